What follows belongs to an exercise in optimizing a design on an open flow for small area; a production flow would make more cautious choices. Where RTL was checked, it was by simulation tests only, not by an equivalence proof against the original. Runs are listed by start time; runs that overlapped did not see each other's results, and the first one shown may already differ from the original design. Some runs may be left out. An edit can pass the tests and still lose a function that they never use. For runs 7 to 9 and 17, only the layout was checked, not whether the RTL still works. In runs 22 to 24 the design's own scripts or RTL, not TritonCTS, make the clock network. The clock input has no modelled driver; a real chip could not lean on it and would need a root buffer or a full tree. Power figures rest on the tool's default switching activity, not on a simulated workload.

--- flow/design.v ---
module ClockDivider(clk, reset, clockOut, tick);
	parameter frequency = 50000000;
	input clk, reset;
	output clockOut;
	output tick;
	reg clockOutReg;
	assign clockOut = clockOutReg;
	reg[31:0] counter;
	assign tick = (counter == frequency) & ~clockOutReg;
	always @ (posedge clk) begin
		if(reset) begin
			counter <= 32'd0;
			clockOutReg <= 1'b0;
		end
		else begin
			counter <= counter + 1;
			if(counter == frequency) begin
				clockOutReg <= ~clockOutReg;
				counter <= 32'd0;
			end
		end
	end  
endmodule
module TimerController(clk, reset, set, startStop, isTimeFlat, 
	flashEn, decEn, timeWrtEn, initValEn, minEn);
	parameter Reset = 3'b000, SetSec = 3'b001, SetMin = 3'b010, WaitForStart = 3'b011, 
		RunTimer = 3'b100, Flash = 3'b101;
	input clk, reset, set, startStop, isTimeFlat;
	output reg flashEn, decEn, timeWrtEn, initValEn, minEn;
	reg[2:0] state;
	always @ (posedge clk) begin
		if(reset) state <= reset;
		else begin
			case(state)
				Reset: begin
					if(set) state <= SetSec;
				end
				SetSec: begin
					if(set) state <= SetMin;
				end
				SetMin: begin
					if(set) state <= WaitForStart;
				end
				WaitForStart: begin
					if(startStop) state <= RunTimer;
				end
				RunTimer: begin
					if(startStop) state <= WaitForStart;
					else if(isTimeFlat) state <= Flash;
				end
				Flash: begin
					if(reset) state <= SetSec;
				end
				default: begin
					state <= Reset;
				end
			endcase
		end
	end
	always @ (state) begin
		case(state)
			Reset: begin
				flashEn <= 1'b0;  
				decEn <= 1'b0;  
				timeWrtEn <= 1'b0;  
				initValEn <= 1'b0;  
				minEn <= 1'b0;  
			end
			SetSec: begin
				flashEn <= 1'b0;
				decEn <= 1'b0;
				timeWrtEn <= 1'b1;
				initValEn <= 1'b1;
				minEn <= 1'b0;
			end
			SetMin: begin
				flashEn <= 1'b0;
				decEn <= 1'b0;
				timeWrtEn <= 1'b1;
				initValEn <= 1'b1;
				minEn <= 1'b1;
			end
			WaitForStart: begin
				flashEn <= 1'b0;
				decEn <= 1'b0;
				timeWrtEn <= 1'b0;
				initValEn <= 1'b0;
				minEn <= 1'b0;
			end
			RunTimer	: begin
				flashEn <= 1'b0;
				decEn <= 1'b1;
				timeWrtEn <= 1'b0;
				initValEn <= 1'b0;
				minEn <= 1'b0;
			end
			Flash: begin
				flashEn <= 1'b1;
				decEn <= 1'b0;
				timeWrtEn <= 1'b0;
				initValEn <= 1'b0;
				minEn <= 1'b0;
			end
			default: begin
				flashEn <= 1'b0;
				decEn <= 1'b0;
				timeWrtEn <= 1'b0;
				initValEn <= 1'b0;
				minEn <= 1'b0;
			end
		endcase
	end
endmodule
module TimeRegister(clk, reset, wrtEn, minEn, dIn, dOut);
	input clk, reset, wrtEn, minEn;
	input[7:0] dIn;
	output reg [15:0] dOut;
	always @ (posedge clk) begin
		if(reset == 1'b1)
			dOut <= 16'h0000;
		else begin
			if(wrtEn) begin
				if(minEn == 1'b1) dOut[15:8] <= dIn;
				else dOut[7:0] <= dIn;
			end
		end
	end
endmodule
module SwitchValidator(clk, timeVal, validTime);
	input clk;
	input[15:0] timeVal;
	output reg [15:0] validTime;
	always @(posedge clk) begin
			if(timeVal[15:12] > 4'h5)
				validTime[15:12] <= 4'b0101;
			else
				validTime[15:12] <= timeVal[15:12];
			if(timeVal[11:8] > 4'h9)
				validTime[11:8] <= 4'h9;
			else
				validTime[11:8] <= timeVal[11:8];
			if(timeVal[7:4] > 4'h5)
				validTime[7:4] <= 4'b0101;
			else
				validTime[7:4] <= timeVal[7:4];
			if(timeVal[3:0] > 4'h9)
				validTime[3:0] <= 4'h9;
			else
				validTime[3:0] <= timeVal[3:0];
	end
endmodule
module DecrementTime(clk, tick, reset, wrtEn, decEn, minsSecsIn, 
	secOnes, secTens, minOnes, minTens);
	input clk, tick, reset, wrtEn, decEn;
	input[15:0] minsSecsIn;
	output reg[3:0] secOnes, secTens, minOnes, minTens;
	always @ (posedge clk) begin
		if(reset == 1'b1) begin
			secOnes <= 4'h0;
			secTens <= 4'h0;
			minOnes <= 4'h0;
			minTens <= 4'h0;
		end
		else if(tick == 1'b1 && wrtEn == 1'b1) begin
			secOnes <= minsSecsIn[3:0];
			secTens <= minsSecsIn[7:4];
			minOnes <= minsSecsIn[11:8];
			minTens <= minsSecsIn[15:12];
		end
		else if(tick == 1'b1 && decEn == 1'b1) begin
			secOnes <= secOnes - 4'h1;
			if(secOnes == 4'h0) begin
				secOnes <= 4'h9;
				secTens <= secTens - 4'h1;
				if(secTens == 4'h0) begin
					secTens <= 4'h5;
					minOnes <= minOnes - 4'h1;
					if(minOnes == 4'h0) begin
						minOnes <= 4'h9;
						minTens <= minTens - 4'h1;
						if(minTens == 4'h0) begin  
							minOnes <= 4'h0;
							minTens <= 4'h0;
							secOnes <= 4'h0;
							secTens <= 4'h0;
						end
					end
				end  
			end  
		end  
	end  
endmodule
module FlashLights(clk, flashEn, ledr);
	input clk, flashEn;
	output[9:0] ledr;
	reg[9:0] ledr;
	always @(posedge clk) begin
		if(flashEn)
			ledr[9:0] = 10'b1111111111;
		else
			ledr[9:0] = 10'b0000000000;
	end
endmodule
module dec2_7seg(input [3:0] num, output[6:0] display);
	assign display =
	num == 0 ? ~7'b0111111 :
	num == 1 ? ~7'b0000110 :
	num == 2 ? ~7'b1011011 :
	num == 3 ? ~7'b1001111 :
	num == 4 ? ~7'b1100110 :
	num == 5 ? ~7'b1101101 :
	num == 6 ? ~7'b1111101 :
	num == 7 ? ~7'b0000111 :
	num == 8 ? ~7'b1111111 :
	num == 9 ? ~7'b1100111 :
	7'b1111111;  
endmodule
module EggTimer(CLOCK_50, KEY, SW, HEX3, HEX2, HEX1, HEX0, LEDR);
	input CLOCK_50;
	input [2:0] KEY;
	input[7:0] SW;
	output[6:0] HEX3;
	output[6:0] HEX2;
	output[6:0] HEX1;
	output[6:0] HEX0;
	output[9:0] LEDR;
	wire reset = ~KEY[0];
	wire set = ~KEY[1];
	wire startStop = ~KEY[2];
	wire clk = CLOCK_50;
	wire oneSecClock, oneSecTick;
	ClockDivider #(15000) dcd(clk, reset, oneSecClock, oneSecTick);
	wire halfSecClock, halfSecTick;
	ClockDivider #(12500) fcd(clk, reset, halfSecClock, halfSecTick);
	wire [3:0] secOnes, secTens, minOnes, minTens;
	wire isTimeFlat = ({secOnes, secTens, minOnes, minTens} == 0) ? 1 : 0;
	wire flashEn, decEn, timeWrtEn, initDecEn, minEn;	
	TimerController tc(clk, reset, set, startStop, isTimeFlat, 
		flashEn, decEn, timeWrtEn, initDecEn, minEn);
	wire[15:0] initMinsSecs;
	TimeRegister tr(clk, reset, timeWrtEn, minEn, SW, initMinsSecs);
	wire[15:0] validInitMinsSecs;
	SwitchValidator sv(clk, initMinsSecs, validInitMinsSecs);
	DecrementTime dt(clk, oneSecTick, reset, initDecEn, decEn, validInitMinsSecs, 
		secOnes, secTens, minOnes, minTens);
	FlashLights fl(clk, flashEn & halfSecClock, LEDR);
	dec2_7seg d1(secOnes, HEX0);
	dec2_7seg d2(secTens, HEX1);
	dec2_7seg d3(minOnes, HEX2);
	dec2_7seg d4(minTens, HEX3);
endmodule
--- flow/constraint.sdc ---
create_clock -name core_clock -period 20.0 [get_ports {CLOCK_50}]
set_input_delay 4.0000 -clock core_clock [delete_from_list [all_inputs] [get_ports {CLOCK_50}]]
set_output_delay 4.0000 -clock core_clock [all_outputs]
set_load 0.01 [all_outputs]
--- flow/config.mk ---
export PLATFORM = sky130hd
export DESIGN_NAME = EggTimer
export DESIGN_NICKNAME = EggTimer
export VERILOG_FILES = /design/flow/design.v
export SDC_FILE = /design/flow/constraint.sdc
export NUM_CORES = 4
export LEC_CHECK = 0
export CAP_MARGIN = 20
export CORE_MARGIN = 2
export CORE_UTILIZATION = 40
export SLEW_MARGIN = 20
--- flow/run.sh ---
#!/bin/bash
# synth_recipe.tcl (not shown) runs the flow's synth.tcl, then flattens the netlist and writes it again
# the make line also repeats each setting of config.mk as NAME=value (left out here)
make -C /OpenROAD-flow-scripts/flow DESIGN_CONFIG=/design/flow/config.mk WORK_HOME=/design/flow/orfs CLKGATE_MAP_FILE= SYNTH_SCRIPT=/design/flow/synth_recipe.tcl finish
==> impl_results.rst, run 1 <==
.. list-table::
   :header-rows: 1

   * - Metric
     - Value
   * - Run status
     - timing/DRC/antenna clean
   * - Most numerous cell in the Yosys netlist
     - sky130_fd_sc_hd__nor2_1
   * - Reported max-cap violation count
     - 0
   * - Aggregate routed wire length
     - 13500 um
   * - Overall Global Routing Usage
     - 17.1%
   * - Worst Setup Path Type
     - reg -> out
   * - Total of hold buffers inserted after clock tree synthesis
     - 0
   * - Average instance area after synthesis
     - 8.36 um2
   * - Count of final max-slew check failures
     - 0
   * - Antenna fix cells
     - 0
   * - Final worst-path cycle share
     - 30.5%
   * - Clock Path Buffers
     - 2
   * - Cts bufs inserted
     - 17
   * - Depth of the worst hold-timing path
     - 0
   * - Transition at the pin with the smallest max-transition slack
     - 863 ps
   * - Fraction of synthesized cell area taken by the top area cell type
     - 38.6%
   * - Endpoint required time on the critical path
     - 16000 ps
   * - Classification of the worst-slack hold path
     - reg -> reg
   * - Area of the mapped netlist
     - 0.00606 mm2
   * - Yosys reg bits
     - 118
   * - HPWL Detailed
     - 9230 um
   * - WL/cell
     - 14.4 um
   * - Via density
     - 5.36
   * - Worst Setup End Kind
     - primary output
   * - CTS-repair resized insts
     - 0
   * - # setup viols final
     - 0
   * - Standard-cell rows
     - 44
   * - Clock-pin slew on the worst setup and hold paths
     - 50 ps
   * - Synth area leader
     - sky130_fd_sc_hd__dfxtp_1
   * - Initial core utilization
     - 41.4%
   * - Top_reg_cell synth
     - sky130_fd_sc_hd__dfxtp_1
   * - Fin Setup TNS
     - 0 ps
   * - Fraction of registers with async set/reset
     - 0%
   * - Final setup skew
     - 13.0 ps
   * - Cell types occupying the most area after synthesis
     - sky130_fd_sc_hd__dfxtp_1 (39%), sky130_fd_sc_hd__nor2_1 (7.7%), sky130_fd_sc_hd__xnor2_1 (4.9%), sky130_fd_sc_hd__xor2_1 (4.5%), sky130_fd_sc_hd__nand2_1 (3.7%)
   * - Aggregate global routing overflow
     - 0
   * - Cell-by-cell listing of the critical path
     - inv_1 -> nand2_1 -> a21boi_0 -> o21a_1 -> clkdlybuf4s50_1
   * - Count of endpoints failing hold in the final timing report
     - 0
   * - IO Pins
     - 50
   * - # H-tree levels
     - 4
   * - RSZ-0062 raised after global routing
     - false
   * - Number of flops mapped to enable cells by yosys
     - 1
   * - Synthesis-to-finish area growth
     - 17.9%
   * - Number of global-route vias before repair
     - 4699
   * - Slowest library cell on the worst path
     - sky130_fd_sc_hd__dfxtp_1
   * - R2r worst-path depth
     - 5
   * - Setup fix buffers added after clock tree synthesis
     - 0
   * - Highest attainable clock frequency
     - 164 MHz
   * - Die ar.
     - 0.0162 mm2
   * - Port Buf Inserts
     - 49
   * - Share of the yosys chip area belonging to registers
     - 39.1%
   * - Pre-Repair DR Iteration Count
     - 5
   * - Library cells used by synthesis
     - 64
   * - Power Density
     - 81.4 mW/mm2
   * - CP Max Fanout
     - 12
   * - Startpoint type of the worst setup path
     - flop
   * - Global-route wire length before repair
     - 22900 um
   * - Lkg Pwr
     - 2.52 nW
   * - Number of nets still failing antenna checks after routing
     - 0
   * - Critical path's largest stage delay
     - 590 ps
   * - Routability Congestion
     - 0.842
   * - Horizontal die dimension
     - 127 um
   * - Via Count
     - 5030
   * - Core occupancy in the finished layout
     - 48.8%
   * - CTS Sinks
     - 118
   * - TritonCTS clock tree
     - built
   * - Worst IR drop on VDD
     - 0.0962 mV
   * - Maximum number of pins on one net before global-route repair
     - 34
   * - Minimum period implied by the final worst setup slack
     - 6100 ps
   * - Clock latency at the later pin of the worst-skew pair
     - 420 ps
   * - Count of unresolved DRC violations after routing
     - 0
   * - Y dimension of the die
     - 127 um
   * - Most used standard cells in the synthesized netlist
     - sky130_fd_sc_hd__nor2_1 (125), sky130_fd_sc_hd__dfxtp_1 (117), sky130_fd_sc_hd__nand2_1 (60)
   * - Master cell of the clock root buffer
     - sky130_fd_sc_hd__clkbuf_16
   * - Initial DRC Count
     - 386
   * - Core Area
     - 0.0146 mm2
   * - Max-Slew Margin vs Limit
     - 42.2%
   * - Synth Instances
     - 725
   * - Share of post-route cells with drive strength above 1
     - 7.43%
   * - Net total in the final layout
     - 759
   * - Count of warnings emitted by yosys
     - 7
   * - Antenna violations before repair
     - 0
   * - Arrival time reported for the critical path endpoint
     - 2100 ps
[state kept, by name, indices dropped and copies added, names as in the netlist, 3 cells and up]
name          flops
dt.minTens        4
dt.secOnes        4
dt.secTens        4
fcd.counter      32
tr.dOut          16
sv.validTime     16
tc.state          3
dt.minOnes        4
dcd.counter      32
[metrics by stage]
| step | setup slack [ps] | total power [W] | hold WS (ps) | cells | cell area (um2) |
|---|---|---|---|---|---|
| floorplan | 14710 | 0.000271 | 410 | 726 | 6060 |
| global placement | 14180 | 0.000278 | 389 | 907 | 6530 |
| detailed placement | 14090 | 0.000279 | 390 | 907 | 6530 |
| CTS | 13900 | 0.000587 | 394 | 937 | 7120 |
| global route | 13710 | 0.000604 | 412 | 938 | 7140 |
| finish | 13900 | 0.000581 | 396 | 938 | 7140 |
[worst max-delay path, delay by kind of cell (launching register included)]
family	cells	cell delay (ps)
flip-flops	1	590
AND/OR/NAND/NOR	1	110
buffers and inverters	2	670
AO/OA/AOI/OAI	2	320
[kinds of logic after synthesis]
| family | Yosys count | share of synthesized area, % |
|---|---|---|
| and+or+nand+nor | 350 | 30.9 |
| DFF | 118 | 39.1 |
| AOI/OAI and AO/OA | 94 | 10.3 |
| buffers and inverters | 70 | 5.45 |
| xor gates and xnor gates | 66 | 9.66 |
| muxes | 22 | 3.65 |
| adders and majority gates | 4 | 0.826 |
| other | 1 | 0.0619 |
[power by group]
group	switching [W]	internal (W)	total, W	leakage, nW
Combinational	0.0000157	0.0000114	0.0000272	1.27
Sequential	0.00000560	0.000242	0.000248	0.958
Clock	0.0000988	0.000208	0.000306	0.288
Total	0.000120	0.000461	0.000581	2.52
[per-layer routing]
layer / up-vias / GRT usage, % / wire length, um
met5: - / 0 / 0
met4: 0 / 3.75 / 67
met3: 6 / 5.19 / 495
met2: 97 / 25.1 / 5950
met1: 2363 / 24.9 / 6960
li1: 2564 / - / -
[final timing paths]
kind                         from          endpoint  slack, ps
setup / recovery    dt.secOnes[2]           HEX0[3]      13900
hold / removal        tr.dOut[11]  sv.validTime[11]        400
setup reg to reg  dcd.counter[22]   dcd.counter[23]      17710
hold reg to reg       tr.dOut[11]  sv.validTime[11]        400
[final cells by class]
| type | instances | area (um2) |
|---|---|---|
| multi-input combinational | 538 | 3370 |
| timing repair buffer | 52 | 520 |
| sequential | 118 | 2370 |
| tap | 184 | 230 |
| inverter | 16 | 60.1 |
| clock inverter | 3 | 90.1 |
| fill | 1370 | 7500 |
| clock buffer | 27 | 503 |
[placed cells by master (no fill, tap or decap), drive strengths merged, types with 4 or more instances in the layout]
cell	instances
a21oi	22
a31oi	9
and2	6
and3	7
and4	16
clkbuf	27
clkdlybuf4s50	49
dfxtp	117
ha	4
inv	15
mux2i	21
nand2	60
nand2b	9
nand3	37
nand4	23
nor2	125
nor2b	6
nor3	13
nor4	25
nor4b	7
o21ai	33
o22a	4
or2	6
xnor2	35
xor2	31
==> run 2: changes to the inputs <==
==> flow/design.v (replaced) <==
module EggTimer(CLOCK_50, KEY, SW, HEX3, HEX2, HEX1, HEX0, LEDR);
	input CLOCK_50;
	input [2:0] KEY;
	input [7:0] SW;
	output [6:0] HEX3;
	output [6:0] HEX2;
	output [6:0] HEX1;
	output [6:0] HEX0;
	output [9:0] LEDR;
	wire clk = CLOCK_50;
	wire reset = ~KEY[0];
	wire set = ~KEY[1];
	wire startStop = ~KEY[2];
	reg [13:0] ca;
	reg ba;
	wire fa = ca[13] ^ (~ca[12] & ca[7]);
	wire lastA = (~ca[13] & ~ca[12] & ~ca[11] & ~ca[10] & ca[9] & ~ca[8] & ~ca[7] & ca[6] & ca[5] & ~ca[4] & ~ca[3] & ca[2] & ca[1] & ca[0]);   
	wire prevA = (ca[13] & ca[12] & ca[11] & ca[10] & ca[9] & ~ca[8] & ca[7] & ca[6] & ~ca[5] & ~ca[4] & ca[3] & ca[2] & ~ca[1] & ~ca[0]);   
	wire step = lastA & ~ba;    
	wire pre = prevA & ~ba;     
	always @(posedge clk) begin
		ca <= (reset | lastA) ? 14'd0 : {~ca[12:0], fa};
		ba <= ~reset & (ba ^ lastA);
	end
	reg [13:0] cb;
	reg bb;
	wire fb = cb[13] ^ (~cb[12] & cb[7]);
	wire lastB = (~cb[13] & ~cb[12] & ~cb[11] & ~cb[10] & ~cb[9] & ~cb[8] & cb[7] & ~cb[6] & ~cb[5] & ~cb[4] & ~cb[3] & ~cb[2] & cb[1] & cb[0]);   
	always @(posedge clk) begin
		cb <= (reset | lastB) ? 14'd0 : {~cb[12:0], fb};
		bb <= ~reset & (bb ^ lastB);
	end
	reg [3:0] so, mo;
	reg [2:0] st, mt;
	wire zso = (so == 4'd0);
	wire zst = (st == 3'd0);
	wire zmo = (mo == 4'd0);
	wire zmt = (mt == 3'd0);
	wire flat = zso & zst & zmo & zmt;
	reg [2:0] state;
	localparam SS = 3'd1;
	localparam SM1 = 3'd6;
	localparam SM = 3'd2;
	localparam SM0 = 3'd0;
	localparam W = 3'd3;
	localparam R = 3'd4;
	localparam F = 3'd5;
	wire isSS = state == SS, isSM = state == SM, isSM0 = state == SM0, isSM1 = state == SM1;
	wire isW = state == W, isR = state == R, isF = state == F;
	reg [2:0] nstate;
	always @(*) begin
		case (state)
			SS: nstate = set ? (pre ? SM0 : SM1) : SS;
			SM1: nstate = set ? W : (pre ? SM0 : SM);
			SM, SM0: nstate = set ? W : SM;
			W: nstate = startStop ? R : W;
			R: nstate = startStop ? W : (flat ? F : R);
			F: nstate = F;
			default: nstate = SS;
		endcase
	end
	always @(posedge clk) state <= reset ? SS : nstate;
	reg [3:0] cO; reg [2:0] cT;
	always @(*) begin
		case (SW[3:0])
			4'd0: cO = 4'd0;
			4'd1: cO = 4'd1;
			4'd2: cO = 4'd2;
			4'd3: cO = 4'd3;
			4'd4: cO = 4'd4;
			4'd5: cO = 4'd5;
			4'd6: cO = 4'd6;
			4'd7: cO = 4'd7;
			4'd8: cO = 4'd8;
			4'd9: cO = 4'd9;
			4'd10: cO = 4'd9;
			4'd11: cO = 4'd9;
			4'd12: cO = 4'd9;
			4'd13: cO = 4'd9;
			4'd14: cO = 4'd9;
			4'd15: cO = 4'd9;
		endcase
		case (SW[7:4])
			4'd0: cT = 3'd0;
			4'd1: cT = 3'd1;
			4'd2: cT = 3'd2;
			4'd3: cT = 3'd3;
			4'd4: cT = 3'd4;
			4'd5: cT = 3'd5;
			4'd6: cT = 3'd5;
			4'd7: cT = 3'd5;
			4'd8: cT = 3'd5;
			4'd9: cT = 3'd5;
			4'd10: cT = 3'd5;
			4'd11: cT = 3'd5;
			4'd12: cT = 3'd5;
			4'd13: cT = 3'd5;
			4'd14: cT = 3'd5;
			4'd15: cT = 3'd5;
		endcase
	end
	reg [6:0] lo, hi;
	wire [6:0] c = {cT, cO};
	wire shift = isSS | isSM1 | isSM0;
	wire hold = pre & (isSM | isSM1);
	always @(posedge clk) begin
		if (shift) lo <= hi;
		if (!hold) hi <= c;
	end
	wire [3:0] dso;
	assign dso[0] = (~so[0]);
	assign dso[1] = (~so[0] & so[3]) | (so[0] & so[1]) | (~so[0] & ~so[1] & so[2]);
	assign dso[2] = (~so[0] & so[3]) | (so[0] & so[2]) | (so[1] & so[2]);
	assign dso[3] = (~so[0] & ~so[1] & ~so[2] & ~so[3]) | (so[0] & so[3]);
	wire [2:0] dst;
	assign dst[0] = (~st[0]);
	assign dst[1] = (st[0] & st[1]) | (~st[0] & st[2]);
	assign dst[2] = (~st[0] & ~st[1] & ~st[2]) | (st[0] & st[2]);
	wire [3:0] dmo;
	assign dmo[0] = (~mo[0]);
	assign dmo[1] = (~mo[0] & mo[3]) | (mo[0] & mo[1]) | (~mo[0] & ~mo[1] & mo[2]);
	assign dmo[2] = (~mo[0] & mo[3]) | (mo[0] & mo[2]) | (mo[1] & mo[2]);
	assign dmo[3] = (~mo[0] & ~mo[1] & ~mo[2] & ~mo[3]) | (mo[0] & mo[3]);
	wire [2:0] dmt;
	assign dmt[0] = (~mt[0]);
	assign dmt[1] = (mt[0] & mt[1]) | (~mt[0] & mt[2]);
	assign dmt[2] = (~mt[0] & ~mt[1] & ~mt[2]) | (mt[0] & mt[2]);
	wire load = step & (isSS | isSM | isSM0);
	wire dec = step & isR & ~flat;
	wire [6:0] zhi = {3'd0, 4'd0};
	wire [6:0] ldhi = (isSM) ? hi : zhi;
	always @(posedge clk) begin
		if (reset) begin
			so <= 4'd0; st <= 3'd0; mo <= 4'd0; mt <= 3'd0;
		end else if (load) begin
			{st, so} <= lo; {mt, mo} <= ldhi;
		end else if (dec) begin
			so <= dso;
			if (zso) st <= dst;
			if (zso & zst) mo <= dmo;
			if (zso & zst & zmo) mt <= dmt;
		end
	end
	reg led;
	always @(posedge clk) led <= isF & bb;
	assign LEDR = {10{led}};
	assign HEX0[0] = (so[0] & ~so[1] & ~so[2] & ~so[3]) | (~so[0] & ~so[1] & so[2]);
	assign HEX0[1] = (so[0] & ~so[1] & so[2]) | (~so[0] & so[1] & so[2]);
	assign HEX0[2] = (~so[0] & so[1] & ~so[2]);
	assign HEX0[3] = (so[0] & ~so[1] & ~so[2]) | (~so[0] & ~so[1] & so[2]) | (so[0] & so[1] & so[2]);
	assign HEX0[4] = (so[0]) | (~so[1] & so[2]);
	assign HEX0[5] = (so[0] & ~so[2] & ~so[3]) | (so[1] & ~so[2]) | (so[0] & so[1]);
	assign HEX0[6] = (~so[1] & ~so[2] & ~so[3]) | (so[0] & so[1] & so[2]);
	assign HEX1[0] = (st[0] & ~st[1] & ~st[2]) | (~st[0] & st[2]);
	assign HEX1[1] = (st[0] & st[2]);
	assign HEX1[2] = (~st[0] & st[1]);
	assign HEX1[3] = (st[0] & ~st[1] & ~st[2]) | (~st[0] & st[2]);
	assign HEX1[4] = (st[0]) | (st[2]);
	assign HEX1[5] = (st[0] & ~st[2]) | (st[1]);
	assign HEX1[6] = (~st[1] & ~st[2]);
	assign HEX2[0] = (mo[0] & ~mo[1] & ~mo[2] & ~mo[3]) | (~mo[0] & ~mo[1] & mo[2]);
	assign HEX2[1] = (mo[0] & ~mo[1] & mo[2]) | (~mo[0] & mo[1] & mo[2]);
	assign HEX2[2] = (~mo[0] & mo[1] & ~mo[2]);
	assign HEX2[3] = (mo[0] & ~mo[1] & ~mo[2]) | (~mo[0] & ~mo[1] & mo[2]) | (mo[0] & mo[1] & mo[2]);
	assign HEX2[4] = (mo[0]) | (~mo[1] & mo[2]);
	assign HEX2[5] = (mo[0] & ~mo[2] & ~mo[3]) | (mo[1] & ~mo[2]) | (mo[0] & mo[1]);
	assign HEX2[6] = (~mo[1] & ~mo[2] & ~mo[3]) | (mo[0] & mo[1] & mo[2]);
	assign HEX3[0] = (mt[0] & ~mt[1] & ~mt[2]) | (~mt[0] & mt[2]);
	assign HEX3[1] = (mt[0] & mt[2]);
	assign HEX3[2] = (~mt[0] & mt[1]);
	assign HEX3[3] = (mt[0] & ~mt[1] & ~mt[2]) | (~mt[0] & mt[2]);
	assign HEX3[4] = (mt[0]) | (mt[2]);
	assign HEX3[5] = (mt[0] & ~mt[2]) | (mt[1]);
	assign HEX3[6] = (~mt[1] & ~mt[2]);
endmodule
==> impl_results.rst, run 2 <==
.. list-table::
   :header-rows: 1

   * - Metric
     - Value
   * - IO Pins
     - 50
   * - Count of warnings emitted by yosys
     - 1
   * - Area of the mapped netlist
     - 0.00280 mm2
   * - Routability Congestion
     - 0.782
   * - Count of endpoints failing hold in the final timing report
     - 0
   * - Fraction of registers with async set/reset
     - 0%
   * - Cell area after placement
     - 0.00326 mm2
   * - Synthesis-to-finish area growth
     - 23.9%
   * - Reported max-cap violation count
     - 0
   * - Aggregate global routing overflow
     - 0
   * - Total power of the final layout
     - 0.000280 W
   * - Number of buffers and inverters on the critical path
     - 1
   * - Count of final max-slew check failures
     - 0
   * - Average instance area after synthesis
     - 9.07 um2
   * - Pre-Repair DR Iteration Count
     - 4
   * - Y dimension of the die
     - 87.7 um
   * - CTS Sinks
     - 62
   * - Synth Instances
     - 309
   * - Highest attainable clock frequency
     - 171 MHz
   * - Clock latency at the later pin of the worst-skew pair
     - 330 ps
   * - Number of global-route vias before repair
     - 1953
   * - Worst Setup Path Type
     - reg -> out
   * - Final Instance Area
     - 0.00347 mm2
   * - Max-Slew Margin vs Limit
     - 30.3%
   * - # setup viols final
     - 0
   * - Core occupancy in the finished layout
     - 51.1%
   * - Final worst-path cycle share
     - 29.2%
   * - Regs by FF count
     - ca (14), cb (14)
   * - Antenna violations before repair
     - 0
   * - Top_reg_cell synth
     - sky130_fd_sc_hd__dfxtp_1
   * - Count of unresolved DRC violations after routing
     - 0
   * - Most numerous cell in the Yosys netlist
     - sky130_fd_sc_hd__nor2_1
   * - CTS-repair resized insts
     - 0
   * - Cts bufs inserted
     - 9
   * - Via density
     - 5.04
   * - Cell types occupying the most area after synthesis
     - sky130_fd_sc_hd__dfxtp_1 (34%), sky130_fd_sc_hd__edfxtp_1 (15%), sky130_fd_sc_hd__nor2_1 (7.4%), sky130_fd_sc_hd__buf_4 (3.2%), sky130_fd_sc_hd__nand2b_1 (3.1%)
   * - Run status
     - timing/DRC/antenna clean
   * - Synth area leader
     - sky130_fd_sc_hd__dfxtp_1
   * - Antenna fix cells
     - 0
   * - Crit path max-delay family
     - flip-flops
   * - Number of nets still failing antenna checks after routing
     - 0
   * - Highest-count cells in the layout ignoring fill and taps
     - sky130_fd_sc_hd__nor2_1 (55), sky130_fd_sc_hd__clkdlybuf4s50_1 (49), sky130_fd_sc_hd__dfxtp_1 (48), sky130_fd_sc_hd__nand2_1 (19)
   * - Cell-by-cell listing of the critical path
     - nor2b_1 -> o21a_1 -> clkdlybuf4s50_1
   * - Global-route wire length before repair
     - 9180 um
   * - Classification of the worst-slack hold path
     - reg -> reg
   * - Fraction of synthesized cell area taken by the top area cell type
     - 34.3%
   * - Core Area
     - 0.00679 mm2
   * - Number of flops mapped to enable cells by yosys
     - 14
   * - Endpoint required time on the critical path
     - 16000 ps
   * - Power Density
     - 80.5 mW/mm2
   * - Share of post-route cells with drive strength above 1
     - 10.1%
   * - Via Count
     - 2231
   * - Die ar.
     - 0.00770 mm2
   * - Most common library cell in the layout ignoring fill and taps
     - sky130_fd_sc_hd__nor2_1
   * - Master cell of the clock root buffer
     - sky130_fd_sc_hd__clkbuf_8
   * - Standard-cell rows
     - 30
   * - Worst Setup End Kind
     - primary output
   * - # H-tree levels
     - 3
   * - Setup fix buffers added after clock tree synthesis
     - 0
   * - Critical path's largest stage delay
     - 620 ps
   * - Horizontal die dimension
     - 87.7 um
   * - Worst IR drop on VDD
     - 0.0415 mV
   * - Total of hold buffers inserted after clock tree synthesis
     - 0
   * - Port Buf Inserts
     - 49
   * - Slowest library cell on the worst path
     - sky130_fd_sc_hd__dfxtp_1
   * - Maximum number of pins on one net before global-route repair
     - 19
   * - Overall Global Routing Usage
     - 15.4%
   * - WL/cell
     - 12.5 um
   * - Clock Path Buffers
     - 2
   * - Startpoint type of the worst setup path
     - flop
   * - Yosys reg bits
     - 62
   * - Most used standard cells in the synthesized netlist
     - sky130_fd_sc_hd__nor2_1 (55), sky130_fd_sc_hd__dfxtp_1 (48), sky130_fd_sc_hd__nand2_1 (19)
   * - CP Max Fanout
     - 16
   * - Share of the yosys chip area belonging to registers
     - 49.3%
   * - RSZ-0062 raised after global routing
     - false
   * - HPWL Detailed
     - 3890 um
   * - Net total in the final layout
     - 355
   * - Arrival time reported for the critical path endpoint
     - 1850 ps
   * - Final setup skew
     - 7.39 ps
   * - Lkg Pwr
     - 1.31 nW
   * - Initial DRC Count
     - 133
   * - Library cells used by synthesis
     - 51
   * - Fin Setup TNS
     - 0 ps
   * - Clock-pin slew on the worst setup and hold paths
     - 60 ps
   * - Transition at the pin with the smallest max-transition slack
     - 1030 ps
   * - Minimum period implied by the final worst setup slack
     - 5850 ps
   * - Initial core utilization
     - 41.3%
   * - Aggregate routed wire length
     - 5560 um
   * - Total of fill cells in the finished design
     - 663
   * - TritonCTS clock tree
     - built
[run 2: logic make-up (layout without fill, tap and decap cells)]
family          after synthesis  count (layout)  synth area share, %
mux                           4               4                 1.47
flops                        62              62                 49.3
buf+inv                      32              70                 6.07
simple gates                146             146                 27.6
compound gates               59              59                 13.6
fa+ha+maj                     1               1                0.446
xor+xnor                      5               5                 1.56
[run 2: area by class of cell]
type                       instances  area, um2  share of cell area, %
sequential                        62       1380                   39.8
multi-input combinational        215       1250                   36.1
timing repair buffer              49        490                   14.1
clock buffer                      12        188                   5.40
tap                               96        120                   3.46
clock inverter                     4       22.5                  0.648
inverter                           5       18.8                  0.540
[run 2: through the flow]
step | std cells | worst slack, ps | hold slack, ps
floorplan | 309 | 14980 | 383
global placement | 427 | 14180 | 396
detailed placement | 427 | 14140 | 400
CTS | 443 | 14120 | 409
global route | 443 | 14020 | 426
finish | 443 | 14150 | 403
[run 2: path summary, 6_finish.rpt]
check | startpoint | end | slack, ps | depth (start not counted)
worst max-delay path | mo[0] | HEX2[1] | 14150 | 3
worst min-delay path | cb[0] | cb[1] | 400 | 1
worst min register to register | cb[0] | cb[1] | 400 | 1
worst max register to register | ca[8] | flop | 16780 | 9
[run 2: where the power goes]
group	internal [W]	leakage (nW)	switching, W	total [W]
combinational	0.00000967	0.654	0.00000986	0.0000195
sequential	0.000139	0.538	0.00000977	0.000148
clock	0.0000632	0.113	0.0000485	0.000112
total	0.000211	1.31	0.0000682	0.000280
[run 2: per-layer routing]
metal | up-vias | global-route usage (%) | wire [um]
li1 | 1142 | - | -
met1 | 1033 | 21.7 | 2760
met2 | 50 | 22.0 | 2470
met3 | 6 | 4.05 | 240
met4 | 0 | 7.55 | 83
met5 | - | 0 | 0
==> run 3: changes to the inputs <==
==> flow/flow/run.sh (new file) <==
#!/bin/bash
# Own layout flow: the standard layout (standard.sh, unchanged synthesis),
# with the port buffers made from the smallest buffer cell instead of the
# default choice. Every tool's output goes to a log file in this folder.
set -euo pipefail
export BUFFER_PORTS_ARGS="-buffer_cell sky130_fd_sc_hd__buf_1"
bash standard.sh finish > standard_flow.log 2>&1
==> flow/standard.sh (new file) <==
#!/bin/bash
# synth_recipe.tcl (not shown) runs the flow's synth.tcl, then flattens the netlist and writes it again
# the make line also repeats each setting of config.mk as NAME=value (left out here)
make -C /OpenROAD-flow-scripts/flow DESIGN_CONFIG=/design/flow/config.mk WORK_HOME=/design/flow/orfs CLKGATE_MAP_FILE= SYNTH_SCRIPT=/design/flow/synth_recipe.tcl "${@:-finish}"
removed: flow/run.sh
==> impl_results.rst, run 3 <==
.. list-table::
   :header-rows: 1

   * - Metric
     - Value
   * - HPWL Detailed
     - 3890 um
   * - Arrival time reported for the critical path endpoint
     - 1500 ps
   * - Number of global-route vias before repair
     - 1905
   * - IO Pins
     - 50
   * - Net total in the final layout
     - 355
   * - Final Instance Area
     - 0.00319 mm2
   * - Count of final max-slew check failures
     - 0
   * - Initial core utilization
     - 41.3%
   * - Most used standard cells in the synthesized netlist
     - sky130_fd_sc_hd__nor2_1 (55), sky130_fd_sc_hd__dfxtp_1 (48), sky130_fd_sc_hd__nand2_1 (19)
   * - Horizontal die dimension
     - 87.7 um
   * - Global-route wire length before repair
     - 9050 um
   * - Port Buf Inserts
     - 49
   * - Number of nets still failing antenna checks after routing
     - 0
   * - Aggregate global routing overflow
     - 0
   * - Initial DRC Count
     - 62
   * - Main combinational cell family by area after synthesis
     - simple AND/OR/NAND/NOR gates
   * - Switch share
     - 22.7%
   * - CP Max Fanout
     - 16
   * - Xor-xnor portion of the synthesized cell area
     - 1.56%
   * - Antenna fix cells
     - 0
   * - Total of hold buffers inserted after clock tree synthesis
     - 0
   * - Library cells used by synthesis
     - 51
   * - Mux contribution to synthesized area
     - 1.47%
   * - Master cell of the clock root buffer
     - sky130_fd_sc_hd__clkbuf_8
   * - Cell area after placement
     - 0.00296 mm2
   * - Minimum period implied by the final worst setup slack
     - 5500 ps
   * - Power Density
     - 90.2 mW/mm2
   * - Comb power frac
     - 6.3%
   * - Standard-cell rows
     - 30
   * - R2R Setup Slk
     - 16840 ps
   * - Most common library cell in the layout ignoring fill and taps
     - sky130_fd_sc_hd__nor2_1
   * - Via Count
     - 2232
   * - Final setup skew
     - 5.80 ps
   * - Y dimension of the die
     - 87.7 um
   * - Endpoint required time on the critical path
     - 16000 ps
   * - Startpoint type of the worst setup path
     - flop
   * - Maximum number of pins on one net before global-route repair
     - 19
   * - Number of flops mapped to enable cells by yosys
     - 14
   * - Transition at the pin with the smallest max-transition slack
     - 1020 ps
   * - Basic-gate share of the synthesized area counting and, or, nand and nor cells
     - 27.6%
   * - Share of the yosys chip area belonging to registers
     - 49.3%
   * - Worst Setup End Kind
     - primary output
   * - Most numerous cell in the Yosys netlist
     - sky130_fd_sc_hd__nor2_1
   * - Fraction of synthesized cell area taken by the top area cell type
     - 34.3%
   * - Yosys reg bits
     - 62
   * - Die ar.
     - 0.00770 mm2
   * - Reported max-cap violation count
     - 0
   * - Worst Setup Path Type
     - reg -> out
   * - Count of unresolved DRC violations after routing
     - 0
   * - Flop pwr share
     - 51.6%
   * - Aggregate routed wire length
     - 5520 um
   * - Area of the mapped netlist
     - 0.00280 mm2
   * - Pre-Repair DR Iteration Count
     - 4
   * - Synthesis-to-finish area growth
     - 13.6%
   * - Max-Slew Margin vs Limit
     - 31.2%
   * - Highest attainable clock frequency
     - 182 MHz
   * - Core Area
     - 0.00679 mm2
   * - Classification of the worst-slack hold path
     - reg -> reg
   * - Clock Path Buffers
     - 2
   * - Synth area leader
     - sky130_fd_sc_hd__dfxtp_1
   * - RSZ-0062 raised after global routing
     - false
   * - Average instance area after synthesis
     - 9.07 um2
   * - Internal power
     - 0.000222 W
   * - CTS-repair resized insts
     - 0
   * - WL/cell
     - 12.5 um
   * - Area fraction in compound gates after synthesis
     - 13.6%
   * - Cts bufs inserted
     - 9
   * - Count of endpoints failing hold in the final timing report
     - 0
   * - Top_reg_cell synth
     - sky130_fd_sc_hd__dfxtp_1
   * - Clock-pin slew on the worst setup and hold paths
     - 70 ps
   * - Antenna violations before repair
     - 0
   * - Highest-count cells in the layout ignoring fill and taps
     - sky130_fd_sc_hd__nor2_1 (55), sky130_fd_sc_hd__buf_1 (49), sky130_fd_sc_hd__dfxtp_1 (48), sky130_fd_sc_hd__nand2_1 (19)
   * - Adder-cell area share of the yosys netlist
     - 0.446%
   * - Via density
     - 5.04
   * - Total of fill cells in the finished design
     - 633
   * - TritonCTS clock tree
     - built
   * - Regs by FF count
     - ca (14), cb (14)
   * - Fraction of registers with async set/reset
     - 0%
   * - Share of post-route cells with drive strength above 1
     - 9.80%
   * - Clock latency at the later pin of the worst-skew pair
     - 330 ps
   * - Synth Instances
     - 309
   * - Clock share of power
     - 42.1%
   * - Worst IR drop on VDD
     - 0.0531 mV
   * - CTS Sinks
     - 62
   * - Lkg Pwr
     - 1.19 nW
   * - Routability Congestion
     - 0.765
   * - Tightest hold margin
     - 405 ps
   * - Count of warnings emitted by yosys
     - 1
   * - # H-tree levels
     - 3
   * - Setup fix buffers added after clock tree synthesis
     - 0
   * - Fin Setup TNS
     - 0 ps
   * - # setup viols final
     - 0
   * - Final worst-path cycle share
     - 27.5%
   * - Reported net switching power
     - 0.0000654 W
   * - Run status
     - timing/DRC/antenna clean
   * - Overall Global Routing Usage
     - 15.3%
   * - Cell types occupying the most area after synthesis
     - sky130_fd_sc_hd__dfxtp_1 (34%), sky130_fd_sc_hd__edfxtp_1 (15%), sky130_fd_sc_hd__nor2_1 (7.4%), sky130_fd_sc_hd__buf_4 (3.2%), sky130_fd_sc_hd__nand2b_1 (3.1%)
run 3: cell counts after synthesis:
No cell type changed its count.
run 3: through the flow:
stage                     utilization [%]  power (W)  worst slack, ps  std cells
after floorplan                         -   0.000163            14980        309
final                                46.9   0.000287            14500        443
after global placement               43.5   0.000169            14500        427
after global routing                 46.9   0.000301            14410        443
after CTS                            46.9   0.000290            14490        443
after detailed placement             43.5   0.000169            14480        427
run 3: layer usage:
| metal | global-route usage, % | share of wire (%) |
|---|---|---|
| met5 | 0 | 0 |
| met1 | 20.9 | 51 |
| met2 | 22.7 | 44 |
| met3 | 5.37 | 4.3 |
| met4 | 5.45 | 1.4 |
run 3: worst paths after layout:
kind | startpoint | end | depth (start not counted)
worst max-delay path | mo[0] | HEX2[1] | 3
worst min-delay path | cb[0] | cb[1] | 1
worst max register to register | ca[8] | flop | 9
worst min register to register | cb[0] | cb[1] | 1
run 3: kinds of logic after synthesis:
logic type | Yosys count
flops | 62
xor+xnor | 5
mux | 4
compound gates | 59
simple gates | 146
buf+inv | 32
fa+ha+maj | 1
run 3: power by group through the flow:
stage / Clock (W) / Sequential, W / Combinational, W
global route: 0.000130 / 0.000150 / 0.0000210
floorplan: 0 / 0.000146 / 0.0000173
CTS: 0.000123 / 0.000148 / 0.0000183
detailed placement: 0 / 0.000151 / 0.0000183
global placement: 0 / 0.000151 / 0.0000178
finish: 0.000121 / 0.000148 / 0.0000182
run 3: worst max-delay path: stages, from the launching register on:
cell,delay [ps]
sky130_fd_sc_hd__dfxtp_1,640
sky130_fd_sc_hd__nor2b_1,240
sky130_fd_sc_hd__o21a_1,140
sky130_fd_sc_hd__buf_1,140
run 3: layout make-up:
class	count	area [um2]	share of cell area, %
well taps	96	120	3.77
repair buffers	49	184	5.77
multi-input cells	215	1250	39.3
clock buffers	14	194	6.09
clock inverters	2	35.0	1.10
flip-flops and latches	62	1380	43.4
inverters	5	18.8	0.589
==> run 4: changes to the inputs <==
==> flow/run.sh (new file) <==
#!/bin/bash
# synth_recipe.tcl (not shown) runs the flow's synth.tcl, then flattens the netlist and writes it again
# the make line also repeats each setting of config.mk as NAME=value (left out here)
make -C /OpenROAD-flow-scripts/flow DESIGN_CONFIG=/design/flow/config.mk WORK_HOME=/design/flow/orfs CLKGATE_MAP_FILE= SYNTH_SCRIPT=/design/flow/synth_recipe.tcl finish
--- a/flow/config.mk
+++ b/flow/config.mk
@@ -10,2 +10,3 @@
 export CORE_UTILIZATION = 40
+export CTS_BUF_LIST = sky130_fd_sc_hd__clkbuf_4
 export SLEW_MARGIN = 20
removed: flow/flow/run.sh
removed: flow/standard.sh
==> impl_results.rst, run 4 <==
.. list-table::
   :header-rows: 1

   * - Metric
     - Value
   * - Run status
     - timing/DRC/antenna clean
   * - Maximum number of pins on one net before global-route repair
     - 19
   * - Internal power
     - 0.000198 W
   * - IO Pins
     - 50
   * - R2R Setup Slk
     - 16710 ps
   * - Start of the worst register-to-register path
     - ca[8]
   * - Beginning of the worst hold path
     - cb[0]
   * - Antenna fix cells
     - 0
   * - Endpoint required time on the critical path
     - 16000 ps
   * - Cell area after placement
     - 0.00326 mm2
   * - Aggregate routed wire length
     - 5570 um
   * - Register area
     - 0.00138 mm2
   * - Regs by FF count
     - ca (14), cb (14)
   * - Library cells used by synthesis
     - 51
   * - Power Density
     - 76.9 mW/mm2
   * - Hold Path End
     - cb[1]
   * - CP Max Fanout
     - 16
   * - Port Buf Inserts
     - 49
   * - Yosys reg bits
     - 62
   * - Net total in the final layout
     - 355
   * - # H-tree levels
     - 3
   * - Worst Setup Path Type
     - reg -> out
   * - Clock share of power
     - 36.2%
   * - Fraction of synthesized cell area taken by the top area cell type
     - 34.3%
   * - Minimum period implied by the final worst setup slack
     - 5920 ps
   * - CTS Sinks
     - 62
   * - Startpoint type of the worst setup path
     - flop
   * - RSZ-0062 raised after global routing
     - false
   * - Core Area
     - 0.00679 mm2
   * - Transition at the pin with the smallest max-transition slack
     - 985 ps
   * - Switch share
     - 24.6%
   * - Cell types occupying the most area after synthesis
     - sky130_fd_sc_hd__dfxtp_1 (34%), sky130_fd_sc_hd__edfxtp_1 (15%), sky130_fd_sc_hd__nor2_1 (7.4%), sky130_fd_sc_hd__buf_4 (3.2%), sky130_fd_sc_hd__nand2b_1 (3.1%)
   * - Lkg Pwr
     - 1.28 nW
   * - Highest-count cells in the layout ignoring fill and taps
     - sky130_fd_sc_hd__nor2_1 (55), sky130_fd_sc_hd__clkdlybuf4s50_1 (49), sky130_fd_sc_hd__dfxtp_1 (48), sky130_fd_sc_hd__nand2_1 (19)
   * - Via Count
     - 2235
   * - Share of the yosys chip area belonging to registers
     - 49.3%
   * - Cts bufs inserted
     - 9
   * - HPWL Detailed
     - 3890 um
   * - Average instance area after synthesis
     - 9.07 um2
   * - Die ar.
     - 0.00770 mm2
   * - Worst IR drop on VDD
     - 0.0496 mV
   * - Initial core utilization
     - 41.3%
   * - Flop pwr share
     - 56.4%
   * - Via density
     - 5.05
   * - Number of global-route vias before repair
     - 1985
   * - Top_reg_cell synth
     - sky130_fd_sc_hd__dfxtp_1
   * - Arrival time reported for the critical path endpoint
     - 1920 ps
   * - CTS-repair resized insts
     - 0
   * - Clock-pin slew on the worst setup and hold paths
     - 100 ps
   * - Highest attainable clock frequency
     - 169 MHz
   * - Reported max-cap violation count
     - 0
   * - Depth of the worst hold-timing path
     - 1
   * - Global-route wire length before repair
     - 9200 um
   * - TritonCTS clock tree
     - built
   * - Share of post-route cells with drive strength above 1
     - 9.80%
   * - Fraction of registers with async set/reset
     - 0%
   * - Count of final max-slew check failures
     - 0
   * - Number of nets still failing antenna checks after routing
     - 0
   * - Number of flops mapped to enable cells by yosys
     - 14
   * - Total of hold buffers inserted after clock tree synthesis
     - 0
   * - Clock Path Buffers
     - 2
   * - Total of fill cells in the finished design
     - 657
   * - Reported net switching power
     - 0.0000645 W
   * - Final Instance Area
     - 0.00342 mm2
   * - Count of unresolved DRC violations after routing
     - 0
   * - Clock latency at the later pin of the worst-skew pair
     - 390 ps
   * - Count of warnings emitted by yosys
     - 1
   * - R2r worst-path depth
     - 9
   * - Area of the mapped netlist
     - 0.00280 mm2
   * - Initial DRC Count
     - 77
   * - Final setup skew
     - 11.4 ps
   * - Final worst-path cycle share
     - 29.6%
   * - Synth Instances
     - 309
   * - Setup fix buffers added after clock tree synthesis
     - 0
   * - Most used standard cells in the synthesized netlist
     - sky130_fd_sc_hd__nor2_1 (55), sky130_fd_sc_hd__dfxtp_1 (48), sky130_fd_sc_hd__nand2_1 (19)
   * - Comb power frac
     - 7.4%
   * - Count of endpoints failing hold in the final timing report
     - 0
   * - Synth area leader
     - sky130_fd_sc_hd__dfxtp_1
   * - Standard-cell rows
     - 30
   * - WL/cell
     - 12.6 um
   * - Max-Slew Margin vs Limit
     - 33.6%
   * - Horizontal die dimension
     - 87.7 um
   * - Antenna violations before repair
     - 0
   * - Footprint of the multi-input gates
     - 0.00125 mm2
   * - Classification of the worst-slack hold path
     - reg -> reg
   * - Y dimension of the die
     - 87.7 um
   * - Most numerous cell in the Yosys netlist
     - sky130_fd_sc_hd__nor2_1
   * - Pre-Repair DR Iteration Count
     - 4
   * - Routability Congestion
     - 0.782
   * - Master cell of the clock root buffer
     - sky130_fd_sc_hd__clkbuf_4
   * - Worst Setup End Kind
     - primary output
   * - Fin Setup TNS
     - 0 ps
   * - Synthesis-to-finish area growth
     - 21.9%
   * - # setup viols final
     - 0
   * - Most common library cell in the layout ignoring fill and taps
     - sky130_fd_sc_hd__nor2_1
   * - Overall Global Routing Usage
     - 15.4%
   * - Aggregate global routing overflow
     - 0
## run 4: cell counts after synthesis
Identical to the previous run, type by type.
## run 4: cells by family after synthesis
logic type | share of synthesized area [%]
AO/OA/AOI/OAI | 13.6
XOR/XNOR | 1.56
adder cells (fa/ha/maj) | 0.446
buffers and inverters | 6.07
flip-flops | 49.3
multiplexers | 1.47
AND/OR/NAND/NOR | 27.6
## run 4: critical path: stages, from the launching register on
cell and delay [ps]:
sky130_fd_sc_hd__dfxtp_1 630, sky130_fd_sc_hd__nor2b_1 230, sky130_fd_sc_hd__o21a_1 140, sky130_fd_sc_hd__clkdlybuf4s50_1 520
## run 4: layer usage
layer,wire length (um),global-route usage [%],vias to the layer above
met2,2510,22.7,51
met5,0,0,-
met3,246,3.77,9
met4,102,6.71,0
li1,-,-,1143
met1,2710,21.3,1032
## run 4: worst max-delay path by stage
stage	depth (start not counted)	slack, ps	from	end
2_1_floorplan	3	14980	mt[2]	HEX3[3]
3_3_place_gp	3	14180	KEY[0]	flop
3_5_place_dp	3	14140	KEY[0]	flop
4_1_cts	3	14050	mo[0]	HEX2[1]
5_1_grt	3	13930	mo[0]	HEX2[1]
6_report	3	14080	mo[0]	HEX2[1]
## run 4: layout make-up
cell class | instances | area share, %
clock inverters | 7 | 2.53
clock buffers | 9 | 1.98
inverters | 5 | 0.549
repair buffers | 49 | 14.4
multi-input cells | 215 | 36.7
well taps | 96 | 3.52
flip-flops and latches | 62 | 40.4
## run 4: metrics by stage
step / cells / worst slack (ps) / utilization (%) / hold WS [ps] / power, W
after floorplan: 309 / 14980 / - / 383 / 0.000163
after global placement: 427 / 14180 / 48.0 / 396 / 0.000170
after detailed placement: 427 / 14140 / 48.0 / 400 / 0.000170
after CTS: 443 / 14050 / 50.3 / 414 / 0.000264
after global routing: 443 / 13930 / 50.3 / 430 / 0.000275
final: 443 / 14080 / 50.3 / 408 / 0.000263
## run 4: power by group through the flow
| stage | registers, W | logic (W) | clock network, W |
|---|---|---|---|
| after floorplan | 0.000146 | 0.0000173 | 0 |
| after CTS | 0.000148 | 0.0000196 | 0.0000968 |
| after global placement | 0.000151 | 0.0000192 | 0 |
| after detailed placement | 0.000151 | 0.0000194 | 0 |
| after global routing | 0.000150 | 0.0000221 | 0.000103 |
| final | 0.000148 | 0.0000195 | 0.0000951 |
==> run 5: changes to the inputs <==
==> flow/flow/run.sh (new file) <==
#!/bin/bash
# Own layout flow: the standard layout (standard.sh, unchanged synthesis)
# with two changes: the port buffers use the smallest buffer cell, and clock
# tree synthesis uses small clock buffers and inserts no dummy loads.
# Every tool's output goes to a log file in this folder (standard_flow.log,
# and ORFS's per-step logs under orfs/logs/).
set -euo pipefail
export BUFFER_PORTS_ARGS="-buffer_cell sky130_fd_sc_hd__buf_1"
export CTS_ARGS="-sink_clustering_enable -repair_clock_nets -dont_use_dummy_load -buf_list sky130_fd_sc_hd__clkbuf_4 -sink_clustering_size 25 -sink_clustering_max_diameter 200"
bash standard.sh finish > standard_flow.log 2>&1
==> flow/standard.sh (new file) <==
#!/bin/bash
# synth_recipe.tcl (not shown) runs the flow's synth.tcl, then flattens the netlist and writes it again
# the make line also repeats each setting of config.mk as NAME=value (left out here)
make -C /OpenROAD-flow-scripts/flow DESIGN_CONFIG=/design/flow/config.mk WORK_HOME=/design/flow/orfs CLKGATE_MAP_FILE= SYNTH_SCRIPT=/design/flow/synth_recipe.tcl "${@:-finish}"
--- a/flow/config.mk
+++ b/flow/config.mk
@@ -10,3 +10,2 @@
 export CORE_UTILIZATION = 40
-export CTS_BUF_LIST = sky130_fd_sc_hd__clkbuf_4
 export SLEW_MARGIN = 20
removed: flow/run.sh
==> impl_results.rst, run 5 <==
.. list-table::
   :header-rows: 1

   * - Metric
     - Value
   * - Run status
     - timing/DRC/antenna clean
   * - Endpoint required time on the critical path
     - 16000 ps
   * - Share of the yosys chip area belonging to registers
     - 49.3%
   * - Cell-by-cell listing of the critical path
     - nor2b_1 -> o21a_1 -> buf_1
   * - Reported max-cap violation count
     - 0
   * - Share of post-route cells with drive strength above 1
     - 8.24%
   * - Yosys reg bits
     - 62
   * - Count of unresolved DRC violations after routing
     - 0
   * - Global-route wire length before repair
     - 8890 um
   * - Top_reg_cell synth
     - sky130_fd_sc_hd__dfxtp_1
   * - RSZ-0062 raised after global routing
     - false
   * - Synth Instances
     - 309
   * - WL/cell
     - 12.4 um
   * - Synth area leader
     - sky130_fd_sc_hd__dfxtp_1
   * - Count of final max-slew check failures
     - 0
   * - Regs by FF count
     - ca (14), cb (14)
   * - Classification of the worst-slack hold path
     - reg -> reg
   * - Total of hold buffers inserted after clock tree synthesis
     - 0
   * - Slowest library cell on the worst path
     - sky130_fd_sc_hd__dfxtp_1
   * - CTS Sinks
     - 62
   * - Pre-CTS setup slack
     - 14480 ps
   * - Crit path max-delay family
     - flip-flops
   * - Fraction of registers with async set/reset
     - 0%
   * - Number of global-route vias before repair
     - 1872
   * - # setup viols final
     - 0
   * - Y dimension of the die
     - 87.7 um
   * - Number of buffers and inverters on the critical path
     - 1
   * - Count of warnings emitted by yosys
     - 1
   * - Net total in the final layout
     - 355
   * - Hold Path End
     - cb[10]
   * - Highest-count cells in the layout ignoring fill and taps
     - sky130_fd_sc_hd__nor2_1 (55), sky130_fd_sc_hd__buf_1 (49), sky130_fd_sc_hd__dfxtp_1 (48), sky130_fd_sc_hd__nand2_1 (19)
   * - IO Pins
     - 50
   * - Cts bufs inserted
     - 9
   * - Beginning of the worst hold path
     - cb[9]
   * - R2r worst-path depth
     - 9
   * - Power Density
     - 73.9 mW/mm2
   * - Depth of the worst hold-timing path
     - 1
   * - Depth of the critical timing path with buffers and inverters included
     - 3
   * - Antenna fix cells
     - 0
   * - Aggregate routed wire length
     - 5430 um
   * - Total placed cells including tap cells
     - 427
   * - Die ar.
     - 0.00770 mm2
   * - Routability Congestion
     - 0.765
   * - Most used standard cells in the synthesized netlist
     - sky130_fd_sc_hd__nor2_1 (55), sky130_fd_sc_hd__dfxtp_1 (48), sky130_fd_sc_hd__nand2_1 (19)
   * - Highest attainable clock frequency
     - 180 MHz
   * - Worst Setup Path Type
     - reg -> out
   * - Clock Path Buffers
     - 2
   * - Clock latency at the later pin of the worst-skew pair
     - 380 ps
   * - Port Buf Inserts
     - 49
   * - Core Area
     - 0.00679 mm2
   * - Aggregate global routing overflow
     - 0
   * - Most numerous cell in the Yosys netlist
     - sky130_fd_sc_hd__nor2_1
   * - Standard-cell rows
     - 30
   * - Maximum number of pins on one net before global-route repair
     - 19
   * - Critical path's largest stage delay
     - 650 ps
   * - Number of flops mapped to enable cells by yosys
     - 14
   * - Cell types occupying the most area after synthesis
     - sky130_fd_sc_hd__dfxtp_1 (34%), sky130_fd_sc_hd__edfxtp_1 (15%), sky130_fd_sc_hd__nor2_1 (7.4%), sky130_fd_sc_hd__buf_4 (3.2%), sky130_fd_sc_hd__nand2b_1 (3.1%)
   * - # H-tree levels
     - 3
   * - Max-Slew Margin vs Limit
     - 32.5%
   * - Via Count
     - 2226
   * - Total of fill cells in the finished design
     - 667
   * - Setup fix buffers added after clock tree synthesis
     - 0
   * - Fin Setup TNS
     - 0 ps
   * - Clock-pin slew on the worst setup and hold paths
     - 100 ps
   * - Worst Setup SP
     - mo[0]
   * - CTS-repair resized insts
     - 0
   * - Antenna violations before repair
     - 0
   * - Number of nets still failing antenna checks after routing
     - 0
   * - Initial DRC Count
     - 93
   * - Final worst-path cycle share
     - 27.7%
   * - Overall Global Routing Usage
     - 15.0%
   * - HPWL Detailed
     - 3890 um
   * - Minimum period implied by the final worst setup slack
     - 5540 ps
   * - Tightest hold margin
     - 410 ps
   * - Lkg Pwr
     - 1.12 nW
   * - Count of endpoints failing hold in the final timing report
     - 0
   * - Pre-Repair DR Iteration Count
     - 4
   * - Final setup skew
     - 17.5 ps
   * - Initial core utilization
     - 41.3%
   * - TritonCTS clock tree
     - built
   * - Most common library cell in the layout ignoring fill and taps
     - sky130_fd_sc_hd__nor2_1
   * - Average instance area after synthesis
     - 9.07 um2
   * - Area of the mapped netlist
     - 0.00280 mm2
   * - Library cells used by synthesis
     - 51
   * - Horizontal die dimension
     - 87.7 um
   * - Transition at the pin with the smallest max-transition slack
     - 1000 ps
   * - Worst Setup End Kind
     - primary output
   * - Arrival time reported for the critical path endpoint
     - 1540 ps
   * - Via density
     - 5.11
   * - Synthesis-to-finish area growth
     - 7.85%
   * - Post-route insts no fill
     - 436
   * - Fraction of synthesized cell area taken by the top area cell type
     - 34.3%
   * - CP Max Fanout
     - 16
   * - Worst IR drop on VDD
     - 0.0478 mV
   * - Startpoint type of the worst setup path
     - flop
   * - R2R Setup Slk
     - 16840 ps
   * - Worst-case setup margin in the final layout
     - 14460 ps
   * - Start of the worst register-to-register path
     - ca[8]
   * - Master cell of the clock root buffer
     - sky130_fd_sc_hd__clkbuf_4
-- run 5: through the flow --
stage / util, % / power [W] / cell area, um2
5_1_grt: 44.5 / 0.000236 / 3020
3_3_place_gp: 43.5 / 0.000169 / 2960
3_5_place_dp: 43.5 / 0.000169 / 2960
4_1_cts: 44.5 / 0.000227 / 3020
2_1_floorplan: - / 0.000163 / 2800
6_report: 44.5 / 0.000224 / 3020
-- run 5: power breakdown --
part | switching [W] | internal, W
Clock | 0.0000366 | 0.0000209
Combinational | 0.00000986 | 0.00000826
Sequential | 0.00000953 | 0.000138
-- run 5: layout make-up --
type	count	area, um2	share of cell area [%]
Timing Repair Buffer	49	184	6.08
Multi-Input combinational cell	215	1250	41.4
Sequential cell	62	1380	45.7
Clock buffer	9	67.6	2.23
Inverter	5	18.8	0.621
Tap cell	96	120	3.97
-- run 5: how the worst max path moves through the flow --
stage and endpoint:
6_report HEX2[1], 5_1_grt HEX2[1], 4_1_cts HEX2[1], 3_5_place_dp flop, 3_3_place_gp flop, 2_1_floorplan HEX3[3]
-- run 5: kinds of logic (layout without fill, tap and decap cells) --
kind of cell	count (synthesis)	count (layout)	share of synthesized area, %
muxes	4	4	1.47
and+or+nand+nor	146	146	27.6
adders and majority gates	1	1	0.446
xor gates and xnor gates	5	5	1.56
buffers and inverters	32	63	6.07
DFF	62	62	49.3
AOI/OAI and AO/OA	59	59	13.6
-- run 5: per-layer routing --
| metal | wire length [um] | part of all wire, % | up-vias | track usage (%) |
|---|---|---|---|---|
| met4 | 29 | 0.53 | 0 | 4.20 |
| li1 | - | - | 1133 | - |
| met3 | 276 | 5.1 | 2 | 5.37 |
| met5 | 0 | 0 | - | 0 |
| met1 | 2700 | 50 | 1038 | 20.8 |
| met2 | 2420 | 45 | 53 | 22.1 |
==> run 6: changes to the inputs <==
--- a/flow/flow/run.sh
+++ b/flow/flow/run.sh
@@ -8,3 +8,3 @@
 export BUFFER_PORTS_ARGS="-buffer_cell sky130_fd_sc_hd__buf_1"
-export CTS_ARGS="-sink_clustering_enable -repair_clock_nets -dont_use_dummy_load -buf_list sky130_fd_sc_hd__clkbuf_4 -sink_clustering_size 25 -sink_clustering_max_diameter 200"
+export CTS_ARGS="-sink_clustering_enable -repair_clock_nets -dont_use_dummy_load -buf_list sky130_fd_sc_hd__clkbuf_4"
 bash standard.sh finish > standard_flow.log 2>&1
==> impl_results.rst, run 6 <==
.. list-table::
   :header-rows: 1

   * - Metric
     - Value
   * - Run status
     - timing/DRC/antenna clean
   * - Crit path max-delay family
     - flip-flops
   * - Fraction of synthesized cell area taken by the top area cell type
     - 34.3%
   * - Final worst-path cycle share
     - 27.7%
   * - Most numerous cell in the Yosys netlist
     - sky130_fd_sc_hd__nor2_1
   * - Overall Global Routing Usage
     - 15.0%
   * - Clock latency at the later pin of the worst-skew pair
     - 380 ps
   * - Share of post-route cells with drive strength above 1
     - 8.24%
   * - Antenna fix cells
     - 0
   * - Top_reg_cell synth
     - sky130_fd_sc_hd__dfxtp_1
   * - # setup viols final
     - 0
   * - Max-Slew Margin vs Limit
     - 32.5%
   * - Post-route insts no fill
     - 436
   * - CTS Sinks
     - 62
   * - Net total in the final layout
     - 355
   * - Cell types occupying the most area after synthesis
     - sky130_fd_sc_hd__dfxtp_1 (34%), sky130_fd_sc_hd__edfxtp_1 (15%), sky130_fd_sc_hd__nor2_1 (7.4%), sky130_fd_sc_hd__buf_4 (3.2%), sky130_fd_sc_hd__nand2b_1 (3.1%)
   * - Pre-CTS setup slack
     - 14480 ps
   * - Start of the worst register-to-register path
     - ca[8]
   * - Global-route wire length before repair
     - 8890 um
   * - Worst IR drop on VDD
     - 0.0478 mV
   * - R2R Setup Slk
     - 16840 ps
   * - Initial DRC Count
     - 93
   * - Tightest hold margin
     - 410 ps
   * - Count of warnings emitted by yosys
     - 1
   * - Count of endpoints failing hold in the final timing report
     - 0
   * - Total of fill cells in the finished design
     - 667
   * - HPWL Detailed
     - 3890 um
   * - Minimum period implied by the final worst setup slack
     - 5540 ps
   * - Area of the mapped netlist
     - 0.00280 mm2
   * - CTS-repair resized insts
     - 0
   * - Endpoint required time on the critical path
     - 16000 ps
   * - Most common library cell in the layout ignoring fill and taps
     - sky130_fd_sc_hd__nor2_1
   * - Port Buf Inserts
     - 49
   * - Lkg Pwr
     - 1.12 nW
   * - Fraction of registers with async set/reset
     - 0%
   * - Average instance area after synthesis
     - 9.07 um2
   * - Worst Setup End Kind
     - primary output
   * - Slowest library cell on the worst path
     - sky130_fd_sc_hd__dfxtp_1
   * - Aggregate routed wire length
     - 5430 um
   * - Synth Instances
     - 309
   * - Power Density
     - 73.9 mW/mm2
   * - Yosys reg bits
     - 62
   * - Transition at the pin with the smallest max-transition slack
     - 1000 ps
   * - Worst-case setup margin in the final layout
     - 14460 ps
   * - Cts bufs inserted
     - 9
   * - RSZ-0062 raised after global routing
     - false
   * - Total of hold buffers inserted after clock tree synthesis
     - 0
   * - Via density
     - 5.11
   * - Via Count
     - 2226
   * - Standard-cell rows
     - 30
   * - Hold Path End
     - cb[10]
   * - # H-tree levels
     - 3
   * - Final setup skew
     - 17.5 ps
   * - Count of final max-slew check failures
     - 0
   * - Cell-by-cell listing of the critical path
     - nor2b_1 -> o21a_1 -> buf_1
   * - Beginning of the worst hold path
     - cb[9]
   * - Synthesis-to-finish area growth
     - 7.85%
   * - Arrival time reported for the critical path endpoint
     - 1540 ps
   * - Setup fix buffers added after clock tree synthesis
     - 0
   * - Startpoint type of the worst setup path
     - flop
   * - IO Pins
     - 50
   * - Aggregate global routing overflow
     - 0
   * - Horizontal die dimension
     - 87.7 um
   * - Regs by FF count
     - ca (14), cb (14)
   * - Core Area
     - 0.00679 mm2
   * - CP Max Fanout
     - 16
   * - Maximum number of pins on one net before global-route repair
     - 19
   * - Highest attainable clock frequency
     - 180 MHz
   * - Worst Setup Path Type
     - reg -> out
   * - Critical path's largest stage delay
     - 650 ps
   * - R2r worst-path depth
     - 9
   * - Total power of the final layout
     - 0.000224 W
   * - Fin Setup TNS
     - 0 ps
   * - Highest-count cells in the layout ignoring fill and taps
     - sky130_fd_sc_hd__nor2_1 (55), sky130_fd_sc_hd__buf_1 (49), sky130_fd_sc_hd__dfxtp_1 (48), sky130_fd_sc_hd__nand2_1 (19)
   * - Number of nets still failing antenna checks after routing
     - 0
   * - Library cells used by synthesis
     - 51
   * - Number of global-route vias before repair
     - 1872
   * - Depth of the worst hold-timing path
     - 1
   * - Clock Path Buffers
     - 2
   * - WL/cell
     - 12.4 um
   * - Master cell of the clock root buffer
     - sky130_fd_sc_hd__clkbuf_4
   * - Number of flops mapped to enable cells by yosys
     - 14
   * - Y dimension of the die
     - 87.7 um
   * - Number of buffers and inverters on the critical path
     - 1
   * - Classification of the worst-slack hold path
     - reg -> reg
   * - Antenna violations before repair
     - 0
   * - Pre-Repair DR Iteration Count
     - 4
   * - Initial core utilization
     - 41.3%
   * - Reported max-cap violation count
     - 0
   * - Share of the yosys chip area belonging to registers
     - 49.3%
   * - TritonCTS clock tree
     - built
   * - Die ar.
     - 0.00770 mm2
   * - Most used standard cells in the synthesized netlist
     - sky130_fd_sc_hd__nor2_1 (55), sky130_fd_sc_hd__dfxtp_1 (48), sky130_fd_sc_hd__nand2_1 (19)
   * - Routability Congestion
     - 0.765
   * - Total placed cells including tap cells
     - 427
   * - Synth area leader
     - sky130_fd_sc_hd__dfxtp_1
   * - Count of unresolved DRC violations after routing
     - 0
   * - Clock-pin slew on the worst setup and hold paths
     - 100 ps
[run 6: cell counts in the layout (fill, tap and decap cells not counted)]
Identical to the previous run, type by type.
[run 6: power breakdown]
part	switching, W	internal (W)	total [W]
combinational	0.00000986	0.00000826	0.0000181
clock	0.0000366	0.0000209	0.0000575
sequential	0.00000953	0.000138	0.000148
total	0.0000560	0.000168	0.000224
[run 6: worst max path at each step]
stage	start	endpoint	slack, ps	cells past startpoint
finish	mo[0]	HEX2[1]	14460	3
global placement	KEY[0]	flop	14500	3
floorplan	mt[2]	HEX3[3]	14980	3
detailed placement	KEY[0]	flop	14480	3
CTS	mo[0]	HEX2[1]	14420	3
global route	mo[0]	HEX2[1]	14340	3
[run 6: cell type report]
| type | count | area [um2] | area share [%] |
|---|---|---|---|
| clock buffers | 9 | 67.6 | 2.23 |
| inverters | 5 | 18.8 | 0.621 |
| multi-input cells | 215 | 1250 | 41.4 |
| flip-flops and latches | 62 | 1380 | 45.7 |
| well taps | 96 | 120 | 3.97 |
| repair buffers | 49 | 184 | 6.08 |
[run 6: through the flow]
stage / instance area (um2) / util [%]
finish: 3020 / 44.5
global route: 3020 / 44.5
CTS: 3020 / 44.5
detailed placement: 2960 / 43.5
global placement: 2960 / 43.5
floorplan: 2800 / -
[run 6: cell families (layout without fill, tap and decap cells)]
family | after synthesis | count (layout) | synth area share [%]
adder cells (fa/ha/maj) | 1 | 1 | 0.446
AND/OR/NAND/NOR | 146 | 146 | 27.6
flip-flops | 62 | 62 | 49.3
XOR/XNOR | 5 | 5 | 1.56
multiplexers | 4 | 4 | 1.47
buffers and inverters | 32 | 63 | 6.07
AO/OA/AOI/OAI | 59 | 59 | 13.6
[run 6: layer usage]
metal	vias to the layer above	GRT usage, %	routed length, um
met1	1038	20.8	2700
met3	2	5.37	276
met5	-	0	0
met4	0	4.20	29
li1	1133	-	-
met2	53	22.1	2420
==> run 7: changes to the inputs <==
--- a/flow/design.v
+++ b/flow/design.v
@@ -15,5 +15,5 @@
 	reg ba;
-	wire fa = ca[13] ^ (~ca[12] & ca[7]);
-	wire lastA = (~ca[13] & ~ca[12] & ~ca[11] & ~ca[10] & ca[9] & ~ca[8] & ~ca[7] & ca[6] & ca[5] & ~ca[4] & ~ca[3] & ca[2] & ca[1] & ca[0]);   
-	wire prevA = (ca[13] & ca[12] & ca[11] & ca[10] & ca[9] & ~ca[8] & ca[7] & ca[6] & ~ca[5] & ~ca[4] & ca[3] & ca[2] & ~ca[1] & ~ca[0]);   
+	wire fa = ca[13] ^ (ca[5] & ca[8]);
+	wire lastA = (ca[13] & ca[12] & ca[11] & ~ca[10] & ca[9] & ~ca[8] & ~ca[7] & ~ca[4] & ~ca[3] & ~ca[2] & ~ca[1] & ~ca[0]);   
+	wire prevA = (~ca[13] & ~ca[12] & ~ca[11] & ~ca[10] & ca[9] & ~ca[8] & ca[7] & ca[6] & ca[3] & ca[2] & ca[1] & ca[0]);   
 	wire step = lastA & ~ba;    
@@ -26,4 +26,4 @@
 	reg bb;
-	wire fb = cb[13] ^ (~cb[12] & cb[7]);
-	wire lastB = (~cb[13] & ~cb[12] & ~cb[11] & ~cb[10] & ~cb[9] & ~cb[8] & cb[7] & ~cb[6] & ~cb[5] & ~cb[4] & ~cb[3] & ~cb[2] & cb[1] & cb[0]);   
+	wire fb = cb[13] ^ (cb[5] & cb[8]);
+	wire lastB = (cb[13] & cb[10] & cb[9] & cb[8] & cb[7] & cb[5] & ~cb[4] & ~cb[3] & cb[2] & cb[1] & ~cb[0]);   
 	always @(posedge clk) begin
@@ -40,23 +40,19 @@
 	reg [2:0] state;
-	localparam SS = 3'd1;
-	localparam SM1 = 3'd6;
-	localparam SM = 3'd2;
-	localparam SM0 = 3'd0;
-	localparam W = 3'd3;
+	localparam SS = 3'd0;
+	localparam SM1 = 3'd1;
+	localparam SM0 = 3'd3;
+	localparam SM = 3'd7;
+	localparam W = 3'd2;
 	localparam R = 3'd4;
-	localparam F = 3'd5;
-	wire isSS = state == SS, isSM = state == SM, isSM0 = state == SM0, isSM1 = state == SM1;
-	wire isW = state == W, isR = state == R, isF = state == F;
-	reg [2:0] nstate;
-	always @(*) begin
-		case (state)
-			SS: nstate = set ? (pre ? SM0 : SM1) : SS;
-			SM1: nstate = set ? W : (pre ? SM0 : SM);
-			SM, SM0: nstate = set ? W : SM;
-			W: nstate = startStop ? R : W;
-			R: nstate = startStop ? W : (flat ? F : R);
-			F: nstate = F;
-			default: nstate = SS;
-		endcase
-	end
+	localparam F = 3'd6;
+	wire [2:0] nstate;
+	assign nstate[0] = (state[0] & ~set) | (~state[0] & ~state[1] & ~state[2] & set);
+	assign nstate[1] = (state[0]) | (state[1] & ~startStop) | (state[2] & startStop) | (state[2] & flat) | (~state[1] & ~state[2] & set & pre);
+	assign nstate[2] = (state[0] & ~set & ~pre) | (~state[0] & state[1] & startStop) | (~state[0] & state[2] & ~startStop) | (state[0] & state[2] & ~set);
+	wire shift = (~state[2]);
+	wire holdsel = (state[0]);
+	wire loadsel = (~state[1] & ~state[2]) | (state[0]);
+	wire ldhisel = (state[2]);
+	wire decsel = (~state[1] & state[2]);
+	wire ledsel = (~state[0] & state[1] & state[2]);
 	always @(posedge clk) state <= reset ? SS : nstate;
@@ -103,4 +99,3 @@
 	wire [6:0] c = {cT, cO};
-	wire shift = isSS | isSM1 | isSM0;
-	wire hold = pre & (isSM | isSM1);
+	wire hold = pre & holdsel;
 	always @(posedge clk) begin
@@ -127,6 +122,6 @@
 	assign dmt[2] = (~mt[0] & ~mt[1] & ~mt[2]) | (mt[0] & mt[2]);
-	wire load = step & (isSS | isSM | isSM0);
-	wire dec = step & isR & ~flat;
+	wire load = step & loadsel;
+	wire dec = step & decsel & ~flat;
 	wire [6:0] zhi = {3'd0, 4'd0};
-	wire [6:0] ldhi = (isSM) ? hi : zhi;
+	wire [6:0] ldhi = ldhisel ? hi : zhi;
 	always @(posedge clk) begin
@@ -144,3 +139,3 @@
 	reg led;
-	always @(posedge clk) led <= isF & bb;
+	always @(posedge clk) led <= ledsel & bb;
 	assign LEDR = {10{led}};
==> impl_results.rst, run 7 <==
.. list-table::
   :header-rows: 1

   * - Metric
     - Value
   * - Synth Instances
     - 299
   * - Synthesis-to-finish area growth
     - 7.26%
   * - Core occupancy in the finished layout
     - 44.4%
   * - Number of nets still failing antenna checks after routing
     - 0
   * - Power Density
     - 68.8 mW/mm2
   * - Most common library cell in the layout ignoring fill and taps
     - sky130_fd_sc_hd__buf_1
   * - Area of the mapped netlist
     - 0.00283 mm2
   * - Count of endpoints failing hold in the final timing report
     - 0
   * - Count of final max-slew check failures
     - 0
   * - Count of warnings emitted by yosys
     - 1
   * - Fraction of registers with async set/reset
     - 0%
   * - CP Max Fanout
     - 9
   * - Count of unresolved DRC violations after routing
     - 0
   * - IO Pins
     - 50
   * - Classification of the worst-slack hold path
     - reg -> reg
   * - Standard-cell rows
     - 30
   * - Minimum period implied by the final worst setup slack
     - 5570 ps
   * - Max-Slew Margin vs Limit
     - 49.4%
   * - Tightest hold margin
     - 381 ps
   * - Average instance area after synthesis
     - 9.45 um2
   * - Routability Congestion
     - 0.770
   * - Transition at the pin with the smallest max-transition slack
     - 754 ps
   * - Aggregate global routing overflow
     - 0
   * - Horizontal die dimension
     - 88.1 um
   * - Final worst-path cycle share
     - 27.9%
   * - Share of post-route cells with drive strength above 1
     - 7.01%
   * - Share of the yosys chip area belonging to registers
     - 48.9%
   * - Port Buf Inserts
     - 49
   * - Clock latency at the later pin of the worst-skew pair
     - 400 ps
   * - Net total in the final layout
     - 343
   * - Worst Setup Path Type
     - reg -> out
   * - Worst IR drop on VDD
     - 0.0298 mV
   * - Antenna fix cells
     - 0
   * - Via density
     - 4.88
   * - Number of global-route vias before repair
     - 1743
   * - Setup fix buffers added after clock tree synthesis
     - 0
   * - Beginning of the worst hold path
     - cb[10]
   * - Lkg Pwr
     - 1.18 nW
   * - Master cell of the clock root buffer
     - sky130_fd_sc_hd__clkbuf_4
   * - CTS-repair resized insts
     - 0
   * - Reported max-cap violation count
     - 0
   * - Worst Setup End Kind
     - primary output
   * - Clock Path Buffers
     - 2
   * - CTS Sinks
     - 62
   * - Pre-Repair DR Iteration Count
     - 5
   * - Total of hold buffers inserted after clock tree synthesis
     - 0
   * - Overall Global Routing Usage
     - 13.9%
   * - Highest-count cells in the layout ignoring fill and taps
     - sky130_fd_sc_hd__buf_1 (49), sky130_fd_sc_hd__dfxtp_1 (48), sky130_fd_sc_hd__nor2_1 (36), sky130_fd_sc_hd__nand2_1 (23), sky130_fd_sc_hd__o21ai_0 (21)
   * - Core Area
     - 0.00683 mm2
   * - Aggregate routed wire length
     - 5020 um
   * - Endpoint required time on the critical path
     - 16000 ps
   * - Number of flops mapped to enable cells by yosys
     - 14
   * - Most used standard cells in the synthesized netlist
     - sky130_fd_sc_hd__dfxtp_1 (48), sky130_fd_sc_hd__nor2_1 (36), sky130_fd_sc_hd__nand2_1 (23)
   * - Global-route wire length before repair
     - 8210 um
   * - Final setup skew
     - 44.3 ps
   * - Y dimension of the die
     - 88.1 um
   * - TritonCTS clock tree
     - built
   * - Initial DRC Count
     - 123
   * - Total of fill cells in the finished design
     - 697
   * - Via Count
     - 2068
   * - WL/cell
     - 11.8 um
   * - Register area
     - 0.00138 mm2
   * - Antenna violations before repair
     - 0
   * - Synth area leader
     - sky130_fd_sc_hd__dfxtp_1
   * - Top_reg_cell synth
     - sky130_fd_sc_hd__dfxtp_1
   * - Library cells used by synthesis
     - 58
   * - Footprint of the multi-input gates
     - 0.00125 mm2
   * - Highest attainable clock frequency
     - 179 MHz
   * - # setup viols final
     - 0
   * - Cts bufs inserted
     - 9
   * - Cell types occupying the most area after synthesis
     - sky130_fd_sc_hd__dfxtp_1 (34%), sky130_fd_sc_hd__edfxtp_1 (15%), sky130_fd_sc_hd__nor2_1 (4.8%), sky130_fd_sc_hd__o21ai_0 (3.9%), sky130_fd_sc_hd__mux2i_1 (3.5%)
   * - R2R Setup Slk
     - 17580 ps
   * - Fin Setup TNS
     - 0 ps
   * - Maximum number of pins on one net before global-route repair
     - 39
   * - # H-tree levels
     - 3
   * - Fraction of synthesized cell area taken by the top area cell type
     - 34.0%
   * - Worst Setup SP
     - so[1]
   * - Arrival time reported for the critical path endpoint
     - 1570 ps
   * - Run status
     - timing/DRC/antenna clean
   * - Die ar.
     - 0.00775 mm2
   * - Most numerous cell in the Yosys netlist
     - sky130_fd_sc_hd__dfxtp_1
   * - Clock-pin slew on the worst setup and hold paths
     - 120 ps
   * - Initial core utilization
     - 41.4%
   * - Yosys reg bits
     - 62
   * - RSZ-0062 raised after global routing
     - false
   * - Regs by FF count
     - ca (14), cb (14)
   * - Startpoint type of the worst setup path
     - flop
   * - HPWL Detailed
     - 3580 um
   * - Start of the worst register-to-register path
     - ca[2]
[run 7: final cells by class]
cell class,count,area share [%]
clock buffers,9,2.23
inverters,6,0.743
multi-input cells,201,41.2
flip-flops and latches,62,45.6
well taps,96,3.96
repair buffers,50,6.31
[run 7: cells by family after synthesis]
kind of cell               after synthesis  share of synthesized area [%]
and+or+nand+nor                        131                           26.1
DFF                                     62                           48.9
AOI/OAI and AO/OA                       53                           12.2
buffers and inverters                   36                           6.95
muxes                                   11                           3.94
xor gates and xnor gates                 5                           1.55
adders and majority gates                1                          0.443
[run 7: path summary, 6_finish.rpt]
| kind | endpoint | cells past startpoint |
|---|---|---|
| worst max-delay path | HEX0[6] | 3 |
| worst min-delay path | cb[11] | 1 |
| worst max register to register | st[2] | 8 |
| worst min register to register | cb[11] | 1 |
[run 7: stage by stage]
step / cells / power, W / cell area, um2 / setup slack [ps]
2_1_floorplan: 299 / 0.000150 / 2830 / 14960
6_report: 424 / 0.000209 / 3030 / 14430
3_5_place_dp: 415 / 0.000154 / 2960 / 14840
3_3_place_gp: 415 / 0.000154 / 2960 / 14850
4_1_cts: 424 / 0.000212 / 3030 / 14400
5_1_grt: 424 / 0.000221 / 3030 / 14280
[run 7: power by group]
group	internal (W)	total [W]	switching [W]
logic	0.00000507	0.0000112	0.00000613
registers	0.000135	0.000140	0.00000481
clock network	0.0000209	0.0000572	0.0000363
[run 7: metal layers]
layer / wire length [um] / GRT usage, % / vias up / share of wire [%]
met5: 0 / 0 / - / 0
met4: 61 / 6.75 / 0 / 1.2
met3: 197 / 4.52 / 5 / 3.9
li1: - / - / 1078 / -
met2: 2150 / 18.5 / 46 / 43
met1: 2610 / 20.1 / 939 / 52
[run 7: critical path: stages (launching register included)]
cell	delay (ps)
sky130_fd_sc_hd__dfxtp_1	390
sky130_fd_sc_hd__or3_1	550
sky130_fd_sc_hd__nand2_1	100
sky130_fd_sc_hd__buf_1	160
==> run 8: changes to the inputs <==
--- a/flow/config.mk
+++ b/flow/config.mk
@@ -7,2 +7,3 @@
 export LEC_CHECK = 0
+export ABC_AREA = 1
 export CAP_MARGIN = 20
==> impl_results.rst, run 8 <==
.. list-table::
   :header-rows: 1

   * - Metric
     - Value
   * - Run status
     - timing/DRC/antenna clean
   * - Count of warnings emitted by yosys
     - 1
   * - Aggregate routed wire length
     - 5270 um
   * - # setup viols final
     - 0
   * - Mux contribution to synthesized area
     - 0%
   * - Library cells used by synthesis
     - 34
   * - Final Instance Area
     - 0.00299 mm2
   * - Worst IR drop on VDD
     - 0.0276 mV
   * - Slowest library cell on the worst path
     - sky130_fd_sc_hd__dfxtp_1
   * - Count of unresolved DRC violations after routing
     - 0
   * - Max-Slew Margin vs Limit
     - 58.5%
   * - Area of the mapped netlist
     - 0.00276 mm2
   * - Cts bufs inserted
     - 9
   * - Final worst-path cycle share
     - 27.0%
   * - Pre-Repair DR Iteration Count
     - 4
   * - Average instance area after synthesis
     - 7.90 um2
   * - Global-route wire length before repair
     - 8810 um
   * - Yosys reg bits
     - 62
   * - Most numerous cell in the Yosys netlist
     - sky130_fd_sc_hd__nand2_1
   * - Share of the yosys chip area belonging to registers
     - 50.0%
   * - Final setup skew
     - 32.0 ps
   * - Cell-by-cell listing of the critical path
     - inv_2 -> nand2_1 -> inv_1 -> nand2_1 -> o21ai_0 -> buf_1
   * - Aggregate global routing overflow
     - 0
   * - Endpoint required time on the critical path
     - 16000 ps
   * - Synthesis-to-finish area growth
     - 8.10%
   * - R2R Setup Slk
     - 18050 ps
   * - Most common library cell in the layout ignoring fill and taps
     - sky130_fd_sc_hd__nand2_1
   * - Highest attainable clock frequency
     - 185 MHz
   * - Number of nets still failing antenna checks after routing
     - 0
   * - Minimum period implied by the final worst setup slack
     - 5410 ps
   * - Reported max-cap violation count
     - 0
   * - Cell types occupying the most area after synthesis
     - sky130_fd_sc_hd__dfxtp_1 (35%), sky130_fd_sc_hd__edfxtp_1 (15%), sky130_fd_sc_hd__nand2_1 (8.8%), sky130_fd_sc_hd__nor2_1 (8.3%), sky130_fd_sc_hd__nand3_1 (4.3%)
   * - Synth Instances
     - 350
   * - Clock-pin slew on the worst setup and hold paths
     - 100 ps
   * - TritonCTS clock tree
     - built
   * - Cell type with the highest occurrence count on the critical path
     - sky130_fd_sc_hd__nand2_1
   * - Transition at the pin with the smallest max-transition slack
     - 623 ps
   * - IO Pins
     - 50
   * - Y dimension of the die
     - 87.1 um
   * - Classification of the worst-slack hold path
     - reg -> reg
   * - Highest-count cells in the layout ignoring fill and taps
     - sky130_fd_sc_hd__nand2_1 (65), sky130_fd_sc_hd__nor2_1 (61), sky130_fd_sc_hd__buf_1 (49), sky130_fd_sc_hd__dfxtp_1 (48), sky130_fd_sc_hd__inv_1 (32)
   * - Power Density
     - 69.5 mW/mm2
   * - Lkg Pwr
     - 1.26 nW
   * - Fraction of registers with async set/reset
     - 0%
   * - Net total in the final layout
     - 403
   * - Initial DRC Count
     - 76
   * - Startpoint type of the worst setup path
     - flop
   * - Number of global-route vias before repair
     - 2003
   * - Die ar.
     - 0.00759 mm2
   * - WL/cell
     - 11.3 um
   * - Horizontal die dimension
     - 87.1 um
   * - Number of flops mapped to enable cells by yosys
     - 14
   * - Arrival time reported for the critical path endpoint
     - 1410 ps
   * - Critical path's largest stage delay
     - 450 ps
   * - # H-tree levels
     - 3
   * - RSZ-0062 raised after global routing
     - false
   * - Overall Global Routing Usage
     - 14.8%
   * - Fraction of synthesized cell area taken by the top area cell type
     - 34.8%
   * - R2r worst-path depth
     - 8
   * - Area fraction in compound gates after synthesis
     - 10.0%
   * - Antenna violations before repair
     - 0
   * - Via density
     - 4.88
   * - Standard-cell rows
     - 30
   * - Maximum number of pins on one net before global-route repair
     - 26
   * - Count of final max-slew check failures
     - 0
   * - Worst Setup End Kind
     - primary output
   * - Port Buf Inserts
     - 49
   * - Fin Setup TNS
     - 0 ps
   * - Most used standard cells in the synthesized netlist
     - sky130_fd_sc_hd__nand2_1 (65), sky130_fd_sc_hd__nor2_1 (61), sky130_fd_sc_hd__dfxtp_1 (48)
   * - Share of post-route cells with drive strength above 1
     - 7.73%
   * - CP Max Fanout
     - 6
   * - HPWL Detailed
     - 3890 um
   * - Xor-xnor portion of the synthesized cell area
     - 0.634%
   * - Count of endpoints failing hold in the final timing report
     - 0
   * - Adder-cell area share of the yosys netlist
     - 0.453%
   * - Post-route insts no fill
     - 468
   * - Total of hold buffers inserted after clock tree synthesis
     - 0
   * - Core Area
     - 0.00676 mm2
   * - Cell area after placement
     - 0.00292 mm2
   * - Total placed cells including tap cells
     - 459
   * - Basic-gate share of the synthesized area counting and, or, nand and nor cells
     - 29.2%
   * - Top_reg_cell synth
     - sky130_fd_sc_hd__dfxtp_1
   * - Routability Congestion
     - 0.813
   * - Main combinational cell family by area after synthesis
     - simple AND/OR/NAND/NOR gates
   * - Master cell of the clock root buffer
     - sky130_fd_sc_hd__clkbuf_4
   * - Synth area leader
     - sky130_fd_sc_hd__dfxtp_1
   * - Setup fix buffers added after clock tree synthesis
     - 0
   * - CTS-repair resized insts
     - 0
   * - CTS Sinks
     - 62
   * - Clock latency at the later pin of the worst-skew pair
     - 390 ps
   * - Clock Path Buffers
     - 2
   * - Via Count
     - 2282
   * - Regs by FF count
     - ca (14), cb (14)
   * - Antenna fix cells
     - 0
   * - Worst Setup Path Type
     - reg -> out
   * - Initial core utilization
     - 40.9%
   * - Depth of the worst hold-timing path
     - 1
[run 8: cell count changes in the layout (fill, tap and decap cells not counted), sizes merged, moves of 3 or more]
cell	before	now
nor3	6	3
and2	13	0
nor2	37	65
a21oi	4	15
nand2b	9	0
o31ai	3	0
nand2	23	72
nand3	9	25
nand4	1	5
nor2b	15	0
and4	3	0
mux2i	10	0
inv	6	36
[run 8: layout make-up]
type | count | area (um2)
fillers | 708 | 3770
clock buffers | 9 | 67.6
well taps | 80 | 100
repair buffers | 49 | 184
multi-input cells | 231 | 1110
flip-flops and latches | 62 | 1380
inverters | 37 | 140
[run 8: critical path: cells and delay by family (launching register included)]
family          cells  cell delay, ps
flops               1             450
buf+inv             3             290
simple gates        2             200
compound gates      1              90
[run 8: logic make-up after synthesis]
logic type / after synthesis
compound gates: 50
buf+inv: 57
fa+ha+maj: 1
simple gates: 178
xor+xnor: 2
flops: 62
[run 8: path summary, 6_finish.rpt]
check,startpoint,endpoint
worst max-delay path,mo[0],HEX2[0]
worst min-delay path,cb[12],cb[13]
worst max register to register,state[2],st[2]
worst min register to register,cb[12],cb[13]
[run 8: per-layer routing]
metal | part of all wire, % | track usage (%) | up-vias
li1 | - | - | 1196
met1 | 48 | 19.2 | 1024
met2 | 46 | 23.7 | 52
met3 | 4.2 | 3.22 | 10
met4 | 2.0 | 6.71 | 0
met5 | 0 | 0 | -
[run 8: where the power goes]
part           leakage, nW  switching, W  internal, W
logic                0.675    0.00000639   0.00000376
registers            0.541    0.00000418     0.000135
clock network       0.0414     0.0000377    0.0000209
[run 8: stage by stage]
| stage | util [%] | hold slack, ps | worst slack, ps | total power [W] |
|---|---|---|---|---|
| 6_report | 44.2 | 391 | 14590 | 0.000208 |
| 5_1_grt | 44.2 | 402 | 14420 | 0.000218 |
| 4_1_cts | 44.2 | 394 | 14560 | 0.000210 |
| 3_5_place_dp | 43.2 | 377 | 14550 | 0.000152 |
| 3_3_place_gp | 43.2 | 372 | 14610 | 0.000152 |
| 2_1_floorplan | - | 368 | 15040 | 0.000148 |
==> run 9: changes to the inputs <==
==> flow/flow/run.sh (replaced) <==
#!/bin/bash
# Own layout flow: the standard layout (standard.sh) with three changes:
#  - synthesis is the standard flow's script with an area-oriented ABC script (flow/synth.tcl,
#    flow/synth.abc); registers are the same as in the standard synthesis;
#  - the port buffers use the smallest buffer cell;
#  - clock tree synthesis uses clkbuf_4 and inserts no dummy loads.
# Every tool's output goes to a log file in this folder (standard_flow.log,
# and ORFS's per-step logs under orfs/logs/).
set -euo pipefail
export OWN_ABC_SCRIPT="$PWD/flow/synth.abc"
export BUFFER_PORTS_ARGS="-buffer_cell sky130_fd_sc_hd__buf_1"
export CTS_ARGS="-sink_clustering_enable -repair_clock_nets -dont_use_dummy_load -buf_list sky130_fd_sc_hd__clkbuf_4"
bash standard.sh SYNTH_SCRIPT="$PWD/flow/synth.tcl" finish > standard_flow.log 2>&1
==> flow/flow/synth.abc (new file) <==
strash
&get -n
&st
&deepsyn -T 20
&dch
&nf -R 1000 -p
&put
topo
==> flow/flow/synth.tcl (new file) <==
# The standard synthesis script (synth_recipe.tcl), with one change: the
# ABC step maps the combinational logic with flow/synth.abc (area-oriented)
# instead of ORFS's speed script. Registers, their names and cell types are
# untouched (ABC only sees the logic between registers).
proc synth {args} { yosys synth -nofsm -noshare {*}$args }
proc abc {args} {
  set i [lsearch -exact $args -script]
  if { $i >= 0 } { lset args [expr {$i + 1}] $::env(OWN_ABC_SCRIPT) }
  yosys abc {*}$args
}
source $::env(SCRIPTS_DIR)/synth.tcl
# left out here: clear keep_hierarchy, flatten, clean up, hide names made inside functions, write 1_2_yosys.v
--- a/flow/config.mk
+++ b/flow/config.mk
@@ -7,3 +7,2 @@
 export LEC_CHECK = 0
-export ABC_AREA = 1
 export CAP_MARGIN = 20
==> impl_results.rst, run 9 <==
.. list-table::
   :header-rows: 1

   * - Metric
     - Value
   * - Worst Setup Path Type
     - reg -> out
   * - Maximum number of pins on one net before global-route repair
     - 15
   * - Minimum period implied by the final worst setup slack
     - 5640 ps
   * - HPWL Detailed
     - 3410 um
   * - Routability Congestion
     - 0.775
   * - Worst Setup SP
     - mo[1]
   * - Yosys reg bits
     - 62
   * - # setup viols final
     - 0
   * - Number of nets still failing antenna checks after routing
     - 0
   * - Clock Path Buffers
     - 2
   * - Horizontal die dimension
     - 82.1 um
   * - Area fraction in compound gates after synthesis
     - 11.0%
   * - Overall Global Routing Usage
     - 15.0%
   * - Classification of the worst-slack hold path
     - reg -> reg
   * - CTS Sinks
     - 62
   * - IO Pins
     - 50
   * - Number of global-route vias before repair
     - 1608
   * - Clock latency at the later pin of the worst-skew pair
     - 390 ps
   * - Synthesis-to-finish area growth
     - 10.5%
   * - Initial core utilization
     - 41.2%
   * - CP Max Fanout
     - 5
   * - Port Buf Inserts
     - 49
   * - Synth area leader
     - sky130_fd_sc_hd__dfxtp_1
   * - Standard-cell rows
     - 28
   * - Most used standard cells in the synthesized netlist
     - sky130_fd_sc_hd__dfxtp_1 (48), sky130_fd_sc_hd__nor2_1 (40), sky130_fd_sc_hd__nand2_1 (30)
   * - Cts bufs inserted
     - 9
   * - Share of post-route cells with drive strength above 1
     - 2.96%
   * - Adder-cell area share of the yosys netlist
     - 0.513%
   * - Start of the worst register-to-register path
     - ca[3]
   * - Fraction of synthesized cell area taken by the top area cell type
     - 39.4%
   * - CTS-repair resized insts
     - 0
   * - Synth Instances
     - 258
   * - Startpoint type of the worst setup path
     - flop
   * - Core Area
     - 0.00592 mm2
   * - Cell area after placement
     - 0.00263 mm2
   * - Count of final max-slew check failures
     - 0
   * - Run status
     - timing/DRC/antenna clean
   * - Via density
     - 4.85
   * - Pre-CTS setup slack
     - 14440 ps
   * - Highest attainable clock frequency
     - 177 MHz
   * - Final worst-path cycle share
     - 28.2%
   * - Average instance area after synthesis
     - 9.46 um2
   * - WL/cell
     - 12.1 um
   * - Antenna fix cells
     - 0
   * - # H-tree levels
     - 3
   * - Setup fix buffers added after clock tree synthesis
     - 0
   * - Library cells used by synthesis
     - 39
   * - Beginning of the worst hold path
     - cb[11]
   * - Endpoint required time on the critical path
     - 16000 ps
   * - Basic-gate share of the synthesized area counting and, or, nand and nor cells
     - 25.2%
   * - Clock-pin slew on the worst setup and hold paths
     - 80 ps
   * - Via Count
     - 1837
   * - Max-Slew Margin vs Limit
     - 64.9%
   * - Most common library cell in the layout ignoring fill and taps
     - sky130_fd_sc_hd__buf_1
   * - Fraction of registers with async set/reset
     - 0%
   * - Aggregate routed wire length
     - 4600 um
   * - Count of endpoints failing hold in the final timing report
     - 0
   * - Final Instance Area
     - 0.00270 mm2
   * - Transition at the pin with the smallest max-transition slack
     - 523 ps
   * - Initial DRC Count
     - 61
   * - Worst-case setup margin in the final layout
     - 14360 ps
   * - Global-route wire length before repair
     - 7460 um
   * - Regs by FF count
     - ca (14), cb (14)
   * - Count of warnings emitted by yosys
     - 1
   * - Total of fill cells in the finished design
     - 616
   * - Total of hold buffers inserted after clock tree synthesis
     - 0
   * - Antenna violations before repair
     - 0
   * - Xor-xnor portion of the synthesized cell area
     - 1.08%
   * - Worst IR drop on VDD
     - 0.0457 mV
   * - Net total in the final layout
     - 319
   * - R2R Setup Slk
     - 16750 ps
   * - Y dimension of the die
     - 82.1 um
   * - Main combinational cell family by area after synthesis
     - simple AND/OR/NAND/NOR gates
   * - Share of the yosys chip area belonging to registers
     - 56.6%
   * - Cell types occupying the most area after synthesis
     - sky130_fd_sc_hd__dfxtp_1 (39%), sky130_fd_sc_hd__edfxtp_1 (17%), sky130_fd_sc_hd__nor2_1 (6.2%), sky130_fd_sc_hd__nand2_1 (4.6%), sky130_fd_sc_hd__buf_4 (3.7%)
   * - Number of flops mapped to enable cells by yosys
     - 14
   * - Core occupancy in the finished layout
     - 45.5%
   * - TritonCTS clock tree
     - built
   * - Power Density
     - 76.3 mW/mm2
   * - Fin Setup TNS
     - 0 ps
   * - Master cell of the clock root buffer
     - sky130_fd_sc_hd__clkbuf_4
   * - Mux contribution to synthesized area
     - 0.871%
   * - Reported max-cap violation count
     - 0
   * - Lkg Pwr
     - 1.06 nW
   * - Most numerous cell in the Yosys netlist
     - sky130_fd_sc_hd__dfxtp_1
   * - Area of the mapped netlist
     - 0.00244 mm2
   * - Highest-count cells in the layout ignoring fill and taps
     - sky130_fd_sc_hd__buf_1 (49), sky130_fd_sc_hd__dfxtp_1 (48), sky130_fd_sc_hd__nor2_1 (40), sky130_fd_sc_hd__nand2_1 (30), sky130_fd_sc_hd__o21ai_0 (15)
   * - Die ar.
     - 0.00674 mm2
   * - Count of unresolved DRC violations after routing
     - 0
   * - Arrival time reported for the critical path endpoint
     - 1640 ps
   * - Top_reg_cell synth
     - sky130_fd_sc_hd__dfxtp_1
   * - Final setup skew
     - 23.8 ps
   * - Total power of the final layout
     - 0.000206 W
   * - Worst Setup End Kind
     - primary output
   * - Aggregate global routing overflow
     - 0
   * - RSZ-0062 raised after global routing
     - false
   * - Pre-Repair DR Iteration Count
     - 5
-- run 9: worst paths after layout --
| path | end | depth (start not counted) |
|---|---|---|
| setup / recovery | HEX2[5] | 5 |
| hold / removal | cb[12] | 1 |
| setup reg to reg | flop | 12 |
| hold reg to reg | cb[12] | 1 |
-- run 9: layer usage --
layer / wire (um) / part of all wire (%) / track usage (%)
met5: 0 / 0 / 0
met4: 79 / 1.7 / 8.00
met3: 215 / 4.7 / 3.59
met2: 1960 / 43 / 21.7
met1: 2340 / 51 / 20.7
-- run 9: metrics by stage --
step,hold WS (ps),instances
floorplan,368,258
global placement,372,370
detailed placement,372,370
CTS,388,379
global route,399,379
finish,383,379
-- run 9: report_power, final --
| part | total, W | internal (W) | switching, W | leakage, nW |
|---|---|---|---|---|
| clock network | 0.0000575 | 0.0000209 | 0.0000366 | 0.0414 |
| logic | 0.00000914 | 0.00000399 | 0.00000516 | 0.473 |
| registers | 0.000139 | 0.000135 | 0.00000418 | 0.541 |
| total | 0.000206 | 0.000160 | 0.0000459 | 1.06 |
-- run 9: logic make-up (layout without fill, tap and decap cells) --
family,count (synthesis),count (layout)
XOR/XNOR,3,3
multiplexers,2,2
AO/OA/AOI/OAI,44,44
flip-flops,62,62
adder cells (fa/ha/maj),1,1
buffers and inverters,19,65
AND/OR/NAND/NOR,127,127
-- run 9: critical path, cell delays in order, from the launching register on --
cell and delay, ps:
sky130_fd_sc_hd__dfxtp_1 350, sky130_fd_sc_hd__nor3_1 470, sky130_fd_sc_hd__a31o_1 180, sky130_fd_sc_hd__nand2_1 50, sky130_fd_sc_hd__nand2_1 80, sky130_fd_sc_hd__buf_1 140
-- run 9: cell type report --
type	instances	area [um2]	share of cell area, %
timing repair buffer	49	184	6.82
clock buffer	9	67.6	2.51
tap	75	93.8	3.48
multi-input combinational	177	943	35.0
inverter	7	26.3	0.974
sequential	62	1380	51.2
==> run 10: changes to the inputs <==
--- a/flow/design.v
+++ b/flow/design.v
@@ -54,3 +54,3 @@
 	wire loadsel = (~state[1] & ~state[2]) | (state[0]);
-	wire ldhisel = (state[2]);
+	wire ldhisel = (state[0] & state[2]);
 	wire decsel = (~state[1] & state[2]);
@@ -124,4 +124,3 @@
 	wire dec = step & decsel & ~flat;
-	wire [6:0] zhi = {3'd0, 4'd0};
-	wire [6:0] ldhi = ldhisel ? hi : zhi;
+	wire loadhi = step & ldhisel;   
 	always @(posedge clk) begin
@@ -129,9 +128,13 @@
 			so <= 4'd0; st <= 3'd0; mo <= 4'd0; mt <= 3'd0;
-		end else if (load) begin
-			{st, so} <= lo; {mt, mo} <= ldhi;
-		end else if (dec) begin
-			so <= dso;
-			if (zso) st <= dst;
-			if (zso & zst) mo <= dmo;
-			if (zso & zst & zmo) mt <= dmt;
+		end else begin
+			if (load) {st, so} <= lo;
+			else if (dec) begin
+				so <= dso;
+				if (zso) st <= dst;
+			end
+			if (loadhi) {mt, mo} <= hi;
+			else if (dec) begin
+				if (zso & zst) mo <= dmo;
+				if (zso & zst & zmo) mt <= dmt;
+			end
 		end
==> flow/flow/run.sh (replaced) <==
#!/bin/bash
# Own layout flow: the standard layout (standard.sh) with three changes:
#  - synthesis: the standard synthesis runs first (its netlist and log are
#    kept in std_synth/); then the same script runs again with an area-oriented
#    ABC script (flow/synth.tcl, flow/synth.abc), and its registers, which are
#    the same cells, get the standard synthesis's instance names;
#  - the port buffers use the smallest buffer cell;
#  - clock tree synthesis uses clkbuf_4 and inserts no dummy loads.
# Every tool's output goes to a log file in this folder (std_synth.log,
# standard_flow.log, and ORFS's per-step logs under orfs/logs/).
set -euo pipefail
W=$PWD
R=$W/orfs/results/$FLOW_PLATFORM/EggTimer/base
L=$W/orfs/logs/$FLOW_PLATFORM/EggTimer/base
bash standard.sh synth > std_synth.log 2>&1
mkdir -p std_synth
cp $R/1_2_yosys.v std_synth/netlist.v
cp $L/1_2_yosys.log std_synth/1_2_yosys.log
rm -f $R/1_2_yosys.v $R/1_2_yosys.sdc $R/1_synth.odb $R/1_synth.sdc
export OWN_FLOW_DIR=$W/flow
export OWN_STD_NETLIST=$W/std_synth/netlist.v
export OWN_ABC_SCRIPT=$W/flow/synth.abc
export BUFFER_PORTS_ARGS="-buffer_cell sky130_fd_sc_hd__buf_1"
export CTS_ARGS="-sink_clustering_enable -repair_clock_nets -dont_use_dummy_load -buf_list sky130_fd_sc_hd__clkbuf_4"
bash standard.sh SYNTH_SCRIPT=$W/flow/synth.tcl finish > standard_flow.log 2>&1
==> flow/flow/rename_regs.py (new file) <==
#!/usr/bin/env python3
"""Give each register of our netlist the instance name the standard synthesis
gave the register that drives the same net (registers are matched by their Q
net, and the cell type must match). An unrelated net or cell that already uses
such a name is renamed out of the way first. usage: rename_regs.py STD.v OWN.v"""
import re, sys

INST = re.compile(r'^\s*(sky130_fd_sc_hd__\w+)\s+(\\\S+|[A-Za-z_][\w$]*)\s*\(', re.M)

def regs(text):
    out = {}
    for m in INST.finditer(text):
        cell, name = m.group(1), m.group(2)
        if not re.search(r'__(s?e?df|sdf)', cell):
            continue
        body = text[m.end():text.index(';', m.end())]
        q = re.search(r'\.Q\(\s*(\\\S+|[\w$\[\]]+)\s*\)', body)
        if not q:
            sys.exit(f'register {name} has no Q connection')
        out[name] = (cell, q.group(1).strip())
    return out

def tok(name):
    if name.startswith('\\'):
        return re.compile(re.escape(name) + r'(?=\s)')
    return re.compile(r'(?<![\w$\\])' + re.escape(name) + r'(?![\w$])')

def sub(text, old, new):
    return tok(old).sub(lambda m: new, text)

std_text = open(sys.argv[1]).read()
text = open(sys.argv[2]).read()
std = {q: (name, cell) for name, (cell, q) in regs(std_text).items()}
own = regs(text)
if len(std) != len(own):
    sys.exit(f'register count differs: standard {len(std)}, own {len(own)}')
plan = []
for name, (cell, q) in own.items():
    if q not in std:
        sys.exit(f'no standard register drives {q}')
    sname, scell = std[q]
    if scell != cell:
        sys.exit(f'register on {q}: cell {cell}, standard {scell}')
    if sname != name:
        plan.append((name, sname))
for i, (name, _) in enumerate(plan):
    text = sub(text, name, f'my_tmp_reg_{i}')
n = 0
for _, sname in plan:
    if tok(sname).search(text):
        while tok(f'_own{n}_').search(text):
            n += 1
        text = sub(text, sname, f'_own{n}_' if not sname.startswith('\\') else f'\\own{n}_' )
        n += 1
for i, (_, sname) in enumerate(plan):
    text = sub(text, f'my_tmp_reg_{i}', sname + (' ' if sname.startswith('\\') else ''))
check = regs(text)
assert {q: (nm, c) for nm, (c, q) in check.items()} == std, 'renaming failed'
open(sys.argv[2], 'w').write(text)
print(f'renamed {len(plan)} registers')
==> flow/flow/synth.tcl (replaced) <==
# The standard synthesis script (synth_recipe.tcl), with two changes: the
# ABC step maps the combinational logic with flow/synth.abc (area-oriented)
# instead of ORFS's speed script, and the registers, which ABC does not touch,
# get the instance names the standard synthesis gave them (flow/rename_regs.py,
# matching each register by the net it drives).
proc synth {args} { yosys synth -nofsm -noshare {*}$args }
proc abc {args} {
  set i [lsearch -exact $args -script]
  if { $i >= 0 } { lset args [expr {$i + 1}] $::env(OWN_ABC_SCRIPT) }
  yosys abc {*}$args
}
source $::env(SCRIPTS_DIR)/synth.tcl
# left out here: clear keep_hierarchy, flatten, clean up, hide names made inside functions, write 1_2_yosys.v
puts [exec python3 $::env(OWN_FLOW_DIR)/rename_regs.py $::env(OWN_STD_NETLIST) $::env(RESULTS_DIR)/1_2_yosys.v]
==> impl_results.rst, run 10 <==
.. list-table::
   :header-rows: 1

   * - Metric
     - Value
   * - Arrival time reported for the critical path endpoint
     - 1730 ps
   * - Share of the yosys chip area belonging to registers
     - 56.4%
   * - HPWL Detailed
     - 3300 um
   * - Most numerous cell in the Yosys netlist
     - sky130_fd_sc_hd__dfxtp_1
   * - Classification of the worst-slack hold path
     - reg -> reg
   * - Maximum number of pins on one net before global-route repair
     - 17
   * - Clock share of power
     - 27.6%
   * - Minimum period implied by the final worst setup slack
     - 5730 ps
   * - IO Pins
     - 50
   * - Routability Congestion
     - 0.830
   * - R2r worst-path depth
     - 12
   * - Initial core utilization
     - 41.3%
   * - Cts bufs inserted
     - 9
   * - Library cells used by synthesis
     - 35
   * - Via Count
     - 1862
   * - WL/cell
     - 11.9 um
   * - Count of warnings emitted by yosys
     - 1
   * - Reported net switching power
     - 0.0000476 W
   * - Initial DRC Count
     - 81
   * - Yosys reg bits
     - 62
   * - Antenna violations before repair
     - 0
   * - Number of nets still failing antenna checks after routing
     - 0
   * - Tightest hold margin
     - 375 ps
   * - Synth Instances
     - 255
   * - Reported max-cap violation count
     - 0
   * - TritonCTS clock tree
     - built
   * - Horizontal die dimension
     - 82.2 um
   * - Count of final max-slew check failures
     - 0
   * - Start of the worst register-to-register path
     - ca[4]
   * - Number of flops mapped to enable cells by yosys
     - 14
   * - Most used standard cells in the synthesized netlist
     - sky130_fd_sc_hd__dfxtp_1 (48), sky130_fd_sc_hd__nor2_1 (43), sky130_fd_sc_hd__nand2_1 (28)
   * - Aggregate global routing overflow
     - 0
   * - CP Max Fanout
     - 5
   * - Overall Global Routing Usage
     - 14.1%
   * - Endpoint required time on the critical path
     - 16000 ps
   * - Master cell of the clock root buffer
     - sky130_fd_sc_hd__clkbuf_4
   * - Total of hold buffers inserted after clock tree synthesis
     - 0
   * - RSZ-0062 raised after global routing
     - false
   * - Regs by FF count
     - ca (14), cb (14)
   * - Highest attainable clock frequency
     - 174 MHz
   * - Pre-Repair DR Iteration Count
     - 4
   * - Fraction of synthesized cell area taken by the top area cell type
     - 39.3%
   * - Depth of the worst hold-timing path
     - 1
   * - Fin Setup TNS
     - 0 ps
   * - # H-tree levels
     - 3
   * - Flop pwr share
     - 67.7%
   * - Run status
     - timing/DRC/antenna clean
   * - Global-route wire length before repair
     - 6960 um
   * - Clock Path Buffers
     - 2
   * - Beginning of the worst hold path
     - cb[1]
   * - Switch share
     - 22.8%
   * - Top_reg_cell synth
     - sky130_fd_sc_hd__dfxtp_1
   * - Worst Setup SP
     - so[2]
   * - Count of unresolved DRC violations after routing
     - 0
   * - Area of the mapped netlist
     - 0.00245 mm2
   * - CTS-repair resized insts
     - 0
   * - Pre-CTS setup slack
     - 14430 ps
   * - Fraction of registers with async set/reset
     - 0%
   * - R2R Setup Slk
     - 16290 ps
   * - Critical path's largest stage delay
     - 380 ps
   * - Internal power
     - 0.000161 W
   * - Worst IR drop on VDD
     - 0.0380 mV
   * - Highest-count cells in the layout ignoring fill and taps
     - sky130_fd_sc_hd__buf_1 (49), sky130_fd_sc_hd__dfxtp_1 (48), sky130_fd_sc_hd__nor2_1 (43), sky130_fd_sc_hd__nand2_1 (28), sky130_fd_sc_hd__o21ai_0 (19)
   * - Slowest library cell on the worst path
     - sky130_fd_sc_hd__dfxtp_1
   * - Net total in the final layout
     - 316
   * - Cell types occupying the most area after synthesis
     - sky130_fd_sc_hd__dfxtp_1 (39%), sky130_fd_sc_hd__edfxtp_1 (17%), sky130_fd_sc_hd__nor2_1 (6.6%), sky130_fd_sc_hd__nand2_1 (4.3%), sky130_fd_sc_hd__o21ai_0 (3.9%)
   * - Via density
     - 4.95
   * - Die ar.
     - 0.00676 mm2
   * - Worst Setup Path Type
     - reg -> out
   * - Synthesis-to-finish area growth
     - 10.4%
   * - Setup fix buffers added after clock tree synthesis
     - 0
   * - Worst Setup End Kind
     - primary output
   * - Lkg Pwr
     - 1.05 nW
   * - Standard-cell rows
     - 28
   * - Most common library cell in the layout ignoring fill and taps
     - sky130_fd_sc_hd__buf_1
   * - Worst-case setup margin in the final layout
     - 14270 ps
   * - Core Area
     - 0.00592 mm2
   * - Core occupancy in the finished layout
     - 45.6%
   * - Cell-by-cell listing of the critical path
     - nor2b_1 -> nor2_1 -> a21oi_1 -> a21o_1 -> nand2_1 -> nand2_1 -> buf_1
   * - Port Buf Inserts
     - 49
   * - Number of global-route vias before repair
     - 1529
   * - Power Density
     - 77.2 mW/mm2
   * - Max-Slew Margin vs Limit
     - 62.1%
   * - Cell type with the highest occurrence count on the critical path
     - sky130_fd_sc_hd__nand2_1
   * - Final setup skew
     - 33.0 ps
   * - Final worst-path cycle share
     - 28.7%
   * - Count of endpoints failing hold in the final timing report
     - 0
   * - Transition at the pin with the smallest max-transition slack
     - 569 ps
   * - Comb power frac
     - 4.7%
   * - Synth area leader
     - sky130_fd_sc_hd__dfxtp_1
   * - CTS Sinks
     - 62
   * - # setup viols final
     - 0
   * - Antenna fix cells
     - 0
   * - Clock-pin slew on the worst setup and hold paths
     - 110 ps
   * - Y dimension of the die
     - 82.2 um
   * - Startpoint type of the worst setup path
     - flop
   * - Share of post-route cells with drive strength above 1
     - 2.99%
   * - Clock latency at the later pin of the worst-skew pair
     - 390 ps
   * - Aggregate routed wire length
     - 4480 um
   * - Average instance area after synthesis
     - 9.60 um2
run 10: changes by cell type after synthesis, moves of 2 or more:
cell | previous run | this run
sky130_fd_sc_hd__nand2b_1 | 6 | 8
sky130_fd_sc_hd__or3_1 | 2 | 0
sky130_fd_sc_hd__xor2_1 | 2 | 4
sky130_fd_sc_hd__nand2_1 | 30 | 28
sky130_fd_sc_hd__and2_0 | 6 | 2
sky130_fd_sc_hd__and3_1 | 2 | 0
sky130_fd_sc_hd__a21oi_1 | 11 | 8
sky130_fd_sc_hd__nor3b_1 | 1 | 3
sky130_fd_sc_hd__nor2_1 | 40 | 43
sky130_fd_sc_hd__clkinv_1 | 7 | 4
sky130_fd_sc_hd__o21ai_0 | 15 | 19
run 10: final timing paths:
path | endpoint
hold / removal | cb[2]
hold reg to reg | cb[2]
setup reg to reg | mt[2]
setup / recovery | HEX0[5]
run 10: kinds of logic after synthesis:
group	share of synthesized area [%]
and+or+nand+nor	24.2
xor gates and xnor gates	1.79
buffers and inverters	4.29
muxes	1.74
DFF	56.4
adders and majority gates	0.511
AOI/OAI and AO/OA	11.0
run 10: metal layers:
| layer | global-route usage, % | wire (um) | up-vias |
|---|---|---|---|
| met4 | 8.17 | 112 | 0 |
| li1 | - | - | 968 |
| met1 | 19.4 | 2270 | 832 |
| met5 | 0 | 0 | - |
| met3 | 4.57 | 233 | 11 |
| met2 | 19.4 | 1860 | 51 |
run 10: stage by stage:
step | cells | instance area (um2) | power (W)
finish | 376 | 2700 | 0.000209
global route | 376 | 2700 | 0.000218
CTS | 376 | 2700 | 0.000211
detailed placement | 367 | 2640 | 0.000154
global placement | 367 | 2640 | 0.000154
floorplan | 255 | 2450 | 0.000150
run 10: cell type report:
type                            instances  area, um2
Tap cell                               75       93.8
Clock buffer                            9       67.6
Inverter                                4       15.0
Multi-Input combinational cell        177        961
Fill cell                             600       3220
Sequential cell                        62       1380
Timing Repair Buffer                   49        184
run 10: power groups by stage:
stage / sequential, W / combinational (W) / clock [W]
floorplan: 0.000142 / 0.00000721 / 0
finish: 0.000141 / 0.00000990 / 0.0000576
global placement: 0.000144 / 0.00000985 / 0
global route: 0.000142 / 0.0000115 / 0.0000642
detailed placement: 0.000144 / 0.0000101 / 0
CTS: 0.000141 / 0.0000101 / 0.0000598
run 10: critical path, delay by kind of cell, from the launching register on:
family          cells  cell delay, ps
compound gates      2             370
buf+inv             1             140
flops               1             380
simple gates        4             440
==> run 11: changes to the inputs <==
==> flow/flow/run.sh (replaced) <==
#!/bin/bash
# Own layout flow: the standard layout (standard.sh) with three changes:
#  - synthesis: the standard synthesis runs first (netlist and log kept in
#    std_synth/). Then the same script (flow/synth.tcl) runs once per ABC script
#    in flow/abc/ (area-oriented mappings of the logic between registers); each
#    run's netlist, log and area go to own_synth/NAME/, and the smallest netlist
#    is laid out. Registers are the standard synthesis's cells, and get its
#    instance names (flow/rename_regs.py matches them by the net they drive).
#  - the port buffers use the smallest buffer cell;
#  - clock tree synthesis uses clkbuf_4 and inserts no dummy loads.
# Every tool's output goes to a log file in this folder (std_synth.log,
# own_synth/*/make.log, standard_flow.log and ORFS's logs under orfs/logs/).
set -euo pipefail
W=$PWD
R=$W/orfs/results/$FLOW_PLATFORM/EggTimer/base
L=$W/orfs/logs/$FLOW_PLATFORM/EggTimer/base
P=$W/orfs/reports/$FLOW_PLATFORM/EggTimer/base
bash standard.sh synth > std_synth.log 2>&1
mkdir -p std_synth own_synth
cp $R/1_2_yosys.v std_synth/netlist.v
cp $L/1_2_yosys.log std_synth/1_2_yosys.log
export OWN_FLOW_DIR=$W/flow
export OWN_STD_NETLIST=$W/std_synth/netlist.v
best=""; best_area=""
for s in $W/flow/abc/*.abc; do
  n=$(basename $s .abc)
  mkdir -p own_synth/$n
  rm -f $R/1_2_yosys.v $R/1_2_yosys.sdc $R/1_synth.odb $R/1_synth.sdc $P/synth_stat.txt
  if OWN_ABC_SCRIPT=$s bash standard.sh SYNTH_SCRIPT=$W/flow/synth.tcl synth > own_synth/$n/make.log 2>&1; then
    cp $R/1_2_yosys.v $R/1_2_yosys.sdc own_synth/$n/
    cp $L/1_2_yosys.log own_synth/$n/
    a=$(grep -oE "Chip area for module .*: [0-9.]+" $P/synth_stat.txt | awk '{print $NF}')
    echo "$a" > own_synth/$n/area.txt
    echo "$n $a" >> own_synth/areas.txt
    if [[ -z "$best" ]] || awk "BEGIN{exit !($a < $best_area)}"; then best=$n; best_area=$a; fi
  else
    echo "$n failed" >> own_synth/areas.txt
  fi
done
[[ -n "$best" ]]
echo "best $best $best_area" >> own_synth/areas.txt
rm -f $R/1_synth.odb $R/1_synth.sdc
cp own_synth/$best/1_2_yosys.v own_synth/$best/1_2_yosys.sdc $R/
export OWN_ABC_SCRIPT=$W/flow/abc/$best.abc
export BUFFER_PORTS_ARGS="-buffer_cell sky130_fd_sc_hd__buf_1"
export CTS_ARGS="-sink_clustering_enable -repair_clock_nets -dont_use_dummy_load -buf_list sky130_fd_sc_hd__clkbuf_4"
bash standard.sh SYNTH_SCRIPT=$W/flow/synth.tcl finish > standard_flow.log 2>&1
==> flow/flow/abc/amap.abc (new file) <==
strash
dch
amap
topo
==> flow/flow/abc/deep0.abc (new file) <==
strash
&get -n
&st
&deepsyn -T 20 -S 0
&dch
&nf -R 1000 -p
&put
topo
==> flow/flow/abc/deep1.abc (new file) <==
strash
&get -n
&st
&deepsyn -T 20 -S 1
&dch
&nf -R 1000 -p
&put
topo
==> flow/flow/abc/deep2.abc (new file) <==
strash
&get -n
&st
&deepsyn -T 20 -S 2
&dch
&nf -R 1000 -p
&put
topo
==> flow/flow/abc/deep3.abc (new file) <==
strash
&get -n
&st
&deepsyn -T 20 -S 3
&dch
&nf -R 1000 -p
&put
topo
==> flow/flow/abc/nf2.abc (new file) <==
strash
&get -n
&st
&syn2
&dch -f
&nf -R 1000
&st
&syn2
&dch -f
&nf -R 1000
&put
topo
removed: flow/flow/synth.abc
==> impl_results.rst, run 11 <==
.. list-table::
   :header-rows: 1

   * - Metric
     - Value
   * - Terminus of the critical flop-to-flop path
     - mt[0]
   * - Area of the mapped netlist
     - 0.00244 mm2
   * - Critical path's largest stage delay
     - 370 ps
   * - Worst Setup Path Type
     - reg -> out
   * - Master cell of the clock root buffer
     - sky130_fd_sc_hd__clkbuf_4
   * - Classification of the worst-slack hold path
     - reg -> reg
   * - Antenna fix cells
     - 0
   * - HPWL Detailed
     - 3220 um
   * - Via Count
     - 1860
   * - Pre-Repair DR Iteration Count
     - 5
   * - Hold Path End
     - cb[12]
   * - Cell-by-cell listing of the critical path
     - nor2b_1 -> nor2_1 -> a21oi_1 -> nand2_1 -> nand2_1 -> nand2_1 -> nand2_1 -> buf_1
   * - Final worst-path cycle share
     - 28.5%
   * - Arrival time reported for the critical path endpoint
     - 1700 ps
   * - Final setup skew
     - 18.1 ps
   * - Core Area
     - 0.00592 mm2
   * - RSZ-0062 raised after global routing
     - false
   * - Cell type with the highest occurrence count on the critical path
     - sky130_fd_sc_hd__nand2_1
   * - IO Pins
     - 50
   * - Global-route wire length before repair
     - 7210 um
   * - Start of the worst register-to-register path
     - ca[4]
   * - Via density
     - 4.92
   * - Cell area after placement
     - 0.00263 mm2
   * - # setup viols final
     - 0
   * - Worst Setup End Kind
     - primary output
   * - Most common library cell in the layout ignoring fill and taps
     - sky130_fd_sc_hd__buf_1
   * - Count of unresolved DRC violations after routing
     - 0
   * - Synth Instances
     - 257
   * - Total placed cells including tap cells
     - 369
   * - Minimum period implied by the final worst setup slack
     - 5700 ps
   * - Fin Setup TNS
     - 0 ps
   * - Depth of the worst hold-timing path
     - 1
   * - Aggregate global routing overflow
     - 0
   * - Crit path max-delay family
     - simple AND/OR/NAND/NOR gates
   * - Average instance area after synthesis
     - 9.48 um2
   * - TritonCTS clock tree
     - built
   * - Number of nets still failing antenna checks after routing
     - 0
   * - CTS-repair resized insts
     - 0
   * - Synthesis-to-finish area growth
     - 10.5%
   * - Max-Slew Margin vs Limit
     - 49.8%
   * - CTS Sinks
     - 62
   * - Die ar.
     - 0.00673 mm2
   * - Reported max-cap violation count
     - 0
   * - Net total in the final layout
     - 318
   * - Routability Congestion
     - 0.751
   * - Beginning of the worst hold path
     - cb[11]
   * - Clock-pin slew on the worst setup and hold paths
     - 90 ps
   * - # H-tree levels
     - 3
   * - Regs by FF count
     - ca (14), cb (14)
   * - Count of final max-slew check failures
     - 0
   * - Y dimension of the die
     - 82.1 um
   * - R2R Setup Slk
     - 16490 ps
   * - Power Density
     - 77.0 mW/mm2
   * - Core occupancy in the finished layout
     - 45.5%
   * - R2r worst-path depth
     - 11
   * - WL/cell
     - 11.9 um
   * - Overall Global Routing Usage
     - 14.8%
   * - Share of post-route cells with drive strength above 1
     - 2.97%
   * - Standard-cell rows
     - 28
   * - Initial DRC Count
     - 87
   * - Run status
     - timing/DRC/antenna clean
   * - Slowest library cell on the worst path
     - sky130_fd_sc_hd__dfxtp_1
   * - Post-route insts no fill
     - 378
   * - Aggregate routed wire length
     - 4490 um
   * - Final Instance Area
     - 0.00269 mm2
   * - Cts bufs inserted
     - 9
   * - Count of endpoints failing hold in the final timing report
     - 0
   * - Count of warnings emitted by yosys
     - 1
   * - Highest-count cells in the layout ignoring fill and taps
     - sky130_fd_sc_hd__buf_1 (49), sky130_fd_sc_hd__dfxtp_1 (48), sky130_fd_sc_hd__nor2_1 (47), sky130_fd_sc_hd__nand2_1 (27), sky130_fd_sc_hd__o21ai_0 (15)
   * - Worst IR drop on VDD
     - 0.0302 mV
   * - Startpoint type of the worst setup path
     - flop
   * - Maximum number of pins on one net before global-route repair
     - 15
   * - Port Buf Inserts
     - 49
   * - Number of global-route vias before repair
     - 1511
   * - Total of hold buffers inserted after clock tree synthesis
     - 0
   * - Number of buffers and inverters on the critical path
     - 1
   * - Endpoint required time on the critical path
     - 16000 ps
   * - Initial core utilization
     - 41.2%
   * - Horizontal die dimension
     - 82.1 um
   * - Clock Path Buffers
     - 2
   * - Setup fix buffers added after clock tree synthesis
     - 0
   * - Lkg Pwr
     - 1.04 nW
   * - Antenna violations before repair
     - 0
   * - Transition at the pin with the smallest max-transition slack
     - 747 ps
   * - CP Max Fanout
     - 5
   * - Highest attainable clock frequency
     - 175 MHz
   * - Clock latency at the later pin of the worst-skew pair
     - 400 ps
==> run 11: worst max path at each step <==
stage | from | end | slack, ps | depth (start not counted)
after floorplan | so[2] | HEX0[5] | 14730 | 7
after CTS | so[2] | HEX0[5] | 14270 | 8
after global placement | KEY[0] | flop | 14190 | 6
after global routing | so[2] | HEX0[5] | 14080 | 8
final | so[2] | HEX0[5] | 14300 | 8
after detailed placement | KEY[0] | flop | 14130 | 6
==> run 11: cell type report <==
cell class,instances,area (um2)
multi-input cells,174,932
flip-flops and latches,62,1380
clock buffers,9,67.6
fillers,631,3230
repair buffers,49,184
inverters,9,33.8
well taps,75,93.8
==> run 11: metal layers <==
layer	vias up	routed length (um)	global-route usage [%]
met5	-	0	0
li1	965	-	-
met3	9	277	4.95
met4	0	107	9.00
met1	827	2270	20.7
met2	59	1830	19.4
==> run 11: metrics by stage <==
| step | total power, W | setup slack, ps | hold slack (ps) |
|---|---|---|---|
| 2_1_floorplan | 0.000147 | 14730 | 368 |
| 3_3_place_gp | 0.000151 | 14190 | 371 |
| 3_5_place_dp | 0.000151 | 14130 | 378 |
| 4_1_cts | 0.000209 | 14270 | 391 |
| 5_1_grt | 0.000218 | 14080 | 408 |
| 6_report | 0.000207 | 14300 | 387 |
==> run 11: power breakdown <==
| part | switching, W | internal (W) | total, W |
|---|---|---|---|
| registers | 0.00000428 | 0.000135 | 0.000139 |
| clock network | 0.0000382 | 0.0000209 | 0.0000591 |
| logic | 0.00000497 | 0.00000390 | 0.00000887 |
==> run 11: worst reg2reg max path, cell delays in order (launching register included) <==
cell,delay [ps]
sky130_fd_sc_hd__dfxtp_1,320
sky130_fd_sc_hd__or4_1,520
sky130_fd_sc_hd__nor4b_1,440
sky130_fd_sc_hd__ha_1,300
sky130_fd_sc_hd__nand2_1,100
sky130_fd_sc_hd__or3_1,420
sky130_fd_sc_hd__nor2_1,240
sky130_fd_sc_hd__nand2_1,140
sky130_fd_sc_hd__or3_1,430
sky130_fd_sc_hd__nor2_1,220
sky130_fd_sc_hd__xor2_1,100
sky130_fd_sc_hd__a22o_1,200
==> run 12: changes to the inputs <==
--- a/flow/design.v
+++ b/flow/design.v
@@ -80,19 +80,37 @@
 			4'd0: cT = 3'd0;
-			4'd1: cT = 3'd1;
-			4'd2: cT = 3'd2;
-			4'd3: cT = 3'd3;
-			4'd4: cT = 3'd4;
-			4'd5: cT = 3'd5;
-			4'd6: cT = 3'd5;
-			4'd7: cT = 3'd5;
-			4'd8: cT = 3'd5;
-			4'd9: cT = 3'd5;
-			4'd10: cT = 3'd5;
-			4'd11: cT = 3'd5;
-			4'd12: cT = 3'd5;
-			4'd13: cT = 3'd5;
-			4'd14: cT = 3'd5;
-			4'd15: cT = 3'd5;
+			4'd1: cT = 3'd7;
+			4'd2: cT = 3'd4;
+			4'd3: cT = 3'd6;
+			4'd4: cT = 3'd3;
+			4'd5: cT = 3'd2;
+			4'd6: cT = 3'd2;
+			4'd7: cT = 3'd2;
+			4'd8: cT = 3'd2;
+			4'd9: cT = 3'd2;
+			4'd10: cT = 3'd2;
+			4'd11: cT = 3'd2;
+			4'd12: cT = 3'd2;
+			4'd13: cT = 3'd2;
+			4'd14: cT = 3'd2;
+			4'd15: cT = 3'd2;
 		endcase
 	end
+	wire [3:0] dso;
+	assign dso[0] = (~so[0]);
+	assign dso[1] = (~so[0] & so[3]) | (so[0] & so[1]) | (~so[0] & ~so[1] & so[2]);
+	assign dso[2] = (~so[0] & so[3]) | (so[0] & so[2]) | (so[1] & so[2]);
+	assign dso[3] = (~so[0] & ~so[1] & ~so[2] & ~so[3]) | (so[0] & so[3]);
+	wire [2:0] dst;
+	assign dst[0] = (~st[0] & st[1] & ~st[2]) | (~st[1] & st[2]);
+	assign dst[1] = (~st[2]) | (~st[1]);
+	assign dst[2] = (st[0] & ~st[2]) | (~st[0] & st[2]);
+	wire [3:0] dmo;
+	assign dmo[0] = (~mo[0]);
+	assign dmo[1] = (~mo[0] & mo[3]) | (mo[0] & mo[1]) | (~mo[0] & ~mo[1] & mo[2]);
+	assign dmo[2] = (~mo[0] & mo[3]) | (mo[0] & mo[2]) | (mo[1] & mo[2]);
+	assign dmo[3] = (~mo[0] & ~mo[1] & ~mo[2] & ~mo[3]) | (mo[0] & mo[3]);
+	wire [2:0] dmt;
+	assign dmt[0] = (~mt[0] & mt[1] & ~mt[2]) | (~mt[1] & mt[2]);
+	assign dmt[1] = (~mt[2]) | (~mt[1]);
+	assign dmt[2] = (mt[0] & ~mt[2]) | (~mt[0] & mt[2]);
 	reg [6:0] lo, hi;
@@ -104,20 +122,2 @@
 	end
-	wire [3:0] dso;
-	assign dso[0] = (~so[0]);
-	assign dso[1] = (~so[0] & so[3]) | (so[0] & so[1]) | (~so[0] & ~so[1] & so[2]);
-	assign dso[2] = (~so[0] & so[3]) | (so[0] & so[2]) | (so[1] & so[2]);
-	assign dso[3] = (~so[0] & ~so[1] & ~so[2] & ~so[3]) | (so[0] & so[3]);
-	wire [2:0] dst;
-	assign dst[0] = (~st[0]);
-	assign dst[1] = (st[0] & st[1]) | (~st[0] & st[2]);
-	assign dst[2] = (~st[0] & ~st[1] & ~st[2]) | (st[0] & st[2]);
-	wire [3:0] dmo;
-	assign dmo[0] = (~mo[0]);
-	assign dmo[1] = (~mo[0] & mo[3]) | (mo[0] & mo[1]) | (~mo[0] & ~mo[1] & mo[2]);
-	assign dmo[2] = (~mo[0] & mo[3]) | (mo[0] & mo[2]) | (mo[1] & mo[2]);
-	assign dmo[3] = (~mo[0] & ~mo[1] & ~mo[2] & ~mo[3]) | (mo[0] & mo[3]);
-	wire [2:0] dmt;
-	assign dmt[0] = (~mt[0]);
-	assign dmt[1] = (mt[0] & mt[1]) | (~mt[0] & mt[2]);
-	assign dmt[2] = (~mt[0] & ~mt[1] & ~mt[2]) | (mt[0] & mt[2]);
 	wire load = step & loadsel;
@@ -151,9 +151,9 @@
 	assign HEX0[6] = (~so[1] & ~so[2] & ~so[3]) | (so[0] & so[1] & so[2]);
-	assign HEX1[0] = (st[0] & ~st[1] & ~st[2]) | (~st[0] & st[2]);
-	assign HEX1[1] = (st[0] & st[2]);
-	assign HEX1[2] = (~st[0] & st[1]);
-	assign HEX1[3] = (st[0] & ~st[1] & ~st[2]) | (~st[0] & st[2]);
-	assign HEX1[4] = (st[0]) | (st[2]);
-	assign HEX1[5] = (st[0] & ~st[2]) | (st[1]);
-	assign HEX1[6] = (~st[1] & ~st[2]);
+	assign HEX1[0] = (st[0]);
+	assign HEX1[1] = (~st[0] & st[1] & ~st[2]);
+	assign HEX1[2] = (~st[1] & st[2]);
+	assign HEX1[3] = (st[0]);
+	assign HEX1[4] = (st[1]);
+	assign HEX1[5] = (st[2]);
+	assign HEX1[6] = (~st[1] & ~st[2]) | (st[0] & st[2]);
 	assign HEX2[0] = (mo[0] & ~mo[1] & ~mo[2] & ~mo[3]) | (~mo[0] & ~mo[1] & mo[2]);
@@ -165,9 +165,9 @@
 	assign HEX2[6] = (~mo[1] & ~mo[2] & ~mo[3]) | (mo[0] & mo[1] & mo[2]);
-	assign HEX3[0] = (mt[0] & ~mt[1] & ~mt[2]) | (~mt[0] & mt[2]);
-	assign HEX3[1] = (mt[0] & mt[2]);
-	assign HEX3[2] = (~mt[0] & mt[1]);
-	assign HEX3[3] = (mt[0] & ~mt[1] & ~mt[2]) | (~mt[0] & mt[2]);
-	assign HEX3[4] = (mt[0]) | (mt[2]);
-	assign HEX3[5] = (mt[0] & ~mt[2]) | (mt[1]);
-	assign HEX3[6] = (~mt[1] & ~mt[2]);
+	assign HEX3[0] = (mt[0]);
+	assign HEX3[1] = (~mt[0] & mt[1] & ~mt[2]);
+	assign HEX3[2] = (~mt[1] & mt[2]);
+	assign HEX3[3] = (mt[0]);
+	assign HEX3[4] = (mt[1]);
+	assign HEX3[5] = (mt[2]);
+	assign HEX3[6] = (~mt[1] & ~mt[2]) | (mt[0] & mt[2]);
 endmodule
removed: flow/flow/abc/amap.abc
removed: flow/flow/abc/deep0.abc
removed: flow/flow/abc/deep1.abc
removed: flow/flow/abc/deep2.abc
removed: flow/flow/abc/deep3.abc
==> impl_results.rst, run 12 <==
.. list-table::
   :header-rows: 1

   * - Metric
     - Value
   * - Count of final max-slew check failures
     - 0
   * - HPWL Detailed
     - 3450 um
   * - Net total in the final layout
     - 336
   * - Crit path max-delay family
     - flip-flops
   * - Most common library cell in the layout ignoring fill and taps
     - sky130_fd_sc_hd__buf_1
   * - Average instance area after synthesis
     - 9.24 um2
   * - Minimum period implied by the final worst setup slack
     - 5470 ps
   * - Power Density
     - 73.7 mW/mm2
   * - Overall Global Routing Usage
     - 14.3%
   * - CP Max Fanout
     - 12
   * - Area of the mapped netlist
     - 0.00253 mm2
   * - Worst Setup Path Type
     - reg -> out
   * - Fraction of registers with async set/reset
     - 0%
   * - Synthesis-to-finish area growth
     - 10.4%
   * - Global-route wire length before repair
     - 8000 um
   * - Antenna fix cells
     - 0
   * - Count of endpoints failing hold in the final timing report
     - 0
   * - Lkg Pwr
     - 1.03 nW
   * - # setup viols final
     - 0
   * - Fin Setup TNS
     - 0 ps
   * - Port Buf Inserts
     - 49
   * - Cell area after placement
     - 0.00273 mm2
   * - RSZ-0062 raised after global routing
     - false
   * - Aggregate routed wire length
     - 4790 um
   * - Top_reg_cell synth
     - sky130_fd_sc_hd__dfxtp_1
   * - Count of unresolved DRC violations after routing
     - 0
   * - Clock-pin slew on the worst setup and hold paths
     - 110 ps
   * - Highest attainable clock frequency
     - 183 MHz
   * - Transition at the pin with the smallest max-transition slack
     - 862 ps
   * - Startpoint type of the worst setup path
     - flop
   * - Die ar.
     - 0.00698 mm2
   * - Number of global-route vias before repair
     - 1760
   * - WL/cell
     - 12.1 um
   * - CTS Sinks
     - 62
   * - Switch share
     - 22.4%
   * - Fraction of synthesized cell area taken by the top area cell type
     - 38.0%
   * - Classification of the worst-slack hold path
     - reg -> reg
   * - Yosys reg bits
     - 62
   * - Most numerous cell in the Yosys netlist
     - sky130_fd_sc_hd__dfxtp_1
   * - Run status
     - timing/DRC/antenna clean
   * - Synth Instances
     - 274
   * - Via density
     - 5.21
   * - Share of the yosys chip area belonging to registers
     - 54.6%
   * - Worst Setup End Kind
     - primary output
   * - Most used standard cells in the synthesized netlist
     - sky130_fd_sc_hd__dfxtp_1 (48), sky130_fd_sc_hd__nor2_1 (42), sky130_fd_sc_hd__nand2_1 (27), sky130_fd_sc_hd__o21ai_0 (27)
   * - Reported max-cap violation count
     - 0
   * - Final worst-path cycle share
     - 27.3%
   * - Max-Slew Margin vs Limit
     - 42.5%
   * - Arrival time reported for the critical path endpoint
     - 1470 ps
   * - Share of post-route cells with drive strength above 1
     - 3.12%
   * - Synth area leader
     - sky130_fd_sc_hd__dfxtp_1
   * - Clock latency at the later pin of the worst-skew pair
     - 390 ps
   * - IO Pins
     - 50
   * - Aggregate global routing overflow
     - 0
   * - Core Area
     - 0.00603 mm2
   * - Antenna violations before repair
     - 0
   * - Clock Path Buffers
     - 2
   * - # H-tree levels
     - 3
   * - Cts bufs inserted
     - 9
   * - Via Count
     - 2063
   * - Number of flops mapped to enable cells by yosys
     - 14
   * - Internal power
     - 0.000160 W
   * - Number of buffers and inverters on the critical path
     - 1
   * - Comb power frac
     - 4.3%
   * - Cell types occupying the most area after synthesis
     - sky130_fd_sc_hd__dfxtp_1 (38%), sky130_fd_sc_hd__edfxtp_1 (17%), sky130_fd_sc_hd__nor2_1 (6.2%), sky130_fd_sc_hd__o21ai_0 (5.3%), sky130_fd_sc_hd__nand2_1 (4.0%)
   * - Y dimension of the die
     - 83.6 um
   * - Initial core utilization
     - 42.0%
   * - Library cells used by synthesis
     - 36
   * - Horizontal die dimension
     - 83.6 um
   * - Initial DRC Count
     - 114
   * - Final Instance Area
     - 0.00279 mm2
   * - Count of warnings emitted by yosys
     - 1
   * - Flop pwr share
     - 67.8%
   * - Reported net switching power
     - 0.0000462 W
   * - Maximum number of pins on one net before global-route repair
     - 22
   * - CTS-repair resized insts
     - 0
   * - Master cell of the clock root buffer
     - sky130_fd_sc_hd__clkbuf_4
   * - Number of nets still failing antenna checks after routing
     - 0
   * - Clock share of power
     - 27.9%
   * - Total of hold buffers inserted after clock tree synthesis
     - 0
   * - Pre-Repair DR Iteration Count
     - 4
   * - Routability Congestion
     - 0.870
   * - TritonCTS clock tree
     - built
   * - Highest-count cells in the layout ignoring fill and taps
     - sky130_fd_sc_hd__buf_1 (49), sky130_fd_sc_hd__dfxtp_1 (48), sky130_fd_sc_hd__nor2_1 (42), sky130_fd_sc_hd__nand2_1 (27), sky130_fd_sc_hd__o21ai_0 (27)
   * - Slowest library cell on the worst path
     - sky130_fd_sc_hd__dfxtp_1
   * - Regs by FF count
     - ca (14), cb (14)
   * - Endpoint required time on the critical path
     - 16000 ps
   * - Setup fix buffers added after clock tree synthesis
     - 0
   * - Final setup skew
     - 41.3 ps
   * - Cell-by-cell listing of the critical path
     - nand2b_1 -> o32ai_1 -> buf_1
   * - Standard-cell rows
     - 28
   * - Worst IR drop on VDD
     - 0.0492 mV
   * - Critical path's largest stage delay
     - 540 ps
-- run 12: cell families after synthesis --
family                   share of synthesized area [%]
AO/OA/AOI/OAI                                     15.4
XOR/XNOR                                          2.08
adder cells (fa/ha/maj)                          0.494
buffers and inverters                             5.04
flip-flops                                        54.6
multiplexers                                     0.791
AND/OR/NAND/NOR                                   21.7
-- run 12: per-layer routing --
layer	wire length, um	up-vias	GRT usage, %
li1	-	1058	-
met5	0	-	0
met3	184	8	3.96
met4	80	0	6.74
met1	2390	953	19.4
met2	2130	44	21.0
-- run 12: area by class of cell --
class                           count  area, um2
Tap cell                           75       93.8
Clock buffer                        9       67.6
Timing Repair Buffer               50        191
Fill cell                         636       3230
Inverter                           10       37.5
Multi-Input combinational cell    190       1020
Sequential cell                    62       1380
-- run 12: worst paths after layout --
path                              from       to  slack (ps)  cells after the start
worst max register to register  ca[10]    mo[2]       17200                     13
worst min-delay path            cb[12]   cb[13]         390                      1
worst max-delay path             so[0]  HEX0[0]       14530                      3
worst min register to register  cb[12]   cb[13]         390                      1
-- run 12: through the flow --
step           setup slack [ps]  cells  hold WS, ps  utilization, %  power, W
5_1_grt                   14350    396          409            46.4  0.000217
3_5_place_dp              14620    387          379            45.2  0.000151
3_3_place_gp              14680    387          371            45.2  0.000151
4_1_cts                   14500    396          396            46.4  0.000208
6_report                  14530    396          391            46.4  0.000206
2_1_floorplan             15070    274          368               -  0.000147
-- run 12: power groups by stage --
| stage | clock, W | sequential [W] | combinational, W |
|---|---|---|---|
| floorplan | 0 | 0.000141 | 0.00000605 |
| global placement | 0 | 0.000142 | 0.00000866 |
| detailed placement | 0 | 0.000142 | 0.00000907 |
| CTS | 0.0000598 | 0.000140 | 0.00000906 |
| global route | 0.0000656 | 0.000140 | 0.0000104 |
| finish | 0.0000574 | 0.000140 | 0.00000889 |
==> run 13: changes to the inputs <==
--- a/flow/flow/run.sh
+++ b/flow/flow/run.sh
@@ -45,3 +45,3 @@
 export BUFFER_PORTS_ARGS="-buffer_cell sky130_fd_sc_hd__buf_1"
-export CTS_ARGS="-sink_clustering_enable -repair_clock_nets -dont_use_dummy_load -buf_list sky130_fd_sc_hd__clkbuf_4"
+export CTS_ARGS="-sink_clustering_enable -repair_clock_nets -dont_use_dummy_load -buf_list sky130_fd_sc_hd__clkbuf_8"
 bash standard.sh SYNTH_SCRIPT=$W/flow/synth.tcl finish > standard_flow.log 2>&1
==> impl_results.rst, run 13 <==
.. list-table::
   :header-rows: 1

   * - Metric
     - Value
   * - Run status
     - timing/DRC/antenna clean
   * - Cell area after placement
     - 0.00273 mm2
   * - Y dimension of the die
     - 83.6 um
   * - Aggregate routed wire length
     - 4800 um
   * - Count of endpoints failing hold in the final timing report
     - 0
   * - Fraction of synthesized cell area taken by the top area cell type
     - 38.0%
   * - Standard-cell rows
     - 28
   * - Clock latency at the later pin of the worst-skew pair
     - 330 ps
   * - Total of hold buffers inserted after clock tree synthesis
     - 0
   * - Via Count
     - 2074
   * - Regs by FF count
     - ca (14), cb (14)
   * - Number of global-route vias before repair
     - 1777
   * - Total of fill cells in the finished design
     - 624
   * - Most common library cell in the layout ignoring fill and taps
     - sky130_fd_sc_hd__buf_1
   * - Yosys reg bits
     - 62
   * - Highest attainable clock frequency
     - 185 MHz
   * - Antenna violations before repair
     - 0
   * - CTS Sinks
     - 62
   * - Final worst-path cycle share
     - 27.1%
   * - Worst IR drop on VDD
     - 0.0573 mV
   * - R2r worst-path depth
     - 13
   * - Share of the yosys chip area belonging to registers
     - 54.6%
   * - Start of the worst register-to-register path
     - ca[10]
   * - Beginning of the worst hold path
     - cb[12]
   * - Initial DRC Count
     - 115
   * - Max-Slew Margin vs Limit
     - 44.8%
   * - Maximum number of pins on one net before global-route repair
     - 22
   * - CTS-repair resized insts
     - 0
   * - Most numerous cell in the Yosys netlist
     - sky130_fd_sc_hd__dfxtp_1
   * - Count of unresolved DRC violations after routing
     - 0
   * - Die ar.
     - 0.00698 mm2
   * - RSZ-0062 raised after global routing
     - false
   * - Via density
     - 5.24
   * - Fraction of registers with async set/reset
     - 0%
   * - Master cell of the clock root buffer
     - sky130_fd_sc_hd__clkbuf_8
   * - Classification of the worst-slack hold path
     - reg -> reg
   * - Highest-count cells in the layout ignoring fill and taps
     - sky130_fd_sc_hd__buf_1 (49), sky130_fd_sc_hd__dfxtp_1 (48), sky130_fd_sc_hd__nor2_1 (42), sky130_fd_sc_hd__nand2_1 (27), sky130_fd_sc_hd__o21ai_0 (27)
   * - HPWL Detailed
     - 3450 um
   * - Worst Setup Path Type
     - reg -> out
   * - Final Instance Area
     - 0.00285 mm2
   * - Port Buf Inserts
     - 49
   * - Synthesis-to-finish area growth
     - 12.6%
   * - TritonCTS clock tree
     - built
   * - # H-tree levels
     - 3
   * - Synth area leader
     - sky130_fd_sc_hd__dfxtp_1
   * - CP Max Fanout
     - 7
   * - Startpoint type of the worst setup path
     - flop
   * - Core Area
     - 0.00603 mm2
   * - Antenna fix cells
     - 0
   * - Arrival time reported for the critical path endpoint
     - 1410 ps
   * - Worst Setup End Kind
     - primary output
   * - Cts bufs inserted
     - 9
   * - WL/cell
     - 12.1 um
   * - Share of post-route cells with drive strength above 1
     - 3.12%
   * - Aggregate global routing overflow
     - 0
   * - Setup fix buffers added after clock tree synthesis
     - 0
   * - Number of nets still failing antenna checks after routing
     - 0
   * - Most used standard cells in the synthesized netlist
     - sky130_fd_sc_hd__dfxtp_1 (48), sky130_fd_sc_hd__nor2_1 (42), sky130_fd_sc_hd__nand2_1 (27), sky130_fd_sc_hd__o21ai_0 (27)
   * - Depth of the worst hold-timing path
     - 1
   * - Synth Instances
     - 274
   * - Initial core utilization
     - 42.0%
   * - Transition at the pin with the smallest max-transition slack
     - 828 ps
   * - Power Density
     - 79.7 mW/mm2
   * - Clock Path Buffers
     - 2
   * - Count of warnings emitted by yosys
     - 1
   * - Lkg Pwr
     - 1.05 nW
   * - Total power of the final layout
     - 0.000227 W
   * - Overall Global Routing Usage
     - 14.1%
   * - Global-route wire length before repair
     - 7970 um
   * - Reported max-cap violation count
     - 0
   * - Pre-Repair DR Iteration Count
     - 4
   * - Cell types occupying the most area after synthesis
     - sky130_fd_sc_hd__dfxtp_1 (38%), sky130_fd_sc_hd__edfxtp_1 (17%), sky130_fd_sc_hd__nor2_1 (6.2%), sky130_fd_sc_hd__o21ai_0 (5.3%), sky130_fd_sc_hd__nand2_1 (4.0%)
   * - # setup viols final
     - 0
   * - Fin Setup TNS
     - 0 ps
   * - Worst Setup SP
     - mo[1]
   * - Horizontal die dimension
     - 83.6 um
   * - Endpoint required time on the critical path
     - 16000 ps
   * - Count of final max-slew check failures
     - 0
   * - Minimum period implied by the final worst setup slack
     - 5410 ps
   * - Final setup skew
     - 23.6 ps
   * - R2R Setup Slk
     - 17190 ps
   * - Routability Congestion
     - 0.870
   * - Top_reg_cell synth
     - sky130_fd_sc_hd__dfxtp_1
   * - Hold Path End
     - cb[13]
   * - Library cells used by synthesis
     - 36
   * - Net total in the final layout
     - 336
   * - Clock-pin slew on the worst setup and hold paths
     - 70 ps
   * - Average instance area after synthesis
     - 9.24 um2
   * - Area of the mapped netlist
     - 0.00253 mm2
   * - Number of flops mapped to enable cells by yosys
     - 14
   * - Terminus of the critical flop-to-flop path
     - mo[2]
   * - IO Pins
     - 50
## run 13: worst max-delay path by stage
stage                          to  cells after the start
after floorplan           HEX0[0]                      2
after global placement      ca[0]                      3
after detailed placement    cb[5]                      3
after CTS                 HEX0[0]                      3
after global routing      HEX2[3]                      5
final                     HEX2[3]                      5
## run 13: stage by stage
step	hold WS (ps)	setup slack (ps)	std cells	utilization, %
after floorplan	368	15070	274	-
after global placement	371	14680	387	45.2
after detailed placement	379	14620	387	45.2
after CTS	390	14580	396	47.3
after global routing	403	14430	396	47.3
final	385	14590	396	47.3
## run 13: layout make-up
type / count / area, um2 / share of cell area, %
Clock buffer: 9 / 124 / 4.35
Multi-Input combinational cell: 190 / 1020 / 35.9
Timing Repair Buffer: 50 / 191 / 6.72
Tap cell: 75 / 93.8 / 3.29
Sequential cell: 62 / 1380 / 48.5
Inverter: 10 / 37.5 / 1.32
## run 13: layer usage
layer / up-vias / global-route usage [%] / wire (um)
met1: 955 / 19.3 / 2390
met3: 9 / 3.36 / 203
met4: 0 / 6.30 / 61
li1: 1056 / - / -
met2: 54 / 21.1 / 2140
met5: - / 0 / 0
## run 13: report_power, final
part	switching, W	leakage [nW]	internal [W]	total (W)
sequential	0.00000443	0.545	0.000135	0.000140
clock	0.0000385	0.0647	0.0000399	0.0000784
combinational	0.00000515	0.444	0.00000368	0.00000883
## run 13: critical path, cell delays in order (launching register included)
cell	delay [ps]
sky130_fd_sc_hd__dfxtp_1	420
sky130_fd_sc_hd__clkinv_1	190
sky130_fd_sc_hd__nand2_1	160
sky130_fd_sc_hd__nand3_1	80
sky130_fd_sc_hd__o21ai_0	80
sky130_fd_sc_hd__buf_1	170
## run 13: cell families after synthesis
| group | after synthesis | share of synthesized area, % |
|---|---|---|
| AO/OA/AOI/OAI | 65 | 15.4 |
| XOR/XNOR | 6 | 2.08 |
| adder cells (fa/ha/maj) | 1 | 0.494 |
| buffers and inverters | 22 | 5.04 |
| flip-flops | 62 | 54.6 |
| multiplexers | 2 | 0.791 |
| AND/OR/NAND/NOR | 116 | 21.7 |
==> run 14: changes to the inputs <==
--- a/flow/flow/run.sh
+++ b/flow/flow/run.sh
@@ -45,3 +45,3 @@
 export BUFFER_PORTS_ARGS="-buffer_cell sky130_fd_sc_hd__buf_1"
-export CTS_ARGS="-sink_clustering_enable -repair_clock_nets -dont_use_dummy_load -buf_list sky130_fd_sc_hd__clkbuf_8"
+export CTS_ARGS="-sink_clustering_enable -repair_clock_nets -dont_use_dummy_load -buf_list sky130_fd_sc_hd__clkbuf_4"
 bash standard.sh SYNTH_SCRIPT=$W/flow/synth.tcl finish > standard_flow.log 2>&1
==> flow/flow/abc/amap.abc (new file) <==
strash
dch
amap
topo
==> flow/flow/abc/deep0.abc (new file) <==
strash
&get -n
&st
&deepsyn -T 20 -S 0
&dch
&nf -R 1000 -p
&put
topo
==> flow/flow/abc/deep1.abc (new file) <==
strash
&get -n
&st
&deepsyn -T 20 -S 1
&dch
&nf -R 1000 -p
&put
topo
==> flow/flow/abc/deep2.abc (new file) <==
strash
&get -n
&st
&deepsyn -T 20 -S 2
&dch
&nf -R 1000 -p
&put
topo
==> flow/flow/abc/deep3.abc (new file) <==
strash
&get -n
&st
&deepsyn -T 20 -S 3
&dch
&nf -R 1000 -p
&put
topo
==> impl_results.rst, run 14 <==
.. list-table::
   :header-rows: 1

   * - Metric
     - Value
   * - Area of the mapped netlist
     - 0.00242 mm2
   * - Standard-cell rows
     - 28
   * - Clock share of power
     - 28.1%
   * - Global-route wire length before repair
     - 7410 um
   * - Switch share
     - 22.8%
   * - Pre-CTS setup slack
     - 14090 ps
   * - Clock Path Buffers
     - 2
   * - Startpoint type of the worst setup path
     - flop
   * - Final setup skew
     - 24.6 ps
   * - Flop pwr share
     - 67.6%
   * - CTS Sinks
     - 62
   * - Horizontal die dimension
     - 81.8 um
   * - Antenna violations before repair
     - 0
   * - Pre-Repair DR Iteration Count
     - 4
   * - Clock latency at the later pin of the worst-skew pair
     - 400 ps
   * - TritonCTS clock tree
     - built
   * - Count of unresolved DRC violations after routing
     - 0
   * - Via density
     - 4.91
   * - Master cell of the clock root buffer
     - sky130_fd_sc_hd__clkbuf_4
   * - Endpoint required time on the critical path
     - 16000 ps
   * - CP Max Fanout
     - 5
   * - Average instance area after synthesis
     - 9.18 um2
   * - Aggregate routed wire length
     - 4610 um
   * - Antenna fix cells
     - 0
   * - Number of global-route vias before repair
     - 1667
   * - Fin Setup TNS
     - 0 ps
   * - Worst IR drop on VDD
     - 0.0361 mV
   * - Power Density
     - 77.3 mW/mm2
   * - Maximum number of pins on one net before global-route repair
     - 14
   * - Total of hold buffers inserted after clock tree synthesis
     - 0
   * - # H-tree levels
     - 3
   * - Transition at the pin with the smallest max-transition slack
     - 769 ps
   * - IO Pins
     - 50
   * - Minimum period implied by the final worst setup slack
     - 5760 ps
   * - Aggregate global routing overflow
     - 0
   * - Arrival time reported for the critical path endpoint
     - 1760 ps
   * - Worst Setup Path Type
     - reg -> out
   * - Total power of the final layout
     - 0.000207 W
   * - Net total in the final layout
     - 325
   * - Y dimension of the die
     - 81.8 um
   * - Highest attainable clock frequency
     - 174 MHz
   * - Classification of the worst-slack hold path
     - reg -> reg
   * - RSZ-0062 raised after global routing
     - false
   * - Synthesis-to-finish area growth
     - 10.5%
   * - CTS-repair resized insts
     - 0
   * - Critical path's largest stage delay
     - 380 ps
   * - Initial DRC Count
     - 111
   * - Slowest library cell on the worst path
     - sky130_fd_sc_hd__dfxtp_1
   * - HPWL Detailed
     - 3330 um
   * - Cell type with the highest occurrence count on the critical path
     - sky130_fd_sc_hd__nand2_1
   * - Via Count
     - 1891
   * - Reported net switching power
     - 0.0000473 W
   * - Share of post-route cells with drive strength above 1
     - 2.90%
   * - Core Area
     - 0.00589 mm2
   * - Number of nets still failing antenna checks after routing
     - 0
   * - Count of endpoints failing hold in the final timing report
     - 0
   * - Comb power frac
     - 4.4%
   * - Cts bufs inserted
     - 9
   * - R2R Setup Slk
     - 16810 ps
   * - Regs by FF count
     - ca (14), cb (14)
   * - Run status
     - timing/DRC/antenna clean
   * - Synth Instances
     - 264
   * - Die ar.
     - 0.00670 mm2
   * - Port Buf Inserts
     - 49
   * - Lkg Pwr
     - 1.01 nW
   * - Cell-by-cell listing of the critical path
     - nor2b_1 -> nor2_1 -> a21oi_1 -> nand2_1 -> nand2_1 -> nand2_1 -> nand2_1 -> buf_1
   * - # setup viols final
     - 0
   * - Setup fix buffers added after clock tree synthesis
     - 0
   * - Highest-count cells in the layout ignoring fill and taps
     - sky130_fd_sc_hd__nor2_1 (49), sky130_fd_sc_hd__buf_1 (49), sky130_fd_sc_hd__dfxtp_1 (48), sky130_fd_sc_hd__nand2_1 (35), sky130_fd_sc_hd__o21ai_0 (19)
   * - Worst-case setup margin in the final layout
     - 14240 ps
   * - Final worst-path cycle share
     - 28.8%
   * - Total of fill cells in the finished design
     - 623
   * - Overall Global Routing Usage
     - 14.9%
   * - Routability Congestion
     - 0.738
   * - WL/cell
     - 12.0 um
   * - Count of final max-slew check failures
     - 0
   * - Count of warnings emitted by yosys
     - 1
   * - Clock-pin slew on the worst setup and hold paths
     - 100 ps
   * - Tightest hold margin
     - 389 ps
   * - Internal power
     - 0.000160 W
   * - Max-Slew Margin vs Limit
     - 48.3%
   * - Initial core utilization
     - 41.2%
   * - Reported max-cap violation count
     - 0
   * - Worst Setup End Kind
     - primary output
## run 14: final timing paths
check,startpoint,depth (start not counted),end
worst max-delay path,so[2],8,HEX0[5]
worst min register to register,cb[11],1,cb[12]
worst max register to register,ca[3],13,mt[2]
worst min-delay path,cb[11],1,cb[12]
## run 14: area by class of cell
type	count	area (um2)	area share [%]
Sequential cell	62	1380	51.6
Multi-Input combinational cell	184	930	34.7
Timing Repair Buffer	49	184	6.87
Tap cell	75	93.8	3.50
Clock buffer	9	67.6	2.52
Inverter	6	22.5	0.841
## run 14: critical path: cells and delay by family (launching register included)
kind                   cells  cell delay, ps
AND/OR/NAND/NOR            6             620
flip-flops                 1             380
AO/OA/AOI/OAI              1             240
buffers and inverters      1             140
## run 14: stage by stage
stage          instance area [um2]  cells  utilization, %
4_1_cts                       2680    385            45.5
6_report                      2680    385            45.5
3_3_place_gp                  2610    376            44.4
2_1_floorplan                 2420    264               -
5_1_grt                       2680    385            45.5
3_5_place_dp                  2610    376            44.4
## run 14: layer usage
layer	global-route usage, %	vias to the layer above	share of wire, %
met5	0	-	0
met4	8.00	0	2.5
met3	3.63	8	3.9
met2	23.0	43	44
met1	19.1	852	49
li1	-	988	-
## run 14: power by group through the flow
stage          sequential (W)  combinational [W]   clock, W
3_5_place_dp         0.000143         0.00000930          0
6_report             0.000140         0.00000903  0.0000582
5_1_grt              0.000141          0.0000108  0.0000652
3_3_place_gp         0.000143         0.00000888          0
2_1_floorplan        0.000141         0.00000634          0
4_1_cts              0.000140         0.00000929  0.0000609
==> run 15: changes to the inputs <==
==> flow/flow/run.sh (replaced) <==
#!/bin/bash
# Own layout flow: the standard layout (standard.sh) with three changes:
#  - synthesis: the standard synthesis runs first (netlist and log kept in
#    std_synth/). Then the same script (flow/synth.tcl) runs once per ABC script
#    in flow/abc/ (area-oriented mappings of the logic between registers), four
#    at a time, each in its own ORFS work folder own_synth/NAME/orfs (logs there
#    and in own_synth/NAME/make.log); the smallest netlist is laid out.
#    Registers are the standard synthesis's cells, and get its instance names
#    (flow/rename_regs.py matches them by the net they drive).
#  - the port buffers use the smallest buffer cell;
#  - clock tree synthesis uses clkbuf_4 and inserts no dummy loads.
# Every tool's output goes to a log file in this folder (std_synth.log,
# own_synth/*/make.log, standard_flow.log and ORFS's logs under orfs/logs/).
set -euo pipefail
W=$PWD
SUB=$FLOW_PLATFORM/EggTimer/base
R=$W/orfs/results/$SUB
L=$W/orfs/logs/$SUB
bash standard.sh synth > std_synth.log 2>&1
mkdir -p std_synth own_synth
cp $R/1_2_yosys.v std_synth/netlist.v
cp $L/1_2_yosys.log std_synth/1_2_yosys.log
export OWN_FLOW_DIR=$W/flow
export OWN_STD_NETLIST=$W/std_synth/netlist.v
one() {
  local s=$1 n; n=$(basename $s .abc)
  mkdir -p $W/own_synth/$n
  if OWN_ABC_SCRIPT=$s bash $W/standard.sh WORK_HOME=$W/own_synth/$n/orfs SYNTH_SCRIPT=$W/flow/synth.tcl synth > $W/own_synth/$n/make.log 2>&1; then
    grep -oE "Chip area for module .*: [0-9.]+" $W/own_synth/$n/orfs/reports/$SUB/synth_stat.txt | awk '{print $NF}' > $W/own_synth/$n/area.txt
  fi
}
i=0
for s in $W/flow/abc/*.abc; do
  one $s &
  i=$((i + 1))
  if (( i % 4 == 0 )); then wait; fi
done
wait
best=""; best_area=""
for s in $W/flow/abc/*.abc; do
  n=$(basename $s .abc)
  if [[ -s own_synth/$n/area.txt ]]; then
    a=$(cat own_synth/$n/area.txt)
    echo "$n $a" >> own_synth/areas.txt
    if [[ -z "$best" ]] || awk "BEGIN{exit !($a < $best_area)}"; then best=$n; best_area=$a; fi
  else
    echo "$n failed" >> own_synth/areas.txt
  fi
done
[[ -n "$best" ]]
echo "best $best $best_area" >> own_synth/areas.txt
rm -f $R/1_synth.odb $R/1_synth.sdc $R/1_2_yosys.v $R/1_2_yosys.sdc
cp own_synth/$best/orfs/results/$SUB/1_2_yosys.v own_synth/$best/orfs/results/$SUB/1_2_yosys.sdc $R/
export OWN_ABC_SCRIPT=$W/flow/abc/$best.abc
export BUFFER_PORTS_ARGS="-buffer_cell sky130_fd_sc_hd__buf_1"
export CTS_ARGS="-sink_clustering_enable -repair_clock_nets -dont_use_dummy_load -buf_list sky130_fd_sc_hd__clkbuf_4"
bash standard.sh SYNTH_SCRIPT=$W/flow/synth.tcl finish > standard_flow.log 2>&1
==> flow/flow/abc/deep4.abc (new file) <==
strash
&get -n
&st
&deepsyn -T 20 -S 4
&dch
&nf -R 1000 -p
&put
topo
==> flow/flow/abc/deep5.abc (new file) <==
strash
&get -n
&st
&deepsyn -T 20 -S 5
&dch
&nf -R 1000 -p
&put
topo
==> flow/flow/abc/deep6.abc (new file) <==
strash
&get -n
&st
&deepsyn -T 20 -S 6
&dch
&nf -R 1000 -p
&put
topo
==> flow/flow/abc/deep7.abc (new file) <==
strash
&get -n
&st
&deepsyn -T 20 -S 7
&dch
&nf -R 1000 -p
&put
topo
==> flow/flow/abc/deepa1.abc (new file) <==
strash
&get -n
&st
&deepsyn -T 20 -S 1
&dch -f
&nf -R 1000 -p -F 8 -A 8 -a
&put
topo
==> flow/flow/abc/deepa2.abc (new file) <==
strash
&get -n
&st
&deepsyn -T 20 -S 2
&dch -f
&nf -R 1000 -p -F 8 -A 8 -a
&put
topo
removed: flow/flow/abc/amap.abc
==> impl_results.rst, run 15 <==
.. list-table::
   :header-rows: 1

   * - Metric
     - Value
   * - Run status
     - timing/DRC/antenna clean
   * - Maximum number of pins on one net before global-route repair
     - 17
   * - Fin Setup TNS
     - 0 ps
   * - Synth Instances
     - 257
   * - Die ar.
     - 0.00673 mm2
   * - Routability Congestion
     - 0.785
   * - Footprint of the multi-input gates
     - 930 um2
   * - Endpoint required time on the critical path
     - 16000 ps
   * - R2R Setup Slk
     - 16400 ps
   * - HPWL Detailed
     - 3240 um
   * - Final worst-path cycle share
     - 28.6%
   * - R2r worst-path depth
     - 11
   * - Core occupancy in the finished layout
     - 45.7%
   * - Minimum period implied by the final worst setup slack
     - 5730 ps
   * - Net total in the final layout
     - 318
   * - Crit path max-delay family
     - flip-flops
   * - IO Pins
     - 50
   * - Area of the mapped netlist
     - 0.00243 mm2
   * - Master cell of the clock root buffer
     - sky130_fd_sc_hd__clkbuf_4
   * - Number of global-route vias before repair
     - 1623
   * - Cell-by-cell listing of the critical path
     - nand2b_1 -> o21ai_0 -> o21ai_0 -> clkinv_1 -> nor2_1 -> buf_1
   * - Transition at the pin with the smallest max-transition slack
     - 613 ps
   * - Slowest library cell on the worst path
     - sky130_fd_sc_hd__dfxtp_1
   * - Clock-pin slew on the worst setup and hold paths
     - 120 ps
   * - Antenna fix cells
     - 0
   * - Worst IR drop on VDD
     - 0.0299 mV
   * - Total of hold buffers inserted after clock tree synthesis
     - 0
   * - Pre-Repair DR Iteration Count
     - 4
   * - Lkg Pwr
     - 1.03 nW
   * - Highest attainable clock frequency
     - 175 MHz
   * - Clock latency at the later pin of the worst-skew pair
     - 400 ps
   * - Cell type with the highest occurrence count on the critical path
     - sky130_fd_sc_hd__o21ai_0
   * - Count of warnings emitted by yosys
     - 1
   * - Initial DRC Count
     - 108
   * - Terminus of the critical flop-to-flop path
     - mt[2]
   * - Setup fix buffers added after clock tree synthesis
     - 0
   * - Worst Setup Path Type
     - reg -> out
   * - # setup viols final
     - 0
   * - Reported max-cap violation count
     - 0
   * - WL/cell
     - 11.8 um
   * - Beginning of the worst hold path
     - cb[6]
   * - Core Area
     - 0.00589 mm2
   * - Port Buf Inserts
     - 49
   * - Post-route insts no fill
     - 378
   * - Number of buffers and inverters on the critical path
     - 2
   * - Max-Slew Margin vs Limit
     - 58.8%
   * - Number of nets still failing antenna checks after routing
     - 0
   * - Count of unresolved DRC violations after routing
     - 0
   * - Total power of the final layout
     - 0.000207 W
   * - Total placed cells including tap cells
     - 369
   * - Register area
     - 0.00138 mm2
   * - Standard-cell rows
     - 28
   * - RSZ-0062 raised after global routing
     - false
   * - Critical path's largest stage delay
     - 460 ps
   * - Antenna violations before repair
     - 0
   * - Y dimension of the die
     - 82.0 um
   * - CTS Sinks
     - 62
   * - Highest-count cells in the layout ignoring fill and taps
     - sky130_fd_sc_hd__buf_1 (49), sky130_fd_sc_hd__dfxtp_1 (48), sky130_fd_sc_hd__nor2_1 (42), sky130_fd_sc_hd__nand2_1 (28), sky130_fd_sc_hd__o21ai_0 (22)
   * - Horizontal die dimension
     - 82.0 um
   * - CTS-repair resized insts
     - 0
   * - Count of endpoints failing hold in the final timing report
     - 0
   * - Clock Path Buffers
     - 2
   * - Regs by FF count
     - ca (14), cb (14)
   * - Power Density
     - 77.0 mW/mm2
   * - Initial core utilization
     - 41.4%
   * - Classification of the worst-slack hold path
     - reg -> reg
   * - Cts bufs inserted
     - 9
   * - Count of final max-slew check failures
     - 0
   * - Share of post-route cells with drive strength above 1
     - 2.97%
   * - Total of fill cells in the finished design
     - 594
   * - Via density
     - 4.91
   * - # H-tree levels
     - 3
   * - Startpoint type of the worst setup path
     - flop
   * - TritonCTS clock tree
     - built
   * - Via Count
     - 1856
   * - Most common library cell in the layout ignoring fill and taps
     - sky130_fd_sc_hd__buf_1
   * - Arrival time reported for the critical path endpoint
     - 1730 ps
   * - Aggregate global routing overflow
     - 0
   * - Aggregate routed wire length
     - 4470 um
   * - Start of the worst register-to-register path
     - ca[4]
   * - Worst Setup End Kind
     - primary output
   * - Overall Global Routing Usage
     - 14.8%
   * - Depth of the worst hold-timing path
     - 1
   * - Average instance area after synthesis
     - 9.47 um2
   * - Final setup skew
     - 36.1 ps
   * - Hold Path End
     - cb[7]
   * - Global-route wire length before repair
     - 7530 um
   * - CP Max Fanout
     - 8
   * - Synthesis-to-finish area growth
     - 10.5%
==> run 15: where the power goes <==
| group | internal [W] | switching, W |
|---|---|---|
| combinational | 0.00000380 | 0.00000520 |
| clock | 0.0000209 | 0.0000366 |
| sequential | 0.000136 | 0.00000497 |
| total | 0.000160 | 0.0000468 |
==> run 15: metrics by stage <==
step	instance area (um2)	worst slack, ps	hold WS (ps)
global placement	2620	14480	372
finish	2690	14270	348
detailed placement	2620	14490	378
CTS	2690	14250	353
global route	2690	14120	380
floorplan	2430	14830	368
==> run 15: worst max path at each step <==
stage                     startpoint      end  slack, ps  cells past startpoint
final                          mo[0]  HEX2[1]      14270                      6
after global routing           mo[0]  HEX2[1]      14120                      6
after CTS                      mo[0]  HEX2[1]      14250                      6
after floorplan                mo[0]  HEX2[1]      14830                      5
after detailed placement      KEY[0]    mo[2]      14490                      5
after global placement        KEY[0]    mo[2]      14480                      5
==> run 15: layer usage <==
metal | vias to the layer above | global-route usage [%] | wire, um
met5 | - | 0 | 0
met4 | 0 | 8.50 | 85
li1 | 976 | - | -
met3 | 9 | 3.30 | 178
met2 | 43 | 21.5 | 1980
met1 | 828 | 20.2 | 2230
==> run 15: cell type report <==
type                    instances  share of cell area (%)
inverters                       9                    1.26
flip-flops and latches         62                    51.3
multi-input cells             174                    34.6
clock buffers                   9                    2.51
repair buffers                 49                    6.84
well taps                      75                    3.49
==> run 16: changes to the inputs <==
==> flow/flow/abc/j10s0.abc (new file) <==
strash
&get -n
&st
&deepsyn -J 10 -T 300 -S 0
&dch
&nf -R 1000 -p
&put
topo
==> flow/flow/abc/j10s1.abc (new file) <==
strash
&get -n
&st
&deepsyn -J 10 -T 300 -S 1
&dch
&nf -R 1000 -p
&put
topo
==> flow/flow/abc/j10s2.abc (new file) <==
strash
&get -n
&st
&deepsyn -J 10 -T 300 -S 2
&dch
&nf -R 1000 -p
&put
topo
==> flow/flow/abc/j10s3.abc (new file) <==
strash
&get -n
&st
&deepsyn -J 10 -T 300 -S 3
&dch
&nf -R 1000 -p
&put
topo
==> flow/flow/abc/j200s0.abc (new file) <==
strash
&get -n
&st
&deepsyn -J 200 -T 300 -S 0
&dch
&nf -R 1000 -p
&put
topo
==> flow/flow/abc/j200s1.abc (new file) <==
strash
&get -n
&st
&deepsyn -J 200 -T 300 -S 1
&dch
&nf -R 1000 -p
&put
topo
==> flow/flow/abc/j50s0.abc (new file) <==
strash
&get -n
&st
&deepsyn -J 50 -T 300 -S 0
&dch
&nf -R 1000 -p
&put
topo
==> flow/flow/abc/j50s1.abc (new file) <==
strash
&get -n
&st
&deepsyn -J 50 -T 300 -S 1
&dch
&nf -R 1000 -p
&put
topo
==> flow/flow/abc/j50s2.abc (new file) <==
strash
&get -n
&st
&deepsyn -J 50 -T 300 -S 2
&dch
&nf -R 1000 -p
&put
topo
==> flow/flow/abc/j50s3.abc (new file) <==
strash
&get -n
&st
&deepsyn -J 50 -T 300 -S 3
&dch
&nf -R 1000 -p
&put
topo
==> flow/flow/abc/j50s4.abc (new file) <==
strash
&get -n
&st
&deepsyn -J 50 -T 300 -S 4
&dch
&nf -R 1000 -p
&put
topo
==> flow/flow/abc/j50s5.abc (new file) <==
strash
&get -n
&st
&deepsyn -J 50 -T 300 -S 5
&dch
&nf -R 1000 -p
&put
topo
==> flow/flow/abc/j50s6.abc (new file) <==
strash
&get -n
&st
&deepsyn -J 50 -T 300 -S 6
&dch
&nf -R 1000 -p
&put
topo
==> flow/flow/abc/j50s7.abc (new file) <==
strash
&get -n
&st
&deepsyn -J 50 -T 300 -S 7
&dch
&nf -R 1000 -p
&put
topo
removed: flow/flow/abc/deep0.abc
removed: flow/flow/abc/deep1.abc
removed: flow/flow/abc/deep2.abc
removed: flow/flow/abc/deep3.abc
removed: flow/flow/abc/deep4.abc
removed: flow/flow/abc/deep5.abc
removed: flow/flow/abc/deep6.abc
removed: flow/flow/abc/deep7.abc
removed: flow/flow/abc/deepa1.abc
removed: flow/flow/abc/deepa2.abc
==> impl_results.rst, run 16 <==
.. list-table::
   :header-rows: 1

   * - Metric
     - Value
   * - Hold Path End
     - cb[7]
   * - Most common library cell in the layout ignoring fill and taps
     - sky130_fd_sc_hd__buf_1
   * - Worst Setup End Kind
     - flop
   * - Total of hold buffers inserted after clock tree synthesis
     - 0
   * - M1 GR Usage
     - 20.1%
   * - Count of endpoints failing hold in the final timing report
     - 0
   * - Y dimension of the die
     - 82.0 um
   * - Fin Setup TNS
     - 0 ps
   * - CP Max Fanout
     - 15
   * - Power Density
     - 76.9 mW/mm2
   * - Initial DRC Count
     - 93
   * - Clock Path Buffers
     - 2
   * - Clock latency at the later pin of the worst-skew pair
     - 400 ps
   * - Area of the mapped netlist
     - 0.00243 mm2
   * - Final worst-path cycle share
     - 28.2%
   * - Global-route wire length before repair
     - 7230 um
   * - Core Area
     - 0.00589 mm2
   * - Max-Slew Margin vs Limit
     - 45.4%
   * - Average instance area after synthesis
     - 9.55 um2
   * - # setup viols final
     - 0
   * - Tightest hold margin
     - 389 ps
   * - Overall Global Routing Usage
     - 14.7%
   * - Clock-pin slew on the worst setup and hold paths
     - 120 ps
   * - Number of global-route vias before repair
     - 1602
   * - CTS Sinks
     - 62
   * - Startpoint type of the worst setup path
     - input port
   * - Number of nets still failing antenna checks after routing
     - 0
   * - Antenna fix cells
     - 0
   * - Final setup skew
     - 37.1 ps
   * - Worst Setup Path Type
     - in -> reg
   * - Antenna violations before repair
     - 0
   * - Via density
     - 5.02
   * - Routability Congestion
     - 0.780
   * - TritonCTS clock tree
     - built
   * - Horizontal die dimension
     - 82.0 um
   * - Reported max-cap violation count
     - 0
   * - IO Pins
     - 50
   * - Synth Instances
     - 255
   * - Net total in the final layout
     - 316
   * - Internal power
     - 0.000160 W
   * - # H-tree levels
     - 3
   * - Beginning of the worst hold path
     - cb[6]
   * - Master cell of the clock root buffer
     - sky130_fd_sc_hd__clkbuf_4
   * - Worst IR drop on VDD
     - 0.0364 mV
   * - Flop pwr share
     - 67.5%
   * - Via Count
     - 1887
   * - Count of unresolved DRC violations after routing
     - 0
   * - Die ar.
     - 0.00673 mm2
   * - Setup fix buffers added after clock tree synthesis
     - 0
   * - Port Buf Inserts
     - 49
   * - GR Util met3
     - 3.74%
   * - Comb power frac
     - 4.5%
   * - Endpoint required time on the critical path
     - 20250 ps
   * - Synthesis-to-finish area growth
     - 10.5%
   * - Total of fill cells in the finished design
     - 584
   * - R2R Setup Slk
     - 16840 ps
   * - Count of final max-slew check failures
     - 0
   * - Met2 capacity usage during global routing
     - 20.5%
   * - Arrival time reported for the critical path endpoint
     - 5880 ps
   * - Regs by FF count
     - ca (14), cb (14)
   * - Transition at the pin with the smallest max-transition slack
     - 812 ps
   * - Aggregate global routing overflow
     - 0
   * - Clock share of power
     - 27.9%
   * - Most Crowded Layer GR
     - met2
   * - R2r worst-path depth
     - 11
   * - Maximum number of pins on one net before global-route repair
     - 16
   * - Terminus of the critical flop-to-flop path
     - mt[0]
   * - Pre-Repair DR Iteration Count
     - 4
   * - Aggregate routed wire length
     - 4550 um
   * - HPWL Detailed
     - 3300 um
   * - Highest attainable clock frequency
     - 177 MHz
   * - Start of the worst register-to-register path
     - ca[4]
   * - Share of post-route cells with drive strength above 1
     - 2.99%
   * - Standard-cell rows
     - 28
   * - CTS-repair resized insts
     - 0
   * - Highest-count cells in the layout ignoring fill and taps
     - sky130_fd_sc_hd__buf_1 (49), sky130_fd_sc_hd__dfxtp_1 (48), sky130_fd_sc_hd__nor2_1 (44), sky130_fd_sc_hd__nand2_1 (31), sky130_fd_sc_hd__edfxtp_1 (14)
   * - Count of warnings emitted by yosys
     - 1
   * - Lkg Pwr
     - 1.00 nW
   * - Cts bufs inserted
     - 9
   * - Classification of the worst-slack hold path
     - reg -> reg
   * - WL/cell
     - 12.1 um
   * - Initial core utilization
     - 41.4%
   * - Depth of the worst hold-timing path
     - 1
   * - Reported net switching power
     - 0.0000466 W
   * - Run status
     - timing/DRC/antenna clean
   * - Minimum period implied by the final worst setup slack
     - 5630 ps
   * - RSZ-0062 raised after global routing
     - false
   * - Switch share
     - 22.5%
-- run 16: worst max path at each step --
stage                     startpoint       to  slack [ps]  cells past startpoint
after global routing          KEY[0]    mo[1]       14140                      7
after CTS                      so[0]  HEX0[1]       14380                      6
after detailed placement      KEY[0]    so[1]       14030                      8
final                         KEY[0]    so[1]       14370                      8
after floorplan               KEY[0]    so[1]       14700                      7
after global placement        KEY[0]    so[1]       14060                      8
-- run 16: through the flow --
step           worst slack, ps  cell area (um2)  util [%]  power [W]  cells
5_1_grt                  14140             2690      45.7   0.000216    376
3_5_place_dp             14030             2620      44.6   0.000152    367
2_1_floorplan            14700             2430         -   0.000148    255
3_3_place_gp             14060             2620      44.6   0.000152    367
4_1_cts                  14380             2690      45.7   0.000209    376
6_report                 14370             2690      45.7   0.000207    376
-- run 16: critical path: stages --
cell and delay (ps):
sky130_fd_sc_hd__buf_1 430, sky130_fd_sc_hd__nand2_1 120, sky130_fd_sc_hd__o31ai_1 680, sky130_fd_sc_hd__nor2b_1 190, sky130_fd_sc_hd__nand2_1 140, sky130_fd_sc_hd__o21ai_0 80
sky130_fd_sc_hd__a31oi_1 150, sky130_fd_sc_hd__o31ai_1 90
-- run 16: power groups by stage --
stage / combinational (W) / clock (W) / sequential [W]
finish: 0.00000931 / 0.0000578 / 0.000140
global route: 0.0000109 / 0.0000646 / 0.000141
CTS: 0.00000949 / 0.0000599 / 0.000140
detailed placement: 0.00000947 / 0 / 0.000143
global placement: 0.00000924 / 0 / 0.000143
floorplan: 0.00000677 / 0 / 0.000141
-- run 16: area by class of cell --
cell class	count	area [um2]	area share [%]
tap	75	93.8	3.49
inverter	5	18.8	0.698
timing repair buffer	49	184	6.84
clock buffer	9	67.6	2.51
sequential	62	1380	51.3
multi-input combinational	176	945	35.1
-- run 16: routing by layer --
layer,wire length [um],up-vias
met4,95,0
met3,283,8
met2,1840,67
met1,2340,827
li1,-,985
met5,0,-
==> run 17: changes to the inputs <==
--- a/flow/design.v
+++ b/flow/design.v
@@ -125,18 +125,12 @@
 	wire loadhi = step & ldhisel;   
-	always @(posedge clk) begin
-		if (reset) begin
-			so <= 4'd0; st <= 3'd0; mo <= 4'd0; mt <= 3'd0;
-		end else begin
-			if (load) {st, so} <= lo;
-			else if (dec) begin
-				so <= dso;
-				if (zso) st <= dst;
-			end
-			if (loadhi) {mt, mo} <= hi;
-			else if (dec) begin
-				if (zso & zst) mo <= dmo;
-				if (zso & zst & zmo) mt <= dmt;
-			end
-		end
-	end
+	wire nr = ~reset;
+	wire dst_en = dec & zso, dmo_en = dec & zso & zst, dmt_en = dec & zso & zst & zmo;
+	wire so_l = nr & load, so_d = nr & dec, so_h = nr & ~load & ~dec;
+	always @(posedge clk) so <= ({4{so_l}} & lo[3:0]) | ({4{so_d}} & dso) | ({4{so_h}} & so);
+	wire st_l = nr & load, st_d = nr & dst_en, st_h = nr & ~load & ~dst_en;
+	always @(posedge clk) st <= ({3{st_l}} & lo[6:4]) | ({3{st_d}} & dst) | ({3{st_h}} & st);
+	wire mo_l = nr & loadhi, mo_d = nr & dmo_en, mo_h = nr & ~loadhi & ~dmo_en;
+	always @(posedge clk) mo <= ({4{mo_l}} & hi[3:0]) | ({4{mo_d}} & dmo) | ({4{mo_h}} & mo);
+	wire mt_l = nr & loadhi, mt_d = nr & dmt_en, mt_h = nr & ~loadhi & ~dmt_en;
+	always @(posedge clk) mt <= ({3{mt_l}} & hi[6:4]) | ({3{mt_d}} & dmt) | ({3{mt_h}} & mt);
 	reg led;
==> impl_results.rst, run 17 <==
.. list-table::
   :header-rows: 1

   * - Metric
     - Value
   * - Lkg Pwr
     - 1.03 nW
   * - # H-tree levels
     - 3
   * - Synth Instances
     - 254
   * - Routability Congestion
     - 0.824
   * - Count of endpoints failing hold in the final timing report
     - 0
   * - HPWL Detailed
     - 3400 um
   * - Via Count
     - 1917
   * - Number of global-route vias before repair
     - 1686
   * - Pre-Repair DR Iteration Count
     - 4
   * - Count of warnings emitted by yosys
     - 1
   * - Antenna violations before repair
     - 0
   * - Total of hold buffers inserted after clock tree synthesis
     - 0
   * - Max-Slew Margin vs Limit
     - 58.0%
   * - Setup fix buffers added after clock tree synthesis
     - 0
   * - Worst Setup Path Type
     - in -> reg
   * - Count of final max-slew check failures
     - 0
   * - Worst IR drop on VDD
     - 0.0385 mV
   * - Fin Setup TNS
     - 0 ps
   * - Area of the mapped netlist
     - 0.00240 mm2
   * - Highest attainable clock frequency
     - 169 MHz
   * - Cell area after placement
     - 0.00259 mm2
   * - Power Density
     - 77.8 mW/mm2
   * - Number of nets still failing antenna checks after routing
     - 0
   * - WL/cell
     - 12.2 um
   * - Clock Path Buffers
     - 2
   * - Cts bufs inserted
     - 9
   * - Final setup skew
     - 34.3 ps
   * - Aggregate global routing overflow
     - 0
   * - Maximum number of pins on one net before global-route repair
     - 15
   * - Worst Setup End Kind
     - flop
   * - Global-route wire length before repair
     - 7690 um
   * - Final worst-path cycle share
     - 29.5%
   * - Footprint of the multi-input gates
     - 911 um2
   * - Startpoint type of the worst setup path
     - input port
   * - Arrival time reported for the critical path endpoint
     - 6150 ps
   * - Average instance area after synthesis
     - 9.47 um2
   * - Final Instance Area
     - 0.00266 mm2
   * - Endpoint required time on the critical path
     - 20250 ps
   * - Total of fill cells in the finished design
     - 599
   * - Highest-count cells in the layout ignoring fill and taps
     - sky130_fd_sc_hd__nor2_1 (49), sky130_fd_sc_hd__buf_1 (49), sky130_fd_sc_hd__dfxtp_1 (48), sky130_fd_sc_hd__nand2_1 (26), sky130_fd_sc_hd__o21ai_0 (15)
   * - Share of post-route cells with drive strength above 1
     - 3.00%
   * - Synthesis-to-finish area growth
     - 10.6%
   * - Horizontal die dimension
     - 81.5 um
   * - Via density
     - 5.11
   * - Classification of the worst-slack hold path
     - reg -> reg
   * - Regs by FF count
     - ca (14), cb (14)
   * - CP Max Fanout
     - 14
   * - Master cell of the clock root buffer
     - sky130_fd_sc_hd__clkbuf_4
   * - GR Util met3
     - 2.97%
   * - Register area
     - 0.00138 mm2
   * - Met2 capacity usage during global routing
     - 22.5%
   * - IO Pins
     - 50
   * - Initial core utilization
     - 41.1%
   * - Transition at the pin with the smallest max-transition slack
     - 623 ps
   * - Port Buf Inserts
     - 49
   * - TritonCTS clock tree
     - built
   * - Standard-cell rows
     - 28
   * - Overall Global Routing Usage
     - 15.5%
   * - Minimum period implied by the final worst setup slack
     - 5900 ps
   * - Clock-pin slew on the worst setup and hold paths
     - 100 ps
   * - # setup viols final
     - 0
   * - Count of unresolved DRC violations after routing
     - 0
   * - Die ar.
     - 0.00665 mm2
   * - RSZ-0062 raised after global routing
     - false
   * - Clock latency at the later pin of the worst-skew pair
     - 390 ps
   * - Antenna fix cells
     - 0
   * - Net total in the final layout
     - 315
   * - Y dimension of the die
     - 81.5 um
   * - Reported max-cap violation count
     - 0
   * - M1 GR Usage
     - 21.2%
   * - Run status
     - timing/DRC/antenna clean
   * - Initial DRC Count
     - 110
   * - Most Crowded Layer GR
     - met2
   * - Core Area
     - 0.00585 mm2
   * - CTS-repair resized insts
     - 0
   * - CTS Sinks
     - 62
   * - Aggregate routed wire length
     - 4580 um
## run 17: cell type report
class	count	share of cell area [%]
flip-flops and latches	62	51.9
multi-input cells	174	34.2
repair buffers	49	6.91
well taps	75	3.53
clock buffers	9	2.54
inverters	6	0.847
## run 17: layer usage
metal / routed length (um) / vias up
met5: 0 / -
met4: 106 / 0
met3: 226 / 10
met2: 1960 / 60
met1: 2280 / 864
li1: - / 983
## run 17: path summary, 6_finish.rpt
check | startpoint | end | slack (ps) | depth (start not counted)
setup / recovery | KEY[0] | mt[2] | 14100 | 9
hold / removal | cb[6] | cb[7] | 390 | 1
setup reg to reg | ca[7] | mt[2] | 16960 | 12
hold reg to reg | cb[6] | cb[7] | 390 | 1
## run 17: metrics by stage
stage	hold WS, ps	util (%)	power [W]	worst slack, ps	std cells
final	390	45.5	0.000207	14100	375
after global routing	405	45.5	0.000217	13620	375
after CTS	394	45.5	0.000210	14100	375
after detailed placement	378	44.3	0.000152	13710	366
after global placement	371	44.3	0.000152	13750	366
after floorplan	368	-	0.000148	14550	254
## run 17: power breakdown
group / total [W] / internal (W) / leakage (nW) / switching, W
Sequential: 0.000140 / 0.000135 / 0.544 / 0.00000479
Combinational: 0.00000934 / 0.00000369 / 0.442 / 0.00000564
Clock: 0.0000574 / 0.0000209 / 0.0414 / 0.0000365
Total: 0.000207 / 0.000160 / 1.03 / 0.0000470
## run 17: worst max-delay path: stages
cell                       delay [ps]
sky130_fd_sc_hd__buf_1            440
sky130_fd_sc_hd__nand3_1          200
sky130_fd_sc_hd__nor2_1           120
sky130_fd_sc_hd__o21ai_0          230
sky130_fd_sc_hd__nor3_1           450
sky130_fd_sc_hd__nand2b_1         130
sky130_fd_sc_hd__nor2_1           190
sky130_fd_sc_hd__nor2_1           100
sky130_fd_sc_hd__a221o_1          300
==> run 18: changes to the inputs <==
--- a/flow/design.v
+++ b/flow/design.v
@@ -43,16 +43,16 @@
 	localparam SM0 = 3'd3;
-	localparam SM = 3'd7;
-	localparam W = 3'd2;
-	localparam R = 3'd4;
-	localparam F = 3'd6;
+	localparam SM = 3'd2;
+	localparam W = 3'd7;
+	localparam R = 3'd6;
+	localparam F = 3'd4;
 	wire [2:0] nstate;
-	assign nstate[0] = (state[0] & ~set) | (~state[0] & ~state[1] & ~state[2] & set);
-	assign nstate[1] = (state[0]) | (state[1] & ~startStop) | (state[2] & startStop) | (state[2] & flat) | (~state[1] & ~state[2] & set & pre);
-	assign nstate[2] = (state[0] & ~set & ~pre) | (~state[0] & state[1] & startStop) | (~state[0] & state[2] & ~startStop) | (state[0] & state[2] & ~set);
-	wire shift = (~state[2]);
-	wire holdsel = (state[0]);
-	wire loadsel = (~state[1] & ~state[2]) | (state[0]);
-	wire ldhisel = (state[0] & state[2]);
-	wire decsel = (~state[1] & state[2]);
-	wire ledsel = (~state[0] & state[1] & state[2]);
+	assign nstate[0] = (state[0] & state[2] & ~startStop) | (~state[2] & set) | (~state[0] & state[1] & state[2] & startStop) | (state[0] & ~state[2] & pre);
+	assign nstate[1] = (state[0]) | (state[1] & ~flat) | (~state[2] & set & pre) | (state[1] & ~state[2]) | (state[1] & startStop);
+	assign nstate[2] = (state[2]) | (state[0] & set) | (state[1] & set);
+	wire shift = (~state[1]) | (state[0]);
+	wire holdsel = (state[0]) | (state[1]);
+	wire loadsel = (~state[2]);
+	wire ldhisel = (~state[0] & state[1] & ~state[2]);
+	wire decsel = (~state[0] & state[1] & state[2]);
+	wire ledsel = (~state[1] & state[2]);
 	always @(posedge clk) state <= reset ? SS : nstate;
==> impl_results.rst, run 18 <==
.. list-table::
   :header-rows: 1

   * - Metric
     - Value
   * - CP Max Fanout
     - 14
   * - CTS Sinks
     - 62
   * - Maximum number of pins on one net before global-route repair
     - 15
   * - Total of hold buffers inserted after clock tree synthesis
     - 0
   * - Final setup skew
     - 53.2 ps
   * - IO Pins
     - 50
   * - RSZ-0062 raised after global routing
     - false
   * - Startpoint type of the worst setup path
     - input port
   * - Lkg Pwr
     - 1.03 nW
   * - # H-tree levels
     - 3
   * - Pre-Repair DR Iteration Count
     - 4
   * - Count of unresolved DRC violations after routing
     - 0
   * - Aggregate global routing overflow
     - 0
   * - R2R Setup Slk
     - 16840 ps
   * - CTS-repair resized insts
     - 0
   * - Classification of the worst-slack hold path
     - reg -> reg
   * - Regs by FF count
     - ca (14), cb (14)
   * - Final worst-path cycle share
     - 29.8%
   * - WL/cell
     - 11.8 um
   * - Count of endpoints failing hold in the final timing report
     - 0
   * - Highest attainable clock frequency
     - 168 MHz
   * - Y dimension of the die
     - 81.3 um
   * - Global-route wire length before repair
     - 7300 um
   * - Arrival time reported for the critical path endpoint
     - 6250 ps
   * - Synthesis-to-finish area growth
     - 11.0%
   * - Number of global-route vias before repair
     - 1619
   * - Initial DRC Count
     - 74
   * - Worst Setup SP
     - KEY[0]
   * - HPWL Detailed
     - 3260 um
   * - Highest-count cells in the layout ignoring fill and taps
     - sky130_fd_sc_hd__buf_1 (49), sky130_fd_sc_hd__dfxtp_1 (48), sky130_fd_sc_hd__nor2_1 (42), sky130_fd_sc_hd__nand2_1 (27), sky130_fd_sc_hd__edfxtp_1 (14)
   * - Reported max-cap violation count
     - 0
   * - Total power of the final layout
     - 0.000205 W
   * - Fin Setup TNS
     - 0 ps
   * - Share of post-route cells with drive strength above 1
     - 3.39%
   * - Overall Global Routing Usage
     - 14.7%
   * - Run status
     - timing/DRC/antenna clean
   * - Max-Slew Margin vs Limit
     - 39.0%
   * - Terminus of the critical flop-to-flop path
     - mt[2]
   * - TritonCTS clock tree
     - built
   * - Most common library cell in the layout ignoring fill and taps
     - sky130_fd_sc_hd__buf_1
   * - Worst Setup End Kind
     - flop
   * - Power Density
     - 77.4 mW/mm2
   * - Minimum period implied by the final worst setup slack
     - 5960 ps
   * - Worst-case setup margin in the final layout
     - 14040 ps
   * - Average instance area after synthesis
     - 9.64 um2
   * - Standard-cell rows
     - 28
   * - Antenna violations before repair
     - 0
   * - Start of the worst register-to-register path
     - ca[7]
   * - Initial core utilization
     - 40.9%
   * - Clock latency at the later pin of the worst-skew pair
     - 410 ps
   * - Net total in the final layout
     - 310
   * - Port Buf Inserts
     - 49
   * - Area of the mapped netlist
     - 0.00239 mm2
   * - Number of nets still failing antenna checks after routing
     - 0
   * - Die ar.
     - 0.00661 mm2
   * - Synth Instances
     - 248
   * - Antenna fix cells
     - 0
   * - Tightest hold margin
     - 392 ps
   * - Via Count
     - 1822
   * - Count of warnings emitted by yosys
     - 1
   * - Master cell of the clock root buffer
     - sky130_fd_sc_hd__clkbuf_4
   * - Via density
     - 4.92
   * - R2r worst-path depth
     - 12
   * - Crit path capture
     - st[1]
   * - Core Area
     - 0.00585 mm2
   * - Count of final max-slew check failures
     - 0
   * - Cts bufs inserted
     - 9
   * - Transition at the pin with the smallest max-transition slack
     - 906 ps
   * - Horizontal die dimension
     - 81.3 um
   * - Pre-CTS setup slack
     - 13720 ps
   * - Clock Path Buffers
     - 2
   * - Worst Setup Path Type
     - in -> reg
   * - Clock-pin slew on the worst setup and hold paths
     - 120 ps
   * - Worst IR drop on VDD
     - 0.0323 mV
   * - Routability Congestion
     - 0.765
   * - Setup fix buffers added after clock tree synthesis
     - 0
   * - Endpoint required time on the critical path
     - 20280 ps
   * - Aggregate routed wire length
     - 4350 um
   * - Core occupancy in the finished layout
     - 45.4%
   * - # setup viols final
     - 0
==> run 18: per-layer routing <==
layer  wire, um  global-route usage, %
met1       2200                   19.8
met4         69                   9.66
met3        173                   3.67
met5          0                      0
met2       1910                   20.8
==> run 18: metrics by stage <==
stage,area [um2],std cells
6_report,2650,370
2_1_floorplan,2390,248
3_3_place_gp,2590,361
4_1_cts,2650,370
3_5_place_dp,2590,361
5_1_grt,2650,370
==> run 18: worst min path at each step <==
| stage | slack, ps | start | cells past startpoint | end |
|---|---|---|---|---|
| detailed placement | 370 | cb[12] | 1 | cb[13] |
| floorplan | 370 | cb[11] | 1 | cb[12] |
| finish | 390 | cb[12] | 1 | cb[13] |
| global route | 400 | cb[7] | 1 | cb[8] |
| global placement | 370 | cb[6] | 1 | cb[7] |
| CTS | 390 | cb[7] | 1 | cb[8] |
==> run 18: final cells by class <==
type                       instances  area [um2]
timing repair buffer              50         191
fill                             576        3200
tap                               75        93.8
inverter                           6        22.5
multi-input combinational        168         897
clock buffer                       9        67.6
sequential                        62        1380
==> run 18: critical path, cell delays in order <==
cell and delay (ps):
sky130_fd_sc_hd__buf_1 290, sky130_fd_sc_hd__clkinv_1 420, sky130_fd_sc_hd__nor3b_1 780, sky130_fd_sc_hd__nor2_1 280
sky130_fd_sc_hd__a22oi_1 250, sky130_fd_sc_hd__a21oi_1 70, sky130_fd_sc_hd__a21o_1 160
==> run 18: power breakdown <==
part,switching [W],internal [W]
registers,0.00000440,0.000135
logic,0.00000512,0.00000381
clock network,0.0000359,0.0000208
total,0.0000455,0.000160
==> run 19: changes to the inputs <==
==> flow/flow/abc/j50s10.abc (new file) <==
strash
&get -n
&st
&deepsyn -J 50 -T 300 -S 10
&dch
&nf -R 1000 -p
&put
topo
==> flow/flow/abc/j50s11.abc (new file) <==
strash
&get -n
&st
&deepsyn -J 50 -T 300 -S 11
&dch
&nf -R 1000 -p
&put
topo
==> flow/flow/abc/j50s12.abc (new file) <==
strash
&get -n
&st
&deepsyn -J 50 -T 300 -S 12
&dch
&nf -R 1000 -p
&put
topo
==> flow/flow/abc/j50s13.abc (new file) <==
strash
&get -n
&st
&deepsyn -J 50 -T 300 -S 13
&dch
&nf -R 1000 -p
&put
topo
==> flow/flow/abc/j50s14.abc (new file) <==
strash
&get -n
&st
&deepsyn -J 50 -T 300 -S 14
&dch
&nf -R 1000 -p
&put
topo
==> flow/flow/abc/j50s15.abc (new file) <==
strash
&get -n
&st
&deepsyn -J 50 -T 300 -S 15
&dch
&nf -R 1000 -p
&put
topo
==> flow/flow/abc/j50s16.abc (new file) <==
strash
&get -n
&st
&deepsyn -J 50 -T 300 -S 16
&dch
&nf -R 1000 -p
&put
topo
==> flow/flow/abc/j50s17.abc (new file) <==
strash
&get -n
&st
&deepsyn -J 50 -T 300 -S 17
&dch
&nf -R 1000 -p
&put
topo
==> flow/flow/abc/j50s18.abc (new file) <==
strash
&get -n
&st
&deepsyn -J 50 -T 300 -S 18
&dch
&nf -R 1000 -p
&put
topo
==> flow/flow/abc/j50s19.abc (new file) <==
strash
&get -n
&st
&deepsyn -J 50 -T 300 -S 19
&dch
&nf -R 1000 -p
&put
topo
==> flow/flow/abc/j50s8.abc (new file) <==
strash
&get -n
&st
&deepsyn -J 50 -T 300 -S 8
&dch
&nf -R 1000 -p
&put
topo
==> flow/flow/abc/j50s9.abc (new file) <==
strash
&get -n
&st
&deepsyn -J 50 -T 300 -S 9
&dch
&nf -R 1000 -p
&put
topo
==> impl_results.rst, run 19 <==
.. list-table::
   :header-rows: 1

   * - Metric
     - Value
   * - Run status
     - timing/DRC/antenna clean
   * - Arrival time reported for the critical path endpoint
     - 6250 ps
   * - Cts bufs inserted
     - 9
   * - Overall Global Routing Usage
     - 14.7%
   * - Net total in the final layout
     - 310
   * - Worst Setup Path Type
     - in -> reg
   * - Routability Congestion
     - 0.765
   * - Count of final max-slew check failures
     - 0
   * - Pre-Repair DR Iteration Count
     - 4
   * - Final setup skew
     - 53.2 ps
   * - Area of the mapped netlist
     - 0.00239 mm2
   * - Die ar.
     - 0.00661 mm2
   * - TritonCTS clock tree
     - built
   * - Total power of the final layout
     - 0.000205 W
   * - Clock Path Buffers
     - 2
   * - Via density
     - 4.92
   * - Master cell of the clock root buffer
     - sky130_fd_sc_hd__clkbuf_4
   * - Highest attainable clock frequency
     - 168 MHz
   * - Highest-count cells in the layout ignoring fill and taps
     - sky130_fd_sc_hd__buf_1 (49), sky130_fd_sc_hd__dfxtp_1 (48), sky130_fd_sc_hd__nor2_1 (42), sky130_fd_sc_hd__nand2_1 (27), sky130_fd_sc_hd__edfxtp_1 (14)
   * - Startpoint type of the worst setup path
     - input port
   * - Transition at the pin with the smallest max-transition slack
     - 906 ps
   * - Max-Slew Margin vs Limit
     - 39.0%
   * - Average instance area after synthesis
     - 9.64 um2
   * - IO Pins
     - 50
   * - Most common library cell in the layout ignoring fill and taps
     - sky130_fd_sc_hd__buf_1
   * - Fin Setup TNS
     - 0 ps
   * - Port Buf Inserts
     - 49
   * - Count of warnings emitted by yosys
     - 1
   * - R2R Setup Slk
     - 16840 ps
   * - Regs by FF count
     - ca (14), cb (14)
   * - Reported max-cap violation count
     - 0
   * - Antenna fix cells
     - 0
   * - RSZ-0062 raised after global routing
     - false
   * - Horizontal die dimension
     - 81.3 um
   * - # H-tree levels
     - 3
   * - Antenna violations before repair
     - 0
   * - Clock-pin slew on the worst setup and hold paths
     - 120 ps
   * - Initial core utilization
     - 40.9%
   * - Share of post-route cells with drive strength above 1
     - 3.39%
   * - CP Max Fanout
     - 14
   * - Y dimension of the die
     - 81.3 um
   * - Number of global-route vias before repair
     - 1619
   * - Count of unresolved DRC violations after routing
     - 0
   * - Global-route wire length before repair
     - 7300 um
   * - WL/cell
     - 11.8 um
   * - HPWL Detailed
     - 3260 um
   * - Via Count
     - 1822
   * - Synthesis-to-finish area growth
     - 11.0%
   * - Setup fix buffers added after clock tree synthesis
     - 0
   * - Worst Setup End Kind
     - flop
   * - Total of fill cells in the finished design
     - 576
   * - Aggregate routed wire length
     - 4350 um
   * - Lkg Pwr
     - 1.03 nW
   * - Power Density
     - 77.4 mW/mm2
   * - Worst IR drop on VDD
     - 0.0323 mV
   * - Clock latency at the later pin of the worst-skew pair
     - 410 ps
   * - Classification of the worst-slack hold path
     - reg -> reg
   * - CTS Sinks
     - 62
   * - # setup viols final
     - 0
   * - Synth Instances
     - 248
   * - Count of endpoints failing hold in the final timing report
     - 0
   * - Core Area
     - 0.00585 mm2
   * - Number of nets still failing antenna checks after routing
     - 0
   * - Final worst-path cycle share
     - 29.8%
   * - Endpoint required time on the critical path
     - 20280 ps
   * - Standard-cell rows
     - 28
   * - CTS-repair resized insts
     - 0
   * - Initial DRC Count
     - 74
   * - Total of hold buffers inserted after clock tree synthesis
     - 0
   * - Aggregate global routing overflow
     - 0
   * - Maximum number of pins on one net before global-route repair
     - 15
   * - Minimum period implied by the final worst setup slack
     - 5960 ps
-- run 19: power by group --
part	switching (W)	total [W]	internal [W]
Sequential	0.00000440	0.000140	0.000135
Combinational	0.00000512	0.00000893	0.00000381
Clock	0.0000359	0.0000568	0.0000208
-- run 19: worst max-delay path, stage by stage --
cell	delay, ps
sky130_fd_sc_hd__buf_1	290
sky130_fd_sc_hd__clkinv_1	420
sky130_fd_sc_hd__nor3b_1	780
sky130_fd_sc_hd__nor2_1	280
sky130_fd_sc_hd__a22oi_1	250
sky130_fd_sc_hd__a21oi_1	70
sky130_fd_sc_hd__a21o_1	160
-- run 19: per-stage QoR --
step	hold slack, ps	std cells	util (%)	setup WS [ps]	cell area [um2]
global route	398	370	45.4	13870	2650
floorplan	368	248	-	14450	2390
CTS	392	370	45.4	14120	2650
detailed placement	373	361	44.2	13720	2590
finish	392	370	45.4	14040	2650
global placement	371	361	44.2	13850	2590
-- run 19: worst paths after layout --
path	start	end	cells past startpoint
worst max-delay path	KEY[0]	st[1]	7
worst min-delay path	cb[12]	cb[13]	1
worst max register to register	ca[7]	mt[2]	12
worst min register to register	cb[12]	cb[13]	1
-- run 19: final cells by class --
type | count | area (um2) | area share [%]
Clock buffer | 9 | 67.6 | 2.55
Tap cell | 75 | 93.8 | 3.54
Timing Repair Buffer | 50 | 191 | 7.21
Sequential cell | 62 | 1380 | 52.1
Multi-Input combinational cell | 168 | 897 | 33.8
Inverter | 6 | 22.5 | 0.849
-- run 19: layer usage --
metal,GRT usage (%),share of wire [%]
met4,9.66,1.6
met2,20.8,44
met3,3.67,4.0
met5,0,0
met1,19.8,51
==> run 20: changes to the inputs <==
--- a/flow/config.mk
+++ b/flow/config.mk
@@ -7,5 +7,5 @@
 export LEC_CHECK = 0
-export CAP_MARGIN = 20
+export CAP_MARGIN = 0
 export CORE_MARGIN = 2
 export CORE_UTILIZATION = 40
-export SLEW_MARGIN = 20
+export SLEW_MARGIN = 0
==> impl_results.rst, run 20 <==
.. list-table::
   :header-rows: 1

   * - Metric
     - Value
   * - Highest-count cells in the layout ignoring fill and taps
     - sky130_fd_sc_hd__buf_1 (49), sky130_fd_sc_hd__dfxtp_1 (48), sky130_fd_sc_hd__nor2_1 (42), sky130_fd_sc_hd__nand2_1 (27), sky130_fd_sc_hd__edfxtp_1 (14)
   * - WL/cell
     - 11.8 um
   * - Total power of the final layout
     - 0.000205 W
   * - Y dimension of the die
     - 81.3 um
   * - Routability Congestion
     - 0.765
   * - Fin Setup TNS
     - 0 ps
   * - Total of hold buffers inserted after clock tree synthesis
     - 0
   * - Aggregate global routing overflow
     - 0
   * - Final worst-path cycle share
     - 29.8%
   * - CP Max Fanout
     - 14
   * - IO Pins
     - 50
   * - Count of warnings emitted by yosys
     - 1
   * - Total of fill cells in the finished design
     - 576
   * - Area of the mapped netlist
     - 0.00239 mm2
   * - Highest attainable clock frequency
     - 168 MHz
   * - Standard-cell rows
     - 28
   * - Aggregate routed wire length
     - 4350 um
   * - Beginning of the worst hold path
     - cb[12]
   * - RSZ-0062 raised after global routing
     - false
   * - Power Density
     - 77.4 mW/mm2
   * - Overall Global Routing Usage
     - 14.7%
   * - # H-tree levels
     - 3
   * - Synthesis-to-finish area growth
     - 11.0%
   * - Startpoint type of the worst setup path
     - input port
   * - Regs by FF count
     - ca (14), cb (14)
   * - Worst Setup Path Type
     - in -> reg
   * - Port Buf Inserts
     - 49
   * - Worst IR drop on VDD
     - 0.0323 mV
   * - Endpoint required time on the critical path
     - 20280 ps
   * - Core Area
     - 0.00585 mm2
   * - Maximum number of pins on one net before global-route repair
     - 15
   * - Count of unresolved DRC violations after routing
     - 0
   * - Lkg Pwr
     - 1.03 nW
   * - Master cell of the clock root buffer
     - sky130_fd_sc_hd__clkbuf_4
   * - Horizontal die dimension
     - 81.3 um
   * - Worst Setup SP
     - KEY[0]
   * - Initial DRC Count
     - 74
   * - Number of nets still failing antenna checks after routing
     - 0
   * - Most common library cell in the layout ignoring fill and taps
     - sky130_fd_sc_hd__buf_1
   * - Net total in the final layout
     - 310
   * - Cts bufs inserted
     - 9
   * - Via Count
     - 1822
   * - Average instance area after synthesis
     - 9.64 um2
   * - Clock latency at the later pin of the worst-skew pair
     - 410 ps
   * - Clock Path Buffers
     - 2
   * - Global-route wire length before repair
     - 7300 um
   * - Count of final max-slew check failures
     - 0
   * - Count of endpoints failing hold in the final timing report
     - 0
   * - Synth Instances
     - 248
   * - Worst Setup End Kind
     - flop
   * - Arrival time reported for the critical path endpoint
     - 6250 ps
   * - Antenna violations before repair
     - 0
   * - HPWL Detailed
     - 3260 um
   * - Via density
     - 4.92
   * - Initial core utilization
     - 40.9%
   * - TritonCTS clock tree
     - built
   * - CTS-repair resized insts
     - 0
   * - Transition at the pin with the smallest max-transition slack
     - 906 ps
   * - Pre-Repair DR Iteration Count
     - 4
   * - Start of the worst register-to-register path
     - ca[7]
   * - Final setup skew
     - 53.2 ps
   * - Antenna fix cells
     - 0
   * - CTS Sinks
     - 62
   * - Setup fix buffers added after clock tree synthesis
     - 0
   * - Max-Slew Margin vs Limit
     - 39.0%
   * - Clock-pin slew on the worst setup and hold paths
     - 120 ps
   * - Die ar.
     - 0.00661 mm2
   * - # setup viols final
     - 0
   * - Number of global-route vias before repair
     - 1619
   * - Run status
     - timing/DRC/antenna clean
   * - Minimum period implied by the final worst setup slack
     - 5960 ps
   * - Reported max-cap violation count
     - 0
   * - Classification of the worst-slack hold path
     - reg -> reg
   * - Share of post-route cells with drive strength above 1
     - 3.39%
-- run 20: final timing paths --
path	end	slack [ps]	cells after the start
max	st[1]	14040	7
max reg2reg	mt[2]	16840	12
min	cb[13]	390	1
min reg2reg	cb[13]	390	1
-- run 20: power breakdown --
group / switching (W) / internal, W
Clock: 0.0000359 / 0.0000208
Combinational: 0.00000512 / 0.00000381
Sequential: 0.00000440 / 0.000135
-- run 20: cell type report --
cell class	count	area, um2	share of cell area (%)
tap	75	93.8	3.54
sequential	62	1380	52.1
timing repair buffer	50	191	7.21
multi-input combinational	168	897	33.8
clock buffer	9	67.6	2.55
inverter	6	22.5	0.849
-- run 20: per-layer routing --
layer	global-route usage, %	wire length (um)	up-vias
met3	3.67	173	6
met1	19.8	2200	828
met2	20.8	1910	40
met5	0	0	-
li1	-	-	948
met4	9.66	69	0
-- run 20: stage by stage --
stage                     util, %  instance area (um2)  setup slack (ps)  hold slack [ps]  std cells
after detailed placement     44.2                 2590             13720              373        361
final                        45.4                 2650             14040              392        370
after CTS                    45.4                 2650             14120              392        370
after global placement       44.2                 2590             13850              371        361
after global routing         45.4                 2650             13870              398        370
after floorplan                 -                 2390             14450              368        248
-- run 20: worst max-delay path: stages --
cell and delay (ps):
sky130_fd_sc_hd__buf_1 290, sky130_fd_sc_hd__clkinv_1 420, sky130_fd_sc_hd__nor3b_1 780, sky130_fd_sc_hd__nor2_1 280, sky130_fd_sc_hd__a22oi_1 250, sky130_fd_sc_hd__a21oi_1 70
sky130_fd_sc_hd__a21o_1 160
==> run 21: changes to the inputs <==
--- a/flow/config.mk
+++ b/flow/config.mk
@@ -7,5 +7,6 @@
 export LEC_CHECK = 0
-export CAP_MARGIN = 0
+export CAP_MARGIN = 20
 export CORE_MARGIN = 2
 export CORE_UTILIZATION = 40
-export SLEW_MARGIN = 0
+export GPL_TIMING_DRIVEN = 0
+export SLEW_MARGIN = 20
==> impl_results.rst, run 21 <==
.. list-table::
   :header-rows: 1

   * - Metric
     - Value
   * - Global-route wire length before repair
     - 7300 um
   * - Share of post-route cells with drive strength above 1
     - 6.86%
   * - Aggregate routed wire length
     - 4450 um
   * - Count of endpoints failing hold in the final timing report
     - 0
   * - Count of final max-slew check failures
     - 0
   * - Total of fill cells in the finished design
     - 568
   * - Net total in the final layout
     - 321
   * - Antenna violations before repair
     - 0
   * - Crit path max-delay family
     - simple AND/OR/NAND/NOR gates
   * - Worst Setup Path Type
     - in -> reg
   * - Power Density
     - 75.4 mW/mm2
   * - Overall Global Routing Usage
     - 15.2%
   * - WL/cell
     - 11.7 um
   * - Area of the mapped netlist
     - 0.00239 mm2
   * - Total of hold buffers inserted after clock tree synthesis
     - 0
   * - Number of nets still failing antenna checks after routing
     - 0
   * - CTS-repair resized insts
     - 0
   * - Fin Setup TNS
     - 0 ps
   * - Via density
     - 4.98
   * - Number of buffers and inverters on the critical path
     - 2
   * - Highest attainable clock frequency
     - 166 MHz
   * - Initial DRC Count
     - 84
   * - Final setup skew
     - 27.0 ps
   * - Critical path's largest stage delay
     - 800 ps
   * - Total power of the final layout
     - 0.000206 W
   * - Cell-by-cell listing of the critical path
     - buf_1 -> clkinv_1 -> nor3b_1 -> nor2_1 -> a22oi_1 -> a21oi_1 -> a21o_1
   * - Cell area after placement
     - 0.00267 mm2
   * - # setup viols final
     - 0
   * - Core Area
     - 0.00585 mm2
   * - Standard-cell rows
     - 28
   * - Arrival time reported for the critical path endpoint
     - 6290 ps
   * - Average instance area after synthesis
     - 9.64 um2
   * - Lkg Pwr
     - 1.09 nW
   * - Highest-count cells in the layout ignoring fill and taps
     - sky130_fd_sc_hd__buf_1 (49), sky130_fd_sc_hd__dfxtp_1 (48), sky130_fd_sc_hd__nor2_1 (42), sky130_fd_sc_hd__nand2_1 (27), sky130_fd_sc_hd__edfxtp_1 (14)
   * - IO Pins
     - 50
   * - Startpoint type of the worst setup path
     - input port
   * - Routability Congestion
     - 0.799
   * - Final worst-path cycle share
     - 30.1%
   * - Final Instance Area
     - 0.00274 mm2
   * - Synthesis-to-finish area growth
     - 14.4%
   * - Setup fix buffers added after clock tree synthesis
     - 0
   * - CP Max Fanout
     - 14
   * - Endpoint required time on the critical path
     - 20280 ps
   * - # H-tree levels
     - 3
   * - Max-Slew Margin vs Limit
     - 37.7%
   * - Worst IR drop on VDD
     - 0.0338 mV
   * - Transition at the pin with the smallest max-transition slack
     - 924 ps
   * - Run status
     - timing/DRC/antenna clean
   * - Antenna fix cells
     - 0
   * - Y dimension of the die
     - 81.3 um
   * - Pre-Repair DR Iteration Count
     - 4
   * - Maximum number of pins on one net before global-route repair
     - 15
   * - Via Count
     - 1898
   * - HPWL Detailed
     - 3290 um
   * - Regs by FF count
     - ca (14), cb (14)
   * - Port Buf Inserts
     - 49
   * - RSZ-0062 raised after global routing
     - false
   * - Most common library cell in the layout ignoring fill and taps
     - sky130_fd_sc_hd__buf_1
   * - Master cell of the clock root buffer
     - sky130_fd_sc_hd__clkbuf_4
   * - Count of unresolved DRC violations after routing
     - 0
   * - Initial core utilization
     - 40.9%
   * - Clock latency at the later pin of the worst-skew pair
     - 400 ps
   * - Slowest library cell on the worst path
     - sky130_fd_sc_hd__nor3b_1
   * - TritonCTS clock tree
     - built
   * - Aggregate global routing overflow
     - 0
   * - Number of global-route vias before repair
     - 1637
   * - Classification of the worst-slack hold path
     - reg -> reg
   * - Clock Path Buffers
     - 2
   * - CTS Sinks
     - 62
   * - Horizontal die dimension
     - 81.3 um
   * - Cts bufs inserted
     - 9
   * - Count of warnings emitted by yosys
     - 1
   * - Minimum period implied by the final worst setup slack
     - 6010 ps
   * - Clock-pin slew on the worst setup and hold paths
     - 100 ps
   * - Reported max-cap violation count
     - 0
   * - Worst Setup End Kind
     - flop
   * - Die ar.
     - 0.00661 mm2
   * - Synth Instances
     - 248
==> run 21: worst paths after layout <==
kind	start	endpoint	slack (ps)	cells past startpoint
setup reg to reg	ca[7]	mt[2]	16910	12
setup / recovery	KEY[0]	st[1]	13990	7
hold / removal	cb[12]	cb[13]	390	1
hold reg to reg	cb[12]	cb[13]	390	1
==> run 21: metal layers <==
| layer | part of all wire (%) | vias to the layer above | global-route usage [%] |
|---|---|---|---|
| met3 | 5.5 | 11 | 6.33 |
| met2 | 44 | 56 | 23.0 |
| li1 | - | 976 | - |
| met5 | 0 | - | 0 |
| met4 | 2.4 | 0 | 7.63 |
| met1 | 48 | 855 | 18.5 |
==> run 21: area by class of cell <==
class                      count  area [um2]  share of cell area, %
inverter                       6        22.5                  0.823
multi-input combinational    168         897                   32.8
buffer                        12        90.1                   3.29
sequential                    62        1380                   50.5
tap                           75        93.8                   3.43
timing repair buffer          49         184                   6.72
clock buffer                   9        67.6                   2.47
==> run 21: where the power goes <==
group          internal, W  switching, W   total (W)
registers         0.000135    0.00000444    0.000140
clock network    0.0000209     0.0000369   0.0000578
logic           0.00000371    0.00000512  0.00000883
==> run 21: stage by stage <==
stage | util [%] | hold WS [ps] | std cells | setup WS (ps)
5_1_grt | 46.8 | 401 | 381 | 13690
3_5_place_dp | 45.6 | 378 | 372 | 13610
4_1_cts | 46.8 | 392 | 381 | 13990
2_1_floorplan | - | 368 | 248 | 14450
3_3_place_gp | 45.6 | 370 | 372 | 13600
6_report | 46.8 | 388 | 381 | 13990
==> run 22: changes to the inputs <==
--- a/flow/flow/run.sh
+++ b/flow/flow/run.sh
@@ -10,3 +10,5 @@
 #  - the port buffers use the smallest buffer cell;
-#  - clock tree synthesis uses clkbuf_4 and inserts no dummy loads.
+#  - clock tree synthesis runs as usual (clkbuf_4, no dummy loads), and then
+#    flow/post_cts.tcl replaces its tree by four buf_6 buffers that the clock
+#    port drives, one per cluster of register clock pins.
 # Every tool's output goes to a log file in this folder (std_synth.log,
@@ -55,2 +57,3 @@
 export BUFFER_PORTS_ARGS="-buffer_cell sky130_fd_sc_hd__buf_1"
+export POST_CTS_TCL=$W/flow/post_cts.tcl
 export CTS_ARGS="-sink_clustering_enable -repair_clock_nets -dont_use_dummy_load -buf_list sky130_fd_sc_hd__clkbuf_4"
==> flow/flow/post_cts.tcl (new file) <==
# ORFS POST_CTS_TCL hook (flow/run.sh sets it): replace the clock tree that
# clock_tree_synthesis built with four buf_6 clock buffers, each driving the
# register clock pins of one cluster (k-means on pin positions); the clock
# port drives the four buffers directly. Then legalize the placement.
set block [ord::get_db_block]
set db [ord::get_db]
set cell sky130_fd_sc_hd__buf_6
set K 4
set master [$db findMaster $cell]
set clkport_net [$block findNet [get_full_name [lindex [get_property [lindex [all_clocks] 0] sources] 0]]]
set sinks {}
set bufs {}
foreach inst [$block getInsts] {
  set m [[$inst getMaster] getName]
  if { [string match "*clkbuf*" $m] && [string match "clkbuf_*" [$inst getName]] } { lappend bufs $inst; continue }
  foreach it [$inst getITerms] {
    if { [[$it getMTerm] getName] eq "CLK" } { lappend sinks $it }
  }
}
set nets {}
foreach b $bufs {
  foreach it [$b getITerms] {
    set n [$it getNet]
    if { $n ne "NULL" && [$n getName] ne [$clkport_net getName] && [$n getSigType] ne "POWER" && [$n getSigType] ne "GROUND" } { lappend nets $n }
  }
}
set pts {}
foreach it $sinks {
  set bb [[$it getInst] getBBox]
  lappend pts [list [expr {([$bb xMin] + [$bb xMax]) / 2.0}] [expr {([$bb yMin] + [$bb yMax]) / 2.0}]]
  $it disconnect
}
foreach b $bufs { odb::dbInst_destroy $b }
foreach n [lsort -unique $nets] { catch { odb::dbNet_destroy $n } }
# k-means, deterministic start: sinks sorted by x+y, evenly spaced
set order [lsort -real -indices [lmap p $pts {expr {[lindex $p 0] + [lindex $p 1]}}]]
set cent {}
for {set k 0} {$k < $K} {incr k} {
  lappend cent [lindex $pts [lindex $order [expr {int(($k + 0.5) * [llength $pts] / $K)}]]]
}
for {set iter 0} {$iter < 50} {incr iter} {
  set asg {}
  foreach p $pts {
    set best 0; set bd 1e30
    for {set k 0} {$k < $K} {incr k} {
      set c [lindex $cent $k]
      set d [expr {abs([lindex $p 0] - [lindex $c 0]) + abs([lindex $p 1] - [lindex $c 1])}]
      if { $d < $bd } { set bd $d; set best $k }
    }
    lappend asg $best
  }
  set nc {}
  for {set k 0} {$k < $K} {incr k} {
    set sx 0; set sy 0; set cnt 0
    foreach p $pts a $asg { if { $a == $k } { set sx [expr {$sx + [lindex $p 0]}]; set sy [expr {$sy + [lindex $p 1]}]; incr cnt } }
    if { $cnt > 0 } { lappend nc [list [expr {$sx / $cnt}] [expr {$sy / $cnt}]] } else { lappend nc [lindex $cent $k] }
  }
  set cent $nc
}
$clkport_net setSigType CLOCK
for {set k 0} {$k < $K} {incr k} {
  set nb [odb::dbInst_create $block $master "clkbuf_leaf_$k"]
  set c [lindex $cent $k]
  $nb setLocation [expr {int([lindex $c 0])}] [expr {int([lindex $c 1])}]
  $nb setPlacementStatus PLACED
  set nn [odb::dbNet_create $block "clknet_leaf_$k"]
  $nn setSigType CLOCK
  [$nb findITerm A] connect $clkport_net
  [$nb findITerm X] connect $nn
  set cnt 0
  foreach it $sinks a $asg { if { $a == $k } { $it connect $nn; incr cnt } }
  puts "kbuf: buffer $k ($cell) drives $cnt clock pins"
}
global_connect
detailed_placement
check_placement -verbose
--- a/flow/config.mk
+++ b/flow/config.mk
@@ -10,3 +10,2 @@
 export CORE_UTILIZATION = 40
-export GPL_TIMING_DRIVEN = 0
 export SLEW_MARGIN = 20
==> impl_results.rst, run 22 <==
.. list-table::
   :header-rows: 1

   * - Metric
     - Value
   * - Overall Global Routing Usage
     - 14.1%
   * - Port Buf Inserts
     - 49
   * - Initial core utilization
     - 40.9%
   * - Worst Setup Path Type
     - in -> reg
   * - Synthesis-to-finish area growth
     - 10.0%
   * - Clock-pin slew on the worst setup and hold paths
     - 100 ps
   * - Aggregate global routing overflow
     - 0
   * - Max-Slew Margin vs Limit
     - 38.7%
   * - Power Density
     - 73.6 mW/mm2
   * - Regs by FF count
     - ca (14), cb (14)
   * - Worst Setup End Kind
     - flop
   * - Standard-cell rows
     - 28
   * - Core Area
     - 0.00585 mm2
   * - Count of endpoints failing hold in the final timing report
     - 0
   * - Worst Setup SP
     - KEY[0]
   * - RSZ-0062 raised after global routing
     - false
   * - Final worst-path cycle share
     - 31.1%
   * - Transition at the pin with the smallest max-transition slack
     - 909 ps
   * - Antenna fix cells
     - 0
   * - Die ar.
     - 0.00661 mm2
   * - Highest-count cells in the layout ignoring fill and taps
     - sky130_fd_sc_hd__buf_1 (49), sky130_fd_sc_hd__dfxtp_1 (48), sky130_fd_sc_hd__nor2_1 (42), sky130_fd_sc_hd__nand2_1 (27), sky130_fd_sc_hd__edfxtp_1 (14)
   * - Flop pwr share
     - 72.1%
   * - Comb power frac
     - 4.6%
   * - Aggregate routed wire length
     - 4250 um
   * - IO Pins
     - 50
   * - Start of the worst register-to-register path
     - ca[7]
   * - Crit path capture
     - st[1]
   * - Endpoint required time on the critical path
     - 20020 ps
   * - Y dimension of the die
     - 81.3 um
   * - Count of final max-slew check failures
     - 0
   * - Terminus of the critical flop-to-flop path
     - mt[1]
   * - Run status
     - timing/DRC/antenna clean
   * - Fin Setup TNS
     - 0 ps
   * - Total power of the final layout
     - 0.000194 W
   * - Worst IR drop on VDD
     - 0.0383 mV
   * - Clock share of power
     - 23.3%
   * - Net total in the final layout
     - 305
   * - Antenna violations before repair
     - 0
   * - Via Count
     - 1820
   * - Routability Congestion
     - 0.765
   * - Synth Instances
     - 248
   * - Share of post-route cells with drive strength above 1
     - 1.72%
   * - Count of unresolved DRC violations after routing
     - 0
   * - CTS Sinks
     - 62
   * - Reported net switching power
     - 0.0000385 W
   * - Internal power
     - 0.000155 W
   * - Via density
     - 4.99
   * - Clock latency at the later pin of the worst-skew pair
     - 130 ps
   * - Minimum period implied by the final worst setup slack
     - 6220 ps
   * - WL/cell
     - 11.7 um
   * - Horizontal die dimension
     - 81.3 um
   * - Initial DRC Count
     - 107
   * - Arrival time reported for the critical path endpoint
     - 6240 ps
   * - # setup viols final
     - 0
   * - Startpoint type of the worst setup path
     - input port
   * - CP Max Fanout
     - 14
   * - Number of global-route vias before repair
     - 1569
   * - Beginning of the worst hold path
     - cb[6]
   * - Pre-Repair DR Iteration Count
     - 4
   * - Lkg Pwr
     - 1.01 nW
   * - Highest attainable clock frequency
     - 161 MHz
   * - Count of warnings emitted by yosys
     - 1
   * - R2R Setup Slk
     - 16900 ps
   * - Average instance area after synthesis
     - 9.64 um2
   * - Reported max-cap violation count
     - 0
   * - Classification of the worst-slack hold path
     - reg -> reg
   * - R2r worst-path depth
     - 12
   * - Maximum number of pins on one net before global-route repair
     - 18
   * - Number of nets still failing antenna checks after routing
     - 0
   * - Switch share
     - 19.9%
   * - Area of the mapped netlist
     - 0.00239 mm2
   * - Most common library cell in the layout ignoring fill and taps
     - sky130_fd_sc_hd__buf_1
   * - HPWL Detailed
     - 3260 um
   * - Final setup skew
     - 18.3 ps
   * - Global-route wire length before repair
     - 7250 um
==> run 22: cell type report <==
type	count	area [um2]
plain buffers	4	45.0
fillers	574	3220
inverters	6	22.5
multi-input cells	168	897
flip-flops and latches	62	1380
well taps	75	93.8
repair buffers	50	191
==> run 22: critical path: stages <==
cell and delay, ps:
sky130_fd_sc_hd__buf_1 280, sky130_fd_sc_hd__clkinv_1 410, sky130_fd_sc_hd__nor3b_1 790, sky130_fd_sc_hd__nor2_1 280, sky130_fd_sc_hd__a22oi_1 250, sky130_fd_sc_hd__a21oi_1 60, sky130_fd_sc_hd__a21o_1 160
==> run 22: power by group through the flow <==
stage | clock (W) | combinational, W | sequential (W)
after floorplan | 0 | 0.00000630 | 0.000141
after global placement | 0 | 0.00000872 | 0.000142
after detailed placement | 0 | 0.00000902 | 0.000142
after global routing | 0.0000525 | 0.0000104 | 0.000141
final | 0.0000451 | 0.00000889 | 0.000140
==> run 22: per-stage QoR <==
step | hold slack (ps) | util, % | cells | setup slack, ps | instance area, um2
floorplan | 368 | - | 248 | 14450 | 2390
global placement | 371 | 44.2 | 361 | 13850 | 2590
detailed placement | 373 | 44.2 | 361 | 13720 | 2590
global route | 406 | 45.0 | 365 | 13600 | 2630
finish | 375 | 45.0 | 365 | 13780 | 2630
==> run 22: worst min-delay path by stage <==
stage               endpoint  slack (ps)  cells past startpoint
floorplan             cb[12]         370                      1
global placement       cb[7]         370                      1
detailed placement    cb[13]         370                      1
global route           cb[7]         410                      1
finish                 cb[7]         380                      1
==> run 22: layer usage <==
metal	GRT usage [%]	vias to the layer above	wire [um]	share of wire (%)
li1	-	940	-	-
met1	20.2	830	2150	50
met2	20.9	45	1850	43
met3	3.67	5	208	4.9
met4	4.07	0	51	1.2
met5	0	-	0	0
==> run 23: changes to the inputs <==
--- a/flow/design.v
+++ b/flow/design.v
@@ -32,4 +32,6 @@
 	end
-	reg [3:0] so, mo;
-	reg [2:0] st, mt;
+	reg [3:0] so_n, mo_n;
+	reg [2:0] st_n, mt_n;
+	wire [3:0] so = ~so_n, mo = ~mo_n;
+	wire [2:0] st = ~st_n, mt = ~mt_n;
 	wire zso = (so == 4'd0);
@@ -57,2 +59,4 @@
 	wire ledsel = (~state[1] & state[2]);
+	wire keepsel = (~state[0] & state[1] & ~state[2]);
+	wire setsel = (~state[2]);
 	always @(posedge clk) state <= reset ? SS : nstate;
@@ -80,17 +84,17 @@
 			4'd0: cT = 3'd0;
-			4'd1: cT = 3'd7;
-			4'd2: cT = 3'd4;
-			4'd3: cT = 3'd6;
-			4'd4: cT = 3'd3;
-			4'd5: cT = 3'd2;
-			4'd6: cT = 3'd2;
-			4'd7: cT = 3'd2;
-			4'd8: cT = 3'd2;
-			4'd9: cT = 3'd2;
-			4'd10: cT = 3'd2;
-			4'd11: cT = 3'd2;
-			4'd12: cT = 3'd2;
-			4'd13: cT = 3'd2;
-			4'd14: cT = 3'd2;
-			4'd15: cT = 3'd2;
+			4'd1: cT = 3'd1;
+			4'd2: cT = 3'd2;
+			4'd3: cT = 3'd3;
+			4'd4: cT = 3'd4;
+			4'd5: cT = 3'd5;
+			4'd6: cT = 3'd5;
+			4'd7: cT = 3'd5;
+			4'd8: cT = 3'd5;
+			4'd9: cT = 3'd5;
+			4'd10: cT = 3'd5;
+			4'd11: cT = 3'd5;
+			4'd12: cT = 3'd5;
+			4'd13: cT = 3'd5;
+			4'd14: cT = 3'd5;
+			4'd15: cT = 3'd5;
 		endcase
@@ -103,5 +107,5 @@
 	wire [2:0] dst;
-	assign dst[0] = (~st[0] & st[1] & ~st[2]) | (~st[1] & st[2]);
-	assign dst[1] = (~st[2]) | (~st[1]);
-	assign dst[2] = (st[0] & ~st[2]) | (~st[0] & st[2]);
+	assign dst[0] = (~st[0]);
+	assign dst[1] = (st[0] & st[1]) | (~st[0] & st[2]);
+	assign dst[2] = (~st[0] & ~st[1] & ~st[2]) | (st[0] & st[2]);
 	wire [3:0] dmo;
@@ -112,5 +116,5 @@
 	wire [2:0] dmt;
-	assign dmt[0] = (~mt[0] & mt[1] & ~mt[2]) | (~mt[1] & mt[2]);
-	assign dmt[1] = (~mt[2]) | (~mt[1]);
-	assign dmt[2] = (mt[0] & ~mt[2]) | (~mt[0] & mt[2]);
+	assign dmt[0] = (~mt[0]);
+	assign dmt[1] = (mt[0] & mt[1]) | (~mt[0] & mt[2]);
+	assign dmt[2] = (~mt[0] & ~mt[1] & ~mt[2]) | (mt[0] & mt[2]);
 	reg [6:0] lo, hi;
@@ -119,4 +123,4 @@
 	always @(posedge clk) begin
-		if (shift) lo <= hi;
-		if (!hold) hi <= c;
+		lo <= ({7{shift}} & hi) | ({7{keepsel}} & lo);
+		hi <= ({7{setsel & ~hold}} & c) | ({7{hold}} & hi);
 	end
@@ -128,9 +132,9 @@
 	wire so_l = nr & load, so_d = nr & dec, so_h = nr & ~load & ~dec;
-	always @(posedge clk) so <= ({4{so_l}} & lo[3:0]) | ({4{so_d}} & dso) | ({4{so_h}} & so);
+	always @(posedge clk) so_n <= ~(({4{so_l}} & lo[3:0]) | ({4{so_d}} & dso) | ({4{so_h}} & so));
 	wire st_l = nr & load, st_d = nr & dst_en, st_h = nr & ~load & ~dst_en;
-	always @(posedge clk) st <= ({3{st_l}} & lo[6:4]) | ({3{st_d}} & dst) | ({3{st_h}} & st);
+	always @(posedge clk) st_n <= ~(({3{st_l}} & lo[6:4]) | ({3{st_d}} & dst) | ({3{st_h}} & st));
 	wire mo_l = nr & loadhi, mo_d = nr & dmo_en, mo_h = nr & ~loadhi & ~dmo_en;
-	always @(posedge clk) mo <= ({4{mo_l}} & hi[3:0]) | ({4{mo_d}} & dmo) | ({4{mo_h}} & mo);
+	always @(posedge clk) mo_n <= ~(({4{mo_l}} & hi[3:0]) | ({4{mo_d}} & dmo) | ({4{mo_h}} & mo));
 	wire mt_l = nr & loadhi, mt_d = nr & dmt_en, mt_h = nr & ~loadhi & ~dmt_en;
-	always @(posedge clk) mt <= ({3{mt_l}} & hi[6:4]) | ({3{mt_d}} & dmt) | ({3{mt_h}} & mt);
+	always @(posedge clk) mt_n <= ~(({3{mt_l}} & hi[6:4]) | ({3{mt_d}} & dmt) | ({3{mt_h}} & mt));
 	reg led;
@@ -145,9 +149,9 @@
 	assign HEX0[6] = (~so[1] & ~so[2] & ~so[3]) | (so[0] & so[1] & so[2]);
-	assign HEX1[0] = (st[0]);
-	assign HEX1[1] = (~st[0] & st[1] & ~st[2]);
-	assign HEX1[2] = (~st[1] & st[2]);
-	assign HEX1[3] = (st[0]);
-	assign HEX1[4] = (st[1]);
-	assign HEX1[5] = (st[2]);
-	assign HEX1[6] = (~st[1] & ~st[2]) | (st[0] & st[2]);
+	assign HEX1[0] = (st[0] & ~st[1] & ~st[2]) | (~st[0] & st[2]);
+	assign HEX1[1] = (st[0] & st[2]);
+	assign HEX1[2] = (~st[0] & st[1]);
+	assign HEX1[3] = (st[0] & ~st[1] & ~st[2]) | (~st[0] & st[2]);
+	assign HEX1[4] = (st[0]) | (st[2]);
+	assign HEX1[5] = (st[0] & ~st[2]) | (st[1]);
+	assign HEX1[6] = (~st[1] & ~st[2]);
 	assign HEX2[0] = (mo[0] & ~mo[1] & ~mo[2] & ~mo[3]) | (~mo[0] & ~mo[1] & mo[2]);
@@ -159,9 +163,9 @@
 	assign HEX2[6] = (~mo[1] & ~mo[2] & ~mo[3]) | (mo[0] & mo[1] & mo[2]);
-	assign HEX3[0] = (mt[0]);
-	assign HEX3[1] = (~mt[0] & mt[1] & ~mt[2]);
-	assign HEX3[2] = (~mt[1] & mt[2]);
-	assign HEX3[3] = (mt[0]);
-	assign HEX3[4] = (mt[1]);
-	assign HEX3[5] = (mt[2]);
-	assign HEX3[6] = (~mt[1] & ~mt[2]) | (mt[0] & mt[2]);
+	assign HEX3[0] = (mt[0] & ~mt[1] & ~mt[2]) | (~mt[0] & mt[2]);
+	assign HEX3[1] = (mt[0] & mt[2]);
+	assign HEX3[2] = (~mt[0] & mt[1]);
+	assign HEX3[3] = (mt[0] & ~mt[1] & ~mt[2]) | (~mt[0] & mt[2]);
+	assign HEX3[4] = (mt[0]) | (mt[2]);
+	assign HEX3[5] = (mt[0] & ~mt[2]) | (mt[1]);
+	assign HEX3[6] = (~mt[1] & ~mt[2]);
 endmodule
==> impl_results.rst, run 23 <==
.. list-table::
   :header-rows: 1

   * - Metric
     - Value
   * - Average instance area after synthesis
     - 9.20 um2
   * - Final Instance Area
     - 0.00258 mm2
   * - Cell area after placement
     - 0.00253 mm2
   * - Antenna violations before repair
     - 0
   * - Net total in the final layout
     - 311
   * - Standard-cell rows
     - 27
   * - HPWL Detailed
     - 3390 um
   * - Aggregate global routing overflow
     - 0
   * - Number of nets still failing antenna checks after routing
     - 0
   * - Crit path capture
     - mt_n[1]
   * - Y dimension of the die
     - 80.6 um
   * - Startpoint type of the worst setup path
     - input port
   * - IO Pins
     - 50
   * - Worst IR drop on VDD
     - 0.0386 mV
   * - CP Max Fanout
     - 14
   * - Count of final max-slew check failures
     - 0
   * - Initial DRC Count
     - 88
   * - Aggregate routed wire length
     - 4580 um
   * - Count of endpoints failing hold in the final timing report
     - 0
   * - Reported max-cap violation count
     - 0
   * - Fin Setup TNS
     - 0 ps
   * - Final setup skew
     - 26.4 ps
   * - Antenna fix cells
     - 0
   * - Overall Global Routing Usage
     - 15.3%
   * - Minimum period implied by the final worst setup slack
     - 6170 ps
   * - Run status
     - timing/DRC/antenna clean
   * - Global-route wire length before repair
     - 7790 um
   * - Routability Congestion
     - 0.745
   * - Most Crowded Layer GR
     - met2
   * - Endpoint required time on the critical path
     - 20040 ps
   * - Classification of the worst-slack hold path
     - reg -> reg
   * - R2R Setup Slk
     - 16060 ps
   * - Number of global-route vias before repair
     - 1659
   * - Regs by FF count
     - ca (14), cb (14)
   * - M1 GR Usage
     - 21.5%
   * - Highest-count cells in the layout ignoring fill and taps
     - sky130_fd_sc_hd__dfxtp_1 (62), sky130_fd_sc_hd__buf_1 (49), sky130_fd_sc_hd__nor2_1 (46), sky130_fd_sc_hd__nand2_1 (16), sky130_fd_sc_hd__nor3_1 (13)
   * - Worst Setup Path Type
     - in -> reg
   * - R2r worst-path depth
     - 15
   * - Start of the worst register-to-register path
     - ca[8]
   * - Port Buf Inserts
     - 49
   * - Area of the mapped netlist
     - 0.00235 mm2
   * - Most common library cell in the layout ignoring fill and taps
     - sky130_fd_sc_hd__dfxtp_1
   * - Terminus of the critical flop-to-flop path
     - mt_n[1]
   * - Transition at the pin with the smallest max-transition slack
     - 746 ps
   * - Pre-Repair DR Iteration Count
     - 4
   * - Max-Slew Margin vs Limit
     - 50.2%
   * - Via density
     - 5.21
   * - Total of fill cells in the finished design
     - 561
   * - Footprint of the multi-input gates
     - 993 um2
   * - Arrival time reported for the critical path endpoint
     - 6210 ps
   * - Power Density
     - 75.1 mW/mm2
   * - Lkg Pwr
     - 0.978 nW
   * - Horizontal die dimension
     - 80.6 um
   * - Critical path's largest stage delay
     - 420 ps
   * - Register area
     - 0.00124 mm2
   * - Synthesis-to-finish area growth
     - 9.75%
   * - Die ar.
     - 0.00650 mm2
   * - Maximum number of pins on one net before global-route repair
     - 19
   * - # setup viols final
     - 0
   * - Final worst-path cycle share
     - 30.9%
   * - Cell-by-cell listing of the critical path
     - buf_1 -> nand2_1 -> nor2_1 -> nand2_1 -> nor2_1 -> nand2_1 -> nor2_1 -> and2_0 -> nor3_1 -> a221oi_1
   * - RSZ-0062 raised after global routing
     - false
   * - Highest attainable clock frequency
     - 162 MHz
   * - Initial core utilization
     - 42.1%
   * - WL/cell
     - 12.4 um
   * - Total power of the final layout
     - 0.000193 W
   * - CTS Sinks
     - 62
   * - Via Count
     - 1916
   * - Clock latency at the later pin of the worst-skew pair
     - 140 ps
   * - Count of warnings emitted by yosys
     - 1
   * - Worst Setup End Kind
     - flop
   * - Synth Instances
     - 255
   * - Worst Setup SP
     - KEY[0]
   * - Clock-pin slew on the worst setup and hold paths
     - 100 ps
   * - GR Util met3
     - 3.71%
   * - Core Area
     - 0.00557 mm2
   * - Met2 capacity usage during global routing
     - 22.9%
   * - Count of unresolved DRC violations after routing
     - 0
   * - Slowest library cell on the worst path
     - sky130_fd_sc_hd__buf_1
   * - Share of post-route cells with drive strength above 1
     - 1.35%
## run 23: cell types whose count changed in the layout (fill, tap and decap cells not counted), sizes merged, moves of 4 or more
cell	delta
a22o	+9
nand2	-11
dfxtp	+14
o21a	+4
nor3	+4
a221oi	+4
edfxtp	-14
a211oi	+8
nor2	+4
o21ai	-5
## run 23: area by class of cell
class | count | share of cell area, %
timing repair buffer | 49 | 7.14
buffer | 4 | 1.75
sequential | 62 | 48.2
tap | 72 | 3.50
multi-input combinational | 175 | 38.6
inverter | 6 | 0.874
## run 23: layer usage
layer | vias up | part of all wire (%)
met3 | 6 | 4.1
met5 | - | 0
met4 | 0 | 1.6
met2 | 41 | 43
li1 | 996 | -
met1 | 873 | 51
## run 23: worst min-delay path by stage
stage,start,to,slack (ps),cells after the start
global route,cb[11],cb[12],420,1
floorplan,cb[11],cb[12],370,1
global placement,cb[11],cb[12],370,1
detailed placement,cb[11],cb[12],380,1
finish,ca[10],ca[11],390,1
## run 23: through the flow
| step | worst slack (ps) | hold slack (ps) | std cells | utilization (%) |
|---|---|---|---|---|
| after global placement | 13730 | 369 | 364 | 45.4 |
| after detailed placement | 13710 | 380 | 364 | 45.4 |
| final | 13830 | 389 | 368 | 46.2 |
| after global routing | 13430 | 417 | 368 | 46.2 |
| after floorplan | 14530 | 368 | 255 | - |
## run 23: power breakdown
group | total [W] | leakage (nW) | switching (W) | internal (W)
Clock | 0.0000456 | 0.0242 | 0.0000295 | 0.0000161
Sequential | 0.000137 | 0.514 | 0.00000579 | 0.000131
Combinational | 0.0000110 | 0.440 | 0.00000570 | 0.00000525
Total | 0.000193 | 0.978 | 0.0000410 | 0.000152
## run 23: critical path, delay by kind of cell
kind / cells / cell delay (ps)
and+or+nand+nor: 8 / 1590
buffers and inverters: 1 / 420
AOI/OAI and AO/OA: 1 / 190
==> run 24: changes to the inputs <==
--- a/flow/design.v
+++ b/flow/design.v
@@ -84,17 +84,17 @@
 			4'd0: cT = 3'd0;
-			4'd1: cT = 3'd1;
-			4'd2: cT = 3'd2;
-			4'd3: cT = 3'd3;
-			4'd4: cT = 3'd4;
-			4'd5: cT = 3'd5;
-			4'd6: cT = 3'd5;
-			4'd7: cT = 3'd5;
-			4'd8: cT = 3'd5;
-			4'd9: cT = 3'd5;
-			4'd10: cT = 3'd5;
-			4'd11: cT = 3'd5;
-			4'd12: cT = 3'd5;
-			4'd13: cT = 3'd5;
-			4'd14: cT = 3'd5;
-			4'd15: cT = 3'd5;
+			4'd1: cT = 3'd7;
+			4'd2: cT = 3'd4;
+			4'd3: cT = 3'd6;
+			4'd4: cT = 3'd3;
+			4'd5: cT = 3'd2;
+			4'd6: cT = 3'd2;
+			4'd7: cT = 3'd2;
+			4'd8: cT = 3'd2;
+			4'd9: cT = 3'd2;
+			4'd10: cT = 3'd2;
+			4'd11: cT = 3'd2;
+			4'd12: cT = 3'd2;
+			4'd13: cT = 3'd2;
+			4'd14: cT = 3'd2;
+			4'd15: cT = 3'd2;
 		endcase
@@ -107,5 +107,5 @@
 	wire [2:0] dst;
-	assign dst[0] = (~st[0]);
-	assign dst[1] = (st[0] & st[1]) | (~st[0] & st[2]);
-	assign dst[2] = (~st[0] & ~st[1] & ~st[2]) | (st[0] & st[2]);
+	assign dst[0] = (~st[0] & st[1] & ~st[2]) | (~st[1] & st[2]);
+	assign dst[1] = (~st[2]) | (~st[1]);
+	assign dst[2] = (st[0] & ~st[2]) | (~st[0] & st[2]);
 	wire [3:0] dmo;
@@ -116,5 +116,5 @@
 	wire [2:0] dmt;
-	assign dmt[0] = (~mt[0]);
-	assign dmt[1] = (mt[0] & mt[1]) | (~mt[0] & mt[2]);
-	assign dmt[2] = (~mt[0] & ~mt[1] & ~mt[2]) | (mt[0] & mt[2]);
+	assign dmt[0] = (~mt[0] & mt[1] & ~mt[2]) | (~mt[1] & mt[2]);
+	assign dmt[1] = (~mt[2]) | (~mt[1]);
+	assign dmt[2] = (mt[0] & ~mt[2]) | (~mt[0] & mt[2]);
 	reg [6:0] lo, hi;
@@ -149,9 +149,9 @@
 	assign HEX0[6] = (~so[1] & ~so[2] & ~so[3]) | (so[0] & so[1] & so[2]);
-	assign HEX1[0] = (st[0] & ~st[1] & ~st[2]) | (~st[0] & st[2]);
-	assign HEX1[1] = (st[0] & st[2]);
-	assign HEX1[2] = (~st[0] & st[1]);
-	assign HEX1[3] = (st[0] & ~st[1] & ~st[2]) | (~st[0] & st[2]);
-	assign HEX1[4] = (st[0]) | (st[2]);
-	assign HEX1[5] = (st[0] & ~st[2]) | (st[1]);
-	assign HEX1[6] = (~st[1] & ~st[2]);
+	assign HEX1[0] = (st[0]);
+	assign HEX1[1] = (~st[0] & st[1] & ~st[2]);
+	assign HEX1[2] = (~st[1] & st[2]);
+	assign HEX1[3] = (st[0]);
+	assign HEX1[4] = (st[1]);
+	assign HEX1[5] = (st[2]);
+	assign HEX1[6] = (~st[1] & ~st[2]) | (st[0] & st[2]);
 	assign HEX2[0] = (mo[0] & ~mo[1] & ~mo[2] & ~mo[3]) | (~mo[0] & ~mo[1] & mo[2]);
@@ -163,9 +163,9 @@
 	assign HEX2[6] = (~mo[1] & ~mo[2] & ~mo[3]) | (mo[0] & mo[1] & mo[2]);
-	assign HEX3[0] = (mt[0] & ~mt[1] & ~mt[2]) | (~mt[0] & mt[2]);
-	assign HEX3[1] = (mt[0] & mt[2]);
-	assign HEX3[2] = (~mt[0] & mt[1]);
-	assign HEX3[3] = (mt[0] & ~mt[1] & ~mt[2]) | (~mt[0] & mt[2]);
-	assign HEX3[4] = (mt[0]) | (mt[2]);
-	assign HEX3[5] = (mt[0] & ~mt[2]) | (mt[1]);
-	assign HEX3[6] = (~mt[1] & ~mt[2]);
+	assign HEX3[0] = (mt[0]);
+	assign HEX3[1] = (~mt[0] & mt[1] & ~mt[2]);
+	assign HEX3[2] = (~mt[1] & mt[2]);
+	assign HEX3[3] = (mt[0]);
+	assign HEX3[4] = (mt[1]);
+	assign HEX3[5] = (mt[2]);
+	assign HEX3[6] = (~mt[1] & ~mt[2]) | (mt[0] & mt[2]);
 endmodule
==> impl_results.rst, run 24 <==
.. list-table::
   :header-rows: 1

   * - Metric
     - Value
   * - Run status
     - timing/DRC/antenna clean
   * - Worst IR drop on VDD
     - 0.0511 mV
   * - Startpoint type of the worst setup path
     - input port
   * - Final worst-path cycle share
     - 30.8%
   * - Port Buf Inserts
     - 49
   * - Cell-by-cell listing of the critical path
     - buf_1 -> clkinv_1 -> nor2_1 -> and4_1 -> nand3_1 -> nor2_1 -> nor2_1 -> a221oi_1
   * - Via density
     - 5.06
   * - CP Max Fanout
     - 14
   * - Terminus of the critical flop-to-flop path
     - mt_n[1]
   * - Crit path capture
     - mt_n[1]
   * - IO Pins
     - 50
   * - Routability Congestion
     - 0.830
   * - WL/cell
     - 12.2 um
   * - Highest attainable clock frequency
     - 162 MHz
   * - Highest-count cells in the layout ignoring fill and taps
     - sky130_fd_sc_hd__dfxtp_1 (62), sky130_fd_sc_hd__nor2_1 (58), sky130_fd_sc_hd__buf_1 (49), sky130_fd_sc_hd__nand2_1 (20), sky130_fd_sc_hd__a21oi_1 (15)
   * - Total of fill cells in the finished design
     - 632
   * - Minimum period implied by the final worst setup slack
     - 6160 ps
   * - # setup viols final
     - 0
   * - Die ar.
     - 0.00655 mm2
   * - Area of the mapped netlist
     - 0.00237 mm2
   * - Aggregate global routing overflow
     - 0
   * - Antenna violations before repair
     - 0
   * - Clock latency at the later pin of the worst-skew pair
     - 130 ps
   * - HPWL Detailed
     - 3590 um
   * - Count of unresolved DRC violations after routing
     - 0
   * - Regs by FF count
     - ca (14), cb (14)
   * - Synth Instances
     - 267
   * - Clock-pin slew on the worst setup and hold paths
     - 110 ps
   * - Critical path's largest stage delay
     - 430 ps
   * - Worst Setup SP
     - KEY[0]
   * - Overall Global Routing Usage
     - 15.2%
   * - Number of nets still failing antenna checks after routing
     - 0
   * - Count of warnings emitted by yosys
     - 1
   * - Cell type with the highest occurrence count on the critical path
     - sky130_fd_sc_hd__nor2_1
   * - Pre-CTS setup slack
     - 13700 ps
   * - Worst Setup End Kind
     - flop
   * - R2R Setup Slk
     - 16870 ps
   * - Average instance area after synthesis
     - 8.86 um2
   * - Pre-Repair DR Iteration Count
     - 5
   * - Number of global-route vias before repair
     - 1619
   * - Via Count
     - 1938
   * - Classification of the worst-slack hold path
     - reg -> reg
   * - RSZ-0062 raised after global routing
     - false
   * - Max-Slew Margin vs Limit
     - 52.9%
   * - CTS Sinks
     - 62
   * - Horizontal die dimension
     - 80.9 um
   * - Transition at the pin with the smallest max-transition slack
     - 701 ps
   * - Initial core utilization
     - 40.7%
   * - Initial DRC Count
     - 115
   * - Net total in the final layout
     - 323
   * - Worst Setup Path Type
     - in -> reg
   * - Synthesis-to-finish area growth
     - 9.84%
   * - Aggregate routed wire length
     - 4680 um
   * - Worst-case setup margin in the final layout
     - 13840 ps
   * - Slowest library cell on the worst path
     - sky130_fd_sc_hd__clkinv_1
   * - Endpoint required time on the critical path
     - 20050 ps
   * - Arrival time reported for the critical path endpoint
     - 6210 ps
   * - Antenna fix cells
     - 0
   * - Count of final max-slew check failures
     - 0
   * - Start of the worst register-to-register path
     - ca[8]
   * - Final setup skew
     - 10.1 ps
   * - Reported max-cap violation count
     - 0
   * - Core Area
     - 0.00582 mm2
   * - Fin Setup TNS
     - 0 ps
   * - Global-route wire length before repair
     - 7720 um
   * - Y dimension of the die
     - 80.9 um
   * - Standard-cell rows
     - 28
   * - Power Density
     - 74.6 mW/mm2
   * - Share of post-route cells with drive strength above 1
     - 1.30%
   * - R2r worst-path depth
     - 12
   * - Maximum number of pins on one net before global-route repair
     - 17
   * - Most common library cell in the layout ignoring fill and taps
     - sky130_fd_sc_hd__dfxtp_1
   * - Lkg Pwr
     - 1.04 nW
   * - Count of endpoints failing hold in the final timing report
     - 0
-- run 24: area by class of cell --
cell class | count | area (um2) | share of cell area [%]
sequential | 62 | 1240 | 47.8
multi-input combinational | 184 | 1000 | 38.5
timing repair buffer | 49 | 184 | 7.08
tap | 75 | 93.8 | 3.61
buffer | 4 | 45.0 | 1.73
inverter | 9 | 33.8 | 1.30
-- run 24: how the worst min path moves through the flow --
stage,cells after the start,start,end,slack (ps)
3_5_place_dp,1,cb[11],cb[12],370
5_1_grt,1,cb[11],cb[12],400
2_1_floorplan,1,cb[11],cb[12],370
3_3_place_gp,1,cb[6],cb[7],370
6_report,1,cb[11],cb[12],390
-- run 24: critical path, delay by kind of cell --
| family | cells | cell delay (ps) |
|---|---|---|
| AND/OR/NAND/NOR | 5 | 1290 |
| AO/OA/AOI/OAI | 1 | 240 |
| buffers and inverters | 2 | 680 |
-- run 24: report_power, final --
group          switching [W]  internal, W
Combinational     0.00000614   0.00000497
Sequential        0.00000563     0.000131
Clock              0.0000302    0.0000161
-- run 24: metal layers --
metal / track usage [%] / wire (um) / vias to the layer above
met5: 0 / 0 / -
met4: 3.56 / 40 / 0
met3: 4.00 / 213 / 3
met2: 22.8 / 1910 / 45
met1: 21.9 / 2510 / 865
li1: - / - / 1025
-- run 24: stage by stage --
step | power, W | instances | instance area (um2) | util [%] | hold slack, ps
after floorplan | 0.000145 | 267 | 2370 | - | 368
after global placement | 0.000150 | 379 | 2550 | 43.9 | 369
after detailed placement | 0.000150 | 379 | 2550 | 43.9 | 373
after global routing | 0.000203 | 383 | 2600 | 44.7 | 398
final | 0.000194 | 383 | 2600 | 44.7 | 389

## afterwards: timing with drivers on the ports
The results above use ideal ports. As a check the final layouts listed here were re-extracted and re-timed, cells and wires unchanged. Step 1 sets driving cells, clkbuf_16 on the clock port and buf_2 on the other inputs (assumed; they add their load-dependent delay and slew). Step 2, shift: input delay + t, output delay - t, t = (earliest + latest rising clock arrival at the registers) / 2. This alone moves slack from input paths to output paths. Three values: ideal ports, drivers, drivers and shift; two values: the first two.
| run | t (ns) | setup WS [ns] | latest minus earliest clock arrival (ns) | worst register clock-pin slew, ns | worst data-port slew with drivers (ns) |
|---|---|---|---|---|---|
| run 1 | 0.449 | 13.897 / 13.859 / 14.019 | 0.013 / 0.013 | 0.05 / 0.05 | 0.05 |
| run 2 | 0.361 | 14.151 / 14.121 / 14.151 | 0.008 / 0.007 | 0.07 / 0.07 | 0.03 |
| run 3 | 0.361 | 14.505 / 14.475 / 14.519 | 0.005 / 0.006 | 0.07 / 0.07 | 0.03 |
| run 4 | 0.412 | 14.080 / 14.052 / 14.152 | 0.012 / 0.013 | 0.11 / 0.11 | 0.03 |
| run 5 | 0.400 | 14.459 / 14.432 / 14.530 | 0.020 / 0.020 | 0.10 / 0.10 | 0.03 |
| run 6 | 0.400 | 14.459 / 14.432 / 14.530 | 0.020 / 0.020 | 0.10 / 0.10 | 0.03 |
| run 7 | 0.399 | 14.428 / 14.403 / 14.802 | 0.045 / 0.044 | 0.12 / 0.12 | 0.04 |
| run 8 | 0.398 | 14.594 / 14.569 / 14.522 | 0.032 / 0.032 | 0.11 / 0.11 | 0.03 |
| run 9 | 0.401 | 14.357 / 14.333 / 14.450 | 0.024 / 0.024 | 0.10 / 0.10 | 0.03 |
| run 10 | 0.407 | 14.269 / 14.243 / 14.388 | 0.041 / 0.041 | 0.11 / 0.11 | 0.04 |
| run 11 | 0.416 | 14.297 / 14.269 / 14.134 | 0.018 / 0.018 | 0.10 / 0.10 | 0.04 |
| run 12 | 0.398 | 14.531 / 14.506 / 14.625 | 0.042 / 0.042 | 0.11 / 0.11 | 0.04 |
| run 13 | 0.345 | 14.590 / 14.563 / 14.644 | 0.024 / 0.024 | 0.07 / 0.07 | 0.04 |
| run 14 | 0.408 | 14.239 / 14.215 / 14.100 | 0.024 / 0.024 | 0.10 / 0.10 | 0.03 |
| run 15 | 0.401 | 14.271 / 14.247 / 14.478 | 0.036 / 0.037 | 0.12 / 0.12 | 0.04 |
| run 16 | 0.408 | 14.366 / 14.363 / 13.954 | 0.037 / 0.037 | 0.12 / 0.12 | 0.04 |
| run 17 | 0.402 | 14.097 / 14.101 / 13.699 | 0.034 / 0.034 | 0.10 / 0.10 | 0.03 |
| run 18 | 0.408 | 14.036 / 14.040 / 13.632 | 0.053 / 0.053 | 0.12 / 0.12 | 0.03 |
| run 19 | 0.408 | 14.036 / 14.040 / 13.632 | 0.053 / 0.053 | 0.12 / 0.12 | 0.03 |
| run 20 | 0.408 | 14.036 / 14.040 / 13.632 | 0.053 / 0.053 | 0.12 / 0.12 | 0.03 |
| run 21 | 0.416 | 13.988 / 13.992 / 13.576 | 0.027 / 0.028 | 0.10 / 0.10 | 0.03 |
| run 22 | 0.183 | 13.778 / 13.816 / 13.633 | 0.018 / 0.018 | 0.10 / 0.11 | 0.03 |
| run 23 | 0.182 | 13.830 / 13.864 / 13.682 | 0.026 / 0.027 | 0.11 / 0.11 | 0.03 |
| run 24 | 0.186 | 13.835 / 13.865 / 13.678 | 0.011 / 0.011 | 0.11 / 0.11 | 0.03 |
After both steps every run listed still meets setup and hold.
